This is an optimization exercise on Yosys and OpenROAD, whose aim is small area and a short achievable clock period, not a production implementation. At most, simulation tests tie the RTL to the original design; equivalence was not proved. The runs stand in the order in which they began. Some may have run side by side, so a run need not build on the results above it, and the first need not be the original design. Not every run is shown, and edits may drop behaviour that the tests do not exercise. Function not checked in run 3: the RTL went through the layout flow alone. Power figures rest on the tool's default switching activity, not on a simulated workload.

File: design/flow/config.mk
export PLATFORM = sky130hd
export DESIGN_NAME = pda_cpu
export DESIGN_NICKNAME = pda_cpu
export VERILOG_FILES = /design/flow/design.v
export SDC_FILE = /design/flow/constraint.sdc
export NUM_CORES = 4
export LEC_CHECK = 0
export CAP_MARGIN = 20
export CORE_MARGIN = 2
export CORE_UTILIZATION = 40
export SLEW_MARGIN = 20
File: design/flow/constraint.sdc
create_clock -name core_clock -period 15.0 [get_ports {clk}]
set_input_delay 3.0000 -clock core_clock [delete_from_list [all_inputs] [get_ports {clk}]]
set_output_delay 3.0000 -clock core_clock [all_outputs]
set_load 0.01 [all_outputs]
File: design/flow/design.v
module pda_booth_enc(input logic [31:0] b,
		output logic [15:0] one, two, neg);
	logic [32:0] bx;
	assign bx = {b, 1'b0};
	genvar j;
	generate for (j = 0; j < 16; j = j + 1) begin : enc
		assign one[j] = bx[2*j+1] ^ bx[2*j];
		assign two[j] = (bx[2*j+2] & ~bx[2*j+1] & ~bx[2*j]) | (~bx[2*j+2] & bx[2*j+1] & bx[2*j]);
		assign neg[j] = bx[2*j+2];
	end endgenerate
endmodule
module pda_mul(input logic [31:0] a,
		input logic [15:0] one, two, neg,
		output logic [31:0] p);
	logic pp0_0;
	logic pp0_1;
	logic pp0_2;
	logic pp0_3;
	logic pp0_4;
	logic pp0_5;
	logic pp0_6;
	logic pp0_7;
	logic pp0_8;
	logic pp0_9;
	logic pp0_10;
	logic pp0_11;
	logic pp0_12;
	logic pp0_13;
	logic pp0_14;
	logic pp0_15;
	logic pp0_16;
	logic pp0_17;
	logic pp0_18;
	logic pp0_19;
	logic pp0_20;
	logic pp0_21;
	logic pp0_22;
	logic pp0_23;
	logic pp0_24;
	logic pp0_25;
	logic pp0_26;
	logic pp0_27;
	logic pp0_28;
	logic pp0_29;
	logic pp0_30;
	logic pp0_31;
	logic pp1_0;
	logic pp1_1;
	logic pp1_2;
	logic pp1_3;
	logic pp1_4;
	logic pp1_5;
	logic pp1_6;
	logic pp1_7;
	logic pp1_8;
	logic pp1_9;
	logic pp1_10;
	logic pp1_11;
	logic pp1_12;
	logic pp1_13;
	logic pp1_14;
	logic pp1_15;
	logic pp1_16;
	logic pp1_17;
	logic pp1_18;
	logic pp1_19;
	logic pp1_20;
	logic pp1_21;
	logic pp1_22;
	logic pp1_23;
	logic pp1_24;
	logic pp1_25;
	logic pp1_26;
	logic pp1_27;
	logic pp1_28;
	logic pp1_29;
	logic pp2_0;
	logic pp2_1;
	logic pp2_2;
	logic pp2_3;
	logic pp2_4;
	logic pp2_5;
	logic pp2_6;
	logic pp2_7;
	logic pp2_8;
	logic pp2_9;
	logic pp2_10;
	logic pp2_11;
	logic pp2_12;
	logic pp2_13;
	logic pp2_14;
	logic pp2_15;
	logic pp2_16;
	logic pp2_17;
	logic pp2_18;
	logic pp2_19;
	logic pp2_20;
	logic pp2_21;
	logic pp2_22;
	logic pp2_23;
	logic pp2_24;
	logic pp2_25;
	logic pp2_26;
	logic pp2_27;
	logic pp3_0;
	logic pp3_1;
	logic pp3_2;
	logic pp3_3;
	logic pp3_4;
	logic pp3_5;
	logic pp3_6;
	logic pp3_7;
	logic pp3_8;
	logic pp3_9;
	logic pp3_10;
	logic pp3_11;
	logic pp3_12;
	logic pp3_13;
	logic pp3_14;
	logic pp3_15;
	logic pp3_16;
	logic pp3_17;
	logic pp3_18;
	logic pp3_19;
	logic pp3_20;
	logic pp3_21;
	logic pp3_22;
	logic pp3_23;
	logic pp3_24;
	logic pp3_25;
	logic pp4_0;
	logic pp4_1;
	logic pp4_2;
	logic pp4_3;
	logic pp4_4;
	logic pp4_5;
	logic pp4_6;
	logic pp4_7;
	logic pp4_8;
	logic pp4_9;
	logic pp4_10;
	logic pp4_11;
	logic pp4_12;
	logic pp4_13;
	logic pp4_14;
	logic pp4_15;
	logic pp4_16;
	logic pp4_17;
	logic pp4_18;
	logic pp4_19;
	logic pp4_20;
	logic pp4_21;
	logic pp4_22;
	logic pp4_23;
	logic pp5_0;
	logic pp5_1;
	logic pp5_2;
	logic pp5_3;
	logic pp5_4;
	logic pp5_5;
	logic pp5_6;
	logic pp5_7;
	logic pp5_8;
	logic pp5_9;
	logic pp5_10;
	logic pp5_11;
	logic pp5_12;
	logic pp5_13;
	logic pp5_14;
	logic pp5_15;
	logic pp5_16;
	logic pp5_17;
	logic pp5_18;
	logic pp5_19;
	logic pp5_20;
	logic pp5_21;
	logic pp6_0;
	logic pp6_1;
	logic pp6_2;
	logic pp6_3;
	logic pp6_4;
	logic pp6_5;
	logic pp6_6;
	logic pp6_7;
	logic pp6_8;
	logic pp6_9;
	logic pp6_10;
	logic pp6_11;
	logic pp6_12;
	logic pp6_13;
	logic pp6_14;
	logic pp6_15;
	logic pp6_16;
	logic pp6_17;
	logic pp6_18;
	logic pp6_19;
	logic pp7_0;
	logic pp7_1;
	logic pp7_2;
	logic pp7_3;
	logic pp7_4;
	logic pp7_5;
	logic pp7_6;
	logic pp7_7;
	logic pp7_8;
	logic pp7_9;
	logic pp7_10;
	logic pp7_11;
	logic pp7_12;
	logic pp7_13;
	logic pp7_14;
	logic pp7_15;
	logic pp7_16;
	logic pp7_17;
	logic pp8_0;
	logic pp8_1;
	logic pp8_2;
	logic pp8_3;
	logic pp8_4;
	logic pp8_5;
	logic pp8_6;
	logic pp8_7;
	logic pp8_8;
	logic pp8_9;
	logic pp8_10;
	logic pp8_11;
	logic pp8_12;
	logic pp8_13;
	logic pp8_14;
	logic pp8_15;
	logic pp9_0;
	logic pp9_1;
	logic pp9_2;
	logic pp9_3;
	logic pp9_4;
	logic pp9_5;
	logic pp9_6;
	logic pp9_7;
	logic pp9_8;
	logic pp9_9;
	logic pp9_10;
	logic pp9_11;
	logic pp9_12;
	logic pp9_13;
	logic pp10_0;
	logic pp10_1;
	logic pp10_2;
	logic pp10_3;
	logic pp10_4;
	logic pp10_5;
	logic pp10_6;
	logic pp10_7;
	logic pp10_8;
	logic pp10_9;
	logic pp10_10;
	logic pp10_11;
	logic pp11_0;
	logic pp11_1;
	logic pp11_2;
	logic pp11_3;
	logic pp11_4;
	logic pp11_5;
	logic pp11_6;
	logic pp11_7;
	logic pp11_8;
	logic pp11_9;
	logic pp12_0;
	logic pp12_1;
	logic pp12_2;
	logic pp12_3;
	logic pp12_4;
	logic pp12_5;
	logic pp12_6;
	logic pp12_7;
	logic pp13_0;
	logic pp13_1;
	logic pp13_2;
	logic pp13_3;
	logic pp13_4;
	logic pp13_5;
	logic pp14_0;
	logic pp14_1;
	logic pp14_2;
	logic pp14_3;
	logic pp15_0;
	logic pp15_1;
	logic t1;
	logic t2;
	logic t3;
	logic t4;
	logic t5;
	logic t6;
	logic t7;
	logic t8;
	logic t9;
	logic t10;
	logic t11;
	logic t12;
	logic t13;
	logic t14;
	logic t15;
	logic t16;
	logic t17;
	logic t18;
	logic t19;
	logic t20;
	logic t21;
	logic t22;
	logic t23;
	logic t24;
	logic t25;
	logic t26;
	logic t27;
	logic t28;
	logic t29;
	logic t30;
	logic t31;
	logic t32;
	logic t33;
	logic t34;
	logic t35;
	logic t36;
	logic t37;
	logic t38;
	logic t39;
	logic t40;
	logic t41;
	logic t42;
	logic t43;
	logic t44;
	logic t45;
	logic t46;
	logic t47;
	logic t48;
	logic t49;
	logic t50;
	logic t51;
	logic t52;
	logic t53;
	logic t54;
	logic t55;
	logic t56;
	logic t57;
	logic t58;
	logic t59;
	logic t60;
	logic t61;
	logic t62;
	logic t63;
	logic t64;
	logic t65;
	logic t66;
	logic t67;
	logic t68;
	logic t69;
	logic t70;
	logic t71;
	logic t72;
	logic t73;
	logic t74;
	logic t75;
	logic t76;
	logic t77;
	logic t78;
	logic t79;
	logic t80;
	logic t81;
	logic t82;
	logic t83;
	logic t84;
	logic t85;
	logic t86;
	logic t87;
	logic t88;
	logic t89;
	logic t90;
	logic t91;
	logic t92;
	logic t93;
	logic t94;
	logic t95;
	logic t96;
	logic t97;
	logic t98;
	logic t99;
	logic t100;
	logic t101;
	logic t102;
	logic t103;
	logic t104;
	logic t105;
	logic t106;
	logic t107;
	logic t108;
	logic t109;
	logic t110;
	logic t111;
	logic t112;
	logic t113;
	logic t114;
	logic t115;
	logic t116;
	logic t117;
	logic t118;
	logic t119;
	logic t120;
	logic t121;
	logic t122;
	logic t123;
	logic t124;
	logic t125;
	logic t126;
	logic t127;
	logic t128;
	logic t129;
	logic t130;
	logic t131;
	logic t132;
	logic t133;
	logic t134;
	logic t135;
	logic t136;
	logic t137;
	logic t138;
	logic t139;
	logic t140;
	logic t141;
	logic t142;
	logic t143;
	logic t144;
	logic t145;
	logic t146;
	logic t147;
	logic t148;
	logic t149;
	logic t150;
	logic t151;
	logic t152;
	logic t153;
	logic t154;
	logic t155;
	logic t156;
	logic t157;
	logic t158;
	logic t159;
	logic t160;
	logic t161;
	logic t162;
	logic t163;
	logic t164;
	logic t165;
	logic t166;
	logic t167;
	logic t168;
	logic t169;
	logic t170;
	logic t171;
	logic t172;
	logic t173;
	logic t174;
	logic t175;
	logic t176;
	logic t177;
	logic t178;
	logic t179;
	logic t180;
	logic t181;
	logic t182;
	logic t183;
	logic t184;
	logic t185;
	logic t186;
	logic t187;
	logic t188;
	logic t189;
	logic t190;
	logic t191;
	logic t192;
	logic t193;
	logic t194;
	logic t195;
	logic t196;
	logic t197;
	logic t198;
	logic t199;
	logic t200;
	logic t201;
	logic t202;
	logic t203;
	logic t204;
	logic t205;
	logic t206;
	logic t207;
	logic t208;
	logic t209;
	logic t210;
	logic t211;
	logic t212;
	logic t213;
	logic t214;
	logic t215;
	logic t216;
	logic t217;
	logic t218;
	logic t219;
	logic t220;
	logic t221;
	logic t222;
	logic t223;
	logic t224;
	logic t225;
	logic t226;
	logic t227;
	logic t228;
	logic t229;
	logic t230;
	logic t231;
	logic t232;
	logic t233;
	logic t234;
	logic t235;
	logic t236;
	logic t237;
	logic t238;
	logic t239;
	logic t240;
	logic t241;
	logic t242;
	logic t243;
	logic t244;
	logic t245;
	logic t246;
	logic t247;
	logic t248;
	logic t249;
	logic t250;
	logic t251;
	logic t252;
	logic t253;
	logic t254;
	logic t255;
	logic t256;
	logic t257;
	logic t258;
	logic t259;
	logic t260;
	logic t261;
	logic t262;
	logic t263;
	logic t264;
	logic t265;
	logic t266;
	logic t267;
	logic t268;
	logic t269;
	logic t270;
	logic t271;
	logic t272;
	logic t273;
	logic t274;
	logic t275;
	logic t276;
	logic t277;
	logic t278;
	logic t279;
	logic t280;
	logic t281;
	logic t282;
	logic t283;
	logic t284;
	logic t285;
	logic t286;
	logic t287;
	logic t288;
	logic t289;
	logic t290;
	logic t291;
	logic t292;
	logic t293;
	logic t294;
	logic t295;
	logic t296;
	logic t297;
	logic t298;
	logic t299;
	logic t300;
	logic t301;
	logic t302;
	logic t303;
	logic t304;
	logic t305;
	logic t306;
	logic t307;
	logic t308;
	logic t309;
	logic t310;
	logic t311;
	logic t312;
	logic t313;
	logic t314;
	logic t315;
	logic t316;
	logic t317;
	logic t318;
	logic t319;
	logic t320;
	logic t321;
	logic t322;
	logic t323;
	logic t324;
	logic t325;
	logic t326;
	logic t327;
	logic t328;
	logic t329;
	logic t330;
	logic t331;
	logic t332;
	logic t333;
	logic t334;
	logic t335;
	logic t336;
	logic t337;
	logic t338;
	logic t339;
	logic t340;
	logic t341;
	logic t342;
	logic t343;
	logic t344;
	logic t345;
	logic t346;
	logic t347;
	logic t348;
	logic t349;
	logic t350;
	logic t351;
	logic t352;
	logic t353;
	logic t354;
	logic t355;
	logic t356;
	logic t357;
	logic t358;
	logic t359;
	logic t360;
	logic t361;
	logic t362;
	logic t363;
	logic t364;
	logic t365;
	logic t366;
	logic t367;
	logic t368;
	logic t369;
	logic t370;
	logic t371;
	logic t372;
	logic t373;
	logic t374;
	logic t375;
	logic t376;
	logic t377;
	logic t378;
	logic t379;
	logic t380;
	logic t381;
	logic t382;
	logic t383;
	logic t384;
	logic t385;
	logic t386;
	logic t387;
	logic t388;
	logic t389;
	logic t390;
	logic t391;
	logic t392;
	logic t393;
	logic t394;
	logic t395;
	logic t396;
	logic t397;
	logic t398;
	logic t399;
	logic t400;
	logic t401;
	logic t402;
	logic t403;
	logic t404;
	logic t405;
	logic t406;
	logic t407;
	logic t408;
	logic t409;
	logic t410;
	logic t411;
	logic t412;
	logic t413;
	logic t414;
	logic t415;
	logic t416;
	logic t417;
	logic t418;
	logic t419;
	logic t420;
	logic t421;
	logic t422;
	logic t423;
	logic t424;
	logic t425;
	logic t426;
	logic t427;
	logic t428;
	logic t429;
	logic t430;
	logic t431;
	logic t432;
	logic t433;
	logic t434;
	logic t435;
	logic t436;
	logic t437;
	logic t438;
	logic t439;
	logic t440;
	logic t441;
	logic t442;
	logic t443;
	logic t444;
	logic t445;
	logic t446;
	logic t447;
	logic t448;
	logic t449;
	logic t450;
	logic t451;
	logic t452;
	logic t453;
	logic t454;
	logic t455;
	logic t456;
	logic t457;
	logic t458;
	logic t459;
	logic t460;
	logic t461;
	logic t462;
	logic t463;
	logic t464;
	logic t465;
	assign pp0_0 = (one[0] & a[0]) ^ neg[0];
	assign pp0_1 = ((one[0] & a[1]) | (two[0] & a[0])) ^ neg[0];
	assign pp0_2 = ((one[0] & a[2]) | (two[0] & a[1])) ^ neg[0];
	assign pp0_3 = ((one[0] & a[3]) | (two[0] & a[2])) ^ neg[0];
	assign pp0_4 = ((one[0] & a[4]) | (two[0] & a[3])) ^ neg[0];
	assign pp0_5 = ((one[0] & a[5]) | (two[0] & a[4])) ^ neg[0];
	assign pp0_6 = ((one[0] & a[6]) | (two[0] & a[5])) ^ neg[0];
	assign pp0_7 = ((one[0] & a[7]) | (two[0] & a[6])) ^ neg[0];
	assign pp0_8 = ((one[0] & a[8]) | (two[0] & a[7])) ^ neg[0];
	assign pp0_9 = ((one[0] & a[9]) | (two[0] & a[8])) ^ neg[0];
	assign pp0_10 = ((one[0] & a[10]) | (two[0] & a[9])) ^ neg[0];
	assign pp0_11 = ((one[0] & a[11]) | (two[0] & a[10])) ^ neg[0];
	assign pp0_12 = ((one[0] & a[12]) | (two[0] & a[11])) ^ neg[0];
	assign pp0_13 = ((one[0] & a[13]) | (two[0] & a[12])) ^ neg[0];
	assign pp0_14 = ((one[0] & a[14]) | (two[0] & a[13])) ^ neg[0];
	assign pp0_15 = ((one[0] & a[15]) | (two[0] & a[14])) ^ neg[0];
	assign pp0_16 = ((one[0] & a[16]) | (two[0] & a[15])) ^ neg[0];
	assign pp0_17 = ((one[0] & a[17]) | (two[0] & a[16])) ^ neg[0];
	assign pp0_18 = ((one[0] & a[18]) | (two[0] & a[17])) ^ neg[0];
	assign pp0_19 = ((one[0] & a[19]) | (two[0] & a[18])) ^ neg[0];
	assign pp0_20 = ((one[0] & a[20]) | (two[0] & a[19])) ^ neg[0];
	assign pp0_21 = ((one[0] & a[21]) | (two[0] & a[20])) ^ neg[0];
	assign pp0_22 = ((one[0] & a[22]) | (two[0] & a[21])) ^ neg[0];
	assign pp0_23 = ((one[0] & a[23]) | (two[0] & a[22])) ^ neg[0];
	assign pp0_24 = ((one[0] & a[24]) | (two[0] & a[23])) ^ neg[0];
	assign pp0_25 = ((one[0] & a[25]) | (two[0] & a[24])) ^ neg[0];
	assign pp0_26 = ((one[0] & a[26]) | (two[0] & a[25])) ^ neg[0];
	assign pp0_27 = ((one[0] & a[27]) | (two[0] & a[26])) ^ neg[0];
	assign pp0_28 = ((one[0] & a[28]) | (two[0] & a[27])) ^ neg[0];
	assign pp0_29 = ((one[0] & a[29]) | (two[0] & a[28])) ^ neg[0];
	assign pp0_30 = ((one[0] & a[30]) | (two[0] & a[29])) ^ neg[0];
	assign pp0_31 = ((one[0] & a[31]) | (two[0] & a[30])) ^ neg[0];
	assign pp1_0 = (one[1] & a[0]) ^ neg[1];
	assign pp1_1 = ((one[1] & a[1]) | (two[1] & a[0])) ^ neg[1];
	assign pp1_2 = ((one[1] & a[2]) | (two[1] & a[1])) ^ neg[1];
	assign pp1_3 = ((one[1] & a[3]) | (two[1] & a[2])) ^ neg[1];
	assign pp1_4 = ((one[1] & a[4]) | (two[1] & a[3])) ^ neg[1];
	assign pp1_5 = ((one[1] & a[5]) | (two[1] & a[4])) ^ neg[1];
	assign pp1_6 = ((one[1] & a[6]) | (two[1] & a[5])) ^ neg[1];
	assign pp1_7 = ((one[1] & a[7]) | (two[1] & a[6])) ^ neg[1];
	assign pp1_8 = ((one[1] & a[8]) | (two[1] & a[7])) ^ neg[1];
	assign pp1_9 = ((one[1] & a[9]) | (two[1] & a[8])) ^ neg[1];
	assign pp1_10 = ((one[1] & a[10]) | (two[1] & a[9])) ^ neg[1];
	assign pp1_11 = ((one[1] & a[11]) | (two[1] & a[10])) ^ neg[1];
	assign pp1_12 = ((one[1] & a[12]) | (two[1] & a[11])) ^ neg[1];
	assign pp1_13 = ((one[1] & a[13]) | (two[1] & a[12])) ^ neg[1];
	assign pp1_14 = ((one[1] & a[14]) | (two[1] & a[13])) ^ neg[1];
	assign pp1_15 = ((one[1] & a[15]) | (two[1] & a[14])) ^ neg[1];
	assign pp1_16 = ((one[1] & a[16]) | (two[1] & a[15])) ^ neg[1];
	assign pp1_17 = ((one[1] & a[17]) | (two[1] & a[16])) ^ neg[1];
	assign pp1_18 = ((one[1] & a[18]) | (two[1] & a[17])) ^ neg[1];
	assign pp1_19 = ((one[1] & a[19]) | (two[1] & a[18])) ^ neg[1];
	assign pp1_20 = ((one[1] & a[20]) | (two[1] & a[19])) ^ neg[1];
	assign pp1_21 = ((one[1] & a[21]) | (two[1] & a[20])) ^ neg[1];
	assign pp1_22 = ((one[1] & a[22]) | (two[1] & a[21])) ^ neg[1];
	assign pp1_23 = ((one[1] & a[23]) | (two[1] & a[22])) ^ neg[1];
	assign pp1_24 = ((one[1] & a[24]) | (two[1] & a[23])) ^ neg[1];
	assign pp1_25 = ((one[1] & a[25]) | (two[1] & a[24])) ^ neg[1];
	assign pp1_26 = ((one[1] & a[26]) | (two[1] & a[25])) ^ neg[1];
	assign pp1_27 = ((one[1] & a[27]) | (two[1] & a[26])) ^ neg[1];
	assign pp1_28 = ((one[1] & a[28]) | (two[1] & a[27])) ^ neg[1];
	assign pp1_29 = ((one[1] & a[29]) | (two[1] & a[28])) ^ neg[1];
	assign pp2_0 = (one[2] & a[0]) ^ neg[2];
	assign pp2_1 = ((one[2] & a[1]) | (two[2] & a[0])) ^ neg[2];
	assign pp2_2 = ((one[2] & a[2]) | (two[2] & a[1])) ^ neg[2];
	assign pp2_3 = ((one[2] & a[3]) | (two[2] & a[2])) ^ neg[2];
	assign pp2_4 = ((one[2] & a[4]) | (two[2] & a[3])) ^ neg[2];
	assign pp2_5 = ((one[2] & a[5]) | (two[2] & a[4])) ^ neg[2];
	assign pp2_6 = ((one[2] & a[6]) | (two[2] & a[5])) ^ neg[2];
	assign pp2_7 = ((one[2] & a[7]) | (two[2] & a[6])) ^ neg[2];
	assign pp2_8 = ((one[2] & a[8]) | (two[2] & a[7])) ^ neg[2];
	assign pp2_9 = ((one[2] & a[9]) | (two[2] & a[8])) ^ neg[2];
	assign pp2_10 = ((one[2] & a[10]) | (two[2] & a[9])) ^ neg[2];
	assign pp2_11 = ((one[2] & a[11]) | (two[2] & a[10])) ^ neg[2];
	assign pp2_12 = ((one[2] & a[12]) | (two[2] & a[11])) ^ neg[2];
	assign pp2_13 = ((one[2] & a[13]) | (two[2] & a[12])) ^ neg[2];
	assign pp2_14 = ((one[2] & a[14]) | (two[2] & a[13])) ^ neg[2];
	assign pp2_15 = ((one[2] & a[15]) | (two[2] & a[14])) ^ neg[2];
	assign pp2_16 = ((one[2] & a[16]) | (two[2] & a[15])) ^ neg[2];
	assign pp2_17 = ((one[2] & a[17]) | (two[2] & a[16])) ^ neg[2];
	assign pp2_18 = ((one[2] & a[18]) | (two[2] & a[17])) ^ neg[2];
	assign pp2_19 = ((one[2] & a[19]) | (two[2] & a[18])) ^ neg[2];
	assign pp2_20 = ((one[2] & a[20]) | (two[2] & a[19])) ^ neg[2];
	assign pp2_21 = ((one[2] & a[21]) | (two[2] & a[20])) ^ neg[2];
	assign pp2_22 = ((one[2] & a[22]) | (two[2] & a[21])) ^ neg[2];
	assign pp2_23 = ((one[2] & a[23]) | (two[2] & a[22])) ^ neg[2];
	assign pp2_24 = ((one[2] & a[24]) | (two[2] & a[23])) ^ neg[2];
	assign pp2_25 = ((one[2] & a[25]) | (two[2] & a[24])) ^ neg[2];
	assign pp2_26 = ((one[2] & a[26]) | (two[2] & a[25])) ^ neg[2];
	assign pp2_27 = ((one[2] & a[27]) | (two[2] & a[26])) ^ neg[2];
	assign pp3_0 = (one[3] & a[0]) ^ neg[3];
	assign pp3_1 = ((one[3] & a[1]) | (two[3] & a[0])) ^ neg[3];
	assign pp3_2 = ((one[3] & a[2]) | (two[3] & a[1])) ^ neg[3];
	assign pp3_3 = ((one[3] & a[3]) | (two[3] & a[2])) ^ neg[3];
	assign pp3_4 = ((one[3] & a[4]) | (two[3] & a[3])) ^ neg[3];
	assign pp3_5 = ((one[3] & a[5]) | (two[3] & a[4])) ^ neg[3];
	assign pp3_6 = ((one[3] & a[6]) | (two[3] & a[5])) ^ neg[3];
	assign pp3_7 = ((one[3] & a[7]) | (two[3] & a[6])) ^ neg[3];
	assign pp3_8 = ((one[3] & a[8]) | (two[3] & a[7])) ^ neg[3];
	assign pp3_9 = ((one[3] & a[9]) | (two[3] & a[8])) ^ neg[3];
	assign pp3_10 = ((one[3] & a[10]) | (two[3] & a[9])) ^ neg[3];
	assign pp3_11 = ((one[3] & a[11]) | (two[3] & a[10])) ^ neg[3];
	assign pp3_12 = ((one[3] & a[12]) | (two[3] & a[11])) ^ neg[3];
	assign pp3_13 = ((one[3] & a[13]) | (two[3] & a[12])) ^ neg[3];
	assign pp3_14 = ((one[3] & a[14]) | (two[3] & a[13])) ^ neg[3];
	assign pp3_15 = ((one[3] & a[15]) | (two[3] & a[14])) ^ neg[3];
	assign pp3_16 = ((one[3] & a[16]) | (two[3] & a[15])) ^ neg[3];
	assign pp3_17 = ((one[3] & a[17]) | (two[3] & a[16])) ^ neg[3];
	assign pp3_18 = ((one[3] & a[18]) | (two[3] & a[17])) ^ neg[3];
	assign pp3_19 = ((one[3] & a[19]) | (two[3] & a[18])) ^ neg[3];
	assign pp3_20 = ((one[3] & a[20]) | (two[3] & a[19])) ^ neg[3];
	assign pp3_21 = ((one[3] & a[21]) | (two[3] & a[20])) ^ neg[3];
	assign pp3_22 = ((one[3] & a[22]) | (two[3] & a[21])) ^ neg[3];
	assign pp3_23 = ((one[3] & a[23]) | (two[3] & a[22])) ^ neg[3];
	assign pp3_24 = ((one[3] & a[24]) | (two[3] & a[23])) ^ neg[3];
	assign pp3_25 = ((one[3] & a[25]) | (two[3] & a[24])) ^ neg[3];
	assign pp4_0 = (one[4] & a[0]) ^ neg[4];
	assign pp4_1 = ((one[4] & a[1]) | (two[4] & a[0])) ^ neg[4];
	assign pp4_2 = ((one[4] & a[2]) | (two[4] & a[1])) ^ neg[4];
	assign pp4_3 = ((one[4] & a[3]) | (two[4] & a[2])) ^ neg[4];
	assign pp4_4 = ((one[4] & a[4]) | (two[4] & a[3])) ^ neg[4];
	assign pp4_5 = ((one[4] & a[5]) | (two[4] & a[4])) ^ neg[4];
	assign pp4_6 = ((one[4] & a[6]) | (two[4] & a[5])) ^ neg[4];
	assign pp4_7 = ((one[4] & a[7]) | (two[4] & a[6])) ^ neg[4];
	assign pp4_8 = ((one[4] & a[8]) | (two[4] & a[7])) ^ neg[4];
	assign pp4_9 = ((one[4] & a[9]) | (two[4] & a[8])) ^ neg[4];
	assign pp4_10 = ((one[4] & a[10]) | (two[4] & a[9])) ^ neg[4];
	assign pp4_11 = ((one[4] & a[11]) | (two[4] & a[10])) ^ neg[4];
	assign pp4_12 = ((one[4] & a[12]) | (two[4] & a[11])) ^ neg[4];
	assign pp4_13 = ((one[4] & a[13]) | (two[4] & a[12])) ^ neg[4];
	assign pp4_14 = ((one[4] & a[14]) | (two[4] & a[13])) ^ neg[4];
	assign pp4_15 = ((one[4] & a[15]) | (two[4] & a[14])) ^ neg[4];
	assign pp4_16 = ((one[4] & a[16]) | (two[4] & a[15])) ^ neg[4];
	assign pp4_17 = ((one[4] & a[17]) | (two[4] & a[16])) ^ neg[4];
	assign pp4_18 = ((one[4] & a[18]) | (two[4] & a[17])) ^ neg[4];
	assign pp4_19 = ((one[4] & a[19]) | (two[4] & a[18])) ^ neg[4];
	assign pp4_20 = ((one[4] & a[20]) | (two[4] & a[19])) ^ neg[4];
	assign pp4_21 = ((one[4] & a[21]) | (two[4] & a[20])) ^ neg[4];
	assign pp4_22 = ((one[4] & a[22]) | (two[4] & a[21])) ^ neg[4];
	assign pp4_23 = ((one[4] & a[23]) | (two[4] & a[22])) ^ neg[4];
	assign pp5_0 = (one[5] & a[0]) ^ neg[5];
	assign pp5_1 = ((one[5] & a[1]) | (two[5] & a[0])) ^ neg[5];
	assign pp5_2 = ((one[5] & a[2]) | (two[5] & a[1])) ^ neg[5];
	assign pp5_3 = ((one[5] & a[3]) | (two[5] & a[2])) ^ neg[5];
	assign pp5_4 = ((one[5] & a[4]) | (two[5] & a[3])) ^ neg[5];
	assign pp5_5 = ((one[5] & a[5]) | (two[5] & a[4])) ^ neg[5];
	assign pp5_6 = ((one[5] & a[6]) | (two[5] & a[5])) ^ neg[5];
	assign pp5_7 = ((one[5] & a[7]) | (two[5] & a[6])) ^ neg[5];
	assign pp5_8 = ((one[5] & a[8]) | (two[5] & a[7])) ^ neg[5];
	assign pp5_9 = ((one[5] & a[9]) | (two[5] & a[8])) ^ neg[5];
	assign pp5_10 = ((one[5] & a[10]) | (two[5] & a[9])) ^ neg[5];
	assign pp5_11 = ((one[5] & a[11]) | (two[5] & a[10])) ^ neg[5];
	assign pp5_12 = ((one[5] & a[12]) | (two[5] & a[11])) ^ neg[5];
	assign pp5_13 = ((one[5] & a[13]) | (two[5] & a[12])) ^ neg[5];
	assign pp5_14 = ((one[5] & a[14]) | (two[5] & a[13])) ^ neg[5];
	assign pp5_15 = ((one[5] & a[15]) | (two[5] & a[14])) ^ neg[5];
	assign pp5_16 = ((one[5] & a[16]) | (two[5] & a[15])) ^ neg[5];
	assign pp5_17 = ((one[5] & a[17]) | (two[5] & a[16])) ^ neg[5];
	assign pp5_18 = ((one[5] & a[18]) | (two[5] & a[17])) ^ neg[5];
	assign pp5_19 = ((one[5] & a[19]) | (two[5] & a[18])) ^ neg[5];
	assign pp5_20 = ((one[5] & a[20]) | (two[5] & a[19])) ^ neg[5];
	assign pp5_21 = ((one[5] & a[21]) | (two[5] & a[20])) ^ neg[5];
	assign pp6_0 = (one[6] & a[0]) ^ neg[6];
	assign pp6_1 = ((one[6] & a[1]) | (two[6] & a[0])) ^ neg[6];
	assign pp6_2 = ((one[6] & a[2]) | (two[6] & a[1])) ^ neg[6];
	assign pp6_3 = ((one[6] & a[3]) | (two[6] & a[2])) ^ neg[6];
	assign pp6_4 = ((one[6] & a[4]) | (two[6] & a[3])) ^ neg[6];
	assign pp6_5 = ((one[6] & a[5]) | (two[6] & a[4])) ^ neg[6];
	assign pp6_6 = ((one[6] & a[6]) | (two[6] & a[5])) ^ neg[6];
	assign pp6_7 = ((one[6] & a[7]) | (two[6] & a[6])) ^ neg[6];
	assign pp6_8 = ((one[6] & a[8]) | (two[6] & a[7])) ^ neg[6];
	assign pp6_9 = ((one[6] & a[9]) | (two[6] & a[8])) ^ neg[6];
	assign pp6_10 = ((one[6] & a[10]) | (two[6] & a[9])) ^ neg[6];
	assign pp6_11 = ((one[6] & a[11]) | (two[6] & a[10])) ^ neg[6];
	assign pp6_12 = ((one[6] & a[12]) | (two[6] & a[11])) ^ neg[6];
	assign pp6_13 = ((one[6] & a[13]) | (two[6] & a[12])) ^ neg[6];
	assign pp6_14 = ((one[6] & a[14]) | (two[6] & a[13])) ^ neg[6];
	assign pp6_15 = ((one[6] & a[15]) | (two[6] & a[14])) ^ neg[6];
	assign pp6_16 = ((one[6] & a[16]) | (two[6] & a[15])) ^ neg[6];
	assign pp6_17 = ((one[6] & a[17]) | (two[6] & a[16])) ^ neg[6];
	assign pp6_18 = ((one[6] & a[18]) | (two[6] & a[17])) ^ neg[6];
	assign pp6_19 = ((one[6] & a[19]) | (two[6] & a[18])) ^ neg[6];
	assign pp7_0 = (one[7] & a[0]) ^ neg[7];
	assign pp7_1 = ((one[7] & a[1]) | (two[7] & a[0])) ^ neg[7];
	assign pp7_2 = ((one[7] & a[2]) | (two[7] & a[1])) ^ neg[7];
	assign pp7_3 = ((one[7] & a[3]) | (two[7] & a[2])) ^ neg[7];
	assign pp7_4 = ((one[7] & a[4]) | (two[7] & a[3])) ^ neg[7];
	assign pp7_5 = ((one[7] & a[5]) | (two[7] & a[4])) ^ neg[7];
	assign pp7_6 = ((one[7] & a[6]) | (two[7] & a[5])) ^ neg[7];
	assign pp7_7 = ((one[7] & a[7]) | (two[7] & a[6])) ^ neg[7];
	assign pp7_8 = ((one[7] & a[8]) | (two[7] & a[7])) ^ neg[7];
	assign pp7_9 = ((one[7] & a[9]) | (two[7] & a[8])) ^ neg[7];
	assign pp7_10 = ((one[7] & a[10]) | (two[7] & a[9])) ^ neg[7];
	assign pp7_11 = ((one[7] & a[11]) | (two[7] & a[10])) ^ neg[7];
	assign pp7_12 = ((one[7] & a[12]) | (two[7] & a[11])) ^ neg[7];
	assign pp7_13 = ((one[7] & a[13]) | (two[7] & a[12])) ^ neg[7];
	assign pp7_14 = ((one[7] & a[14]) | (two[7] & a[13])) ^ neg[7];
	assign pp7_15 = ((one[7] & a[15]) | (two[7] & a[14])) ^ neg[7];
	assign pp7_16 = ((one[7] & a[16]) | (two[7] & a[15])) ^ neg[7];
	assign pp7_17 = ((one[7] & a[17]) | (two[7] & a[16])) ^ neg[7];
	assign pp8_0 = (one[8] & a[0]) ^ neg[8];
	assign pp8_1 = ((one[8] & a[1]) | (two[8] & a[0])) ^ neg[8];
	assign pp8_2 = ((one[8] & a[2]) | (two[8] & a[1])) ^ neg[8];
	assign pp8_3 = ((one[8] & a[3]) | (two[8] & a[2])) ^ neg[8];
	assign pp8_4 = ((one[8] & a[4]) | (two[8] & a[3])) ^ neg[8];
	assign pp8_5 = ((one[8] & a[5]) | (two[8] & a[4])) ^ neg[8];
	assign pp8_6 = ((one[8] & a[6]) | (two[8] & a[5])) ^ neg[8];
	assign pp8_7 = ((one[8] & a[7]) | (two[8] & a[6])) ^ neg[8];
	assign pp8_8 = ((one[8] & a[8]) | (two[8] & a[7])) ^ neg[8];
	assign pp8_9 = ((one[8] & a[9]) | (two[8] & a[8])) ^ neg[8];
	assign pp8_10 = ((one[8] & a[10]) | (two[8] & a[9])) ^ neg[8];
	assign pp8_11 = ((one[8] & a[11]) | (two[8] & a[10])) ^ neg[8];
	assign pp8_12 = ((one[8] & a[12]) | (two[8] & a[11])) ^ neg[8];
	assign pp8_13 = ((one[8] & a[13]) | (two[8] & a[12])) ^ neg[8];
	assign pp8_14 = ((one[8] & a[14]) | (two[8] & a[13])) ^ neg[8];
	assign pp8_15 = ((one[8] & a[15]) | (two[8] & a[14])) ^ neg[8];
	assign pp9_0 = (one[9] & a[0]) ^ neg[9];
	assign pp9_1 = ((one[9] & a[1]) | (two[9] & a[0])) ^ neg[9];
	assign pp9_2 = ((one[9] & a[2]) | (two[9] & a[1])) ^ neg[9];
	assign pp9_3 = ((one[9] & a[3]) | (two[9] & a[2])) ^ neg[9];
	assign pp9_4 = ((one[9] & a[4]) | (two[9] & a[3])) ^ neg[9];
	assign pp9_5 = ((one[9] & a[5]) | (two[9] & a[4])) ^ neg[9];
	assign pp9_6 = ((one[9] & a[6]) | (two[9] & a[5])) ^ neg[9];
	assign pp9_7 = ((one[9] & a[7]) | (two[9] & a[6])) ^ neg[9];
	assign pp9_8 = ((one[9] & a[8]) | (two[9] & a[7])) ^ neg[9];
	assign pp9_9 = ((one[9] & a[9]) | (two[9] & a[8])) ^ neg[9];
	assign pp9_10 = ((one[9] & a[10]) | (two[9] & a[9])) ^ neg[9];
	assign pp9_11 = ((one[9] & a[11]) | (two[9] & a[10])) ^ neg[9];
	assign pp9_12 = ((one[9] & a[12]) | (two[9] & a[11])) ^ neg[9];
	assign pp9_13 = ((one[9] & a[13]) | (two[9] & a[12])) ^ neg[9];
	assign pp10_0 = (one[10] & a[0]) ^ neg[10];
	assign pp10_1 = ((one[10] & a[1]) | (two[10] & a[0])) ^ neg[10];
	assign pp10_2 = ((one[10] & a[2]) | (two[10] & a[1])) ^ neg[10];
	assign pp10_3 = ((one[10] & a[3]) | (two[10] & a[2])) ^ neg[10];
	assign pp10_4 = ((one[10] & a[4]) | (two[10] & a[3])) ^ neg[10];
	assign pp10_5 = ((one[10] & a[5]) | (two[10] & a[4])) ^ neg[10];
	assign pp10_6 = ((one[10] & a[6]) | (two[10] & a[5])) ^ neg[10];
	assign pp10_7 = ((one[10] & a[7]) | (two[10] & a[6])) ^ neg[10];
	assign pp10_8 = ((one[10] & a[8]) | (two[10] & a[7])) ^ neg[10];
	assign pp10_9 = ((one[10] & a[9]) | (two[10] & a[8])) ^ neg[10];
	assign pp10_10 = ((one[10] & a[10]) | (two[10] & a[9])) ^ neg[10];
	assign pp10_11 = ((one[10] & a[11]) | (two[10] & a[10])) ^ neg[10];
	assign pp11_0 = (one[11] & a[0]) ^ neg[11];
	assign pp11_1 = ((one[11] & a[1]) | (two[11] & a[0])) ^ neg[11];
	assign pp11_2 = ((one[11] & a[2]) | (two[11] & a[1])) ^ neg[11];
	assign pp11_3 = ((one[11] & a[3]) | (two[11] & a[2])) ^ neg[11];
	assign pp11_4 = ((one[11] & a[4]) | (two[11] & a[3])) ^ neg[11];
	assign pp11_5 = ((one[11] & a[5]) | (two[11] & a[4])) ^ neg[11];
	assign pp11_6 = ((one[11] & a[6]) | (two[11] & a[5])) ^ neg[11];
	assign pp11_7 = ((one[11] & a[7]) | (two[11] & a[6])) ^ neg[11];
	assign pp11_8 = ((one[11] & a[8]) | (two[11] & a[7])) ^ neg[11];
	assign pp11_9 = ((one[11] & a[9]) | (two[11] & a[8])) ^ neg[11];
	assign pp12_0 = (one[12] & a[0]) ^ neg[12];
	assign pp12_1 = ((one[12] & a[1]) | (two[12] & a[0])) ^ neg[12];
	assign pp12_2 = ((one[12] & a[2]) | (two[12] & a[1])) ^ neg[12];
	assign pp12_3 = ((one[12] & a[3]) | (two[12] & a[2])) ^ neg[12];
	assign pp12_4 = ((one[12] & a[4]) | (two[12] & a[3])) ^ neg[12];
	assign pp12_5 = ((one[12] & a[5]) | (two[12] & a[4])) ^ neg[12];
	assign pp12_6 = ((one[12] & a[6]) | (two[12] & a[5])) ^ neg[12];
	assign pp12_7 = ((one[12] & a[7]) | (two[12] & a[6])) ^ neg[12];
	assign pp13_0 = (one[13] & a[0]) ^ neg[13];
	assign pp13_1 = ((one[13] & a[1]) | (two[13] & a[0])) ^ neg[13];
	assign pp13_2 = ((one[13] & a[2]) | (two[13] & a[1])) ^ neg[13];
	assign pp13_3 = ((one[13] & a[3]) | (two[13] & a[2])) ^ neg[13];
	assign pp13_4 = ((one[13] & a[4]) | (two[13] & a[3])) ^ neg[13];
	assign pp13_5 = ((one[13] & a[5]) | (two[13] & a[4])) ^ neg[13];
	assign pp14_0 = (one[14] & a[0]) ^ neg[14];
	assign pp14_1 = ((one[14] & a[1]) | (two[14] & a[0])) ^ neg[14];
	assign pp14_2 = ((one[14] & a[2]) | (two[14] & a[1])) ^ neg[14];
	assign pp14_3 = ((one[14] & a[3]) | (two[14] & a[2])) ^ neg[14];
	assign pp15_0 = (one[15] & a[0]) ^ neg[15];
	assign pp15_1 = ((one[15] & a[1]) | (two[15] & a[0])) ^ neg[15];
	assign t1 = pp0_24 ^ pp1_22;
	assign t2 = pp0_24 & pp1_22;
	assign t3 = pp0_25 ^ pp1_23;
	assign t4 = pp0_25 & pp1_23;
	assign t5 = pp0_26 ^ pp1_24 ^ pp2_22;
	assign t6 = (pp0_26 & pp1_24) | (pp0_26 & pp2_22) | (pp1_24 & pp2_22);
	assign t7 = pp3_20 ^ pp4_18;
	assign t8 = pp3_20 & pp4_18;
	assign t9 = pp0_27 ^ pp1_25 ^ pp2_23;
	assign t10 = (pp0_27 & pp1_25) | (pp0_27 & pp2_23) | (pp1_25 & pp2_23);
	assign t11 = pp3_21 ^ pp4_19;
	assign t12 = pp3_21 & pp4_19;
	assign t13 = pp0_28 ^ pp1_26 ^ pp2_24;
	assign t14 = (pp0_28 & pp1_26) | (pp0_28 & pp2_24) | (pp1_26 & pp2_24);
	assign t15 = pp3_22 ^ pp4_20 ^ pp5_18;
	assign t16 = (pp3_22 & pp4_20) | (pp3_22 & pp5_18) | (pp4_20 & pp5_18);
	assign t17 = pp6_16 ^ pp7_14;
	assign t18 = pp6_16 & pp7_14;
	assign t19 = pp0_29 ^ pp1_27 ^ pp2_25;
	assign t20 = (pp0_29 & pp1_27) | (pp0_29 & pp2_25) | (pp1_27 & pp2_25);
	assign t21 = pp3_23 ^ pp4_21 ^ pp5_19;
	assign t22 = (pp3_23 & pp4_21) | (pp3_23 & pp5_19) | (pp4_21 & pp5_19);
	assign t23 = pp6_17 ^ pp7_15;
	assign t24 = pp6_17 & pp7_15;
	assign t25 = pp0_30 ^ pp1_28 ^ pp2_26;
	assign t26 = (pp0_30 & pp1_28) | (pp0_30 & pp2_26) | (pp1_28 & pp2_26);
	assign t27 = pp3_24 ^ pp4_22 ^ pp5_20;
	assign t28 = (pp3_24 & pp4_22) | (pp3_24 & pp5_20) | (pp4_22 & pp5_20);
	assign t29 = pp6_18 ^ pp7_16 ^ pp8_14;
	assign t30 = (pp6_18 & pp7_16) | (pp6_18 & pp8_14) | (pp7_16 & pp8_14);
	assign t31 = pp9_12 ^ pp10_10;
	assign t32 = pp9_12 & pp10_10;
	assign t33 = pp0_31 ^ pp1_29 ^ pp2_27;
	assign t34 = pp3_25 ^ pp4_23 ^ pp5_21;
	assign t35 = pp6_19 ^ pp7_17 ^ pp8_15;
	assign t36 = pp9_13 ^ pp10_11;
	assign t37 = pp0_16 ^ pp1_14;
	assign t38 = pp0_16 & pp1_14;
	assign t39 = pp0_17 ^ pp1_15;
	assign t40 = pp0_17 & pp1_15;
	assign t41 = pp0_18 ^ pp1_16 ^ pp2_14;
	assign t42 = (pp0_18 & pp1_16) | (pp0_18 & pp2_14) | (pp1_16 & pp2_14);
	assign t43 = pp3_12 ^ pp4_10;
	assign t44 = pp3_12 & pp4_10;
	assign t45 = pp0_19 ^ pp1_17 ^ pp2_15;
	assign t46 = (pp0_19 & pp1_17) | (pp0_19 & pp2_15) | (pp1_17 & pp2_15);
	assign t47 = pp3_13 ^ pp4_11;
	assign t48 = pp3_13 & pp4_11;
	assign t49 = pp0_20 ^ pp1_18 ^ pp2_16;
	assign t50 = (pp0_20 & pp1_18) | (pp0_20 & pp2_16) | (pp1_18 & pp2_16);
	assign t51 = pp3_14 ^ pp4_12 ^ pp5_10;
	assign t52 = (pp3_14 & pp4_12) | (pp3_14 & pp5_10) | (pp4_12 & pp5_10);
	assign t53 = pp6_8 ^ pp7_6;
	assign t54 = pp6_8 & pp7_6;
	assign t55 = pp0_21 ^ pp1_19 ^ pp2_17;
	assign t56 = (pp0_21 & pp1_19) | (pp0_21 & pp2_17) | (pp1_19 & pp2_17);
	assign t57 = pp3_15 ^ pp4_13 ^ pp5_11;
	assign t58 = (pp3_15 & pp4_13) | (pp3_15 & pp5_11) | (pp4_13 & pp5_11);
	assign t59 = pp6_9 ^ pp7_7;
	assign t60 = pp6_9 & pp7_7;
	assign t61 = pp0_22 ^ pp1_20 ^ pp2_18;
	assign t62 = (pp0_22 & pp1_20) | (pp0_22 & pp2_18) | (pp1_20 & pp2_18);
	assign t63 = pp3_16 ^ pp4_14 ^ pp5_12;
	assign t64 = (pp3_16 & pp4_14) | (pp3_16 & pp5_12) | (pp4_14 & pp5_12);
	assign t65 = pp6_10 ^ pp7_8 ^ pp8_6;
	assign t66 = (pp6_10 & pp7_8) | (pp6_10 & pp8_6) | (pp7_8 & pp8_6);
	assign t67 = pp9_4 ^ pp10_2;
	assign t68 = pp9_4 & pp10_2;
	assign t69 = pp0_23 ^ pp1_21 ^ pp2_19;
	assign t70 = (pp0_23 & pp1_21) | (pp0_23 & pp2_19) | (pp1_21 & pp2_19);
	assign t71 = pp3_17 ^ pp4_15 ^ pp5_13;
	assign t72 = (pp3_17 & pp4_15) | (pp3_17 & pp5_13) | (pp4_15 & pp5_13);
	assign t73 = pp6_11 ^ pp7_9 ^ pp8_7;
	assign t74 = (pp6_11 & pp7_9) | (pp6_11 & pp8_7) | (pp7_9 & pp8_7);
	assign t75 = pp9_5 ^ pp10_3;
	assign t76 = pp9_5 & pp10_3;
	assign t77 = pp2_20 ^ pp3_18 ^ pp4_16;
	assign t78 = (pp2_20 & pp3_18) | (pp2_20 & pp4_16) | (pp3_18 & pp4_16);
	assign t79 = pp5_14 ^ pp6_12 ^ pp7_10;
	assign t80 = (pp5_14 & pp6_12) | (pp5_14 & pp7_10) | (pp6_12 & pp7_10);
	assign t81 = pp8_8 ^ pp9_6 ^ pp10_4;
	assign t82 = (pp8_8 & pp9_6) | (pp8_8 & pp10_4) | (pp9_6 & pp10_4);
	assign t83 = pp11_2 ^ pp12_0 ^ neg[12];
	assign t84 = (pp11_2 & pp12_0) | (pp11_2 & neg[12]) | (pp12_0 & neg[12]);
	assign t85 = pp2_21 ^ pp3_19 ^ pp4_17;
	assign t86 = (pp2_21 & pp3_19) | (pp2_21 & pp4_17) | (pp3_19 & pp4_17);
	assign t87 = pp5_15 ^ pp6_13 ^ pp7_11;
	assign t88 = (pp5_15 & pp6_13) | (pp5_15 & pp7_11) | (pp6_13 & pp7_11);
	assign t89 = pp8_9 ^ pp9_7 ^ pp10_5;
	assign t90 = (pp8_9 & pp9_7) | (pp8_9 & pp10_5) | (pp9_7 & pp10_5);
	assign t91 = pp11_3 ^ pp12_1 ^ t2;
	assign t92 = (pp11_3 & pp12_1) | (pp11_3 & t2) | (pp12_1 & t2);
	assign t93 = pp5_16 ^ pp6_14 ^ pp7_12;
	assign t94 = (pp5_16 & pp6_14) | (pp5_16 & pp7_12) | (pp6_14 & pp7_12);
	assign t95 = pp8_10 ^ pp9_8 ^ pp10_6;
	assign t96 = (pp8_10 & pp9_8) | (pp8_10 & pp10_6) | (pp9_8 & pp10_6);
	assign t97 = pp11_4 ^ pp12_2 ^ pp13_0;
	assign t98 = (pp11_4 & pp12_2) | (pp11_4 & pp13_0) | (pp12_2 & pp13_0);
	assign t99 = neg[13] ^ t4 ^ t5;
	assign t100 = (neg[13] & t4) | (neg[13] & t5) | (t4 & t5);
	assign t101 = pp5_17 ^ pp6_15 ^ pp7_13;
	assign t102 = (pp5_17 & pp6_15) | (pp5_17 & pp7_13) | (pp6_15 & pp7_13);
	assign t103 = pp8_11 ^ pp9_9 ^ pp10_7;
	assign t104 = (pp8_11 & pp9_9) | (pp8_11 & pp10_7) | (pp9_9 & pp10_7);
	assign t105 = pp11_5 ^ pp12_3 ^ pp13_1;
	assign t106 = (pp11_5 & pp12_3) | (pp11_5 & pp13_1) | (pp12_3 & pp13_1);
	assign t107 = t6 ^ t8 ^ t9;
	assign t108 = (t6 & t8) | (t6 & t9) | (t8 & t9);
	assign t109 = pp8_12 ^ pp9_10 ^ pp10_8;
	assign t110 = (pp8_12 & pp9_10) | (pp8_12 & pp10_8) | (pp9_10 & pp10_8);
	assign t111 = pp11_6 ^ pp12_4 ^ pp13_2;
	assign t112 = (pp11_6 & pp12_4) | (pp11_6 & pp13_2) | (pp12_4 & pp13_2);
	assign t113 = pp14_0 ^ neg[14] ^ t10;
	assign t114 = (pp14_0 & neg[14]) | (pp14_0 & t10) | (neg[14] & t10);
	assign t115 = t12 ^ t13 ^ t15;
	assign t116 = (t12 & t13) | (t12 & t15) | (t13 & t15);
	assign t117 = pp8_13 ^ pp9_11 ^ pp10_9;
	assign t118 = (pp8_13 & pp9_11) | (pp8_13 & pp10_9) | (pp9_11 & pp10_9);
	assign t119 = pp11_7 ^ pp12_5 ^ pp13_3;
	assign t120 = (pp11_7 & pp12_5) | (pp11_7 & pp13_3) | (pp12_5 & pp13_3);
	assign t121 = pp14_1 ^ t14 ^ t16;
	assign t122 = (pp14_1 & t14) | (pp14_1 & t16) | (t14 & t16);
	assign t123 = t18 ^ t19 ^ t21;
	assign t124 = (t18 & t19) | (t18 & t21) | (t19 & t21);
	assign t125 = pp11_8 ^ pp12_6 ^ pp13_4;
	assign t126 = (pp11_8 & pp12_6) | (pp11_8 & pp13_4) | (pp12_6 & pp13_4);
	assign t127 = pp14_2 ^ pp15_0 ^ neg[15];
	assign t128 = (pp14_2 & pp15_0) | (pp14_2 & neg[15]) | (pp15_0 & neg[15]);
	assign t129 = t20 ^ t22 ^ t24;
	assign t130 = (t20 & t22) | (t20 & t24) | (t22 & t24);
	assign t131 = t25 ^ t27 ^ t29;
	assign t132 = (t25 & t27) | (t25 & t29) | (t27 & t29);
	assign t133 = pp11_9 ^ pp12_7 ^ pp13_5;
	assign t134 = pp14_3 ^ pp15_1 ^ t26;
	assign t135 = t28 ^ t30 ^ t32;
	assign t136 = t33 ^ t34 ^ t35;
	assign t137 = pp0_10 ^ pp1_8;
	assign t138 = pp0_10 & pp1_8;
	assign t139 = pp0_11 ^ pp1_9;
	assign t140 = pp0_11 & pp1_9;
	assign t141 = pp0_12 ^ pp1_10 ^ pp2_8;
	assign t142 = (pp0_12 & pp1_10) | (pp0_12 & pp2_8) | (pp1_10 & pp2_8);
	assign t143 = pp3_6 ^ pp4_4;
	assign t144 = pp3_6 & pp4_4;
	assign t145 = pp0_13 ^ pp1_11 ^ pp2_9;
	assign t146 = (pp0_13 & pp1_11) | (pp0_13 & pp2_9) | (pp1_11 & pp2_9);
	assign t147 = pp3_7 ^ pp4_5;
	assign t148 = pp3_7 & pp4_5;
	assign t149 = pp0_14 ^ pp1_12 ^ pp2_10;
	assign t150 = (pp0_14 & pp1_12) | (pp0_14 & pp2_10) | (pp1_12 & pp2_10);
	assign t151 = pp3_8 ^ pp4_6 ^ pp5_4;
	assign t152 = (pp3_8 & pp4_6) | (pp3_8 & pp5_4) | (pp4_6 & pp5_4);
	assign t153 = pp6_2 ^ pp7_0;
	assign t154 = pp6_2 & pp7_0;
	assign t155 = pp0_15 ^ pp1_13 ^ pp2_11;
	assign t156 = (pp0_15 & pp1_13) | (pp0_15 & pp2_11) | (pp1_13 & pp2_11);
	assign t157 = pp3_9 ^ pp4_7 ^ pp5_5;
	assign t158 = (pp3_9 & pp4_7) | (pp3_9 & pp5_5) | (pp4_7 & pp5_5);
	assign t159 = pp6_3 ^ pp7_1;
	assign t160 = pp6_3 & pp7_1;
	assign t161 = pp2_12 ^ pp3_10 ^ pp4_8;
	assign t162 = (pp2_12 & pp3_10) | (pp2_12 & pp4_8) | (pp3_10 & pp4_8);
	assign t163 = pp5_6 ^ pp6_4 ^ pp7_2;
	assign t164 = (pp5_6 & pp6_4) | (pp5_6 & pp7_2) | (pp6_4 & pp7_2);
	assign t165 = pp8_0 ^ neg[8] ^ t37;
	assign t166 = (pp8_0 & neg[8]) | (pp8_0 & t37) | (neg[8] & t37);
	assign t167 = pp2_13 ^ pp3_11 ^ pp4_9;
	assign t168 = (pp2_13 & pp3_11) | (pp2_13 & pp4_9) | (pp3_11 & pp4_9);
	assign t169 = pp5_7 ^ pp6_5 ^ pp7_3;
	assign t170 = (pp5_7 & pp6_5) | (pp5_7 & pp7_3) | (pp6_5 & pp7_3);
	assign t171 = pp8_1 ^ t38 ^ t39;
	assign t172 = (pp8_1 & t38) | (pp8_1 & t39) | (t38 & t39);
	assign t173 = pp5_8 ^ pp6_6 ^ pp7_4;
	assign t174 = (pp5_8 & pp6_6) | (pp5_8 & pp7_4) | (pp6_6 & pp7_4);
	assign t175 = pp8_2 ^ pp9_0 ^ neg[9];
	assign t176 = (pp8_2 & pp9_0) | (pp8_2 & neg[9]) | (pp9_0 & neg[9]);
	assign t177 = t40 ^ t41 ^ t43;
	assign t178 = (t40 & t41) | (t40 & t43) | (t41 & t43);
	assign t179 = pp5_9 ^ pp6_7 ^ pp7_5;
	assign t180 = (pp5_9 & pp6_7) | (pp5_9 & pp7_5) | (pp6_7 & pp7_5);
	assign t181 = pp8_3 ^ pp9_1 ^ t42;
	assign t182 = (pp8_3 & pp9_1) | (pp8_3 & t42) | (pp9_1 & t42);
	assign t183 = t44 ^ t45 ^ t47;
	assign t184 = (t44 & t45) | (t44 & t47) | (t45 & t47);
	assign t185 = pp8_4 ^ pp9_2 ^ pp10_0;
	assign t186 = (pp8_4 & pp9_2) | (pp8_4 & pp10_0) | (pp9_2 & pp10_0);
	assign t187 = neg[10] ^ t46 ^ t48;
	assign t188 = (neg[10] & t46) | (neg[10] & t48) | (t46 & t48);
	assign t189 = t49 ^ t51 ^ t53;
	assign t190 = (t49 & t51) | (t49 & t53) | (t51 & t53);
	assign t191 = pp8_5 ^ pp9_3 ^ pp10_1;
	assign t192 = (pp8_5 & pp9_3) | (pp8_5 & pp10_1) | (pp9_3 & pp10_1);
	assign t193 = t50 ^ t52 ^ t54;
	assign t194 = (t50 & t52) | (t50 & t54) | (t52 & t54);
	assign t195 = t55 ^ t57 ^ t59;
	assign t196 = (t55 & t57) | (t55 & t59) | (t57 & t59);
	assign t197 = pp11_0 ^ neg[11] ^ t56;
	assign t198 = (pp11_0 & neg[11]) | (pp11_0 & t56) | (neg[11] & t56);
	assign t199 = t58 ^ t60 ^ t61;
	assign t200 = (t58 & t60) | (t58 & t61) | (t60 & t61);
	assign t201 = t63 ^ t65 ^ t67;
	assign t202 = (t63 & t65) | (t63 & t67) | (t65 & t67);
	assign t203 = pp11_1 ^ t62 ^ t64;
	assign t204 = (pp11_1 & t62) | (pp11_1 & t64) | (t62 & t64);
	assign t205 = t66 ^ t68 ^ t69;
	assign t206 = (t66 & t68) | (t66 & t69) | (t68 & t69);
	assign t207 = t71 ^ t73 ^ t75;
	assign t208 = (t71 & t73) | (t71 & t75) | (t73 & t75);
	assign t209 = t1 ^ t70 ^ t72;
	assign t210 = (t1 & t70) | (t1 & t72) | (t70 & t72);
	assign t211 = t74 ^ t76 ^ t77;
	assign t212 = (t74 & t76) | (t74 & t77) | (t76 & t77);
	assign t213 = t79 ^ t81 ^ t83;
	assign t214 = (t79 & t81) | (t79 & t83) | (t81 & t83);
	assign t215 = t3 ^ t78 ^ t80;
	assign t216 = (t3 & t78) | (t3 & t80) | (t78 & t80);
	assign t217 = t82 ^ t84 ^ t85;
	assign t218 = (t82 & t84) | (t82 & t85) | (t84 & t85);
	assign t219 = t87 ^ t89 ^ t91;
	assign t220 = (t87 & t89) | (t87 & t91) | (t89 & t91);
	assign t221 = t7 ^ t86 ^ t88;
	assign t222 = (t7 & t86) | (t7 & t88) | (t86 & t88);
	assign t223 = t90 ^ t92 ^ t93;
	assign t224 = (t90 & t92) | (t90 & t93) | (t92 & t93);
	assign t225 = t95 ^ t97 ^ t99;
	assign t226 = (t95 & t97) | (t95 & t99) | (t97 & t99);
	assign t227 = t11 ^ t94 ^ t96;
	assign t228 = (t11 & t94) | (t11 & t96) | (t94 & t96);
	assign t229 = t98 ^ t100 ^ t101;
	assign t230 = (t98 & t100) | (t98 & t101) | (t100 & t101);
	assign t231 = t103 ^ t105 ^ t107;
	assign t232 = (t103 & t105) | (t103 & t107) | (t105 & t107);
	assign t233 = t17 ^ t102 ^ t104;
	assign t234 = (t17 & t102) | (t17 & t104) | (t102 & t104);
	assign t235 = t106 ^ t108 ^ t109;
	assign t236 = (t106 & t108) | (t106 & t109) | (t108 & t109);
	assign t237 = t111 ^ t113 ^ t115;
	assign t238 = (t111 & t113) | (t111 & t115) | (t113 & t115);
	assign t239 = t23 ^ t110 ^ t112;
	assign t240 = (t23 & t110) | (t23 & t112) | (t110 & t112);
	assign t241 = t114 ^ t116 ^ t117;
	assign t242 = (t114 & t116) | (t114 & t117) | (t116 & t117);
	assign t243 = t119 ^ t121 ^ t123;
	assign t244 = (t119 & t121) | (t119 & t123) | (t121 & t123);
	assign t245 = t31 ^ t118 ^ t120;
	assign t246 = (t31 & t118) | (t31 & t120) | (t118 & t120);
	assign t247 = t122 ^ t124 ^ t125;
	assign t248 = (t122 & t124) | (t122 & t125) | (t124 & t125);
	assign t249 = t127 ^ t129 ^ t131;
	assign t250 = (t127 & t129) | (t127 & t131) | (t129 & t131);
	assign t251 = t36 ^ t126 ^ t128;
	assign t252 = t130 ^ t132 ^ t133;
	assign t253 = t134 ^ t135 ^ t136;
	assign t254 = pp0_6 ^ pp1_4;
	assign t255 = pp0_6 & pp1_4;
	assign t256 = pp0_7 ^ pp1_5;
	assign t257 = pp0_7 & pp1_5;
	assign t258 = pp0_8 ^ pp1_6 ^ pp2_4;
	assign t259 = (pp0_8 & pp1_6) | (pp0_8 & pp2_4) | (pp1_6 & pp2_4);
	assign t260 = pp3_2 ^ pp4_0;
	assign t261 = pp3_2 & pp4_0;
	assign t262 = pp0_9 ^ pp1_7 ^ pp2_5;
	assign t263 = (pp0_9 & pp1_7) | (pp0_9 & pp2_5) | (pp1_7 & pp2_5);
	assign t264 = pp3_3 ^ pp4_1;
	assign t265 = pp3_3 & pp4_1;
	assign t266 = pp2_6 ^ pp3_4 ^ pp4_2;
	assign t267 = (pp2_6 & pp3_4) | (pp2_6 & pp4_2) | (pp3_4 & pp4_2);
	assign t268 = pp5_0 ^ neg[5] ^ t137;
	assign t269 = (pp5_0 & neg[5]) | (pp5_0 & t137) | (neg[5] & t137);
	assign t270 = pp2_7 ^ pp3_5 ^ pp4_3;
	assign t271 = (pp2_7 & pp3_5) | (pp2_7 & pp4_3) | (pp3_5 & pp4_3);
	assign t272 = pp5_1 ^ t138 ^ t139;
	assign t273 = (pp5_1 & t138) | (pp5_1 & t139) | (t138 & t139);
	assign t274 = pp5_2 ^ pp6_0 ^ neg[6];
	assign t275 = (pp5_2 & pp6_0) | (pp5_2 & neg[6]) | (pp6_0 & neg[6]);
	assign t276 = t140 ^ t141 ^ t143;
	assign t277 = (t140 & t141) | (t140 & t143) | (t141 & t143);
	assign t278 = pp5_3 ^ pp6_1 ^ t142;
	assign t279 = (pp5_3 & pp6_1) | (pp5_3 & t142) | (pp6_1 & t142);
	assign t280 = t144 ^ t145 ^ t147;
	assign t281 = (t144 & t145) | (t144 & t147) | (t145 & t147);
	assign t282 = neg[7] ^ t146 ^ t148;
	assign t283 = (neg[7] & t146) | (neg[7] & t148) | (t146 & t148);
	assign t284 = t149 ^ t151 ^ t153;
	assign t285 = (t149 & t151) | (t149 & t153) | (t151 & t153);
	assign t286 = t150 ^ t152 ^ t154;
	assign t287 = (t150 & t152) | (t150 & t154) | (t152 & t154);
	assign t288 = t155 ^ t157 ^ t159;
	assign t289 = (t155 & t157) | (t155 & t159) | (t157 & t159);
	assign t290 = t156 ^ t158 ^ t160;
	assign t291 = (t156 & t158) | (t156 & t160) | (t158 & t160);
	assign t292 = t161 ^ t163 ^ t165;
	assign t293 = (t161 & t163) | (t161 & t165) | (t163 & t165);
	assign t294 = t162 ^ t164 ^ t166;
	assign t295 = (t162 & t164) | (t162 & t166) | (t164 & t166);
	assign t296 = t167 ^ t169 ^ t171;
	assign t297 = (t167 & t169) | (t167 & t171) | (t169 & t171);
	assign t298 = t168 ^ t170 ^ t172;
	assign t299 = (t168 & t170) | (t168 & t172) | (t170 & t172);
	assign t300 = t173 ^ t175 ^ t177;
	assign t301 = (t173 & t175) | (t173 & t177) | (t175 & t177);
	assign t302 = t174 ^ t176 ^ t178;
	assign t303 = (t174 & t176) | (t174 & t178) | (t176 & t178);
	assign t304 = t179 ^ t181 ^ t183;
	assign t305 = (t179 & t181) | (t179 & t183) | (t181 & t183);
	assign t306 = t180 ^ t182 ^ t184;
	assign t307 = (t180 & t182) | (t180 & t184) | (t182 & t184);
	assign t308 = t185 ^ t187 ^ t189;
	assign t309 = (t185 & t187) | (t185 & t189) | (t187 & t189);
	assign t310 = t186 ^ t188 ^ t190;
	assign t311 = (t186 & t188) | (t186 & t190) | (t188 & t190);
	assign t312 = t191 ^ t193 ^ t195;
	assign t313 = (t191 & t193) | (t191 & t195) | (t193 & t195);
	assign t314 = t192 ^ t194 ^ t196;
	assign t315 = (t192 & t194) | (t192 & t196) | (t194 & t196);
	assign t316 = t197 ^ t199 ^ t201;
	assign t317 = (t197 & t199) | (t197 & t201) | (t199 & t201);
	assign t318 = t198 ^ t200 ^ t202;
	assign t319 = (t198 & t200) | (t198 & t202) | (t200 & t202);
	assign t320 = t203 ^ t205 ^ t207;
	assign t321 = (t203 & t205) | (t203 & t207) | (t205 & t207);
	assign t322 = t204 ^ t206 ^ t208;
	assign t323 = (t204 & t206) | (t204 & t208) | (t206 & t208);
	assign t324 = t209 ^ t211 ^ t213;
	assign t325 = (t209 & t211) | (t209 & t213) | (t211 & t213);
	assign t326 = t210 ^ t212 ^ t214;
	assign t327 = (t210 & t212) | (t210 & t214) | (t212 & t214);
	assign t328 = t215 ^ t217 ^ t219;
	assign t329 = (t215 & t217) | (t215 & t219) | (t217 & t219);
	assign t330 = t216 ^ t218 ^ t220;
	assign t331 = (t216 & t218) | (t216 & t220) | (t218 & t220);
	assign t332 = t221 ^ t223 ^ t225;
	assign t333 = (t221 & t223) | (t221 & t225) | (t223 & t225);
	assign t334 = t222 ^ t224 ^ t226;
	assign t335 = (t222 & t224) | (t222 & t226) | (t224 & t226);
	assign t336 = t227 ^ t229 ^ t231;
	assign t337 = (t227 & t229) | (t227 & t231) | (t229 & t231);
	assign t338 = t228 ^ t230 ^ t232;
	assign t339 = (t228 & t230) | (t228 & t232) | (t230 & t232);
	assign t340 = t233 ^ t235 ^ t237;
	assign t341 = (t233 & t235) | (t233 & t237) | (t235 & t237);
	assign t342 = t234 ^ t236 ^ t238;
	assign t343 = (t234 & t236) | (t234 & t238) | (t236 & t238);
	assign t344 = t239 ^ t241 ^ t243;
	assign t345 = (t239 & t241) | (t239 & t243) | (t241 & t243);
	assign t346 = t240 ^ t242 ^ t244;
	assign t347 = (t240 & t242) | (t240 & t244) | (t242 & t244);
	assign t348 = t245 ^ t247 ^ t249;
	assign t349 = (t245 & t247) | (t245 & t249) | (t247 & t249);
	assign t350 = t246 ^ t248 ^ t250;
	assign t351 = t251 ^ t252 ^ t253;
	assign t352 = pp0_4 ^ pp1_2;
	assign t353 = pp0_4 & pp1_2;
	assign t354 = pp0_5 ^ pp1_3;
	assign t355 = pp0_5 & pp1_3;
	assign t356 = pp2_2 ^ pp3_0 ^ neg[3];
	assign t357 = (pp2_2 & pp3_0) | (pp2_2 & neg[3]) | (pp3_0 & neg[3]);
	assign t358 = pp2_3 ^ pp3_1 ^ t255;
	assign t359 = (pp2_3 & pp3_1) | (pp2_3 & t255) | (pp3_1 & t255);
	assign t360 = neg[4] ^ t257 ^ t258;
	assign t361 = (neg[4] & t257) | (neg[4] & t258) | (t257 & t258);
	assign t362 = t259 ^ t261 ^ t262;
	assign t363 = (t259 & t261) | (t259 & t262) | (t261 & t262);
	assign t364 = t263 ^ t265 ^ t266;
	assign t365 = (t263 & t265) | (t263 & t266) | (t265 & t266);
	assign t366 = t267 ^ t269 ^ t270;
	assign t367 = (t267 & t269) | (t267 & t270) | (t269 & t270);
	assign t368 = t271 ^ t273 ^ t274;
	assign t369 = (t271 & t273) | (t271 & t274) | (t273 & t274);
	assign t370 = t275 ^ t277 ^ t278;
	assign t371 = (t275 & t277) | (t275 & t278) | (t277 & t278);
	assign t372 = t279 ^ t281 ^ t282;
	assign t373 = (t279 & t281) | (t279 & t282) | (t281 & t282);
	assign t374 = t283 ^ t285 ^ t286;
	assign t375 = (t283 & t285) | (t283 & t286) | (t285 & t286);
	assign t376 = t287 ^ t289 ^ t290;
	assign t377 = (t287 & t289) | (t287 & t290) | (t289 & t290);
	assign t378 = t291 ^ t293 ^ t294;
	assign t379 = (t291 & t293) | (t291 & t294) | (t293 & t294);
	assign t380 = t295 ^ t297 ^ t298;
	assign t381 = (t295 & t297) | (t295 & t298) | (t297 & t298);
	assign t382 = t299 ^ t301 ^ t302;
	assign t383 = (t299 & t301) | (t299 & t302) | (t301 & t302);
	assign t384 = t303 ^ t305 ^ t306;
	assign t385 = (t303 & t305) | (t303 & t306) | (t305 & t306);
	assign t386 = t307 ^ t309 ^ t310;
	assign t387 = (t307 & t309) | (t307 & t310) | (t309 & t310);
	assign t388 = t311 ^ t313 ^ t314;
	assign t389 = (t311 & t313) | (t311 & t314) | (t313 & t314);
	assign t390 = t315 ^ t317 ^ t318;
	assign t391 = (t315 & t317) | (t315 & t318) | (t317 & t318);
	assign t392 = t319 ^ t321 ^ t322;
	assign t393 = (t319 & t321) | (t319 & t322) | (t321 & t322);
	assign t394 = t323 ^ t325 ^ t326;
	assign t395 = (t323 & t325) | (t323 & t326) | (t325 & t326);
	assign t396 = t327 ^ t329 ^ t330;
	assign t397 = (t327 & t329) | (t327 & t330) | (t329 & t330);
	assign t398 = t331 ^ t333 ^ t334;
	assign t399 = (t331 & t333) | (t331 & t334) | (t333 & t334);
	assign t400 = t335 ^ t337 ^ t338;
	assign t401 = (t335 & t337) | (t335 & t338) | (t337 & t338);
	assign t402 = t339 ^ t341 ^ t342;
	assign t403 = (t339 & t341) | (t339 & t342) | (t341 & t342);
	assign t404 = t343 ^ t345 ^ t346;
	assign t405 = (t343 & t345) | (t343 & t346) | (t345 & t346);
	assign t406 = t347 ^ t349 ^ t350;
	assign t407 = pp0_2 ^ pp1_0;
	assign t408 = pp0_2 & pp1_0;
	assign t409 = pp0_3 ^ pp1_1;
	assign t410 = pp0_3 & pp1_1;
	assign t411 = pp2_0 ^ neg[2] ^ t352;
	assign t412 = (pp2_0 & neg[2]) | (pp2_0 & t352) | (neg[2] & t352);
	assign t413 = pp2_1 ^ t353 ^ t354;
	assign t414 = (pp2_1 & t353) | (pp2_1 & t354) | (t353 & t354);
	assign t415 = t254 ^ t355 ^ t356;
	assign t416 = (t254 & t355) | (t254 & t356) | (t355 & t356);
	assign t417 = t256 ^ t357 ^ t358;
	assign t418 = (t256 & t357) | (t256 & t358) | (t357 & t358);
	assign t419 = t260 ^ t359 ^ t360;
	assign t420 = (t260 & t359) | (t260 & t360) | (t359 & t360);
	assign t421 = t264 ^ t361 ^ t362;
	assign t422 = (t264 & t361) | (t264 & t362) | (t361 & t362);
	assign t423 = t268 ^ t363 ^ t364;
	assign t424 = (t268 & t363) | (t268 & t364) | (t363 & t364);
	assign t425 = t272 ^ t365 ^ t366;
	assign t426 = (t272 & t365) | (t272 & t366) | (t365 & t366);
	assign t427 = t276 ^ t367 ^ t368;
	assign t428 = (t276 & t367) | (t276 & t368) | (t367 & t368);
	assign t429 = t280 ^ t369 ^ t370;
	assign t430 = (t280 & t369) | (t280 & t370) | (t369 & t370);
	assign t431 = t284 ^ t371 ^ t372;
	assign t432 = (t284 & t371) | (t284 & t372) | (t371 & t372);
	assign t433 = t288 ^ t373 ^ t374;
	assign t434 = (t288 & t373) | (t288 & t374) | (t373 & t374);
	assign t435 = t292 ^ t375 ^ t376;
	assign t436 = (t292 & t375) | (t292 & t376) | (t375 & t376);
	assign t437 = t296 ^ t377 ^ t378;
	assign t438 = (t296 & t377) | (t296 & t378) | (t377 & t378);
	assign t439 = t300 ^ t379 ^ t380;
	assign t440 = (t300 & t379) | (t300 & t380) | (t379 & t380);
	assign t441 = t304 ^ t381 ^ t382;
	assign t442 = (t304 & t381) | (t304 & t382) | (t381 & t382);
	assign t443 = t308 ^ t383 ^ t384;
	assign t444 = (t308 & t383) | (t308 & t384) | (t383 & t384);
	assign t445 = t312 ^ t385 ^ t386;
	assign t446 = (t312 & t385) | (t312 & t386) | (t385 & t386);
	assign t447 = t316 ^ t387 ^ t388;
	assign t448 = (t316 & t387) | (t316 & t388) | (t387 & t388);
	assign t449 = t320 ^ t389 ^ t390;
	assign t450 = (t320 & t389) | (t320 & t390) | (t389 & t390);
	assign t451 = t324 ^ t391 ^ t392;
	assign t452 = (t324 & t391) | (t324 & t392) | (t391 & t392);
	assign t453 = t328 ^ t393 ^ t394;
	assign t454 = (t328 & t393) | (t328 & t394) | (t393 & t394);
	assign t455 = t332 ^ t395 ^ t396;
	assign t456 = (t332 & t395) | (t332 & t396) | (t395 & t396);
	assign t457 = t336 ^ t397 ^ t398;
	assign t458 = (t336 & t397) | (t336 & t398) | (t397 & t398);
	assign t459 = t340 ^ t399 ^ t400;
	assign t460 = (t340 & t399) | (t340 & t400) | (t399 & t400);
	assign t461 = t344 ^ t401 ^ t402;
	assign t462 = (t344 & t401) | (t344 & t402) | (t401 & t402);
	assign t463 = t348 ^ t403 ^ t404;
	assign t464 = (t348 & t403) | (t348 & t404) | (t403 & t404);
	assign t465 = t351 ^ t405 ^ t406;
	logic [31:0] r0, r1;
	assign r0 = {t464, t462, t460, t458, t456, t454, t452, t450, t448, t446, t444, t442, t440, t438, t436, t434, t432, t430, t428, t426, t424, t422, t420, t418, t416, t414, t412, t410, t408, neg[1], pp0_1, pp0_0};
	assign r1 = {t465, t463, t461, t459, t457, t455, t453, t451, t449, t447, t445, t443, t441, t439, t437, t435, t433, t431, t429, t427, t425, t423, t421, t419, t417, t415, t413, t411, t409, t407, 1'b0, neg[0]};
	assign p = r0 + r1;
endmodule
module SenLUT(input logic [6:0] idx,
		output logic [31:0] value);
	always_comb begin
		case (idx)
			7'd1: value = 32'h3f576aa4;
			7'd2: value = 32'h3f68c7b7;
			7'd3: value = 32'h3e1081c3;
			7'd4: value = 32'h3d8edc7b;
			7'd5: value = 32'h3db27eb6;
			7'd6: value = 32'h3dd61305;
			7'd7: value = 32'h3df996a2;
			7'd8: value = 32'h3e0e8365;
			7'd9: value = 32'h3e20305b;
			7'd10: value = 32'h3e31d0d4;
			7'd11: value = 32'h3e43636f;
			7'd12: value = 32'h3e54e6cd;
			7'd13: value = 32'h3e665992;
			7'd14: value = 32'h3e77ba60;
			7'd15: value = 32'h3e8483ee;
			7'd16: value = 32'h3e8d2057;
			7'd17: value = 32'h3e95b1be;
			7'd18: value = 32'h3e9e377a;
			7'd19: value = 32'h3ea6b0df;
			7'd20: value = 32'h3eaf1d44;
			7'd21: value = 32'h3eb77c01;
			7'd22: value = 32'h3ebfcc6f;
			7'd23: value = 32'h3ec80de9;
			7'd24: value = 32'h3ed03fc9;
			7'd25: value = 32'h3ed8616c;
			7'd26: value = 32'h3ee0722f;
			7'd27: value = 32'h3ee87171;
			7'd28: value = 32'h3ef05e94;
			7'd29: value = 32'h3ef838f7;
			7'd30: value = 32'h3f000000;
			7'd31: value = 32'h3f03d989;
			7'd32: value = 32'h3f07a8ca;
			7'd33: value = 32'h3f0b6d77;
			7'd34: value = 32'h3f0f2744;
			7'd35: value = 32'h3f12d5e8;
			7'd36: value = 32'h3f167918;
			7'd37: value = 32'h3f1a108d;
			7'd38: value = 32'h3f1d9bfe;
			7'd39: value = 32'h3f211b24;
			7'd40: value = 32'h3f248dbb;
			7'd41: value = 32'h3f27f37c;
			7'd42: value = 32'h3f2b4c25;
			7'd43: value = 32'h3f2e9772;
			7'd44: value = 32'h3f31d522;
			7'd45: value = 32'h3f3504f3;
			7'd46: value = 32'h3f3826a7;
			7'd47: value = 32'h3f3b39ff;
			7'd48: value = 32'h3f3e3ebd;
			7'd49: value = 32'h3f4134a6;
			7'd50: value = 32'h3f441b7d;
			7'd51: value = 32'h3f46f30a;
			7'd52: value = 32'h3f49bb13;
			7'd53: value = 32'h3f4c7360;
			7'd54: value = 32'h3f4f1bbd;
			7'd55: value = 32'h3f51b3f3;
			7'd56: value = 32'h3f543bce;
			7'd57: value = 32'h3f56b31d;
			7'd58: value = 32'h3f5919ae;
			7'd59: value = 32'h3f5b6f51;
			7'd60: value = 32'h3f5db3d7;
			7'd61: value = 32'h3f5fe714;
			7'd62: value = 32'h3f6208da;
			7'd63: value = 32'h3f641901;
			7'd64: value = 32'h3f66175e;
			7'd65: value = 32'h3f6803ca;
			7'd67: value = 32'h3f69de1d;
			7'd68: value = 32'h3f6d5bec;
			7'd69: value = 32'h3f6eff20;
			7'd70: value = 32'h3f708fb2;
			7'd71: value = 32'h3f720d81;
			7'd72: value = 32'h3f737871;
			7'd73: value = 32'h3f74d063;
			7'd74: value = 32'h3f76153f;
			7'd75: value = 32'h3f7746ea;
			7'd76: value = 32'h3f78654d;
			7'd77: value = 32'h3f797051;
			7'd78: value = 32'h3f7a67e2;
			7'd79: value = 32'h3f7b4beb;
			7'd80: value = 32'h3f7c1c5c;
			7'd81: value = 32'h3f7cd925;
			7'd82: value = 32'h3f7d8235;
			7'd83: value = 32'h3f7e1781;
			7'd84: value = 32'h3f7e98fd;
			7'd85: value = 32'h3f7f069e;
			7'd86: value = 32'h3f7f605c;
			7'd87: value = 32'h3f7fa62f;
			7'd88: value = 32'h3f7fd814;
			7'd89: value = 32'h3f7ff605;
			7'd90: value = 32'h00000001;
			default: value = 32'h00000000;
		endcase
	end
endmodule
module LUT(input logic op_selector,           
		input logic [31:0] angle,
		output logic [31:0] value);
	logic [8:0] a;
	logic hi, valid;
	logic [6:0] idx;
	logic [31:0] t;
	assign a  = angle[8:0];
	assign hi = |angle[31:9];
	always_comb begin
		valid = 1'b1;
		idx = 7'd0;
		if (hi) valid = 1'b0;
		else if (a <= 9'd90)  idx = op_selector ? 7'd90 - a[6:0] : a[6:0];
		else if (a <= 9'd180) begin idx = 7'd52 - a[6:0]; valid = ~op_selector; end    
		else if (a <= 9'd270) begin idx = a[6:0] - 7'd52; valid = ~op_selector; end    
		else if (a <= 9'd360) idx = op_selector ? a[6:0] - 7'd14 : 7'd104 - a[6:0];    
		else valid = 1'b0;
	end
	SenLUT table0 (idx, t);
	assign value = valid ? t : 32'b0;
endmodule
module pda_cpu(input logic clk, reset,
		output logic [31:0] imem_addr,
		input  logic [31:0] imem_rdata,
		output logic [31:0] dmem_addr,
		output logic [31:0] dmem_wdata,
		output logic dmem_we,
		input  logic [31:0] dmem_rdata,
		output logic [8:0]  pix_x,
		output logic [7:0]  pix_y,
		output logic [31:0] pix_wdata,
		output logic pix_we,
		input  logic [31:0] pix_rdata);
	logic [31:0] pcF, sumE;
	logic takenE;
	always_ff @(posedge clk)
		if (reset)       pcF <= 32'b0;
		else if (takenE) pcF <= sumE;
		else             pcF <= pcF + 32'd1;
	assign imem_addr = pcF;
	logic [31:0] instD;
	logic validD;
	always_ff @(posedge clk) begin
		instD  <= imem_rdata;
		validD <= ~(reset | takenE);
	end
	logic [1:0] op;
	logic [4:0] cmd;
	logic immI;
	logic [3:0] RdD, RnD, RsD, A1, A2;
	logic [2:0] condD;
	assign op    = validD ? instD[28:27] : 2'b00;
	assign cmd   = validD ? instD[25:21] : 5'b0;
	assign RnD   = validD ? instD[16:13] : 4'd0;
	assign immI  = instD[26];
	assign RdD   = instD[20:17];
	assign RsD   = instD[3:0];
	assign condD = instD[31:29];
	logic regWriteD, memWriteD, memPixWriteD, flagWriteD, branchD, aluSrcD, regSrcA2;
	logic trigD;
	logic [1:0] memToRegD;
	logic sPassD, sSumD, sAndD, sOrD, sXorD, sMulD, sLsrD;
	logic subD, shiftD;
	always_comb begin
		regWriteD = 1'b0; memWriteD = 1'b0; memPixWriteD = 1'b0; flagWriteD = 1'b0;
		branchD = 1'b0; aluSrcD = immI; regSrcA2 = 1'b0; trigD = 1'b0; memToRegD = 2'b00;
		sPassD = 1'b0; sSumD = 1'b0; sAndD = 1'b0; sOrD = 1'b0; sXorD = 1'b0;
		sMulD = 1'b0; sLsrD = 1'b0; subD = 1'b0; shiftD = 1'b0;
		if (op == 2'b00) begin
			case (cmd)
				5'd1:  begin regWriteD = 1'b1; memToRegD = 2'b01; sAndD = 1'b1; end
				5'd2:  begin regWriteD = 1'b1; memToRegD = 2'b01; sXorD = 1'b1; end
				5'd3:  begin regWriteD = 1'b1; memToRegD = 2'b01; sSumD = 1'b1; subD = 1'b1; end
				5'd4:  begin regWriteD = 1'b1; memToRegD = 2'b01; sSumD = 1'b1; end
				5'd5:  begin flagWriteD = 1'b1; sSumD = 1'b1; subD = 1'b1; end
				5'd6:  begin regWriteD = 1'b1; memToRegD = 2'b01; sOrD = 1'b1; end
				5'd7:  begin regWriteD = 1'b1; memToRegD = 2'b01; sPassD = 1'b1; end
				5'd8:  begin regWriteD = 1'b1; memToRegD = 2'b01; sMulD = 1'b1; shiftD = 1'b1; end
				5'd9:  begin regWriteD = 1'b1; memToRegD = 2'b01; sLsrD = 1'b1; shiftD = 1'b1; end
				5'd10: begin regWriteD = 1'b1; memToRegD = 2'b01; sMulD = 1'b1; end
				5'd11: begin regWriteD = 1'b1; memToRegD = 2'b11; sPassD = 1'b1; end
				5'd12: begin regWriteD = 1'b1; memToRegD = 2'b11; sPassD = 1'b1; trigD = 1'b1; end
				default: sPassD = 1'b1;
			endcase
		end else if (op == 2'b01) begin
			case (cmd[4:3])
				2'b00: begin regWriteD = 1'b1; sSumD = 1'b1; end                        
				2'b01: begin regSrcA2 = 1'b1; memWriteD = 1'b1; sSumD = 1'b1; end       
				2'b10: begin regWriteD = 1'b1; memToRegD = 2'b10; sPassD = 1'b1; end    
				default: begin regSrcA2 = 1'b1; memPixWriteD = 1'b1; sPassD = 1'b1; end  
			endcase
		end else begin                                                               
			branchD = 1'b1; aluSrcD = 1'b1; sSumD = 1'b1;
		end
	end
	assign A1 = op[1] ? 4'd15 : RnD;
	assign A2 = regSrcA2 ? RdD : RsD;
	logic [8:0]  rf0;
	logic [7:0]  rf1;
	logic [31:0] rf [2:14];
	logic [14:0] rfValid;
	logic regWriteW;
	logic [3:0] RdW;
	logic [31:0] wbW;         
	always_ff @(posedge clk) begin
		if (reset) rfValid <= 15'b0;
		else if (regWriteW && RdW != 4'd15) rfValid[RdW] <= 1'b1;
	end
	always_ff @(posedge clk) begin
		if (regWriteW && RdW == 4'd0) rf0 <= wbW[8:0];
		if (regWriteW && RdW == 4'd1) rf1 <= wbW[7:0];
	end
	genvar gi;
	generate for (gi = 2; gi < 15; gi = gi + 1) begin : rfw
		always_ff @(posedge clk)
			if (regWriteW && RdW == gi) rf[gi] <= wbW;
	end endgenerate
	logic [31:0] rfQ [0:14];
	assign rfQ[0] = {23'b0, rf0};
	assign rfQ[1] = {24'b0, rf1};
	generate for (gi = 2; gi < 15; gi = gi + 1) begin : rfq
		assign rfQ[gi] = rf[gi];
	end endgenerate
	logic fwd1, fwd2;
	logic [15:0] sel1, sel2;
	assign fwd1 = regWriteW && RdW == A1;
	assign fwd2 = regWriteW && RdW == A2;
	always_comb
		for (int k = 0; k < 16; k++) begin
			sel1[k] = ~fwd1 && A1 == k && (k == 15 || rfValid[k % 15]);
			sel2[k] = ~fwd2 && A2 == k && (k == 15 || rfValid[k % 15]);
		end
	logic [31:0] RD1D, RD2D;
	logic [8:0] R0D;
	logic [7:0] R1D;
	always_comb begin
		RD1D = ({32{fwd1}} & wbW) | ({32{sel1[15]}} & pcF);
		RD2D = ({32{fwd2}} & wbW) | ({32{sel2[15]}} & pcF);
		for (int k = 0; k < 15; k++) begin
			RD1D = RD1D | ({32{sel1[k]}} & rfQ[k]);
			RD2D = RD2D | ({32{sel2[k]}} & rfQ[k]);
		end
	end
	assign R0D  = (regWriteW && RdW == 4'd0) ? wbW[8:0] : (rfValid[0] ? rf0 : 9'b0);
	assign R1D  = (regWriteW && RdW == 4'd1) ? wbW[7:0] : (rfValid[1] ? rf1 : 8'b0);
	logic [31:0] immD, src2D, aD, bD;
	assign immD  = op[1] ? {{6{instD[25]}}, instD[25:0]} : {{19{instD[12]}}, instD[12:0]};
	assign src2D = aluSrcD ? immD : RD2D;
	function automatic logic [31:0] rev32(input logic [31:0] x);
		for (int k = 0; k < 32; k++) rev32[k] = x[31-k];
	endfunction
	logic [31:0] shOneHot;
	assign shOneHot = (|src2D[31:5]) ? 32'b0 : (32'b1 << src2D[4:0]);
	assign aD = sLsrD ? rev32(RD1D) : RD1D;
	assign bD = shiftD ? shOneHot : (subD ? ~src2D : src2D);
	logic regWriteE, memWriteE, memPixWriteE, flagWriteE, branchE, validE;
	logic sPassE, sSumE, sAndE, sOrE, sXorE, sMulE, sLsrE, subE, trigE;
	logic [1:0] memToRegE;
	logic [3:0] RdE;
	logic [2:0] condE;
	logic [31:0] aE, bE, wdE;
	logic [15:0] bOneE, bTwoE, bNegE;
	logic [15:0] bOneD, bTwoD, bNegD;
	pda_booth_enc benc (bD, bOneD, bTwoD, bNegD);
	logic [8:0] R0E;
	logic [7:0] R1E;
	always_ff @(posedge clk) begin
		if (reset | takenE) begin
			regWriteE <= 1'b0; memWriteE <= 1'b0; memPixWriteE <= 1'b0; flagWriteE <= 1'b0;
			branchE <= 1'b0; validE <= 1'b0;
			sPassE <= 1'b0; sSumE <= 1'b0; sAndE <= 1'b0; sOrE <= 1'b0; sXorE <= 1'b0;
			sMulE <= 1'b0; sLsrE <= 1'b0;
		end else begin
			regWriteE <= regWriteD; memWriteE <= memWriteD; memPixWriteE <= memPixWriteD;
			flagWriteE <= flagWriteD; branchE <= branchD; validE <= 1'b1;
			sPassE <= sPassD; sSumE <= sSumD; sAndE <= sAndD; sOrE <= sOrD; sXorE <= sXorD;
			sMulE <= sMulD; sLsrE <= sLsrD;
		end
		subE <= subD; trigE <= trigD; memToRegE <= memToRegD; RdE <= RdD; condE <= condD;
		aE <= aD; bE <= bD; bOneE <= bOneD; bTwoE <= bTwoD; bNegE <= bNegD; wdE <= RD2D; R0E <= R0D; R1E <= R1D;
	end
	logic [32:0] sumFull;
	logic [31:0] prodE, resultE;
	assign sumFull = {1'b0, aE} + {1'b0, bE} + {32'b0, subE};
	assign sumE = sumFull[31:0];
	pda_mul mul (aE, bOneE, bTwoE, bNegE, prodE);
	assign resultE = ({32{sPassE}} & aE) | ({32{sSumE}} & sumE) | ({32{sAndE}} & (aE & bE)) |
					 ({32{sOrE}} & (aE | bE)) | ({32{sXorE}} & (aE ^ bE)) |
					 ({32{sMulE}} & prodE) | ({32{sLsrE}} & rev32(prodE));
	logic flagN, flagZ, condOut;
	always_ff @(posedge clk)
		if (reset) begin flagN <= 1'b0; flagZ <= 1'b0; end
		else if (flagWriteE) begin flagN <= ~sumFull[32]; flagZ <= &(aE ^ bE); end
	always_comb
		case (condE)
			3'd1, 3'd2: condOut = flagZ;
			3'd3: condOut = ~flagN;
			3'd4: condOut = flagN;
			3'd5: condOut = ~flagZ & ~flagN;
			3'd6: condOut = flagZ & flagN;
			default: condOut = 1'b1;
		endcase
	assign takenE = condOut & branchE;
	logic regWriteM, memWriteM, memPixWriteM, trigM;
	logic [1:0] memToRegM;
	logic [3:0] RdM;
	logic [31:0] aluResultM, wdM;
	logic [8:0] AxM;
	logic [7:0] AyM;
	always_ff @(posedge clk) begin
		if (reset) begin
			regWriteM <= 1'b0; memWriteM <= 1'b0; memPixWriteM <= 1'b0; aluResultM <= 32'b0;
		end else begin
			regWriteM <= condOut & regWriteE; memWriteM <= condOut & memWriteE;
			memPixWriteM <= condOut & memPixWriteE; aluResultM <= resultE;
		end
		if (reset | ~validE) begin AxM <= 9'b0; AyM <= 8'b0; end
		else begin AxM <= R0E; AyM <= R1E; end
		trigM <= trigE; memToRegM <= memToRegE; RdM <= RdE; wdM <= wdE;
	end
	assign dmem_addr  = aluResultM;
	assign dmem_wdata = wdM;
	assign dmem_we    = memWriteM;
	assign pix_x      = AxM;
	assign pix_y      = AyM;
	assign pix_wdata  = wdM;
	assign pix_we     = memPixWriteM;
	logic [31:0] trigResultM, wbM, wbMaskedM;
	LUT lut (trigM, aluResultM, trigResultM);
	always_comb
		case (memToRegM)
			2'b00: wbM = dmem_rdata;
			2'b01: wbM = aluResultM;
			2'b10: wbM = pix_rdata;
			default: wbM = trigResultM;
		endcase
	assign wbMaskedM = (RdM == 4'd0) ? {23'b0, wbM[8:0]} :
					   (RdM == 4'd1) ? {24'b0, wbM[7:0]} : wbM;
	always_ff @(posedge clk) begin
		if (reset) regWriteW <= 1'b0;
		else       regWriteW <= regWriteM;
		RdW <= RdM;
		wbW <= wbMaskedM;
	end
endmodule
File: design/flow/flow/run.sh
#!/bin/bash
# Standard ORFS layout (standard.sh, standard synthesis unchanged),
# with timing repair asked to leave 10 ns of setup slack at the 15 ns clock.
set -euo pipefail
bash standard.sh SETUP_SLACK_MARGIN=10 finish > orfs_flow.log 2>&1
File: design/flow/standard.sh
#!/bin/bash
# synth_recipe.tcl (not shown) runs the flow's synth.tcl, then flattens the netlist and writes it again
# the make line also repeats each setting of config.mk as NAME=value (left out here)
make -C /OpenROAD-flow-scripts/flow DESIGN_CONFIG=/design/flow/config.mk WORK_HOME=/design/flow/orfs CLKGATE_MAP_FILE= SYNTH_SCRIPT=/design/flow/synth_recipe.tcl "${@:-finish}"
==> summary.txt, run 1 <==
Final layout
The total area of multi-input combinational cells is 0.0302 sq mm. Compared with the post-synthesis result, the final layout area differs by 22.4%. Measured on the finished design, the core utilization comes to between 40% and 50%. The count of nets after finishing is roughly 5.9k. The register cell area after layout is between 0.02 and 0.025 sq mm. The share of layout cells above drive strength 1 is ~17%. Leaving out filler cells and counting taps, the final layout contains 7300.

The total of fill cells in the finished design is approximately 12k. The post-route cell area is between 0.06 and 0.07 sq mm.

Die
The number of core rows is between 100 and 150. The die is ~360 um wide. The initial core utilization is between 40% and 50%. The die area is around 0.13 sq mm.

The vertical extent of the die is between 300 and 400 um. The number of primary I/O pins is 245. The floorplan step defined a core boundary enclosing approximately 0.13 sq mm.

Clock network
The longest clock path from root to sink contains 3 buffers. The number of buffers created by CTS is 87. Clock-pin slew was measured on the worst setup and hold paths at ~0.070 ns. The CTS tree is done. The H-tree depth is 3. The total clock sinks is 810.

The quantity of hold-fixing buffers added after cts is 0. The clock latency at the later pin of the worst-skew pair is 0.71 ns. The root buffer cell is sky130_fd_sc_hd__clkbuf_16.

Route
Dividing the detail-routed via count by the number of cells gives 6.65. The detail route stage leaves a number of antenna-violating nets equal to 0. In the routed design, unresolved DRC markers number 0.

The first-pass iteration count of the detailed router is 10. Summed over all layers, the routed wires come to between 200000 and 250000 um. The detailed router finished its first iteration with around 8.5k violations.

Dividing the detail-routed wire length by the instance count gives 33.3 um. The detailed-route via count is 48.6k.

Hold path
The path with the worst hold slack has its endpoint at RdM[1]$_DFF_P_. The classification of the worst-slack hold path is flop to flop. The worst hold path startpoint is RdE[1]$_DFF_P_. The worst hold path passes through 0 cells.

Synth
The flip-flop and latch count after synthesis is between 800 and 900. The post-synthesis average cell area is around 9.8 sq um. For this run, asynchronously set or reset flops after synthesis account for 0%. Counting every net in the synthesized netlist gives ~5.8k. In the synthesized netlist, the number of instances is 5307. By area the synthesized netlist is led by sky130_fd_sc_hd__edfxtp_1, sky130_fd_sc_hd__dfxtp_1, sky130_fd_sc_hd__fa_1.

The number of enable flip-flop cells after synthesis is roughly 430. The dominant register cell in the synthesized netlist is sky130_fd_sc_hd__edfxtp_1. The dominant cell type by area after synthesis is sky130_fd_sc_hd__edfxtp_1. The netlist area before placement is just over 0.05 sq mm. The commonest cells after synthesis are sky130_fd_sc_hd__a22oi_1, sky130_fd_sc_hd__edfxtp_1, sky130_fd_sc_hd__xnor2_1, sky130_fd_sc_hd__dfxtp_1, sky130_fd_sc_hd__clkbuf_1. The sequential fraction of the synthesis area is between 30 and 40%. Among all cell types in the netlist, the one instantiated most often is sky130_fd_sc_hd__a22oi_1. The number of distinct standard cells referenced by the synthesized netlist is 93. The total number of yosys warnings is 5. Summed over its instances, the top area cell type makes up ~25% of the synthesized netlist area.

Placed design
The number of placed instances with taps included is 6977. The instance area at placement is approximately 0.056 sq mm. Buffers placed on the I/O ports in this run total 244. The routability congestion estimate from global placement is roughly 0.99.

The total half-perimeter wirelength after legalization and detailed placement is 159000 um.

STA
Summed over all failing endpoints, the final setup total negative slack is 0 ns. The clock period minus worst slack is 5.58 ns. Setup repair after global routing could not meet its margin everywhere.

At the pin with the least slew margin, the transition time is around 1.2 ns. The max-slew headroom at the worst pin is between 20% and 30%. The period utilization is approximately 37%. The final setup violation count is 0. The maximum operating frequency is 179 MHz. The total count of max-transition violations in the final report was 0. The largest clock skew in the final design is slightly above 0.06 ns. The count of final hold-check violations came to 0.

Critical path
The maximum single-stage delay on the critical path is 0.55 ns. STA classifies the critical path endpoint as a flop. For the worst setup path, the data required time is approximately 16 ns. Of all nets on the critical path, the largest fanout is 5. The beginning of the worst register-to-register path is bTwoE[0]$_DFF_P_.

The setup check on the worst reg-to-reg path leaves a slack of 9.42 ns. The worst setup path is of the flop to flop kind. At the worst endpoint, the arrival time is about 6 ns. The type of origin of the critical path is a flop. The master of the slowest instance on the critical path is sky130_fd_sc_hd__fa_1. The depth of the worst register-to-register path is 22.

The end of the worst register-to-register path is aluResultM[0]$_SDFF_PP0_. The critical path goes through buf_12 -> a22oi_2 -> xnor2_4 -> fa_1 -> inv_1 -> fa_1 -> inv_2 -> fa_2 -> inv_2 -> fa_2 -> inv_2 -> fa_1 -> fa_2 -> xnor2_2 -> xnor2_1 -> xnor2_1 -> xnor2_1 -> xnor2_1 -> xnor2_1 -> xnor2_2 -> a221oi_2 -> nor2_1. The most used cell along the critical path is sky130_fd_sc_hd__xnor2_1.

Global routing
The via count of the first global-routing pass was about 46k. The overall overflow remaining after global route is 0. Entering global routing, the biggest net connects 67 pins. The wire length of the first global-routing pass is around 340000 um.

The number of antenna violations at the first check in global routing is 18. In the global route stage, overall resource usage came out at between 30% and 40%.

Power
The leakage power is roughly 23 nW. Total power for the finished layout comes to around 0.014 W. The power per unit of standard cell area is 216 mW/mm^2. The worst voltage drop across the vdd grid is roughly 700 uV.

Outcome
The run finished with no timing, DRC or antenna violations.

Flow run
The number of violations of the max-capacitance limit is 0.
[repair_timing]
item                                    4_1_cts  5_1_grt
buffers inserted                             81       44
cloned                                       17        5
resized for setup                           410      155
pin swaps                                   100       98
endpoints found under the setup margin      139      106
[layout make-up]
class	count	share of cell area, %
sequential	810	32.7
timing repair buffer	558	9.08
antenna	14	0.0552
tap	1742	3.44
inverter	348	2.18
clock inverter	53	1.10
multi-input combinational	3666	47.6
clock buffer	109	3.85
[cell families (layout without fill, tap and decap cells)]
logic type               count (synthesis)  in the layout  share of synthesized area (%)
buffers and inverters                  836           1068                           6.41
AO/OA/AOI/OAI                         1590           1593                           22.3
AND/OR/NAND/NOR                       1172           1173                           11.0
other                                    0             14                              0
XOR/XNOR                               449            449                           7.59
multiplexers                           105            106                           2.05
adder cells (fa/ha/maj)                345            345                           11.1
flip-flops                             810            810                           39.6
[placed cells by master, fill, tap and decap left out, types with 60 or more instances in the layout]
master and count:
sky130_fd_sc_hd__a21oi_1 203, sky130_fd_sc_hd__a221oi_1 79, sky130_fd_sc_hd__a222oi_1 63, sky130_fd_sc_hd__a22o_1 79
sky130_fd_sc_hd__a22oi_1 435, sky130_fd_sc_hd__buf_4 234, sky130_fd_sc_hd__clkbuf_16 96, sky130_fd_sc_hd__clkdlybuf4s50_1 240
sky130_fd_sc_hd__dfxtp_1 304, sky130_fd_sc_hd__edfxtp_1 433, sky130_fd_sc_hd__fa_1 162, sky130_fd_sc_hd__ha_1 131
sky130_fd_sc_hd__inv_1 305, sky130_fd_sc_hd__mux2i_1 93, sky130_fd_sc_hd__nand2_1 335, sky130_fd_sc_hd__nand3_1 82
sky130_fd_sc_hd__nand4_1 80, sky130_fd_sc_hd__nor2_1 289, sky130_fd_sc_hd__nor3_1 60, sky130_fd_sc_hd__o21ai_0 164
sky130_fd_sc_hd__xnor2_1 347, sky130_fd_sc_hd__xor2_1 62
[metal layers]
layer / global-route usage, % / share of wire, % / vias up
li1: - / - / 19900
met1: 44.5 / 36 / 23600
met2: 51.6 / 42 / 3982
met3: 11.4 / 14 / 1036
met4: 23.3 / 8.1 / 22
met5: 0 / 0.068 / -
[critical path, delay by kind of cell (launching register included)]
family | cells | cell delay [ns]
XOR/XNOR | 8 | 1.40
buffers and inverters | 5 | 0.36
adder cells (fa/ha/maj) | 6 | 2.70
AND/OR/NAND/NOR | 1 | 0.06
AO/OA/AOI/OAI | 2 | 0.50
flip-flops | 1 | 0.38
[worst max-delay path by stage]
stage	startpoint	end	slack, ns	cells past startpoint
2_1_floorplan	bNegE[0]$_DFF_P_	aluResultM[0]$_SDFF_PP0_	9.85	21
3_3_place_gp	validE$_DFF_P_	bTwoE[10]$_DFF_P_	7.84	15
3_5_place_dp	validE$_DFF_P_	bTwoE[11]$_DFF_P_	7.57	15
4_1_cts	bTwoE[0]$_DFF_P_	aluResultM[0]$_SDFF_PP0_	9.49	22
5_1_grt	aE[14]$_DFF_P_	aluResultM[0]$_SDFF_PP0_	9.28	24
6_report	bTwoE[0]$_DFF_P_	aluResultM[0]$_SDFF_PP0_	9.42	22
[sequential cells by signal, indices dropped and copies added (netlist names), 32 cells and up]
| signal | count |
|---|---|
| instD | 32 |
| wdM | 32 |
| wdE | 32 |
| aE | 32 |
| rf | 416 |
| pcF | 32 |
| aluResultM | 32 |
| wbW | 32 |
[power breakdown]
part	switching (W)	internal, W	total, W
registers	0.000137	0.00239	0.00253
clock network	0.000970	0.00136	0.00233
logic	0.00510	0.00372	0.00882
total	0.00620	0.00748	0.0137
[metrics by stage]
step,hold WS (ns),setup WS [ns]
after floorplan,0.310,9.85
after global placement,0.311,7.84
after detailed placement,0.312,7.57
after CTS,0.310,9.49
after global routing,0.316,9.28
final,0.292,9.42
==> run 2, diff against run 1 <==
==> design/flow/flow/run.sh (replaced) <==
#!/bin/bash
# Standard ORFS layout (standard.sh, standard synthesis unchanged),
# with timing repair asked to leave 9.4 ns of setup slack at the 15 ns clock.
set -euo pipefail
bash standard.sh SETUP_SLACK_MARGIN=9.4 finish > orfs_flow.log 2>&1
--- a/design/flow/config.mk
+++ b/design/flow/config.mk
@@ -5,7 +5,8 @@
 export SDC_FILE = /design/flow/constraint.sdc
 export NUM_CORES = 4
 export LEC_CHECK = 0
-export CAP_MARGIN = 20
+export CAP_MARGIN = 10
 export CORE_MARGIN = 2
 export CORE_UTILIZATION = 40
-export SLEW_MARGIN = 20
+export CTS_BUF_LIST = sky130_fd_sc_hd__clkbuf_8
+export SLEW_MARGIN = 10
==> summary.txt, run 2 <==
Power
The total net switching power is 0.00555 W (-11%). The power per unit of standard cell area came to 197 mW/mm^2 (-8.8%). The total power after layout is 0.0122 W (-11%).

The clock share of power was 17.2% (about the same). The internal power summed over all cells is 0.00661 W (-12%). The power share of the sequential group is 20.7% (+2.2 points). The leakage power was 22.6 nW (-1.6%). The relative contribution of combinational cells to total power was 62.1% (-2.4 points). The worst voltage drop across the vdd grid is 596 uV (-15%). The switching part of the total is 45.6% (+0.29 points).

Global routing
The wire length of the first global-routing pass is 333000 um (-1.4%). The number of antenna violations at the first check in global routing is 14 (-4). The pin count of the biggest net entering global routing came to 69 (+3.0%). The total global-route track usage is 34.8% (-0.48 points). The via count of the first global-routing pass came to 45.6k (-1.4%).

The overall overflow remaining after global route is 0 (unchanged).

Route
The DRC violation count after routing was 0 (unchanged). The total length of routed wires is 242000 um (-0.46%). The remaining antenna violation count is 0 (unchanged). The detailed-routed wire length on met2 came to 102000 um (+0.98%). The number of vias per cell after detailed routing came to 6.60 (-0.79%).

The sum of met3 wire segment lengths after detailed routing was 34000 um (+0.43%). After detailed routing, no signal wire sits above met5. The wire length on met1 came to 87600 um (-0.71%). The detailed-route via count came to 48.5k (-0.22%). The average wire per standard cell is 33.0 um (-1.0%). The violation count after the first detailed-route iteration is 9236 (+8.9%). The first-pass iteration count of the detailed router is 10 (unchanged).

Synth
After synthesis, the largest family of logic cells by area is compound AO/OA/AOI/OAI gates. The number of enable flip-flop cells after synthesis is 433 (unchanged). The compound-gate portion of the synthesized area is 22.3% (unchanged). The number of instances in the synthesized netlist is 5307 (unchanged). The synthesized-area fraction occupied by and/or/nand/nor cells is 11.0% (unchanged). The share of Yosys cell area claimed by the top area cell type is 25.1% (unchanged). The number of nets in the synthesized netlist is 5750 (unchanged).

Ranked by total cell area, the synthesized netlist is headed by sky130_fd_sc_hd__edfxtp_1, sky130_fd_sc_hd__dfxtp_1, sky130_fd_sc_hd__fa_1. The async set-or-reset flop fraction in the synthesized netlist was 0% (unchanged). The post-synthesis average cell area is 9.77 sq um (unchanged). Among all flip-flop cells after synthesis, the most frequent one is sky130_fd_sc_hd__edfxtp_1. By count the netlist is led by sky130_fd_sc_hd__a22oi_1, sky130_fd_sc_hd__edfxtp_1, sky130_fd_sc_hd__xnor2_1, sky130_fd_sc_hd__dfxtp_1, sky130_fd_sc_hd__clkbuf_1. The sequential fraction of the synthesis area is 39.6% (unchanged). In the post-synthesis netlist, the cell with the most instances is sky130_fd_sc_hd__a22oi_1. Of all cell types, the one taking the most synthesized area is sky130_fd_sc_hd__edfxtp_1. The total number of yosys warnings is 5 (unchanged). The number of distinct standard cells referenced by the synthesized netlist came to 93 (unchanged).

The area share of xor/xnor cells in the synthesized design was 7.59% (unchanged). The flip-flop and latch count after synthesis is 810 (unchanged). The post-synthesis adder-cell area fraction is 11.1% (unchanged). The netlist area before placement was 0.0518 sq mm (unchanged). The multiplexer share of the synthesized area came to 2.05% (unchanged).

STA
The maximum operating frequency is 173 MHz (-3.4%). Setup repair after global routing could not meet its margin everywhere. The largest clock skew in the final design is 0.0577 ns (-0.00279 ns).

The transition at the pin with the smallest max-transition slack is 1.32 ns (+0.155 ns). The count of final hold-check violations was 0 (unchanged). The worst hold slack is 0.325 ns (+0.0331 ns). The max-slew headroom at the worst pin is 11.1% (-11 points). The clock period minus worst slack was 5.78 ns (+0.198 ns). The period utilization was 38.5% (+1.3 points). The final setup violation count is 0 (unchanged).

The total count of max-transition violations in the final report was 0 (unchanged). The total negative slack is 0 ns (unchanged).

Critical path
Among the stages of the critical path, the cell type that occurs most often is sky130_fd_sc_hd__fa_1. The maximum net fanout on the critical path is 12 (+7). The startpoint-to-endpoint class of the critical path is flop to flop. The type of origin of the critical path is a flop. The slowest stage of the critical path is the sky130_fd_sc_hd__fa_1 cell. The endpoint class of the critical path is a flop.

The critical path goes through buf_4 -> bufbuf_16 -> a22oi_2 -> xnor2_1 -> fa_1 -> fa_1 -> fa_1 -> inv_1 -> fa_1 -> fa_1 -> ha_4 -> a21o_1 -> a21oi_4 -> o21a_1 -> inv_1 -> a31oi_4 -> xnor2_2 -> a221oi_2 -> a21oi_1. The data arrival time of the critical path is 6.45 ns (+0.34 ns). The maximum single-stage delay on the critical path is 0.61 ns (+0.06 ns). The required time at the worst-slack endpoint was 15.67 ns (+0.14 ns).

Die
The core box area is 0.129 sq mm (unchanged). The vertical extent of the die is 364 um (unchanged). The initial core utilization is 40.2% (unchanged).

The die width is 364 um (unchanged). The die area came to 0.132 sq mm (unchanged). The number of core rows was 132 (unchanged). The number of primary I/O pins came to 245 (unchanged).

Final layout
The share of layout cells above drive strength 1 is 13.9% (-3.0 points). The library cell used most frequently in the layout, excluding fill and tap cells, is sky130_fd_sc_hd__a22oi_1. The register with the highest flop count is rf. The top cell types in the final layout, fill and taps aside, are sky130_fd_sc_hd__a22oi_1, sky130_fd_sc_hd__edfxtp_1, sky130_fd_sc_hd__inv_1, sky130_fd_sc_hd__xnor2_1, sky130_fd_sc_hd__nand2_1.

The synthesis-to-layout area growth is 19.2%. The number of flip-flops in the largest register is 416 (unchanged). The count of nets after finishing was 5922 (+0.14%).

Clock network
The clock latency at the later pin of the worst-skew pair was 0.85 ns (+0.14 ns). TritonCTS built the clock tree. The H-tree depth is 4 (+1). The number of buffers created by CTS was 141 (+62%).

The total clock sinks came to 810 (unchanged). The root buffer cell chosen for the clock tree is sky130_fd_sc_hd__clkbuf_8. The deepest clock path buffer count came to 3 (unchanged). The clock transition time at the flip-flop clock pins of the worst setup and hold paths is 0.07 ns (about the same).

Placed design
The total half-perimeter wirelength after legalization and detailed placement is 157000 um (-0.79%). The routability congestion estimate from global placement was 0.987 (-0.60%). The count of input and output buffers is 244 (unchanged).

Hold path
The classification of the worst-slack hold path is flop to flop.

Outcome
The flow ran to the end and the layout has no timing, DRC or antenna violations.

Flow run
The number of violations of the max-capacitance limit is 0 (unchanged).
run 2: metrics by stage:
| step | setup WS, ns | area, sq um | util, % | instances |
|---|---|---|---|---|
| finish | 9.22 | 61800 | 47.9 | 7342 |
| global placement | 7.98 | 55900 | 43.3 | 6976 |
| CTS | 9.35 | 60400 | 46.8 | 7280 |
| floorplan | 9.40 | 51900 | - | 5307 |
| detailed placement | 7.82 | 55900 | 43.3 | 6976 |
| global route | 9.08 | 61800 | 47.9 | 7338 |
run 2: area by class of cell:
cell class	count	area [sq um]
Clock buffer	158	2170
Clock inverter	96	726
Multi-Input combinational cell	3665	29200
Timing Repair Buffer	513	5440
Tap cell	1742	2180
Sequential cell	810	20700
Inverter	348	1360
Fill cell	11800	67200
Antenna cell	10	25.0
run 2: path summary, 6_finish.rpt:
check / startpoint / endpoint / slack [ns] / cells past startpoint
worst max-delay path: bOneE[4]$_DFF_P_ / aluResultM[27]$_SDFF_PP0_ / 9.22 / 19
worst min-delay path: wdE[14]$_DFF_P_ / wdM[14]$_DFF_P_ / 0.33 / 0
worst max register to register: bOneE[4]$_DFF_P_ / aluResultM[27]$_SDFF_PP0_ / 9.22 / 19
worst min register to register: wdE[14]$_DFF_P_ / wdM[14]$_DFF_P_ / 0.33 / 0
run 2: cell families (layout without fill, tap and decap cells):
| logic type | count (synthesis) | after routing |
|---|---|---|
| AO/OA/AOI/OAI | 1590 | 1592 |
| AND/OR/NAND/NOR | 1172 | 1174 |
| buffers and inverters | 836 | 1115 |
| flip-flops | 810 | 810 |
| XOR/XNOR | 449 | 449 |
| adder cells (fa/ha/maj) | 345 | 345 |
| multiplexers | 105 | 105 |
| other | 0 | 10 |
run 2: layer usage:
layer  vias to the layer above  global-route usage, %
li1                      20000                      -
met1                     23400                   44.1
met2                      4088                   51.9
met3                      1011                   10.7
met4                         8                   20.9
met5                         -                 0.0726
run 2: power groups by stage:
stage	Clock, W	Combinational (W)	Sequential (W)
2_1_floorplan	0	0.00344	0.00248
3_3_place_gp	0	0.00519	0.00256
3_5_place_dp	0	0.00520	0.00255
4_1_cts	0.00211	0.00622	0.00251
5_1_grt	0.00221	0.00789	0.00252
6_report	0.00209	0.00754	0.00252
run 2: worst max-delay path, delay by kind of cell, from the launching register on:
family / cells / cell delay (ns)
fa+ha+maj: 6 / 2.83
buf+inv: 4 / 0.61
xor+xnor: 2 / 0.23
compound gates: 7 / 1.58
flops: 1 / 0.37
run 2: timing repair:
item                       CTS  global route
setup buffers               40            37
gates cloned                10            15
resized for setup          238           178
hold buffers                 0             0
setup endpoints to repair  118            78
pin swaps                   44            86
==> run 3, diff against run 2 <==
--- a/design/flow/design.v
+++ b/design/flow/design.v
@@ -1775,9 +1775,12 @@
 	assign sumFull = {1'b0, aE} + {1'b0, bE} + {32'b0, subE};
 	assign sumE = sumFull[31:0];
 	pda_mul mul (aE, bOneE, bTwoE, bNegE, prodE);
-	assign resultE = ({32{sPassE}} & aE) | ({32{sSumE}} & sumE) | ({32{sAndE}} & (aE & bE)) |
-					 ({32{sOrE}} & (aE | bE)) | ({32{sXorE}} & (aE ^ bE)) |
-					 ({32{sMulE}} & prodE) | ({32{sLsrE}} & rev32(prodE));
+	logic kPass, kSum, kAnd, kOr, kXor, kMul, kLsr;
+	assign {kPass, kSum, kAnd, kOr, kXor, kMul, kLsr} =
+		{sPassE, sSumE, sAndE, sOrE, sXorE, sMulE, sLsrE} & {7{~reset}};
+	assign resultE = ({32{kPass}} & aE) | ({32{kSum}} & sumE) | ({32{kAnd}} & (aE & bE)) |
+					 ({32{kOr}} & (aE | bE)) | ({32{kXor}} & (aE ^ bE)) |
+					 ({32{kMul}} & prodE) | ({32{kLsr}} & rev32(prodE));
 	logic flagN, flagZ, condOut;
 	always_ff @(posedge clk)
 		if (reset) begin flagN <= 1'b0; flagZ <= 1'b0; end
@@ -1800,11 +1803,12 @@
 	logic [7:0] AyM;
 	always_ff @(posedge clk) begin
 		if (reset) begin
-			regWriteM <= 1'b0; memWriteM <= 1'b0; memPixWriteM <= 1'b0; aluResultM <= 32'b0;
+			regWriteM <= 1'b0; memWriteM <= 1'b0; memPixWriteM <= 1'b0;
 		end else begin
 			regWriteM <= condOut & regWriteE; memWriteM <= condOut & memWriteE;
-			memPixWriteM <= condOut & memPixWriteE; aluResultM <= resultE;
+			memPixWriteM <= condOut & memPixWriteE;
 		end
+		aluResultM <= resultE;
 		if (reset | ~validE) begin AxM <= 9'b0; AyM <= 8'b0; end
 		else begin AxM <= R0E; AyM <= R1E; end
 		trigM <= trigE; memToRegM <= memToRegE; RdM <= RdE; wdM <= wdE;
--- a/design/flow/config.mk
+++ b/design/flow/config.mk
@@ -7,6 +7,6 @@
 export LEC_CHECK = 0
 export CAP_MARGIN = 10
 export CORE_MARGIN = 2
-export CORE_UTILIZATION = 40
+export CORE_UTILIZATION = 55
 export CTS_BUF_LIST = sky130_fd_sc_hd__clkbuf_8
 export SLEW_MARGIN = 10
==> summary.txt, run 3 <==
Outcome
The flow ran to the end and the layout has no timing, DRC or antenna violations.

Global routing
The overall overflow remaining after global route is 0 (unchanged). The pin count of the biggest net entering global routing is 89 (+29%). The total global-route track usage is 48.5% (+14 points).

The via count of the first global-routing pass is 46.1k (+1.1%). The wire length of the first global-routing pass was 332000 um (-0.42%). The number of antenna violations at the first check in global routing is 18 (+4).

STA
The period utilization is 39.6% (+1.1 points). The transition at the pin with the smallest max-transition slack is 1.31 ns (-0.0134 ns). Setup repair after global routing could not meet its margin everywhere. The total negative slack was 0 ns (unchanged). The max-slew headroom at the worst pin is 12.5% (+1.4 points). The maximum operating frequency came to 168 MHz (-2.8%). The final setup violation count is 0 (unchanged).

The total count of max-transition violations in the final report is 0 (unchanged). The clock period minus worst slack is 5.95 ns (+0.168 ns). The largest clock skew in the final design is 0.0592 ns (+0.00156 ns).

The count of final hold-check violations is 0 (unchanged).

Clock network
The quantity of hold-fixing buffers added after cts is 0 (unchanged). TritonCTS built the clock tree. The total clock sinks is 810 (unchanged). The cell sitting at the root of the clock tree is a sky130_fd_sc_hd__clkbuf_8.

The clock transition time at the flip-flop clock pins of the worst setup and hold paths was 0.06 ns (about the same). The clock latency at the later pin of the worst-skew pair came to 0.87 ns (+0.02 ns). The H-tree depth is 4 (unchanged). The number of buffers created by CTS is 135 (-4.3%). The deepest clock path buffer count is 3 (unchanged).

Route
The remaining antenna violation count is 0 (unchanged). The number of vias per cell after detailed routing is 7.18 (+8.8%). The total length of routed wires is 239000 um (-1.3%).

The violation count after the first detailed-route iteration came to 9610 (+4.0%). The first-pass iteration count of the detailed router is 13 (+3). The average wire per standard cell was 35.0 um (+6.1%). The DRC violation count after routing came to 0 (unchanged).

The detailed-route via count came to 49.1k (+1.2%).

Synth
The number of enable flip-flop cells after synthesis is 433 (unchanged). The post-synthesis average cell area came to 9.72 sq um (-0.49%). The netlist area before placement came to 0.0516 sq mm (-0.40%). The most repeated cell in the gate-level netlist after synthesis is sky130_fd_sc_hd__a22oi_1. The number of distinct standard cells referenced by the synthesized netlist was 92 (-1.1%). The async set-or-reset flop fraction in the synthesized netlist is 0% (unchanged).

The flip-flop and latch count after synthesis was 810 (unchanged). The number of nets in the synthesized netlist is 5755 (+0.087%). In the post-synthesis netlist, the biggest area contributors are sky130_fd_sc_hd__edfxtp_1, sky130_fd_sc_hd__dfxtp_1, sky130_fd_sc_hd__fa_1. The share of Yosys cell area claimed by the top area cell type is 25.2% (+0.10 points). The dominant register cell in the synthesized netlist is sky130_fd_sc_hd__edfxtp_1. The largest total area in the synthesized netlist belongs to sky130_fd_sc_hd__edfxtp_1.

The total number of yosys warnings came to 5 (unchanged). The number of instances in the synthesized netlist is 5312 (+0.094%). The commonest cells after synthesis are sky130_fd_sc_hd__a22oi_1, sky130_fd_sc_hd__edfxtp_1, sky130_fd_sc_hd__dfxtp_1, sky130_fd_sc_hd__xnor2_1. The sequential fraction of the synthesis area is 39.8% (+0.16 points).

Die
The initial core utilization came to 55.4% (+15 points). The core box area is 0.0932 sq mm (-28%). The number of primary I/O pins is 245 (unchanged). The vertical extent of the die is 310 um (-15%). The die area came to 0.0963 sq mm (-27%).

The die width is 310 um (-15%). The number of core rows is 112 (-15%).

Critical path
The maximum net fanout on the critical path is 7 (-5). The required time at the worst-slack endpoint is 15.64 ns (-0.03 ns). The depth of the worst register-to-register path is 18 (-1). The data arrival time of the critical path was 6.59 ns (+0.14 ns). The critical path is of the flop to flop type. The endpoint of the worst setup timing path is aluResultM[0]$_DFF_P_.

The register-to-register setup slack is 9.05 ns (-0.17 ns). Tracing the worst setup path back leads to its startpoint at bNegE[11]$_DFF_P_. The worst setup path is captured at a flop.

The type of origin of the critical path is a flop. The end of the worst register-to-register path is aluResultM[0]$_DFF_P_. In this run the critical register-to-register path is launched from bNegE[11]$_DFF_P_.

Placed design
The routability congestion estimate from global placement is 1.10 (+11%). The instance area at placement is 0.0552 sq mm (-1.4%). The total half-perimeter wirelength after legalization and detailed placement is 153000 um (-2.5%). The count of input and output buffers is 244 (unchanged).

Power
The leakage power came to 22.2 nW (-1.8%). The worst voltage drop across the vdd grid was 534 uV (-11%). The power per unit of standard cell area is 189 mW/mm^2 (-3.8%). The total power after layout came to 0.0115 W (-5.6%).

Flow run
The number of violations of the max-capacitance limit is 0 (unchanged).

Hold path
The classification of the worst-slack hold path is flop to flop.

Final layout
The share of layout cells above drive strength 1 is 14.0% (+0.060 points). The number of flip-flops in the largest register came to 416 (unchanged). The synthesis-to-layout area growth is 17.4%. The count of nets after finishing is 5896 (-0.44%). The total of fill cells in the finished design is 7534 (-36%). rf holds more flip-flops than any other register. The most common cell after layout, fill and taps aside is sky130_fd_sc_hd__a22oi_1. Leaving out fill and tap cells, the most frequent cells in the layout are sky130_fd_sc_hd__a22oi_1, sky130_fd_sc_hd__edfxtp_1, sky130_fd_sc_hd__nand2_1.

The post-route cell area was 0.0606 sq mm (-1.9%).
==> run 3: through the flow <==
| stage | hold WS, ns | worst slack (ns) | util, % | std cells |
|---|---|---|---|---|
| 4_1_cts | 0.326 | 9.08 | 64.2 | 6801 |
| 3_3_place_gp | 0.311 | 7.95 | 59.2 | 6485 |
| 3_5_place_dp | 0.312 | 7.77 | 59.2 | 6485 |
| 6_report | 0.326 | 9.05 | 65.0 | 6830 |
| 5_1_grt | 0.330 | 8.95 | 65.0 | 6823 |
| 2_1_floorplan | 0.310 | 9.41 | - | 5312 |
==> run 3: layout make-up <==
class | count | area, sq um | area share, %
diodes | 10 | 25.0 | 0.0413
multi-input cells | 3683 | 29100 | 48.0
well taps | 1254 | 1570 | 2.59
inverters | 347 | 1360 | 2.25
clock inverters | 99 | 805 | 1.33
flip-flops and latches | 810 | 20700 | 34.1
repair buffers | 476 | 5010 | 8.26
clock buffers | 151 | 2080 | 3.43
==> run 3: cells by family (layout without fill, tap and decap cells) <==
group	count (synthesis)	after routing	share of synthesized area (%)
DFF	810	810	39.8
adders and majority gates	345	345	11.1
buffers and inverters	821	1073	6.31
AOI/OAI and AO/OA	1564	1565	21.6
muxes	116	116	2.30
xor gates and xnor gates	447	447	7.58
other	0	10	0
and+or+nand+nor	1209	1210	11.3
==> run 3: what timing repair did <==
| item | 4_1_cts | 5_1_grt |
|---|---|---|
| cloned | 15 | 3 |
| pin swaps | 63 | 67 |
| setup endpoints to repair | 123 | 112 |
| setup buffers | 51 | 16 |
| gates resized for setup | 259 | 148 |
==> run 3: where the power goes <==
| group | internal (W) | switching (W) |
|---|---|---|
| registers | 0.00240 | 0.000147 |
| logic | 0.00285 | 0.00398 |
| clock network | 0.00112 | 0.000974 |
| total | 0.00637 | 0.00510 |
==> run 3: how the worst min path moves through the flow <==
stage / start / end / cells past startpoint
after detailed placement: RdE[0]$_DFF_P_ / RdM[0]$_DFF_P_ / 0
after global routing: memToRegE[0]$_SDFF_PN0_ / memToRegM[0]$_DFF_P_ / 0
after global placement: RdE[3]$_DFF_P_ / RdM[3]$_DFF_P_ / 0
final: RdE[0]$_DFF_P_ / RdM[0]$_DFF_P_ / 0
after CTS: RdE[0]$_DFF_P_ / RdM[0]$_DFF_P_ / 0
after floorplan: RdE[0]$_DFF_P_ / RdM[0]$_DFF_P_ / 0
==> run 3: layer usage <==
metal / global-route usage [%] / wire (um) / up-vias
met5: 0.708 / 167 / -
li1: - / - / 19800
met3: 18.9 / 37500 / 1350
met4: 39.1 / 23500 / 18
met2: 67.9 / 96700 / 4711
met1: 59.2 / 81200 / 23200
==> run 3: critical path, stage by stage (launching register included) <==
cell and delay [ns]:
sky130_fd_sc_hd__dfxtp_1 0.82, sky130_fd_sc_hd__inv_2 0.34, sky130_fd_sc_hd__xnor2_1 0.29, sky130_fd_sc_hd__fa_1 0.51
sky130_fd_sc_hd__fa_2 0.39, sky130_fd_sc_hd__fa_1 0.53, sky130_fd_sc_hd__inv_1 0.05, sky130_fd_sc_hd__fa_1 0.55
sky130_fd_sc_hd__fa_2 0.47, sky130_fd_sc_hd__ha_4 0.27, sky130_fd_sc_hd__nand4_1 0.09, sky130_fd_sc_hd__inv_2 0.07
sky130_fd_sc_hd__and3_4 0.18, sky130_fd_sc_hd__a311o_1 0.27, sky130_fd_sc_hd__a21o_1 0.21, sky130_fd_sc_hd__a21o_1 0.17
sky130_fd_sc_hd__a21oi_2 0.18, sky130_fd_sc_hd__xnor2_2 0.19, sky130_fd_sc_hd__o211ai_1 0.18
==> run 4, diff against run 3 <==
==> design/flow/design.v (replaced) <==
module pda_booth_enc(input logic [31:0] b,
		output logic [15:0] one, two, neg);
	logic [32:0] bx;
	assign bx = {b, 1'b0};
	genvar j;
	generate for (j = 0; j < 16; j = j + 1) begin : enc
		assign one[j] = bx[2*j+1] ^ bx[2*j];
		assign two[j] = (bx[2*j+2] & ~bx[2*j+1] & ~bx[2*j]) | (~bx[2*j+2] & bx[2*j+1] & bx[2*j]);
		assign neg[j] = bx[2*j+2];
	end endgenerate
endmodule
module pda_col31(input logic [31:0] a,
		input logic [15:0] one, two, neg,
		output logic p31);
	logic [15:0] pp;
	genvar j;
	generate for (j = 0; j < 16; j = j + 1) begin : col
		assign pp[j] = ((one[j] & a[31-2*j]) | (two[j] & a[30-2*j])) ^ neg[j];
	end endgenerate
	assign p31 = ^pp;
endmodule
module pda_mul_pre(input logic [31:0] a,
		input logic [15:0] one, two, neg,
		output logic [31:0] pre);
	logic pp0_24;
	logic pp1_22;
	logic t1;
	logic t2;
	logic pp0_25;
	logic pp1_23;
	logic t3;
	logic t4;
	logic pp0_26;
	logic pp1_24;
	logic pp2_22;
	logic t5;
	logic t6;
	logic pp3_20;
	logic pp4_18;
	logic t7;
	logic t8;
	logic pp0_27;
	logic pp1_25;
	logic pp2_23;
	logic t9;
	logic t10;
	logic pp3_21;
	logic pp4_19;
	logic t11;
	logic t12;
	logic pp0_28;
	logic pp1_26;
	logic pp2_24;
	logic t13;
	logic t14;
	logic pp3_22;
	logic pp4_20;
	logic pp5_18;
	logic t15;
	logic t16;
	logic pp6_16;
	logic pp7_14;
	logic t17;
	logic t18;
	logic pp0_29;
	logic pp1_27;
	logic pp2_25;
	logic t19;
	logic t20;
	logic pp3_23;
	logic pp4_21;
	logic pp5_19;
	logic t21;
	logic t22;
	logic pp6_17;
	logic pp7_15;
	logic t23;
	logic t24;
	logic pp0_30;
	logic pp1_28;
	logic pp2_26;
	logic t25;
	logic t26;
	logic pp3_24;
	logic pp4_22;
	logic pp5_20;
	logic t27;
	logic t28;
	logic pp6_18;
	logic pp7_16;
	logic pp8_14;
	logic t29;
	logic t30;
	logic pp9_12;
	logic pp10_10;
	logic t31;
	logic t32;
	assign pp0_24 = ((one[0] & a[24]) | (two[0] & a[23])) ^ neg[0];
	assign pp1_22 = ((one[1] & a[22]) | (two[1] & a[21])) ^ neg[1];
	assign t1 = pp0_24 ^ pp1_22;
	assign t2 = pp0_24 & pp1_22;
	assign pp0_25 = ((one[0] & a[25]) | (two[0] & a[24])) ^ neg[0];
	assign pp1_23 = ((one[1] & a[23]) | (two[1] & a[22])) ^ neg[1];
	assign t3 = pp0_25 ^ pp1_23;
	assign t4 = pp0_25 & pp1_23;
	assign pp0_26 = ((one[0] & a[26]) | (two[0] & a[25])) ^ neg[0];
	assign pp1_24 = ((one[1] & a[24]) | (two[1] & a[23])) ^ neg[1];
	assign pp2_22 = ((one[2] & a[22]) | (two[2] & a[21])) ^ neg[2];
	assign t5 = pp0_26 ^ pp1_24 ^ pp2_22;
	assign t6 = (pp0_26 & pp1_24) | (pp0_26 & pp2_22) | (pp1_24 & pp2_22);
	assign pp3_20 = ((one[3] & a[20]) | (two[3] & a[19])) ^ neg[3];
	assign pp4_18 = ((one[4] & a[18]) | (two[4] & a[17])) ^ neg[4];
	assign t7 = pp3_20 ^ pp4_18;
	assign t8 = pp3_20 & pp4_18;
	assign pp0_27 = ((one[0] & a[27]) | (two[0] & a[26])) ^ neg[0];
	assign pp1_25 = ((one[1] & a[25]) | (two[1] & a[24])) ^ neg[1];
	assign pp2_23 = ((one[2] & a[23]) | (two[2] & a[22])) ^ neg[2];
	assign t9 = pp0_27 ^ pp1_25 ^ pp2_23;
	assign t10 = (pp0_27 & pp1_25) | (pp0_27 & pp2_23) | (pp1_25 & pp2_23);
	assign pp3_21 = ((one[3] & a[21]) | (two[3] & a[20])) ^ neg[3];
	assign pp4_19 = ((one[4] & a[19]) | (two[4] & a[18])) ^ neg[4];
	assign t11 = pp3_21 ^ pp4_19;
	assign t12 = pp3_21 & pp4_19;
	assign pp0_28 = ((one[0] & a[28]) | (two[0] & a[27])) ^ neg[0];
	assign pp1_26 = ((one[1] & a[26]) | (two[1] & a[25])) ^ neg[1];
	assign pp2_24 = ((one[2] & a[24]) | (two[2] & a[23])) ^ neg[2];
	assign t13 = pp0_28 ^ pp1_26 ^ pp2_24;
	assign t14 = (pp0_28 & pp1_26) | (pp0_28 & pp2_24) | (pp1_26 & pp2_24);
	assign pp3_22 = ((one[3] & a[22]) | (two[3] & a[21])) ^ neg[3];
	assign pp4_20 = ((one[4] & a[20]) | (two[4] & a[19])) ^ neg[4];
	assign pp5_18 = ((one[5] & a[18]) | (two[5] & a[17])) ^ neg[5];
	assign t15 = pp3_22 ^ pp4_20 ^ pp5_18;
	assign t16 = (pp3_22 & pp4_20) | (pp3_22 & pp5_18) | (pp4_20 & pp5_18);
	assign pp6_16 = ((one[6] & a[16]) | (two[6] & a[15])) ^ neg[6];
	assign pp7_14 = ((one[7] & a[14]) | (two[7] & a[13])) ^ neg[7];
	assign t17 = pp6_16 ^ pp7_14;
	assign t18 = pp6_16 & pp7_14;
	assign pp0_29 = ((one[0] & a[29]) | (two[0] & a[28])) ^ neg[0];
	assign pp1_27 = ((one[1] & a[27]) | (two[1] & a[26])) ^ neg[1];
	assign pp2_25 = ((one[2] & a[25]) | (two[2] & a[24])) ^ neg[2];
	assign t19 = pp0_29 ^ pp1_27 ^ pp2_25;
	assign t20 = (pp0_29 & pp1_27) | (pp0_29 & pp2_25) | (pp1_27 & pp2_25);
	assign pp3_23 = ((one[3] & a[23]) | (two[3] & a[22])) ^ neg[3];
	assign pp4_21 = ((one[4] & a[21]) | (two[4] & a[20])) ^ neg[4];
	assign pp5_19 = ((one[5] & a[19]) | (two[5] & a[18])) ^ neg[5];
	assign t21 = pp3_23 ^ pp4_21 ^ pp5_19;
	assign t22 = (pp3_23 & pp4_21) | (pp3_23 & pp5_19) | (pp4_21 & pp5_19);
	assign pp6_17 = ((one[6] & a[17]) | (two[6] & a[16])) ^ neg[6];
	assign pp7_15 = ((one[7] & a[15]) | (two[7] & a[14])) ^ neg[7];
	assign t23 = pp6_17 ^ pp7_15;
	assign t24 = pp6_17 & pp7_15;
	assign pp0_30 = ((one[0] & a[30]) | (two[0] & a[29])) ^ neg[0];
	assign pp1_28 = ((one[1] & a[28]) | (two[1] & a[27])) ^ neg[1];
	assign pp2_26 = ((one[2] & a[26]) | (two[2] & a[25])) ^ neg[2];
	assign t25 = pp0_30 ^ pp1_28 ^ pp2_26;
	assign t26 = (pp0_30 & pp1_28) | (pp0_30 & pp2_26) | (pp1_28 & pp2_26);
	assign pp3_24 = ((one[3] & a[24]) | (two[3] & a[23])) ^ neg[3];
	assign pp4_22 = ((one[4] & a[22]) | (two[4] & a[21])) ^ neg[4];
	assign pp5_20 = ((one[5] & a[20]) | (two[5] & a[19])) ^ neg[5];
	assign t27 = pp3_24 ^ pp4_22 ^ pp5_20;
	assign t28 = (pp3_24 & pp4_22) | (pp3_24 & pp5_20) | (pp4_22 & pp5_20);
	assign pp6_18 = ((one[6] & a[18]) | (two[6] & a[17])) ^ neg[6];
	assign pp7_16 = ((one[7] & a[16]) | (two[7] & a[15])) ^ neg[7];
	assign pp8_14 = ((one[8] & a[14]) | (two[8] & a[13])) ^ neg[8];
	assign t29 = pp6_18 ^ pp7_16 ^ pp8_14;
	assign t30 = (pp6_18 & pp7_16) | (pp6_18 & pp8_14) | (pp7_16 & pp8_14);
	assign pp9_12 = ((one[9] & a[12]) | (two[9] & a[11])) ^ neg[9];
	assign pp10_10 = ((one[10] & a[10]) | (two[10] & a[9])) ^ neg[10];
	assign t31 = pp9_12 ^ pp10_10;
	assign t32 = pp9_12 & pp10_10;
	assign pre[0] = t1;
	assign pre[1] = t2;
	assign pre[2] = t3;
	assign pre[3] = t4;
	assign pre[4] = t5;
	assign pre[5] = t7;
	assign pre[6] = t6;
	assign pre[7] = t8;
	assign pre[8] = t9;
	assign pre[9] = t11;
	assign pre[10] = t10;
	assign pre[11] = t12;
	assign pre[12] = t13;
	assign pre[13] = t15;
	assign pre[14] = t17;
	assign pre[15] = t14;
	assign pre[16] = t16;
	assign pre[17] = t18;
	assign pre[18] = t19;
	assign pre[19] = t21;
	assign pre[20] = t23;
	assign pre[21] = t20;
	assign pre[22] = t22;
	assign pre[23] = t24;
	assign pre[24] = t25;
	assign pre[25] = t27;
	assign pre[26] = t29;
	assign pre[27] = t31;
	assign pre[28] = t26;
	assign pre[29] = t28;
	assign pre[30] = t30;
	assign pre[31] = t32;
endmodule
module pda_mul(input logic [31:0] a,
		input logic [15:0] one, two, neg,
		input logic p31,
		input logic [31:0] pre,
		output logic [31:0] p);
	logic pp0_16;
	logic pp1_14;
	logic t1;
	logic t2;
	logic pp0_17;
	logic pp1_15;
	logic t3;
	logic t4;
	logic pp0_18;
	logic pp1_16;
	logic pp2_14;
	logic t5;
	logic t6;
	logic pp3_12;
	logic pp4_10;
	logic t7;
	logic t8;
	logic pp0_19;
	logic pp1_17;
	logic pp2_15;
	logic t9;
	logic t10;
	logic pp3_13;
	logic pp4_11;
	logic t11;
	logic t12;
	logic pp0_20;
	logic pp1_18;
	logic pp2_16;
	logic t13;
	logic t14;
	logic pp3_14;
	logic pp4_12;
	logic pp5_10;
	logic t15;
	logic t16;
	logic pp6_8;
	logic pp7_6;
	logic t17;
	logic t18;
	logic pp0_21;
	logic pp1_19;
	logic pp2_17;
	logic t19;
	logic t20;
	logic pp3_15;
	logic pp4_13;
	logic pp5_11;
	logic t21;
	logic t22;
	logic pp6_9;
	logic pp7_7;
	logic t23;
	logic t24;
	logic pp0_22;
	logic pp1_20;
	logic pp2_18;
	logic t25;
	logic t26;
	logic pp3_16;
	logic pp4_14;
	logic pp5_12;
	logic t27;
	logic t28;
	logic pp6_10;
	logic pp7_8;
	logic pp8_6;
	logic t29;
	logic t30;
	logic pp9_4;
	logic pp10_2;
	logic t31;
	logic t32;
	logic pp0_23;
	logic pp1_21;
	logic pp2_19;
	logic t33;
	logic t34;
	logic pp3_17;
	logic pp4_15;
	logic pp5_13;
	logic t35;
	logic t36;
	logic pp6_11;
	logic pp7_9;
	logic pp8_7;
	logic t37;
	logic t38;
	logic pp9_5;
	logic pp10_3;
	logic t39;
	logic t40;
	logic pp2_20;
	logic pp3_18;
	logic pp4_16;
	logic t41;
	logic t42;
	logic pp5_14;
	logic pp6_12;
	logic pp7_10;
	logic t43;
	logic t44;
	logic pp8_8;
	logic pp9_6;
	logic pp10_4;
	logic t45;
	logic t46;
	logic pp11_2;
	logic pp12_0;
	logic t47;
	logic t48;
	logic pp2_21;
	logic pp3_19;
	logic pp4_17;
	logic t49;
	logic t50;
	logic pp5_15;
	logic pp6_13;
	logic pp7_11;
	logic t51;
	logic t52;
	logic pp8_9;
	logic pp9_7;
	logic pp10_5;
	logic t53;
	logic t54;
	logic pp11_3;
	logic pp12_1;
	logic t55;
	logic t56;
	logic pp5_16;
	logic pp6_14;
	logic pp7_12;
	logic t57;
	logic t58;
	logic pp8_10;
	logic pp9_8;
	logic pp10_6;
	logic t59;
	logic t60;
	logic pp11_4;
	logic pp12_2;
	logic pp13_0;
	logic t61;
	logic t62;
	logic t63;
	logic t64;
	logic pp5_17;
	logic pp6_15;
	logic pp7_13;
	logic t65;
	logic t66;
	logic pp8_11;
	logic pp9_9;
	logic pp10_7;
	logic t67;
	logic t68;
	logic pp11_5;
	logic pp12_3;
	logic pp13_1;
	logic t69;
	logic t70;
	logic t71;
	logic t72;
	logic pp8_12;
	logic pp9_10;
	logic pp10_8;
	logic t73;
	logic t74;
	logic pp11_6;
	logic pp12_4;
	logic pp13_2;
	logic t75;
	logic t76;
	logic pp14_0;
	logic t77;
	logic t78;
	logic t79;
	logic t80;
	logic pp8_13;
	logic pp9_11;
	logic pp10_9;
	logic t81;
	logic t82;
	logic pp11_7;
	logic pp12_5;
	logic pp13_3;
	logic t83;
	logic t84;
	logic pp14_1;
	logic t85;
	logic t86;
	logic t87;
	logic t88;
	logic pp11_8;
	logic pp12_6;
	logic pp13_4;
	logic t89;
	logic t90;
	logic pp14_2;
	logic pp15_0;
	logic t91;
	logic t92;
	logic t93;
	logic t94;
	logic t95;
	logic t96;
	logic pp0_10;
	logic pp1_8;
	logic t97;
	logic t98;
	logic pp0_11;
	logic pp1_9;
	logic t99;
	logic t100;
	logic pp0_12;
	logic pp1_10;
	logic pp2_8;
	logic t101;
	logic t102;
	logic pp3_6;
	logic pp4_4;
	logic t103;
	logic t104;
	logic pp0_13;
	logic pp1_11;
	logic pp2_9;
	logic t105;
	logic t106;
	logic pp3_7;
	logic pp4_5;
	logic t107;
	logic t108;
	logic pp0_14;
	logic pp1_12;
	logic pp2_10;
	logic t109;
	logic t110;
	logic pp3_8;
	logic pp4_6;
	logic pp5_4;
	logic t111;
	logic t112;
	logic pp6_2;
	logic pp7_0;
	logic t113;
	logic t114;
	logic pp0_15;
	logic pp1_13;
	logic pp2_11;
	logic t115;
	logic t116;
	logic pp3_9;
	logic pp4_7;
	logic pp5_5;
	logic t117;
	logic t118;
	logic pp6_3;
	logic pp7_1;
	logic t119;
	logic t120;
	logic pp2_12;
	logic pp3_10;
	logic pp4_8;
	logic t121;
	logic t122;
	logic pp5_6;
	logic pp6_4;
	logic pp7_2;
	logic t123;
	logic t124;
	logic pp8_0;
	logic t125;
	logic t126;
	logic pp2_13;
	logic pp3_11;
	logic pp4_9;
	logic t127;
	logic t128;
	logic pp5_7;
	logic pp6_5;
	logic pp7_3;
	logic t129;
	logic t130;
	logic pp8_1;
	logic t131;
	logic t132;
	logic pp5_8;
	logic pp6_6;
	logic pp7_4;
	logic t133;
	logic t134;
	logic pp8_2;
	logic pp9_0;
	logic t135;
	logic t136;
	logic t137;
	logic t138;
	logic pp5_9;
	logic pp6_7;
	logic pp7_5;
	logic t139;
	logic t140;
	logic pp8_3;
	logic pp9_1;
	logic t141;
	logic t142;
	logic t143;
	logic t144;
	logic pp8_4;
	logic pp9_2;
	logic pp10_0;
	logic t145;
	logic t146;
	logic t147;
	logic t148;
	logic t149;
	logic t150;
	logic pp8_5;
	logic pp9_3;
	logic pp10_1;
	logic t151;
	logic t152;
	logic t153;
	logic t154;
	logic t155;
	logic t156;
	logic pp11_0;
	logic t157;
	logic t158;
	logic t159;
	logic t160;
	logic t161;
	logic t162;
	logic pp11_1;
	logic t163;
	logic t164;
	logic t165;
	logic t166;
	logic t167;
	logic t168;
	logic t169;
	logic t170;
	logic t171;
	logic t172;
	logic t173;
	logic t174;
	logic t175;
	logic t176;
	logic t177;
	logic t178;
	logic t179;
	logic t180;
	logic t181;
	logic t182;
	logic t183;
	logic t184;
	logic t185;
	logic t186;
	logic t187;
	logic t188;
	logic t189;
	logic t190;
	logic t191;
	logic t192;
	logic t193;
	logic t194;
	logic t195;
	logic t196;
	logic t197;
	logic t198;
	logic t199;
	logic t200;
	logic t201;
	logic t202;
	logic t203;
	logic t204;
	logic t205;
	logic t206;
	logic t207;
	logic t208;
	logic t209;
	logic t210;
	logic t211;
	logic t212;
	logic t213;
	logic pp0_6;
	logic pp1_4;
	logic t214;
	logic t215;
	logic pp0_7;
	logic pp1_5;
	logic t216;
	logic t217;
	logic pp0_8;
	logic pp1_6;
	logic pp2_4;
	logic t218;
	logic t219;
	logic pp3_2;
	logic pp4_0;
	logic t220;
	logic t221;
	logic pp0_9;
	logic pp1_7;
	logic pp2_5;
	logic t222;
	logic t223;
	logic pp3_3;
	logic pp4_1;
	logic t224;
	logic t225;
	logic pp2_6;
	logic pp3_4;
	logic pp4_2;
	logic t226;
	logic t227;
	logic pp5_0;
	logic t228;
	logic t229;
	logic pp2_7;
	logic pp3_5;
	logic pp4_3;
	logic t230;
	logic t231;
	logic pp5_1;
	logic t232;
	logic t233;
	logic pp5_2;
	logic pp6_0;
	logic t234;
	logic t235;
	logic t236;
	logic t237;
	logic pp5_3;
	logic pp6_1;
	logic t238;
	logic t239;
	logic t240;
	logic t241;
	logic t242;
	logic t243;
	logic t244;
	logic t245;
	logic t246;
	logic t247;
	logic t248;
	logic t249;
	logic t250;
	logic t251;
	logic t252;
	logic t253;
	logic t254;
	logic t255;
	logic t256;
	logic t257;
	logic t258;
	logic t259;
	logic t260;
	logic t261;
	logic t262;
	logic t263;
	logic t264;
	logic t265;
	logic t266;
	logic t267;
	logic t268;
	logic t269;
	logic t270;
	logic t271;
	logic t272;
	logic t273;
	logic t274;
	logic t275;
	logic t276;
	logic t277;
	logic t278;
	logic t279;
	logic t280;
	logic t281;
	logic t282;
	logic t283;
	logic t284;
	logic t285;
	logic t286;
	logic t287;
	logic t288;
	logic t289;
	logic t290;
	logic t291;
	logic t292;
	logic t293;
	logic t294;
	logic t295;
	logic t296;
	logic t297;
	logic t298;
	logic t299;
	logic t300;
	logic t301;
	logic t302;
	logic t303;
	logic t304;
	logic t305;
	logic t306;
	logic t307;
	logic t308;
	logic t309;
	logic t310;
	logic t311;
	logic pp0_4;
	logic pp1_2;
	logic t312;
	logic t313;
	logic pp0_5;
	logic pp1_3;
	logic t314;
	logic t315;
	logic pp2_2;
	logic pp3_0;
	logic t316;
	logic t317;
	logic pp2_3;
	logic pp3_1;
	logic t318;
	logic t319;
	logic t320;
	logic t321;
	logic t322;
	logic t323;
	logic t324;
	logic t325;
	logic t326;
	logic t327;
	logic t328;
	logic t329;
	logic t330;
	logic t331;
	logic t332;
	logic t333;
	logic t334;
	logic t335;
	logic t336;
	logic t337;
	logic t338;
	logic t339;
	logic t340;
	logic t341;
	logic t342;
	logic t343;
	logic t344;
	logic t345;
	logic t346;
	logic t347;
	logic t348;
	logic t349;
	logic t350;
	logic t351;
	logic t352;
	logic t353;
	logic t354;
	logic t355;
	logic t356;
	logic t357;
	logic t358;
	logic t359;
	logic t360;
	logic t361;
	logic t362;
	logic t363;
	logic t364;
	logic t365;
	logic t366;
	logic pp0_2;
	logic pp1_0;
	logic t367;
	logic t368;
	logic pp0_3;
	logic pp1_1;
	logic t369;
	logic t370;
	logic pp2_0;
	logic t371;
	logic t372;
	logic pp2_1;
	logic t373;
	logic t374;
	logic t375;
	logic t376;
	logic t377;
	logic t378;
	logic t379;
	logic t380;
	logic t381;
	logic t382;
	logic t383;
	logic t384;
	logic t385;
	logic t386;
	logic t387;
	logic t388;
	logic t389;
	logic t390;
	logic t391;
	logic t392;
	logic t393;
	logic t394;
	logic t395;
	logic t396;
	logic t397;
	logic t398;
	logic t399;
	logic t400;
	logic t401;
	logic t402;
	logic t403;
	logic t404;
	logic t405;
	logic t406;
	logic t407;
	logic t408;
	logic t409;
	logic t410;
	logic t411;
	logic t412;
	logic t413;
	logic t414;
	logic t415;
	logic t416;
	logic t417;
	logic t418;
	logic t419;
	logic t420;
	logic t421;
	logic t422;
	logic t423;
	logic t424;
	logic t425;
	logic pp0_0;
	logic pp0_1;
	assign pp0_16 = ((one[0] & a[16]) | (two[0] & a[15])) ^ neg[0];
	assign pp1_14 = ((one[1] & a[14]) | (two[1] & a[13])) ^ neg[1];
	assign t1 = pp0_16 ^ pp1_14;
	assign t2 = pp0_16 & pp1_14;
	assign pp0_17 = ((one[0] & a[17]) | (two[0] & a[16])) ^ neg[0];
	assign pp1_15 = ((one[1] & a[15]) | (two[1] & a[14])) ^ neg[1];
	assign t3 = pp0_17 ^ pp1_15;
	assign t4 = pp0_17 & pp1_15;
	assign pp0_18 = ((one[0] & a[18]) | (two[0] & a[17])) ^ neg[0];
	assign pp1_16 = ((one[1] & a[16]) | (two[1] & a[15])) ^ neg[1];
	assign pp2_14 = ((one[2] & a[14]) | (two[2] & a[13])) ^ neg[2];
	assign t5 = pp0_18 ^ pp1_16 ^ pp2_14;
	assign t6 = (pp0_18 & pp1_16) | (pp0_18 & pp2_14) | (pp1_16 & pp2_14);
	assign pp3_12 = ((one[3] & a[12]) | (two[3] & a[11])) ^ neg[3];
	assign pp4_10 = ((one[4] & a[10]) | (two[4] & a[9])) ^ neg[4];
	assign t7 = pp3_12 ^ pp4_10;
	assign t8 = pp3_12 & pp4_10;
	assign pp0_19 = ((one[0] & a[19]) | (two[0] & a[18])) ^ neg[0];
	assign pp1_17 = ((one[1] & a[17]) | (two[1] & a[16])) ^ neg[1];
	assign pp2_15 = ((one[2] & a[15]) | (two[2] & a[14])) ^ neg[2];
	assign t9 = pp0_19 ^ pp1_17 ^ pp2_15;
	assign t10 = (pp0_19 & pp1_17) | (pp0_19 & pp2_15) | (pp1_17 & pp2_15);
	assign pp3_13 = ((one[3] & a[13]) | (two[3] & a[12])) ^ neg[3];
	assign pp4_11 = ((one[4] & a[11]) | (two[4] & a[10])) ^ neg[4];
	assign t11 = pp3_13 ^ pp4_11;
	assign t12 = pp3_13 & pp4_11;
	assign pp0_20 = ((one[0] & a[20]) | (two[0] & a[19])) ^ neg[0];
	assign pp1_18 = ((one[1] & a[18]) | (two[1] & a[17])) ^ neg[1];
	assign pp2_16 = ((one[2] & a[16]) | (two[2] & a[15])) ^ neg[2];
	assign t13 = pp0_20 ^ pp1_18 ^ pp2_16;
	assign t14 = (pp0_20 & pp1_18) | (pp0_20 & pp2_16) | (pp1_18 & pp2_16);
	assign pp3_14 = ((one[3] & a[14]) | (two[3] & a[13])) ^ neg[3];
	assign pp4_12 = ((one[4] & a[12]) | (two[4] & a[11])) ^ neg[4];
	assign pp5_10 = ((one[5] & a[10]) | (two[5] & a[9])) ^ neg[5];
	assign t15 = pp3_14 ^ pp4_12 ^ pp5_10;
	assign t16 = (pp3_14 & pp4_12) | (pp3_14 & pp5_10) | (pp4_12 & pp5_10);
	assign pp6_8 = ((one[6] & a[8]) | (two[6] & a[7])) ^ neg[6];
	assign pp7_6 = ((one[7] & a[6]) | (two[7] & a[5])) ^ neg[7];
	assign t17 = pp6_8 ^ pp7_6;
	assign t18 = pp6_8 & pp7_6;
	assign pp0_21 = ((one[0] & a[21]) | (two[0] & a[20])) ^ neg[0];
	assign pp1_19 = ((one[1] & a[19]) | (two[1] & a[18])) ^ neg[1];
	assign pp2_17 = ((one[2] & a[17]) | (two[2] & a[16])) ^ neg[2];
	assign t19 = pp0_21 ^ pp1_19 ^ pp2_17;
	assign t20 = (pp0_21 & pp1_19) | (pp0_21 & pp2_17) | (pp1_19 & pp2_17);
	assign pp3_15 = ((one[3] & a[15]) | (two[3] & a[14])) ^ neg[3];
	assign pp4_13 = ((one[4] & a[13]) | (two[4] & a[12])) ^ neg[4];
	assign pp5_11 = ((one[5] & a[11]) | (two[5] & a[10])) ^ neg[5];
	assign t21 = pp3_15 ^ pp4_13 ^ pp5_11;
	assign t22 = (pp3_15 & pp4_13) | (pp3_15 & pp5_11) | (pp4_13 & pp5_11);
	assign pp6_9 = ((one[6] & a[9]) | (two[6] & a[8])) ^ neg[6];
	assign pp7_7 = ((one[7] & a[7]) | (two[7] & a[6])) ^ neg[7];
	assign t23 = pp6_9 ^ pp7_7;
	assign t24 = pp6_9 & pp7_7;
	assign pp0_22 = ((one[0] & a[22]) | (two[0] & a[21])) ^ neg[0];
	assign pp1_20 = ((one[1] & a[20]) | (two[1] & a[19])) ^ neg[1];
	assign pp2_18 = ((one[2] & a[18]) | (two[2] & a[17])) ^ neg[2];
	assign t25 = pp0_22 ^ pp1_20 ^ pp2_18;
	assign t26 = (pp0_22 & pp1_20) | (pp0_22 & pp2_18) | (pp1_20 & pp2_18);
	assign pp3_16 = ((one[3] & a[16]) | (two[3] & a[15])) ^ neg[3];
	assign pp4_14 = ((one[4] & a[14]) | (two[4] & a[13])) ^ neg[4];
	assign pp5_12 = ((one[5] & a[12]) | (two[5] & a[11])) ^ neg[5];
	assign t27 = pp3_16 ^ pp4_14 ^ pp5_12;
	assign t28 = (pp3_16 & pp4_14) | (pp3_16 & pp5_12) | (pp4_14 & pp5_12);
	assign pp6_10 = ((one[6] & a[10]) | (two[6] & a[9])) ^ neg[6];
	assign pp7_8 = ((one[7] & a[8]) | (two[7] & a[7])) ^ neg[7];
	assign pp8_6 = ((one[8] & a[6]) | (two[8] & a[5])) ^ neg[8];
	assign t29 = pp6_10 ^ pp7_8 ^ pp8_6;
	assign t30 = (pp6_10 & pp7_8) | (pp6_10 & pp8_6) | (pp7_8 & pp8_6);
	assign pp9_4 = ((one[9] & a[4]) | (two[9] & a[3])) ^ neg[9];
	assign pp10_2 = ((one[10] & a[2]) | (two[10] & a[1])) ^ neg[10];
	assign t31 = pp9_4 ^ pp10_2;
	assign t32 = pp9_4 & pp10_2;
	assign pp0_23 = ((one[0] & a[23]) | (two[0] & a[22])) ^ neg[0];
	assign pp1_21 = ((one[1] & a[21]) | (two[1] & a[20])) ^ neg[1];
	assign pp2_19 = ((one[2] & a[19]) | (two[2] & a[18])) ^ neg[2];
	assign t33 = pp0_23 ^ pp1_21 ^ pp2_19;
	assign t34 = (pp0_23 & pp1_21) | (pp0_23 & pp2_19) | (pp1_21 & pp2_19);
	assign pp3_17 = ((one[3] & a[17]) | (two[3] & a[16])) ^ neg[3];
	assign pp4_15 = ((one[4] & a[15]) | (two[4] & a[14])) ^ neg[4];
	assign pp5_13 = ((one[5] & a[13]) | (two[5] & a[12])) ^ neg[5];
	assign t35 = pp3_17 ^ pp4_15 ^ pp5_13;
	assign t36 = (pp3_17 & pp4_15) | (pp3_17 & pp5_13) | (pp4_15 & pp5_13);
	assign pp6_11 = ((one[6] & a[11]) | (two[6] & a[10])) ^ neg[6];
	assign pp7_9 = ((one[7] & a[9]) | (two[7] & a[8])) ^ neg[7];
	assign pp8_7 = ((one[8] & a[7]) | (two[8] & a[6])) ^ neg[8];
	assign t37 = pp6_11 ^ pp7_9 ^ pp8_7;
	assign t38 = (pp6_11 & pp7_9) | (pp6_11 & pp8_7) | (pp7_9 & pp8_7);
	assign pp9_5 = ((one[9] & a[5]) | (two[9] & a[4])) ^ neg[9];
	assign pp10_3 = ((one[10] & a[3]) | (two[10] & a[2])) ^ neg[10];
	assign t39 = pp9_5 ^ pp10_3;
	assign t40 = pp9_5 & pp10_3;
	assign pp2_20 = ((one[2] & a[20]) | (two[2] & a[19])) ^ neg[2];
	assign pp3_18 = ((one[3] & a[18]) | (two[3] & a[17])) ^ neg[3];
	assign pp4_16 = ((one[4] & a[16]) | (two[4] & a[15])) ^ neg[4];
	assign t41 = pp2_20 ^ pp3_18 ^ pp4_16;
	assign t42 = (pp2_20 & pp3_18) | (pp2_20 & pp4_16) | (pp3_18 & pp4_16);
	assign pp5_14 = ((one[5] & a[14]) | (two[5] & a[13])) ^ neg[5];
	assign pp6_12 = ((one[6] & a[12]) | (two[6] & a[11])) ^ neg[6];
	assign pp7_10 = ((one[7] & a[10]) | (two[7] & a[9])) ^ neg[7];
	assign t43 = pp5_14 ^ pp6_12 ^ pp7_10;
	assign t44 = (pp5_14 & pp6_12) | (pp5_14 & pp7_10) | (pp6_12 & pp7_10);
	assign pp8_8 = ((one[8] & a[8]) | (two[8] & a[7])) ^ neg[8];
	assign pp9_6 = ((one[9] & a[6]) | (two[9] & a[5])) ^ neg[9];
	assign pp10_4 = ((one[10] & a[4]) | (two[10] & a[3])) ^ neg[10];
	assign t45 = pp8_8 ^ pp9_6 ^ pp10_4;
	assign t46 = (pp8_8 & pp9_6) | (pp8_8 & pp10_4) | (pp9_6 & pp10_4);
	assign pp11_2 = ((one[11] & a[2]) | (two[11] & a[1])) ^ neg[11];
	assign pp12_0 = (one[12] & a[0]) ^ neg[12];
	assign t47 = pp11_2 ^ pp12_0 ^ neg[12];
	assign t48 = (pp11_2 & pp12_0) | (pp11_2 & neg[12]) | (pp12_0 & neg[12]);
	assign pp2_21 = ((one[2] & a[21]) | (two[2] & a[20])) ^ neg[2];
	assign pp3_19 = ((one[3] & a[19]) | (two[3] & a[18])) ^ neg[3];
	assign pp4_17 = ((one[4] & a[17]) | (two[4] & a[16])) ^ neg[4];
	assign t49 = pp2_21 ^ pp3_19 ^ pp4_17;
	assign t50 = (pp2_21 & pp3_19) | (pp2_21 & pp4_17) | (pp3_19 & pp4_17);
	assign pp5_15 = ((one[5] & a[15]) | (two[5] & a[14])) ^ neg[5];
	assign pp6_13 = ((one[6] & a[13]) | (two[6] & a[12])) ^ neg[6];
	assign pp7_11 = ((one[7] & a[11]) | (two[7] & a[10])) ^ neg[7];
	assign t51 = pp5_15 ^ pp6_13 ^ pp7_11;
	assign t52 = (pp5_15 & pp6_13) | (pp5_15 & pp7_11) | (pp6_13 & pp7_11);
	assign pp8_9 = ((one[8] & a[9]) | (two[8] & a[8])) ^ neg[8];
	assign pp9_7 = ((one[9] & a[7]) | (two[9] & a[6])) ^ neg[9];
	assign pp10_5 = ((one[10] & a[5]) | (two[10] & a[4])) ^ neg[10];
	assign t53 = pp8_9 ^ pp9_7 ^ pp10_5;
	assign t54 = (pp8_9 & pp9_7) | (pp8_9 & pp10_5) | (pp9_7 & pp10_5);
	assign pp11_3 = ((one[11] & a[3]) | (two[11] & a[2])) ^ neg[11];
	assign pp12_1 = ((one[12] & a[1]) | (two[12] & a[0])) ^ neg[12];
	assign t55 = pp11_3 ^ pp12_1 ^ pre[1];
	assign t56 = (pp11_3 & pp12_1) | (pp11_3 & pre[1]) | (pp12_1 & pre[1]);
	assign pp5_16 = ((one[5] & a[16]) | (two[5] & a[15])) ^ neg[5];
	assign pp6_14 = ((one[6] & a[14]) | (two[6] & a[13])) ^ neg[6];
	assign pp7_12 = ((one[7] & a[12]) | (two[7] & a[11])) ^ neg[7];
	assign t57 = pp5_16 ^ pp6_14 ^ pp7_12;
	assign t58 = (pp5_16 & pp6_14) | (pp5_16 & pp7_12) | (pp6_14 & pp7_12);
	assign pp8_10 = ((one[8] & a[10]) | (two[8] & a[9])) ^ neg[8];
	assign pp9_8 = ((one[9] & a[8]) | (two[9] & a[7])) ^ neg[9];
	assign pp10_6 = ((one[10] & a[6]) | (two[10] & a[5])) ^ neg[10];
	assign t59 = pp8_10 ^ pp9_8 ^ pp10_6;
	assign t60 = (pp8_10 & pp9_8) | (pp8_10 & pp10_6) | (pp9_8 & pp10_6);
	assign pp11_4 = ((one[11] & a[4]) | (two[11] & a[3])) ^ neg[11];
	assign pp12_2 = ((one[12] & a[2]) | (two[12] & a[1])) ^ neg[12];
	assign pp13_0 = (one[13] & a[0]) ^ neg[13];
	assign t61 = pp11_4 ^ pp12_2 ^ pp13_0;
	assign t62 = (pp11_4 & pp12_2) | (pp11_4 & pp13_0) | (pp12_2 & pp13_0);
	assign t63 = neg[13] ^ pre[3] ^ pre[4];
	assign t64 = (neg[13] & pre[3]) | (neg[13] & pre[4]) | (pre[3] & pre[4]);
	assign pp5_17 = ((one[5] & a[17]) | (two[5] & a[16])) ^ neg[5];
	assign pp6_15 = ((one[6] & a[15]) | (two[6] & a[14])) ^ neg[6];
	assign pp7_13 = ((one[7] & a[13]) | (two[7] & a[12])) ^ neg[7];
	assign t65 = pp5_17 ^ pp6_15 ^ pp7_13;
	assign t66 = (pp5_17 & pp6_15) | (pp5_17 & pp7_13) | (pp6_15 & pp7_13);
	assign pp8_11 = ((one[8] & a[11]) | (two[8] & a[10])) ^ neg[8];
	assign pp9_9 = ((one[9] & a[9]) | (two[9] & a[8])) ^ neg[9];
	assign pp10_7 = ((one[10] & a[7]) | (two[10] & a[6])) ^ neg[10];
	assign t67 = pp8_11 ^ pp9_9 ^ pp10_7;
	assign t68 = (pp8_11 & pp9_9) | (pp8_11 & pp10_7) | (pp9_9 & pp10_7);
	assign pp11_5 = ((one[11] & a[5]) | (two[11] & a[4])) ^ neg[11];
	assign pp12_3 = ((one[12] & a[3]) | (two[12] & a[2])) ^ neg[12];
	assign pp13_1 = ((one[13] & a[1]) | (two[13] & a[0])) ^ neg[13];
	assign t69 = pp11_5 ^ pp12_3 ^ pp13_1;
	assign t70 = (pp11_5 & pp12_3) | (pp11_5 & pp13_1) | (pp12_3 & pp13_1);
	assign t71 = pre[6] ^ pre[7] ^ pre[8];
	assign t72 = (pre[6] & pre[7]) | (pre[6] & pre[8]) | (pre[7] & pre[8]);
	assign pp8_12 = ((one[8] & a[12]) | (two[8] & a[11])) ^ neg[8];
	assign pp9_10 = ((one[9] & a[10]) | (two[9] & a[9])) ^ neg[9];
	assign pp10_8 = ((one[10] & a[8]) | (two[10] & a[7])) ^ neg[10];
	assign t73 = pp8_12 ^ pp9_10 ^ pp10_8;
	assign t74 = (pp8_12 & pp9_10) | (pp8_12 & pp10_8) | (pp9_10 & pp10_8);
	assign pp11_6 = ((one[11] & a[6]) | (two[11] & a[5])) ^ neg[11];
	assign pp12_4 = ((one[12] & a[4]) | (two[12] & a[3])) ^ neg[12];
	assign pp13_2 = ((one[13] & a[2]) | (two[13] & a[1])) ^ neg[13];
	assign t75 = pp11_6 ^ pp12_4 ^ pp13_2;
	assign t76 = (pp11_6 & pp12_4) | (pp11_6 & pp13_2) | (pp12_4 & pp13_2);
	assign pp14_0 = (one[14] & a[0]) ^ neg[14];
	assign t77 = pp14_0 ^ neg[14] ^ pre[10];
	assign t78 = (pp14_0 & neg[14]) | (pp14_0 & pre[10]) | (neg[14] & pre[10]);
	assign t79 = pre[11] ^ pre[12] ^ pre[13];
	assign t80 = (pre[11] & pre[12]) | (pre[11] & pre[13]) | (pre[12] & pre[13]);
	assign pp8_13 = ((one[8] & a[13]) | (two[8] & a[12])) ^ neg[8];
	assign pp9_11 = ((one[9] & a[11]) | (two[9] & a[10])) ^ neg[9];
	assign pp10_9 = ((one[10] & a[9]) | (two[10] & a[8])) ^ neg[10];
	assign t81 = pp8_13 ^ pp9_11 ^ pp10_9;
	assign t82 = (pp8_13 & pp9_11) | (pp8_13 & pp10_9) | (pp9_11 & pp10_9);
	assign pp11_7 = ((one[11] & a[7]) | (two[11] & a[6])) ^ neg[11];
	assign pp12_5 = ((one[12] & a[5]) | (two[12] & a[4])) ^ neg[12];
	assign pp13_3 = ((one[13] & a[3]) | (two[13] & a[2])) ^ neg[13];
	assign t83 = pp11_7 ^ pp12_5 ^ pp13_3;
	assign t84 = (pp11_7 & pp12_5) | (pp11_7 & pp13_3) | (pp12_5 & pp13_3);
	assign pp14_1 = ((one[14] & a[1]) | (two[14] & a[0])) ^ neg[14];
	assign t85 = pp14_1 ^ pre[15] ^ pre[16];
	assign t86 = (pp14_1 & pre[15]) | (pp14_1 & pre[16]) | (pre[15] & pre[16]);
	assign t87 = pre[17] ^ pre[18] ^ pre[19];
	assign t88 = (pre[17] & pre[18]) | (pre[17] & pre[19]) | (pre[18] & pre[19]);
	assign pp11_8 = ((one[11] & a[8]) | (two[11] & a[7])) ^ neg[11];
	assign pp12_6 = ((one[12] & a[6]) | (two[12] & a[5])) ^ neg[12];
	assign pp13_4 = ((one[13] & a[4]) | (two[13] & a[3])) ^ neg[13];
	assign t89 = pp11_8 ^ pp12_6 ^ pp13_4;
	assign t90 = (pp11_8 & pp12_6) | (pp11_8 & pp13_4) | (pp12_6 & pp13_4);
	assign pp14_2 = ((one[14] & a[2]) | (two[14] & a[1])) ^ neg[14];
	assign pp15_0 = (one[15] & a[0]) ^ neg[15];
	assign t91 = pp14_2 ^ pp15_0 ^ neg[15];
	assign t92 = (pp14_2 & pp15_0) | (pp14_2 & neg[15]) | (pp15_0 & neg[15]);
	assign t93 = pre[21] ^ pre[22] ^ pre[23];
	assign t94 = (pre[21] & pre[22]) | (pre[21] & pre[23]) | (pre[22] & pre[23]);
	assign t95 = pre[24] ^ pre[25] ^ pre[26];
	assign t96 = (pre[24] & pre[25]) | (pre[24] & pre[26]) | (pre[25] & pre[26]);
	assign pp0_10 = ((one[0] & a[10]) | (two[0] & a[9])) ^ neg[0];
	assign pp1_8 = ((one[1] & a[8]) | (two[1] & a[7])) ^ neg[1];
	assign t97 = pp0_10 ^ pp1_8;
	assign t98 = pp0_10 & pp1_8;
	assign pp0_11 = ((one[0] & a[11]) | (two[0] & a[10])) ^ neg[0];
	assign pp1_9 = ((one[1] & a[9]) | (two[1] & a[8])) ^ neg[1];
	assign t99 = pp0_11 ^ pp1_9;
	assign t100 = pp0_11 & pp1_9;
	assign pp0_12 = ((one[0] & a[12]) | (two[0] & a[11])) ^ neg[0];
	assign pp1_10 = ((one[1] & a[10]) | (two[1] & a[9])) ^ neg[1];
	assign pp2_8 = ((one[2] & a[8]) | (two[2] & a[7])) ^ neg[2];
	assign t101 = pp0_12 ^ pp1_10 ^ pp2_8;
	assign t102 = (pp0_12 & pp1_10) | (pp0_12 & pp2_8) | (pp1_10 & pp2_8);
	assign pp3_6 = ((one[3] & a[6]) | (two[3] & a[5])) ^ neg[3];
	assign pp4_4 = ((one[4] & a[4]) | (two[4] & a[3])) ^ neg[4];
	assign t103 = pp3_6 ^ pp4_4;
	assign t104 = pp3_6 & pp4_4;
	assign pp0_13 = ((one[0] & a[13]) | (two[0] & a[12])) ^ neg[0];
	assign pp1_11 = ((one[1] & a[11]) | (two[1] & a[10])) ^ neg[1];
	assign pp2_9 = ((one[2] & a[9]) | (two[2] & a[8])) ^ neg[2];
	assign t105 = pp0_13 ^ pp1_11 ^ pp2_9;
	assign t106 = (pp0_13 & pp1_11) | (pp0_13 & pp2_9) | (pp1_11 & pp2_9);
	assign pp3_7 = ((one[3] & a[7]) | (two[3] & a[6])) ^ neg[3];
	assign pp4_5 = ((one[4] & a[5]) | (two[4] & a[4])) ^ neg[4];
	assign t107 = pp3_7 ^ pp4_5;
	assign t108 = pp3_7 & pp4_5;
	assign pp0_14 = ((one[0] & a[14]) | (two[0] & a[13])) ^ neg[0];
	assign pp1_12 = ((one[1] & a[12]) | (two[1] & a[11])) ^ neg[1];
	assign pp2_10 = ((one[2] & a[10]) | (two[2] & a[9])) ^ neg[2];
	assign t109 = pp0_14 ^ pp1_12 ^ pp2_10;
	assign t110 = (pp0_14 & pp1_12) | (pp0_14 & pp2_10) | (pp1_12 & pp2_10);
	assign pp3_8 = ((one[3] & a[8]) | (two[3] & a[7])) ^ neg[3];
	assign pp4_6 = ((one[4] & a[6]) | (two[4] & a[5])) ^ neg[4];
	assign pp5_4 = ((one[5] & a[4]) | (two[5] & a[3])) ^ neg[5];
	assign t111 = pp3_8 ^ pp4_6 ^ pp5_4;
	assign t112 = (pp3_8 & pp4_6) | (pp3_8 & pp5_4) | (pp4_6 & pp5_4);
	assign pp6_2 = ((one[6] & a[2]) | (two[6] & a[1])) ^ neg[6];
	assign pp7_0 = (one[7] & a[0]) ^ neg[7];
	assign t113 = pp6_2 ^ pp7_0;
	assign t114 = pp6_2 & pp7_0;
	assign pp0_15 = ((one[0] & a[15]) | (two[0] & a[14])) ^ neg[0];
	assign pp1_13 = ((one[1] & a[13]) | (two[1] & a[12])) ^ neg[1];
	assign pp2_11 = ((one[2] & a[11]) | (two[2] & a[10])) ^ neg[2];
	assign t115 = pp0_15 ^ pp1_13 ^ pp2_11;
	assign t116 = (pp0_15 & pp1_13) | (pp0_15 & pp2_11) | (pp1_13 & pp2_11);
	assign pp3_9 = ((one[3] & a[9]) | (two[3] & a[8])) ^ neg[3];
	assign pp4_7 = ((one[4] & a[7]) | (two[4] & a[6])) ^ neg[4];
	assign pp5_5 = ((one[5] & a[5]) | (two[5] & a[4])) ^ neg[5];
	assign t117 = pp3_9 ^ pp4_7 ^ pp5_5;
	assign t118 = (pp3_9 & pp4_7) | (pp3_9 & pp5_5) | (pp4_7 & pp5_5);
	assign pp6_3 = ((one[6] & a[3]) | (two[6] & a[2])) ^ neg[6];
	assign pp7_1 = ((one[7] & a[1]) | (two[7] & a[0])) ^ neg[7];
	assign t119 = pp6_3 ^ pp7_1;
	assign t120 = pp6_3 & pp7_1;
	assign pp2_12 = ((one[2] & a[12]) | (two[2] & a[11])) ^ neg[2];
	assign pp3_10 = ((one[3] & a[10]) | (two[3] & a[9])) ^ neg[3];
	assign pp4_8 = ((one[4] & a[8]) | (two[4] & a[7])) ^ neg[4];
	assign t121 = pp2_12 ^ pp3_10 ^ pp4_8;
	assign t122 = (pp2_12 & pp3_10) | (pp2_12 & pp4_8) | (pp3_10 & pp4_8);
	assign pp5_6 = ((one[5] & a[6]) | (two[5] & a[5])) ^ neg[5];
	assign pp6_4 = ((one[6] & a[4]) | (two[6] & a[3])) ^ neg[6];
	assign pp7_2 = ((one[7] & a[2]) | (two[7] & a[1])) ^ neg[7];
	assign t123 = pp5_6 ^ pp6_4 ^ pp7_2;
	assign t124 = (pp5_6 & pp6_4) | (pp5_6 & pp7_2) | (pp6_4 & pp7_2);
	assign pp8_0 = (one[8] & a[0]) ^ neg[8];
	assign t125 = pp8_0 ^ neg[8] ^ t1;
	assign t126 = (pp8_0 & neg[8]) | (pp8_0 & t1) | (neg[8] & t1);
	assign pp2_13 = ((one[2] & a[13]) | (two[2] & a[12])) ^ neg[2];
	assign pp3_11 = ((one[3] & a[11]) | (two[3] & a[10])) ^ neg[3];
	assign pp4_9 = ((one[4] & a[9]) | (two[4] & a[8])) ^ neg[4];
	assign t127 = pp2_13 ^ pp3_11 ^ pp4_9;
	assign t128 = (pp2_13 & pp3_11) | (pp2_13 & pp4_9) | (pp3_11 & pp4_9);
	assign pp5_7 = ((one[5] & a[7]) | (two[5] & a[6])) ^ neg[5];
	assign pp6_5 = ((one[6] & a[5]) | (two[6] & a[4])) ^ neg[6];
	assign pp7_3 = ((one[7] & a[3]) | (two[7] & a[2])) ^ neg[7];
	assign t129 = pp5_7 ^ pp6_5 ^ pp7_3;
	assign t130 = (pp5_7 & pp6_5) | (pp5_7 & pp7_3) | (pp6_5 & pp7_3);
	assign pp8_1 = ((one[8] & a[1]) | (two[8] & a[0])) ^ neg[8];
	assign t131 = pp8_1 ^ t2 ^ t3;
	assign t132 = (pp8_1 & t2) | (pp8_1 & t3) | (t2 & t3);
	assign pp5_8 = ((one[5] & a[8]) | (two[5] & a[7])) ^ neg[5];
	assign pp6_6 = ((one[6] & a[6]) | (two[6] & a[5])) ^ neg[6];
	assign pp7_4 = ((one[7] & a[4]) | (two[7] & a[3])) ^ neg[7];
	assign t133 = pp5_8 ^ pp6_6 ^ pp7_4;
	assign t134 = (pp5_8 & pp6_6) | (pp5_8 & pp7_4) | (pp6_6 & pp7_4);
	assign pp8_2 = ((one[8] & a[2]) | (two[8] & a[1])) ^ neg[8];
	assign pp9_0 = (one[9] & a[0]) ^ neg[9];
	assign t135 = pp8_2 ^ pp9_0 ^ neg[9];
	assign t136 = (pp8_2 & pp9_0) | (pp8_2 & neg[9]) | (pp9_0 & neg[9]);
	assign t137 = t4 ^ t5 ^ t7;
	assign t138 = (t4 & t5) | (t4 & t7) | (t5 & t7);
	assign pp5_9 = ((one[5] & a[9]) | (two[5] & a[8])) ^ neg[5];
	assign pp6_7 = ((one[6] & a[7]) | (two[6] & a[6])) ^ neg[6];
	assign pp7_5 = ((one[7] & a[5]) | (two[7] & a[4])) ^ neg[7];
	assign t139 = pp5_9 ^ pp6_7 ^ pp7_5;
	assign t140 = (pp5_9 & pp6_7) | (pp5_9 & pp7_5) | (pp6_7 & pp7_5);
	assign pp8_3 = ((one[8] & a[3]) | (two[8] & a[2])) ^ neg[8];
	assign pp9_1 = ((one[9] & a[1]) | (two[9] & a[0])) ^ neg[9];
	assign t141 = pp8_3 ^ pp9_1 ^ t6;
	assign t142 = (pp8_3 & pp9_1) | (pp8_3 & t6) | (pp9_1 & t6);
	assign t143 = t8 ^ t9 ^ t11;
	assign t144 = (t8 & t9) | (t8 & t11) | (t9 & t11);
	assign pp8_4 = ((one[8] & a[4]) | (two[8] & a[3])) ^ neg[8];
	assign pp9_2 = ((one[9] & a[2]) | (two[9] & a[1])) ^ neg[9];
	assign pp10_0 = (one[10] & a[0]) ^ neg[10];
	assign t145 = pp8_4 ^ pp9_2 ^ pp10_0;
	assign t146 = (pp8_4 & pp9_2) | (pp8_4 & pp10_0) | (pp9_2 & pp10_0);
	assign t147 = neg[10] ^ t10 ^ t12;
	assign t148 = (neg[10] & t10) | (neg[10] & t12) | (t10 & t12);
	assign t149 = t13 ^ t15 ^ t17;
	assign t150 = (t13 & t15) | (t13 & t17) | (t15 & t17);
	assign pp8_5 = ((one[8] & a[5]) | (two[8] & a[4])) ^ neg[8];
	assign pp9_3 = ((one[9] & a[3]) | (two[9] & a[2])) ^ neg[9];
	assign pp10_1 = ((one[10] & a[1]) | (two[10] & a[0])) ^ neg[10];
	assign t151 = pp8_5 ^ pp9_3 ^ pp10_1;
	assign t152 = (pp8_5 & pp9_3) | (pp8_5 & pp10_1) | (pp9_3 & pp10_1);
	assign t153 = t14 ^ t16 ^ t18;
	assign t154 = (t14 & t16) | (t14 & t18) | (t16 & t18);
	assign t155 = t19 ^ t21 ^ t23;
	assign t156 = (t19 & t21) | (t19 & t23) | (t21 & t23);
	assign pp11_0 = (one[11] & a[0]) ^ neg[11];
	assign t157 = pp11_0 ^ neg[11] ^ t20;
	assign t158 = (pp11_0 & neg[11]) | (pp11_0 & t20) | (neg[11] & t20);
	assign t159 = t22 ^ t24 ^ t25;
	assign t160 = (t22 & t24) | (t22 & t25) | (t24 & t25);
	assign t161 = t27 ^ t29 ^ t31;
	assign t162 = (t27 & t29) | (t27 & t31) | (t29 & t31);
	assign pp11_1 = ((one[11] & a[1]) | (two[11] & a[0])) ^ neg[11];
	assign t163 = pp11_1 ^ t26 ^ t28;
	assign t164 = (pp11_1 & t26) | (pp11_1 & t28) | (t26 & t28);
	assign t165 = t30 ^ t32 ^ t33;
	assign t166 = (t30 & t32) | (t30 & t33) | (t32 & t33);
	assign t167 = t35 ^ t37 ^ t39;
	assign t168 = (t35 & t37) | (t35 & t39) | (t37 & t39);
	assign t169 = pre[0] ^ t34 ^ t36;
	assign t170 = (pre[0] & t34) | (pre[0] & t36) | (t34 & t36);
	assign t171 = t38 ^ t40 ^ t41;
	assign t172 = (t38 & t40) | (t38 & t41) | (t40 & t41);
	assign t173 = t43 ^ t45 ^ t47;
	assign t174 = (t43 & t45) | (t43 & t47) | (t45 & t47);
	assign t175 = pre[2] ^ t42 ^ t44;
	assign t176 = (pre[2] & t42) | (pre[2] & t44) | (t42 & t44);
	assign t177 = t46 ^ t48 ^ t49;
	assign t178 = (t46 & t48) | (t46 & t49) | (t48 & t49);
	assign t179 = t51 ^ t53 ^ t55;
	assign t180 = (t51 & t53) | (t51 & t55) | (t53 & t55);
	assign t181 = pre[5] ^ t50 ^ t52;
	assign t182 = (pre[5] & t50) | (pre[5] & t52) | (t50 & t52);
	assign t183 = t54 ^ t56 ^ t57;
	assign t184 = (t54 & t56) | (t54 & t57) | (t56 & t57);
	assign t185 = t59 ^ t61 ^ t63;
	assign t186 = (t59 & t61) | (t59 & t63) | (t61 & t63);
	assign t187 = pre[9] ^ t58 ^ t60;
	assign t188 = (pre[9] & t58) | (pre[9] & t60) | (t58 & t60);
	assign t189 = t62 ^ t64 ^ t65;
	assign t190 = (t62 & t64) | (t62 & t65) | (t64 & t65);
	assign t191 = t67 ^ t69 ^ t71;
	assign t192 = (t67 & t69) | (t67 & t71) | (t69 & t71);
	assign t193 = pre[14] ^ t66 ^ t68;
	assign t194 = (pre[14] & t66) | (pre[14] & t68) | (t66 & t68);
	assign t195 = t70 ^ t72 ^ t73;
	assign t196 = (t70 & t72) | (t70 & t73) | (t72 & t73);
	assign t197 = t75 ^ t77 ^ t79;
	assign t198 = (t75 & t77) | (t75 & t79) | (t77 & t79);
	assign t199 = pre[20] ^ t74 ^ t76;
	assign t200 = (pre[20] & t74) | (pre[20] & t76) | (t74 & t76);
	assign t201 = t78 ^ t80 ^ t81;
	assign t202 = (t78 & t80) | (t78 & t81) | (t80 & t81);
	assign t203 = t83 ^ t85 ^ t87;
	assign t204 = (t83 & t85) | (t83 & t87) | (t85 & t87);
	assign t205 = pre[27] ^ t82 ^ t84;
	assign t206 = (pre[27] & t82) | (pre[27] & t84) | (t82 & t84);
	assign t207 = t86 ^ t88 ^ t89;
	assign t208 = (t86 & t88) | (t86 & t89) | (t88 & t89);
	assign t209 = t91 ^ t93 ^ t95;
	assign t210 = (t91 & t93) | (t91 & t95) | (t93 & t95);
	assign t211 = p31 ^ pre[28] ^ pre[29];
	assign t212 = pre[30] ^ pre[31] ^ t90;
	assign t213 = t92 ^ t94 ^ t96;
	assign pp0_6 = ((one[0] & a[6]) | (two[0] & a[5])) ^ neg[0];
	assign pp1_4 = ((one[1] & a[4]) | (two[1] & a[3])) ^ neg[1];
	assign t214 = pp0_6 ^ pp1_4;
	assign t215 = pp0_6 & pp1_4;
	assign pp0_7 = ((one[0] & a[7]) | (two[0] & a[6])) ^ neg[0];
	assign pp1_5 = ((one[1] & a[5]) | (two[1] & a[4])) ^ neg[1];
	assign t216 = pp0_7 ^ pp1_5;
	assign t217 = pp0_7 & pp1_5;
	assign pp0_8 = ((one[0] & a[8]) | (two[0] & a[7])) ^ neg[0];
	assign pp1_6 = ((one[1] & a[6]) | (two[1] & a[5])) ^ neg[1];
	assign pp2_4 = ((one[2] & a[4]) | (two[2] & a[3])) ^ neg[2];
	assign t218 = pp0_8 ^ pp1_6 ^ pp2_4;
	assign t219 = (pp0_8 & pp1_6) | (pp0_8 & pp2_4) | (pp1_6 & pp2_4);
	assign pp3_2 = ((one[3] & a[2]) | (two[3] & a[1])) ^ neg[3];
	assign pp4_0 = (one[4] & a[0]) ^ neg[4];
	assign t220 = pp3_2 ^ pp4_0;
	assign t221 = pp3_2 & pp4_0;
	assign pp0_9 = ((one[0] & a[9]) | (two[0] & a[8])) ^ neg[0];
	assign pp1_7 = ((one[1] & a[7]) | (two[1] & a[6])) ^ neg[1];
	assign pp2_5 = ((one[2] & a[5]) | (two[2] & a[4])) ^ neg[2];
	assign t222 = pp0_9 ^ pp1_7 ^ pp2_5;
	assign t223 = (pp0_9 & pp1_7) | (pp0_9 & pp2_5) | (pp1_7 & pp2_5);
	assign pp3_3 = ((one[3] & a[3]) | (two[3] & a[2])) ^ neg[3];
	assign pp4_1 = ((one[4] & a[1]) | (two[4] & a[0])) ^ neg[4];
	assign t224 = pp3_3 ^ pp4_1;
	assign t225 = pp3_3 & pp4_1;
	assign pp2_6 = ((one[2] & a[6]) | (two[2] & a[5])) ^ neg[2];
	assign pp3_4 = ((one[3] & a[4]) | (two[3] & a[3])) ^ neg[3];
	assign pp4_2 = ((one[4] & a[2]) | (two[4] & a[1])) ^ neg[4];
	assign t226 = pp2_6 ^ pp3_4 ^ pp4_2;
	assign t227 = (pp2_6 & pp3_4) | (pp2_6 & pp4_2) | (pp3_4 & pp4_2);
	assign pp5_0 = (one[5] & a[0]) ^ neg[5];
	assign t228 = pp5_0 ^ neg[5] ^ t97;
	assign t229 = (pp5_0 & neg[5]) | (pp5_0 & t97) | (neg[5] & t97);
	assign pp2_7 = ((one[2] & a[7]) | (two[2] & a[6])) ^ neg[2];
	assign pp3_5 = ((one[3] & a[5]) | (two[3] & a[4])) ^ neg[3];
	assign pp4_3 = ((one[4] & a[3]) | (two[4] & a[2])) ^ neg[4];
	assign t230 = pp2_7 ^ pp3_5 ^ pp4_3;
	assign t231 = (pp2_7 & pp3_5) | (pp2_7 & pp4_3) | (pp3_5 & pp4_3);
	assign pp5_1 = ((one[5] & a[1]) | (two[5] & a[0])) ^ neg[5];
	assign t232 = pp5_1 ^ t98 ^ t99;
	assign t233 = (pp5_1 & t98) | (pp5_1 & t99) | (t98 & t99);
	assign pp5_2 = ((one[5] & a[2]) | (two[5] & a[1])) ^ neg[5];
	assign pp6_0 = (one[6] & a[0]) ^ neg[6];
	assign t234 = pp5_2 ^ pp6_0 ^ neg[6];
	assign t235 = (pp5_2 & pp6_0) | (pp5_2 & neg[6]) | (pp6_0 & neg[6]);
	assign t236 = t100 ^ t101 ^ t103;
	assign t237 = (t100 & t101) | (t100 & t103) | (t101 & t103);
	assign pp5_3 = ((one[5] & a[3]) | (two[5] & a[2])) ^ neg[5];
	assign pp6_1 = ((one[6] & a[1]) | (two[6] & a[0])) ^ neg[6];
	assign t238 = pp5_3 ^ pp6_1 ^ t102;
	assign t239 = (pp5_3 & pp6_1) | (pp5_3 & t102) | (pp6_1 & t102);
	assign t240 = t104 ^ t105 ^ t107;
	assign t241 = (t104 & t105) | (t104 & t107) | (t105 & t107);
	assign t242 = neg[7] ^ t106 ^ t108;
	assign t243 = (neg[7] & t106) | (neg[7] & t108) | (t106 & t108);
	assign t244 = t109 ^ t111 ^ t113;
	assign t245 = (t109 & t111) | (t109 & t113) | (t111 & t113);
	assign t246 = t110 ^ t112 ^ t114;
	assign t247 = (t110 & t112) | (t110 & t114) | (t112 & t114);
	assign t248 = t115 ^ t117 ^ t119;
	assign t249 = (t115 & t117) | (t115 & t119) | (t117 & t119);
	assign t250 = t116 ^ t118 ^ t120;
	assign t251 = (t116 & t118) | (t116 & t120) | (t118 & t120);
	assign t252 = t121 ^ t123 ^ t125;
	assign t253 = (t121 & t123) | (t121 & t125) | (t123 & t125);
	assign t254 = t122 ^ t124 ^ t126;
	assign t255 = (t122 & t124) | (t122 & t126) | (t124 & t126);
	assign t256 = t127 ^ t129 ^ t131;
	assign t257 = (t127 & t129) | (t127 & t131) | (t129 & t131);
	assign t258 = t128 ^ t130 ^ t132;
	assign t259 = (t128 & t130) | (t128 & t132) | (t130 & t132);
	assign t260 = t133 ^ t135 ^ t137;
	assign t261 = (t133 & t135) | (t133 & t137) | (t135 & t137);
	assign t262 = t134 ^ t136 ^ t138;
	assign t263 = (t134 & t136) | (t134 & t138) | (t136 & t138);
	assign t264 = t139 ^ t141 ^ t143;
	assign t265 = (t139 & t141) | (t139 & t143) | (t141 & t143);
	assign t266 = t140 ^ t142 ^ t144;
	assign t267 = (t140 & t142) | (t140 & t144) | (t142 & t144);
	assign t268 = t145 ^ t147 ^ t149;
	assign t269 = (t145 & t147) | (t145 & t149) | (t147 & t149);
	assign t270 = t146 ^ t148 ^ t150;
	assign t271 = (t146 & t148) | (t146 & t150) | (t148 & t150);
	assign t272 = t151 ^ t153 ^ t155;
	assign t273 = (t151 & t153) | (t151 & t155) | (t153 & t155);
	assign t274 = t152 ^ t154 ^ t156;
	assign t275 = (t152 & t154) | (t152 & t156) | (t154 & t156);
	assign t276 = t157 ^ t159 ^ t161;
	assign t277 = (t157 & t159) | (t157 & t161) | (t159 & t161);
	assign t278 = t158 ^ t160 ^ t162;
	assign t279 = (t158 & t160) | (t158 & t162) | (t160 & t162);
	assign t280 = t163 ^ t165 ^ t167;
	assign t281 = (t163 & t165) | (t163 & t167) | (t165 & t167);
	assign t282 = t164 ^ t166 ^ t168;
	assign t283 = (t164 & t166) | (t164 & t168) | (t166 & t168);
	assign t284 = t169 ^ t171 ^ t173;
	assign t285 = (t169 & t171) | (t169 & t173) | (t171 & t173);
	assign t286 = t170 ^ t172 ^ t174;
	assign t287 = (t170 & t172) | (t170 & t174) | (t172 & t174);
	assign t288 = t175 ^ t177 ^ t179;
	assign t289 = (t175 & t177) | (t175 & t179) | (t177 & t179);
	assign t290 = t176 ^ t178 ^ t180;
	assign t291 = (t176 & t178) | (t176 & t180) | (t178 & t180);
	assign t292 = t181 ^ t183 ^ t185;
	assign t293 = (t181 & t183) | (t181 & t185) | (t183 & t185);
	assign t294 = t182 ^ t184 ^ t186;
	assign t295 = (t182 & t184) | (t182 & t186) | (t184 & t186);
	assign t296 = t187 ^ t189 ^ t191;
	assign t297 = (t187 & t189) | (t187 & t191) | (t189 & t191);
	assign t298 = t188 ^ t190 ^ t192;
	assign t299 = (t188 & t190) | (t188 & t192) | (t190 & t192);
	assign t300 = t193 ^ t195 ^ t197;
	assign t301 = (t193 & t195) | (t193 & t197) | (t195 & t197);
	assign t302 = t194 ^ t196 ^ t198;
	assign t303 = (t194 & t196) | (t194 & t198) | (t196 & t198);
	assign t304 = t199 ^ t201 ^ t203;
	assign t305 = (t199 & t201) | (t199 & t203) | (t201 & t203);
	assign t306 = t200 ^ t202 ^ t204;
	assign t307 = (t200 & t202) | (t200 & t204) | (t202 & t204);
	assign t308 = t205 ^ t207 ^ t209;
	assign t309 = (t205 & t207) | (t205 & t209) | (t207 & t209);
	assign t310 = t206 ^ t208 ^ t210;
	assign t311 = t211 ^ t212 ^ t213;
	assign pp0_4 = ((one[0] & a[4]) | (two[0] & a[3])) ^ neg[0];
	assign pp1_2 = ((one[1] & a[2]) | (two[1] & a[1])) ^ neg[1];
	assign t312 = pp0_4 ^ pp1_2;
	assign t313 = pp0_4 & pp1_2;
	assign pp0_5 = ((one[0] & a[5]) | (two[0] & a[4])) ^ neg[0];
	assign pp1_3 = ((one[1] & a[3]) | (two[1] & a[2])) ^ neg[1];
	assign t314 = pp0_5 ^ pp1_3;
	assign t315 = pp0_5 & pp1_3;
	assign pp2_2 = ((one[2] & a[2]) | (two[2] & a[1])) ^ neg[2];
	assign pp3_0 = (one[3] & a[0]) ^ neg[3];
	assign t316 = pp2_2 ^ pp3_0 ^ neg[3];
	assign t317 = (pp2_2 & pp3_0) | (pp2_2 & neg[3]) | (pp3_0 & neg[3]);
	assign pp2_3 = ((one[2] & a[3]) | (two[2] & a[2])) ^ neg[2];
	assign pp3_1 = ((one[3] & a[1]) | (two[3] & a[0])) ^ neg[3];
	assign t318 = pp2_3 ^ pp3_1 ^ t215;
	assign t319 = (pp2_3 & pp3_1) | (pp2_3 & t215) | (pp3_1 & t215);
	assign t320 = neg[4] ^ t217 ^ t218;
	assign t321 = (neg[4] & t217) | (neg[4] & t218) | (t217 & t218);
	assign t322 = t219 ^ t221 ^ t222;
	assign t323 = (t219 & t221) | (t219 & t222) | (t221 & t222);
	assign t324 = t223 ^ t225 ^ t226;
	assign t325 = (t223 & t225) | (t223 & t226) | (t225 & t226);
	assign t326 = t227 ^ t229 ^ t230;
	assign t327 = (t227 & t229) | (t227 & t230) | (t229 & t230);
	assign t328 = t231 ^ t233 ^ t234;
	assign t329 = (t231 & t233) | (t231 & t234) | (t233 & t234);
	assign t330 = t235 ^ t237 ^ t238;
	assign t331 = (t235 & t237) | (t235 & t238) | (t237 & t238);
	assign t332 = t239 ^ t241 ^ t242;
	assign t333 = (t239 & t241) | (t239 & t242) | (t241 & t242);
	assign t334 = t243 ^ t245 ^ t246;
	assign t335 = (t243 & t245) | (t243 & t246) | (t245 & t246);
	assign t336 = t247 ^ t249 ^ t250;
	assign t337 = (t247 & t249) | (t247 & t250) | (t249 & t250);
	assign t338 = t251 ^ t253 ^ t254;
	assign t339 = (t251 & t253) | (t251 & t254) | (t253 & t254);
	assign t340 = t255 ^ t257 ^ t258;
	assign t341 = (t255 & t257) | (t255 & t258) | (t257 & t258);
	assign t342 = t259 ^ t261 ^ t262;
	assign t343 = (t259 & t261) | (t259 & t262) | (t261 & t262);
	assign t344 = t263 ^ t265 ^ t266;
	assign t345 = (t263 & t265) | (t263 & t266) | (t265 & t266);
	assign t346 = t267 ^ t269 ^ t270;
	assign t347 = (t267 & t269) | (t267 & t270) | (t269 & t270);
	assign t348 = t271 ^ t273 ^ t274;
	assign t349 = (t271 & t273) | (t271 & t274) | (t273 & t274);
	assign t350 = t275 ^ t277 ^ t278;
	assign t351 = (t275 & t277) | (t275 & t278) | (t277 & t278);
	assign t352 = t279 ^ t281 ^ t282;
	assign t353 = (t279 & t281) | (t279 & t282) | (t281 & t282);
	assign t354 = t283 ^ t285 ^ t286;
	assign t355 = (t283 & t285) | (t283 & t286) | (t285 & t286);
	assign t356 = t287 ^ t289 ^ t290;
	assign t357 = (t287 & t289) | (t287 & t290) | (t289 & t290);
	assign t358 = t291 ^ t293 ^ t294;
	assign t359 = (t291 & t293) | (t291 & t294) | (t293 & t294);
	assign t360 = t295 ^ t297 ^ t298;
	assign t361 = (t295 & t297) | (t295 & t298) | (t297 & t298);
	assign t362 = t299 ^ t301 ^ t302;
	assign t363 = (t299 & t301) | (t299 & t302) | (t301 & t302);
	assign t364 = t303 ^ t305 ^ t306;
	assign t365 = (t303 & t305) | (t303 & t306) | (t305 & t306);
	assign t366 = t307 ^ t309 ^ t310;
	assign pp0_2 = ((one[0] & a[2]) | (two[0] & a[1])) ^ neg[0];
	assign pp1_0 = (one[1] & a[0]) ^ neg[1];
	assign t367 = pp0_2 ^ pp1_0;
	assign t368 = pp0_2 & pp1_0;
	assign pp0_3 = ((one[0] & a[3]) | (two[0] & a[2])) ^ neg[0];
	assign pp1_1 = ((one[1] & a[1]) | (two[1] & a[0])) ^ neg[1];
	assign t369 = pp0_3 ^ pp1_1;
	assign t370 = pp0_3 & pp1_1;
	assign pp2_0 = (one[2] & a[0]) ^ neg[2];
	assign t371 = pp2_0 ^ neg[2] ^ t312;
	assign t372 = (pp2_0 & neg[2]) | (pp2_0 & t312) | (neg[2] & t312);
	assign pp2_1 = ((one[2] & a[1]) | (two[2] & a[0])) ^ neg[2];
	assign t373 = pp2_1 ^ t313 ^ t314;
	assign t374 = (pp2_1 & t313) | (pp2_1 & t314) | (t313 & t314);
	assign t375 = t214 ^ t315 ^ t316;
	assign t376 = (t214 & t315) | (t214 & t316) | (t315 & t316);
	assign t377 = t216 ^ t317 ^ t318;
	assign t378 = (t216 & t317) | (t216 & t318) | (t317 & t318);
	assign t379 = t220 ^ t319 ^ t320;
	assign t380 = (t220 & t319) | (t220 & t320) | (t319 & t320);
	assign t381 = t224 ^ t321 ^ t322;
	assign t382 = (t224 & t321) | (t224 & t322) | (t321 & t322);
	assign t383 = t228 ^ t323 ^ t324;
	assign t384 = (t228 & t323) | (t228 & t324) | (t323 & t324);
	assign t385 = t232 ^ t325 ^ t326;
	assign t386 = (t232 & t325) | (t232 & t326) | (t325 & t326);
	assign t387 = t236 ^ t327 ^ t328;
	assign t388 = (t236 & t327) | (t236 & t328) | (t327 & t328);
	assign t389 = t240 ^ t329 ^ t330;
	assign t390 = (t240 & t329) | (t240 & t330) | (t329 & t330);
	assign t391 = t244 ^ t331 ^ t332;
	assign t392 = (t244 & t331) | (t244 & t332) | (t331 & t332);
	assign t393 = t248 ^ t333 ^ t334;
	assign t394 = (t248 & t333) | (t248 & t334) | (t333 & t334);
	assign t395 = t252 ^ t335 ^ t336;
	assign t396 = (t252 & t335) | (t252 & t336) | (t335 & t336);
	assign t397 = t256 ^ t337 ^ t338;
	assign t398 = (t256 & t337) | (t256 & t338) | (t337 & t338);
	assign t399 = t260 ^ t339 ^ t340;
	assign t400 = (t260 & t339) | (t260 & t340) | (t339 & t340);
	assign t401 = t264 ^ t341 ^ t342;
	assign t402 = (t264 & t341) | (t264 & t342) | (t341 & t342);
	assign t403 = t268 ^ t343 ^ t344;
	assign t404 = (t268 & t343) | (t268 & t344) | (t343 & t344);
	assign t405 = t272 ^ t345 ^ t346;
	assign t406 = (t272 & t345) | (t272 & t346) | (t345 & t346);
	assign t407 = t276 ^ t347 ^ t348;
	assign t408 = (t276 & t347) | (t276 & t348) | (t347 & t348);
	assign t409 = t280 ^ t349 ^ t350;
	assign t410 = (t280 & t349) | (t280 & t350) | (t349 & t350);
	assign t411 = t284 ^ t351 ^ t352;
	assign t412 = (t284 & t351) | (t284 & t352) | (t351 & t352);
	assign t413 = t288 ^ t353 ^ t354;
	assign t414 = (t288 & t353) | (t288 & t354) | (t353 & t354);
	assign t415 = t292 ^ t355 ^ t356;
	assign t416 = (t292 & t355) | (t292 & t356) | (t355 & t356);
	assign t417 = t296 ^ t357 ^ t358;
	assign t418 = (t296 & t357) | (t296 & t358) | (t357 & t358);
	assign t419 = t300 ^ t359 ^ t360;
	assign t420 = (t300 & t359) | (t300 & t360) | (t359 & t360);
	assign t421 = t304 ^ t361 ^ t362;
	assign t422 = (t304 & t361) | (t304 & t362) | (t361 & t362);
	assign t423 = t308 ^ t363 ^ t364;
	assign t424 = (t308 & t363) | (t308 & t364) | (t363 & t364);
	assign t425 = t311 ^ t365 ^ t366;
	assign pp0_0 = (one[0] & a[0]) ^ neg[0];
	assign pp0_1 = ((one[0] & a[1]) | (two[0] & a[0])) ^ neg[0];
	logic [31:0] r0, r1;
	assign r0 = {t424, t422, t420, t418, t416, t414, t412, t410, t408, t406, t404, t402, t400, t398, t396, t394, t392, t390, t388, t386, t384, t382, t380, t378, t376, t374, t372, t370, t368, neg[1], pp0_1, pp0_0};
	assign r1 = {t425, t423, t421, t419, t417, t415, t413, t411, t409, t407, t405, t403, t401, t399, t397, t395, t393, t391, t389, t387, t385, t383, t381, t379, t377, t375, t373, t371, t369, t367, 1'b0, neg[0]};
	assign p = r0 + r1;
endmodule
module SenLUT(input logic [6:0] idx,
		output logic [31:0] value);
	always_comb begin
		case (idx)
			7'd1: value = 32'h3f576aa4;
			7'd2: value = 32'h3f68c7b7;
			7'd3: value = 32'h3e1081c3;
			7'd4: value = 32'h3d8edc7b;
			7'd5: value = 32'h3db27eb6;
			7'd6: value = 32'h3dd61305;
			7'd7: value = 32'h3df996a2;
			7'd8: value = 32'h3e0e8365;
			7'd9: value = 32'h3e20305b;
			7'd10: value = 32'h3e31d0d4;
			7'd11: value = 32'h3e43636f;
			7'd12: value = 32'h3e54e6cd;
			7'd13: value = 32'h3e665992;
			7'd14: value = 32'h3e77ba60;
			7'd15: value = 32'h3e8483ee;
			7'd16: value = 32'h3e8d2057;
			7'd17: value = 32'h3e95b1be;
			7'd18: value = 32'h3e9e377a;
			7'd19: value = 32'h3ea6b0df;
			7'd20: value = 32'h3eaf1d44;
			7'd21: value = 32'h3eb77c01;
			7'd22: value = 32'h3ebfcc6f;
			7'd23: value = 32'h3ec80de9;
			7'd24: value = 32'h3ed03fc9;
			7'd25: value = 32'h3ed8616c;
			7'd26: value = 32'h3ee0722f;
			7'd27: value = 32'h3ee87171;
			7'd28: value = 32'h3ef05e94;
			7'd29: value = 32'h3ef838f7;
			7'd30: value = 32'h3f000000;
			7'd31: value = 32'h3f03d989;
			7'd32: value = 32'h3f07a8ca;
			7'd33: value = 32'h3f0b6d77;
			7'd34: value = 32'h3f0f2744;
			7'd35: value = 32'h3f12d5e8;
			7'd36: value = 32'h3f167918;
			7'd37: value = 32'h3f1a108d;
			7'd38: value = 32'h3f1d9bfe;
			7'd39: value = 32'h3f211b24;
			7'd40: value = 32'h3f248dbb;
			7'd41: value = 32'h3f27f37c;
			7'd42: value = 32'h3f2b4c25;
			7'd43: value = 32'h3f2e9772;
			7'd44: value = 32'h3f31d522;
			7'd45: value = 32'h3f3504f3;
			7'd46: value = 32'h3f3826a7;
			7'd47: value = 32'h3f3b39ff;
			7'd48: value = 32'h3f3e3ebd;
			7'd49: value = 32'h3f4134a6;
			7'd50: value = 32'h3f441b7d;
			7'd51: value = 32'h3f46f30a;
			7'd52: value = 32'h3f49bb13;
			7'd53: value = 32'h3f4c7360;
			7'd54: value = 32'h3f4f1bbd;
			7'd55: value = 32'h3f51b3f3;
			7'd56: value = 32'h3f543bce;
			7'd57: value = 32'h3f56b31d;
			7'd58: value = 32'h3f5919ae;
			7'd59: value = 32'h3f5b6f51;
			7'd60: value = 32'h3f5db3d7;
			7'd61: value = 32'h3f5fe714;
			7'd62: value = 32'h3f6208da;
			7'd63: value = 32'h3f641901;
			7'd64: value = 32'h3f66175e;
			7'd65: value = 32'h3f6803ca;
			7'd67: value = 32'h3f69de1d;
			7'd68: value = 32'h3f6d5bec;
			7'd69: value = 32'h3f6eff20;
			7'd70: value = 32'h3f708fb2;
			7'd71: value = 32'h3f720d81;
			7'd72: value = 32'h3f737871;
			7'd73: value = 32'h3f74d063;
			7'd74: value = 32'h3f76153f;
			7'd75: value = 32'h3f7746ea;
			7'd76: value = 32'h3f78654d;
			7'd77: value = 32'h3f797051;
			7'd78: value = 32'h3f7a67e2;
			7'd79: value = 32'h3f7b4beb;
			7'd80: value = 32'h3f7c1c5c;
			7'd81: value = 32'h3f7cd925;
			7'd82: value = 32'h3f7d8235;
			7'd83: value = 32'h3f7e1781;
			7'd84: value = 32'h3f7e98fd;
			7'd85: value = 32'h3f7f069e;
			7'd86: value = 32'h3f7f605c;
			7'd87: value = 32'h3f7fa62f;
			7'd88: value = 32'h3f7fd814;
			7'd89: value = 32'h3f7ff605;
			7'd90: value = 32'h00000001;
			default: value = 32'h00000000;
		endcase
	end
endmodule
module LUT(input logic op_selector,           
		input logic [31:0] angle,
		output logic [6:0] idx,
		output logic valid);
	logic [8:0] a;
	logic hi;
	assign a  = angle[8:0];
	assign hi = |angle[31:9];
	always_comb begin
		valid = 1'b1;
		idx = 7'd0;
		if (hi) valid = 1'b0;
		else if (a <= 9'd90)  idx = op_selector ? 7'd90 - a[6:0] : a[6:0];
		else if (a <= 9'd180) begin idx = 7'd52 - a[6:0]; valid = ~op_selector; end    
		else if (a <= 9'd270) begin idx = a[6:0] - 7'd52; valid = ~op_selector; end    
		else if (a <= 9'd360) idx = op_selector ? a[6:0] - 7'd14 : 7'd104 - a[6:0];    
		else valid = 1'b0;
	end
endmodule
module pda_cpu(input logic clk, reset,
		output logic [31:0] imem_addr,
		input  logic [31:0] imem_rdata,
		output logic [31:0] dmem_addr,
		output logic [31:0] dmem_wdata,
		output logic dmem_we,
		input  logic [31:0] dmem_rdata,
		output logic [8:0]  pix_x,
		output logic [7:0]  pix_y,
		output logic [31:0] pix_wdata,
		output logic pix_we,
		input  logic [31:0] pix_rdata);
	logic [31:0] pcF, sumE;
	logic takenE;
	always_ff @(posedge clk)
		if (reset)       pcF <= 32'b0;
		else if (takenE) pcF <= sumE;
		else             pcF <= pcF + 32'd1;
	assign imem_addr = pcF;
	logic [31:0] instD;
	logic validD;
	always_ff @(posedge clk) begin
		instD  <= imem_rdata;
		validD <= ~(reset | takenE);
	end
	logic [3:0] A1F, A2F, RdM;
	logic regWriteM;
	logic [15:0] oh1D, oh2D;
	logic fwd1, fwd2;
	assign A1F = imem_rdata[28] ? 4'd15 : imem_rdata[16:13];
	assign A2F = (imem_rdata[28:27] == 2'b01 && imem_rdata[24]) ? imem_rdata[20:17] : imem_rdata[3:0];
	always_ff @(posedge clk) begin
		for (int k = 0; k < 16; k++) begin
			oh1D[k] <= (A1F == k);
			oh2D[k] <= (A2F == k);
		end
		fwd1 <= ~reset & regWriteM & (RdM == A1F);
		fwd2 <= ~reset & regWriteM & (RdM == A2F);
	end
	logic [1:0] op;
	logic [4:0] cmd;
	logic immI;
	logic [3:0] RdD, RnD, RsD;
	logic [2:0] condD;
	assign op    = validD ? instD[28:27] : 2'b00;
	assign cmd   = validD ? instD[25:21] : 5'b0;
	assign RnD   = validD ? instD[16:13] : 4'd0;
	assign immI  = instD[26];
	assign RdD   = instD[20:17];
	assign RsD   = instD[3:0];
	assign condD = instD[31:29];
	logic regWriteD, memWriteD, memPixWriteD, flagWriteD, branchD, aluSrcD, regSrcA2;
	logic trigD;
	logic [1:0] memToRegD;
	logic sPassD, sSumD, sAndD, sOrD, sXorD, sMulD, sLsrD;
	logic subD, shiftD;
	always_comb begin
		regWriteD = 1'b0; memWriteD = 1'b0; memPixWriteD = 1'b0; flagWriteD = 1'b0;
		branchD = 1'b0; aluSrcD = immI; regSrcA2 = 1'b0; trigD = 1'b0; memToRegD = 2'b00;
		sPassD = 1'b0; sSumD = 1'b0; sAndD = 1'b0; sOrD = 1'b0; sXorD = 1'b0;
		sMulD = 1'b0; sLsrD = 1'b0; subD = 1'b0; shiftD = 1'b0;
		if (op == 2'b00) begin
			case (cmd)
				5'd1:  begin regWriteD = 1'b1; memToRegD = 2'b01; sAndD = 1'b1; end
				5'd2:  begin regWriteD = 1'b1; memToRegD = 2'b01; sXorD = 1'b1; end
				5'd3:  begin regWriteD = 1'b1; memToRegD = 2'b01; sSumD = 1'b1; subD = 1'b1; end
				5'd4:  begin regWriteD = 1'b1; memToRegD = 2'b01; sSumD = 1'b1; end
				5'd5:  begin flagWriteD = 1'b1; sSumD = 1'b1; subD = 1'b1; end
				5'd6:  begin regWriteD = 1'b1; memToRegD = 2'b01; sOrD = 1'b1; end
				5'd7:  begin regWriteD = 1'b1; memToRegD = 2'b01; sPassD = 1'b1; end
				5'd8:  begin regWriteD = 1'b1; memToRegD = 2'b01; sMulD = 1'b1; shiftD = 1'b1; end
				5'd9:  begin regWriteD = 1'b1; memToRegD = 2'b01; sLsrD = 1'b1; shiftD = 1'b1; end
				5'd10: begin regWriteD = 1'b1; memToRegD = 2'b01; sMulD = 1'b1; end
				5'd11: begin regWriteD = 1'b1; memToRegD = 2'b11; sPassD = 1'b1; end
				5'd12: begin regWriteD = 1'b1; memToRegD = 2'b11; sPassD = 1'b1; trigD = 1'b1; end
				default: sPassD = 1'b1;
			endcase
		end else if (op == 2'b01) begin
			case (cmd[4:3])
				2'b00: begin regWriteD = 1'b1; sSumD = 1'b1; end                        
				2'b01: begin regSrcA2 = 1'b1; memWriteD = 1'b1; sSumD = 1'b1; end       
				2'b10: begin regWriteD = 1'b1; memToRegD = 2'b10; sPassD = 1'b1; end    
				default: begin regSrcA2 = 1'b1; memPixWriteD = 1'b1; sPassD = 1'b1; end  
			endcase
		end else begin                                                               
			branchD = 1'b1; aluSrcD = 1'b1; sSumD = 1'b1;
		end
	end
	logic [8:0]  rf0;
	logic [7:0]  rf1;
	logic [31:0] rf [2:14];
	logic [14:0] rfValid;
	logic regWriteW;
	logic [3:0] RdW;
	logic [31:0] wbW;         
	always_ff @(posedge clk) begin
		if (reset) rfValid <= 15'b0;
		else if (regWriteW && RdW != 4'd15) rfValid[RdW] <= 1'b1;
	end
	always_ff @(posedge clk) begin
		if (regWriteW && RdW == 4'd0) rf0 <= wbW[8:0];
		if (regWriteW && RdW == 4'd1) rf1 <= wbW[7:0];
	end
	genvar gi;
	generate for (gi = 2; gi < 15; gi = gi + 1) begin : rfw
		always_ff @(posedge clk)
			if (regWriteW && RdW == gi) rf[gi] <= wbW;
	end endgenerate
	logic [31:0] rfQ [0:14];
	assign rfQ[0] = {23'b0, rf0};
	assign rfQ[1] = {24'b0, rf1};
	generate for (gi = 2; gi < 15; gi = gi + 1) begin : rfq
		assign rfQ[gi] = rf[gi];
	end endgenerate
	logic [15:0] sel1, sel2;
	always_comb
		for (int k = 0; k < 16; k++) begin
			sel1[k] = validD && ~fwd1 && oh1D[k] && (k == 15 || rfValid[k % 15]);
			sel2[k] = ~fwd2 && oh2D[k] && (k == 15 || rfValid[k % 15]);
		end
	logic [31:0] RD1D, RD2D;
	logic [8:0] R0D;
	logic [7:0] R1D;
	always_comb begin
		RD1D = ({32{validD & fwd1}} & wbW) | ({32{sel1[15]}} & pcF) | {23'b0, {9{~validD}} & R0D};
		RD2D = ({32{fwd2}} & wbW) | ({32{sel2[15]}} & pcF);
		for (int k = 0; k < 15; k++) begin
			RD1D = RD1D | ({32{sel1[k]}} & rfQ[k]);
			RD2D = RD2D | ({32{sel2[k]}} & rfQ[k]);
		end
	end
	assign R0D  = (regWriteW && RdW == 4'd0) ? wbW[8:0] : (rfValid[0] ? rf0 : 9'b0);
	assign R1D  = (regWriteW && RdW == 4'd1) ? wbW[7:0] : (rfValid[1] ? rf1 : 8'b0);
	logic [31:0] immD, src2D, aD, bD;
	assign immD  = op[1] ? {{6{instD[25]}}, instD[25:0]} : {{19{instD[12]}}, instD[12:0]};
	assign src2D = aluSrcD ? immD : RD2D;
	function automatic logic [31:0] rev32(input logic [31:0] x);
		for (int k = 0; k < 32; k++) rev32[k] = x[31-k];
	endfunction
	logic shInRange;
	logic [15:0] shOne, shTwo;
	assign shInRange = ~|src2D[31:5];
	always_comb
		for (int j = 0; j < 16; j++) begin
			shOne[j] = shInRange && src2D[4:0] == 2*j;
			shTwo[j] = shInRange && src2D[4:0] == 2*j+1;
		end
	assign aD = sLsrD ? rev32(RD1D) : RD1D;
	assign bD = subD ? ~src2D : src2D;
	logic regWriteE, memWriteE, memPixWriteE, flagWriteE, branchE, validE;
	logic sPassE, sSumE, sAndE, sOrE, sXorE, sMulE, sLsrE, subE, trigE;
	logic [1:0] memToRegE;
	logic [3:0] RdE;
	logic [2:0] condE;
	logic [31:0] aE, bE, wdE;
	logic [15:0] bOneE, bTwoE, bNegE;
	logic [15:0] bOneD, bTwoD, bNegD;
	logic [15:0] eOne, eTwo, eNeg;
	pda_booth_enc benc (bD, eOne, eTwo, eNeg);
	assign bOneD = shiftD ? shOne : eOne;
	assign bTwoD = shiftD ? shTwo : eTwo;
	assign bNegD = shiftD ? 16'b0 : eNeg;
	logic p31D, p31E;
	pda_col31 col31 (aD, bOneD, bTwoD, bNegD, p31D);
	logic [31:0] mulPreD, mulPreE;
	pda_mul_pre mulpre (aD, bOneD, bTwoD, bNegD, mulPreD);
	logic [8:0] R0E;
	logic [7:0] R1E;
	always_ff @(posedge clk) begin
		if (reset | takenE) begin
			regWriteE <= 1'b0; memWriteE <= 1'b0; memPixWriteE <= 1'b0; flagWriteE <= 1'b0;
			branchE <= 1'b0; validE <= 1'b0;
			sPassE <= 1'b0; sSumE <= 1'b0; sAndE <= 1'b0; sOrE <= 1'b0; sXorE <= 1'b0;
			sMulE <= 1'b0; sLsrE <= 1'b0;
		end else begin
			regWriteE <= regWriteD; memWriteE <= memWriteD; memPixWriteE <= memPixWriteD;
			flagWriteE <= flagWriteD; branchE <= branchD; validE <= 1'b1;
			sPassE <= sPassD; sSumE <= sSumD; sAndE <= sAndD; sOrE <= sOrD; sXorE <= sXorD;
			sMulE <= sMulD; sLsrE <= sLsrD;
		end
		subE <= subD; trigE <= trigD; memToRegE <= memToRegD; RdE <= RdD; condE <= condD;
		aE <= aD; bE <= bD; bOneE <= bOneD; bTwoE <= bTwoD; bNegE <= bNegD; p31E <= p31D; mulPreE <= mulPreD; wdE <= RD2D; R0E <= R0D; R1E <= R1D;
	end
	logic [32:0] sumFull;
	logic [31:0] prodE, resultE;
	assign sumFull = {1'b0, aE} + {1'b0, bE} + {32'b0, subE};
	assign sumE = sumFull[31:0];
	pda_mul mul (aE, bOneE, bTwoE, bNegE, p31E, mulPreE, prodE);
	assign resultE = ({32{sPassE}} & aE) | ({32{sSumE}} & sumE) | ({32{sAndE}} & (aE & bE)) |
					 ({32{sOrE}} & (aE | bE)) | ({32{sXorE}} & (aE ^ bE));
	logic flagN, flagZ, condOut;
	always_ff @(posedge clk)
		if (reset) begin flagN <= 1'b0; flagZ <= 1'b0; end
		else if (flagWriteE) begin flagN <= ~sumFull[32]; flagZ <= &(aE ^ bE); end
	always_comb
		case (condE)
			3'd1, 3'd2: condOut = flagZ;
			3'd3: condOut = ~flagN;
			3'd4: condOut = flagN;
			3'd5: condOut = ~flagZ & ~flagN;
			3'd6: condOut = flagZ & flagN;
			default: condOut = 1'b1;
		endcase
	assign takenE = condOut & branchE;
	logic [6:0] lutIdxE;
	logic lutValidE;
	LUT lut (trigE, aE, lutIdxE, lutValidE);
	logic memWriteM, memPixWriteM, lutValidM;
	logic [6:0] lutIdxM;
	logic [1:0] memToRegM;
	logic [31:0] aluResultM, resultM, prodM, wdM;
	logic sMulM, sLsrM;
	logic [8:0] AxM;
	logic [7:0] AyM;
	always_ff @(posedge clk) begin
		if (reset) begin
			regWriteM <= 1'b0; memWriteM <= 1'b0; memPixWriteM <= 1'b0; resultM <= 32'b0;
			sMulM <= 1'b0; sLsrM <= 1'b0;
		end else begin
			regWriteM <= condOut & regWriteE; memWriteM <= condOut & memWriteE;
			memPixWriteM <= condOut & memPixWriteE; resultM <= resultE;
			sMulM <= sMulE; sLsrM <= sLsrE;
		end
		if (reset | ~validE) begin AxM <= 9'b0; AyM <= 8'b0; end
		else begin AxM <= R0E; AyM <= R1E; end
		prodM <= prodE;
		lutIdxM <= lutIdxE; lutValidM <= lutValidE; memToRegM <= memToRegE; RdM <= RdE; wdM <= wdE;
	end
	assign aluResultM = resultM | ({32{sMulM}} & prodM) | ({32{sLsrM}} & rev32(prodM));
	assign dmem_addr  = aluResultM;
	assign dmem_wdata = wdM;
	assign dmem_we    = memWriteM;
	assign pix_x      = AxM;
	assign pix_y      = AyM;
	assign pix_wdata  = wdM;
	assign pix_we     = memPixWriteM;
	logic [31:0] trigResultM, wbM, wbMaskedM;
	logic [31:0] tableM;
	SenLUT table0 (lutIdxM, tableM);
	assign trigResultM = lutValidM ? tableM : 32'b0;
	always_comb
		case (memToRegM)
			2'b00: wbM = dmem_rdata;
			2'b01: wbM = aluResultM;
			2'b10: wbM = pix_rdata;
			default: wbM = trigResultM;
		endcase
	assign wbMaskedM = (RdM == 4'd0) ? {23'b0, wbM[8:0]} :
					   (RdM == 4'd1) ? {24'b0, wbM[7:0]} : wbM;
	always_ff @(posedge clk) begin
		if (reset) regWriteW <= 1'b0;
		else       regWriteW <= regWriteM;
		RdW <= RdM;
		wbW <= wbMaskedM;
	end
endmodule
==> design/flow/flow/run.sh (replaced) <==
#!/bin/bash
# Standard ORFS layout (standard.sh, standard synthesis unchanged),
# with timing repair asked to leave 10 ns of setup slack at the 15 ns clock.
set -euo pipefail
bash standard.sh SETUP_SLACK_MARGIN=10 finish > orfs_flow.log 2>&1
--- a/design/flow/config.mk
+++ b/design/flow/config.mk
@@ -7,6 +7,6 @@
 export LEC_CHECK = 0
 export CAP_MARGIN = 10
 export CORE_MARGIN = 2
-export CORE_UTILIZATION = 55
+export CORE_UTILIZATION = 40
 export CTS_BUF_LIST = sky130_fd_sc_hd__clkbuf_8
 export SLEW_MARGIN = 10
==> summary.txt, run 4 <==
Outcome
The flow ran to the end and the layout has no timing, DRC or antenna violations.

Critical path
The depth of the worst register-to-register path came to 17 (-1). Grouping stages by cell kind, the critical path spends the most delay in adder cells. The beginning of the worst register-to-register path is aE[8]$_DFF_P_. The most used cell along the critical path is sky130_fd_sc_hd__fa_1. The number of cells on the critical path is 17 (-1). The worst setup path is launched from a flop. The largest individual stage delay along the critical path comes from the cell sky130_fd_sc_hd__fa_1.

Walking the worst path, the cells encountered are buf_8 -> buf_12 -> buf_16 -> a22oi_2 -> xor2_1 -> fa_1 -> fa_1 -> fa_1 -> inv_1 -> fa_1 -> fa_1 -> ha_2 -> and2_1 -> a311oi_2 -> o21ai_1 -> a31oi_1 -> xnor2_1. The critical path launch point is aE[8]$_DFF_P_. The worst setup path is captured at a flop. The required time at the worst-slack endpoint is 15.78 ns (+0.14 ns). The setup path with the least slack is of type flop to flop. The maximum single-stage delay on the critical path is 0.56 ns (-0.26 ns).

The number of buffer and inverter stages on the critical path is 4 (+1). The data arrival time of the critical path is 6.07 ns (-0.52 ns). The maximum net fanout on the critical path was 17 (+10).

Synth
In the synthesized netlist the dominant register cell turns out to be sky130_fd_sc_hd__dfxtp_1. The post-synthesis average cell area is 10.2 sq um (+4.5%). The number of enable flip-flop cells after synthesis is 433 (unchanged).

The share of Yosys cell area claimed by the top area cell type is 23.8% (-1.3 points). The number of nets in the synthesized netlist is 5811 (+0.97%). The number of distinct standard cells referenced by the synthesized netlist is 93 (+1.1%). The synthesized design spends more area on one cell type than any other, namely sky130_fd_sc_hd__edfxtp_1. The number of instances in the synthesized netlist is 5366 (+1.0%). After synthesis, the cell types taking the most area are sky130_fd_sc_hd__edfxtp_1, sky130_fd_sc_hd__dfxtp_1, sky130_fd_sc_hd__a22oi_1.

The total number of yosys warnings was 5 (unchanged). The async set-or-reset flop fraction in the synthesized netlist is 0% (unchanged). The sequential fraction of the synthesis area is 43.0% (+3.2 points). The most repeated cell in the gate-level netlist after synthesis is sky130_fd_sc_hd__a22oi_1.

By count the netlist is led by sky130_fd_sc_hd__a22oi_1, sky130_fd_sc_hd__dfxtp_1, sky130_fd_sc_hd__edfxtp_1, sky130_fd_sc_hd__nand2_1, sky130_fd_sc_hd__nor2_1. The flip-flop and latch count after synthesis came to 954 (+18%). The netlist area before placement was 0.0545 sq mm (+5.6%).

Final layout
The count of nets after finishing is 6099 (+3.4%). Ranked by flip-flop count, first place goes to rf. The number of flip-flops in the largest register is 416 (unchanged). In the layout the commonest cells are sky130_fd_sc_hd__a22oi_1, sky130_fd_sc_hd__dfxtp_1, sky130_fd_sc_hd__edfxtp_1. The most common cell after layout, fill and taps aside is sky130_fd_sc_hd__a22oi_1. The share of layout cells above drive strength 1 is 16.5% (+2.5 points).

The synthesis-to-layout area growth is 19.8%. The final non-filler cell total came to 7576 (+11%).

STA
The max-slew headroom at the worst pin was 16.7% (+4.2 points). The maximum operating frequency is 189 MHz (+12%). The transition at the pin with the smallest max-transition slack is 1.21 ns (-0.0953 ns). The total negative slack is 0 ns (unchanged).

The final setup violation count is 0 (unchanged). The total count of max-transition violations in the final report is 0 (unchanged). The clock period minus worst slack is 5.29 ns (-0.659 ns). The count of final hold-check violations is 0 (unchanged). Setup repair after global routing could not meet its margin everywhere.

The largest clock skew in the final design came to 0.0666 ns (+0.00737 ns). The period utilization is 35.2% (-4.4 points).

Global routing
The via count of the first global-routing pass is 46.3k (+0.30%). The total global-route track usage is 33.6% (-15 points). The wire length of the first global-routing pass is 340000 um (+2.4%).

The number of antenna violations at the first check in global routing is 16 (-2). The overall overflow remaining after global route came to 0 (unchanged). The pin count of the biggest net entering global routing came to 79 (-11%).

Die
The die width was 373 um (+20%). The die area is 0.139 sq mm (+45%). The core box area is 0.135 sq mm (+45%). The initial core utilization is 40.3% (-15 points). The number of core rows is 135 (+21%). The number of primary I/O pins is 245 (unchanged). The vertical extent of the die is 373 um (+20%).

Route
The number of vias per cell after detailed routing is 6.38 (-11%). The violation count after the first detailed-route iteration came to 8283 (-14%). The remaining antenna violation count was 0 (unchanged). The DRC violation count after routing came to 0 (unchanged).

The total length of routed wires is 243000 um (+1.6%). The detailed-route via count was 48.3k (-1.5%). The first-pass iteration count of the detailed router was 9 (-4).

The average wire per standard cell was 32.0 um (-8.4%).

Clock network
The deepest clock path buffer count is 3 (unchanged). The total clock sinks came to 954 (+18%). The clock transition time at the flip-flop clock pins of the worst setup and hold paths is 0.06 ns (about the same).

The number of buffers created by CTS came to 161 (+19%). The clock latency at the later pin of the worst-skew pair came to 0.95 ns (+0.08 ns). The root buffer cell is sky130_fd_sc_hd__clkbuf_8. The H-tree depth is 4 (unchanged).

The CTS tree is done.

Hold path
The worst hold path startpoint is wdE[8]$_DFF_P_. The min-delay analysis places its worst path in the category flop to flop. The number of instances on the worst hold path is 0 (unchanged).

Power
The power per unit of standard cell area is 194 mW/mm^2 (+2.7%). The leakage power came to 24.3 nW (+9.1%). The worst voltage drop across the vdd grid is 550 uV (+3.1%).

Placed design
The routability congestion estimate from global placement is 0.989 (-10%). The number of placed instances with taps included was 7076 (+9.1%). The total half-perimeter wirelength after legalization and detailed placement is 159000 um (+3.9%). The count of input and output buffers came to 244 (unchanged).

Flow run
The number of violations of the max-capacitance limit is 0 (unchanged).
## run 4: changes by cell type after synthesis, moves of 27 or more
cell / before / now
sky130_fd_sc_hd__a222oi_1: 66 / 36
sky130_fd_sc_hd__nand2_1: 364 / 393
sky130_fd_sc_hd__a22oi_1: 482 / 536
sky130_fd_sc_hd__xor2_1: 70 / 183
sky130_fd_sc_hd__clkbuf_1: 364 / 302
sky130_fd_sc_hd__a221o_1: 17 / 44
sky130_fd_sc_hd__and3b_1: 0 / 33
sky130_fd_sc_hd__o21ai_0: 214 / 187
sky130_fd_sc_hd__nand3_1: 90 / 122
sky130_fd_sc_hd__and4b_1: 1 / 52
sky130_fd_sc_hd__a21oi_1: 236 / 195
sky130_fd_sc_hd__xnor2_1: 377 / 255
sky130_fd_sc_hd__dfxtp_1: 377 / 521
## run 4: layer usage
| layer | global-route usage [%] | part of all wire [%] | vias up |
|---|---|---|---|
| met5 | 0 | 0.042 | - |
| met4 | 21.0 | 7.6 | 12 |
| met3 | 9.33 | 12 | 803 |
| met2 | 49.2 | 42 | 3644 |
| met1 | 43.7 | 38 | 23600 |
| li1 | - | - | 20300 |
## run 4: cell type report
cell class,count,area (sq um)
Antenna cell,13,32.5
Clock buffer,188,2590
Clock inverter,103,871
Fill cell,12400,70000
Inverter,319,1220
Multi-Input combinational cell,3654,29200
Sequential cell,954,23700
Tap cell,1781,2230
Timing Repair Buffer,564,5470
## run 4: metrics by stage
stage               setup WS, ns  hold WS, ns  total power (W)  utilization [%]  instance area [sq um]
finish                      9.71        0.314           0.0127             48.3                  65300
global route                9.57        0.317           0.0135             48.3                  65300
CTS                         9.70        0.314           0.0123             47.4                  64100
detailed placement          8.93        0.313          0.00927             43.5                  58800
global placement            9.00        0.311          0.00922             43.5                  58800
floorplan                   9.98        0.310          0.00752                -                  55300
## run 4: cells by family after synthesis
logic type | after synthesis | synth area share (%)
AOI/OAI and AO/OA | 1539 | 20.5
xor gates and xnor gates | 443 | 7.23
adders and majority gates | 347 | 10.6
buffers and inverters | 758 | 5.61
DFF | 954 | 43.0
muxes | 88 | 1.77
and+or+nand+nor | 1237 | 11.3
## run 4: path summary, 6_finish.rpt
kind / to / slack (ns)
worst max-delay path: prodM[31]$_DFF_P_ / 9.71
worst max register to register: prodM[31]$_DFF_P_ / 9.71
worst min register to register: wdM[8]$_DFF_P_ / 0.31
worst min-delay path: wdM[8]$_DFF_P_ / 0.31
## run 4: report_power, final
part           switching (W)  internal [W]
clock network        0.00119       0.00132
registers           0.000245       0.00298
logic                0.00373       0.00323
total                0.00517       0.00753
## run 4: timing repair
| action | CTS | global route |
|---|---|---|
| hold buffers | 0 | 0 |
| pin swaps | 66 | 83 |
| cloned | 8 | 6 |
| gates resized for setup | 380 | 126 |
| setup buffers | 117 | 65 |
| endpoints found under the setup margin | 168 | 105 |
==> run 5, diff against run 4 <==
==> design/flow/flow/run.sh (replaced) <==
#!/bin/bash
# Standard ORFS layout (standard.sh, standard synthesis unchanged),
# with timing repair asked to leave 9.7 ns of setup slack at the 15 ns clock.
set -euo pipefail
bash standard.sh SETUP_SLACK_MARGIN=9.7 finish > orfs_flow.log 2>&1
==> summary.txt, run 5 <==
Synth
By count the netlist is led by sky130_fd_sc_hd__a22oi_1, sky130_fd_sc_hd__dfxtp_1, sky130_fd_sc_hd__edfxtp_1, sky130_fd_sc_hd__nand2_1, sky130_fd_sc_hd__nor2_1. The async set-or-reset flop fraction in the synthesized netlist is 0% (unchanged). The number of nets in the synthesized netlist is 5811 (unchanged). The flip-flop and latch count after synthesis is 954 (unchanged).

The share of Yosys cell area claimed by the top area cell type is 23.8% (unchanged). Yosys attributes the largest share of cell area to sky130_fd_sc_hd__edfxtp_1, sky130_fd_sc_hd__dfxtp_1, sky130_fd_sc_hd__a22oi_1. The sequential fraction of the synthesis area came to 43.0% (unchanged). The number of enable flip-flop cells after synthesis is 433 (unchanged).

The number of distinct standard cells referenced by the synthesized netlist is 93 (unchanged). The most common cell in the synthesized netlist is sky130_fd_sc_hd__a22oi_1. The dominant cell type by area after synthesis is sky130_fd_sc_hd__edfxtp_1. The total number of yosys warnings is 5 (unchanged).

The number of instances in the synthesized netlist is 5366 (unchanged). The netlist area before placement came to 0.0545 sq mm (unchanged). The dominant register cell in the synthesized netlist is sky130_fd_sc_hd__dfxtp_1. The post-synthesis average cell area is 10.2 sq um (unchanged).

Critical path
The signal on the critical path passes through buf_8 -> a22oi_2 -> xor2_2 -> fa_2 -> fa_1 -> inv_2 -> fa_1 -> inv_2 -> fa_1 -> inv_2 -> ha_4 -> and4_4 -> and3_4 -> or3b_4 -> o221ai_4 -> a41oi_2 -> o21ai_2 -> a311oi_2 -> o21ai_1 -> a31oi_1 -> xnor2_1. The startpoint-to-endpoint class of the critical path is flop to flop. STA classifies the critical path endpoint as a flop. The data arrival time of the critical path is 6.25 ns (+0.18 ns). The type of origin of the critical path is a flop.

The startpoint identified for the worst register-to-register timing path is bOneE[2]$_DFF_P_. The maximum net fanout on the critical path is 6 (-11). The number of buffer and inverter stages on the critical path is 4 (unchanged).

The endpoint identified for the worst register-to-register timing path is prodM[31]$_DFF_P_. The master of the slowest instance on the critical path is sky130_fd_sc_hd__fa_1. The register-to-register setup slack came to 9.59 ns (-0.13 ns). The depth of the worst register-to-register path is 21 (+4). The maximum single-stage delay on the critical path is 0.55 ns (about the same). The required time at the worst-slack endpoint is 15.83 ns (+0.05 ns). In this design, the largest share of critical-path delay is due to adder cells.

Route
The DRC violation count after routing was 0 (unchanged). The violation count after the first detailed-route iteration is 8037 (-3.0%). The remaining antenna violation count is 0 (unchanged). The total length of routed wires came to 243000 um (+0.28%). The first-pass iteration count of the detailed router is 10 (+1).

The number of vias per cell after detailed routing is 6.43 (+0.87%). The detailed-route via count was 48.3k (-0.027%). The average wire per standard cell was 32.4 um (+1.2%).

Final layout
Counting flops per register, the top entry is rf. The final non-filler cell total is 7509 (-0.88%). The share of layout cells above drive strength 1 is 12.7% (-3.8 points). The number of flip-flops in the largest register is 416 (unchanged). The count of nets after finishing was 6012 (-1.4%). Relative to the synthesized area, the layout overhead comes to 17.4%.

The library cell used most frequently in the layout, excluding fill and tap cells, is sky130_fd_sc_hd__a22oi_1. The top cell types in the final layout, fill and taps aside, are sky130_fd_sc_hd__a22oi_1, sky130_fd_sc_hd__dfxtp_1, sky130_fd_sc_hd__edfxtp_1.

Hold path
The path with the worst hold slack has its endpoint at condE[2]$_DFF_P_. The number of instances on the worst hold path is 0 (unchanged). The worst hold path startpoint is instD[31]$_DFF_P_. The tightest min-delay check is of the flop to flop type.

Placed design
The number of placed instances with taps included is 7086 (+0.14%). The count of input and output buffers came to 244 (unchanged). The routability congestion estimate from global placement was 1.00 (+1.2%).

The total half-perimeter wirelength after legalization and detailed placement is 163000 um (+2.0%).

Clock network
The total clock sinks is 954 (unchanged). In this run the clock root is driven by a sky130_fd_sc_hd__clkbuf_8. The H-tree depth is 4 (unchanged). The clock latency at the later pin of the worst-skew pair is 0.93 ns (-0.02 ns). The deepest clock path buffer count is 3 (unchanged). The clock transition time at the flip-flop clock pins of the worst setup and hold paths was 0.07 ns (about the same).

The number of buffers created by CTS is 162 (+0.62%). The quantity of hold-fixing buffers added after cts came to 0 (unchanged). TritonCTS built the clock tree.

STA
Setup repair after global routing could not meet its margin everywhere. The clock period minus worst slack was 5.41 ns (+0.126 ns). The count of final hold-check violations is 0 (unchanged). The max-slew headroom at the worst pin came to 16.7% (about the same).

The maximum operating frequency is 185 MHz (-2.3%). The total count of max-transition violations in the final report was 0 (unchanged). The worst hold slack is 0.322 ns (+0.00792 ns). The final setup violation count was 0 (unchanged). The total negative slack is 0 ns (unchanged). The transition at the pin with the smallest max-transition slack is 1.24 ns (+0.0288 ns). The period utilization is 36.1% (+0.84 points). The largest clock skew in the final design is 0.0593 ns (-0.00728 ns).

Die
The initial core utilization is 40.3% (unchanged). The core box area is 0.135 sq mm (unchanged). The die area came to 0.139 sq mm (unchanged). The number of primary I/O pins is 245 (unchanged). The vertical extent of the die is 373 um (unchanged). The number of core rows came to 135 (unchanged).

The die width came to 373 um (unchanged).

Global routing
The overall overflow remaining after global route is 0 (unchanged). The total global-route track usage is 33.6% (+0.052 points). The wire length of the first global-routing pass is 340000 um (about the same). The number of antenna violations at the first check in global routing was 19 (+3).

The via count of the first global-routing pass is 46.3k (+0.054%). The pin count of the biggest net entering global routing is 79 (unchanged).

Outcome
The flow ran to the end and the layout has no timing, DRC or antenna violations.

Flow run
The number of violations of the max-capacitance limit is 0 (unchanged).

Power
The worst voltage drop across the vdd grid is 447 uV (-19%). The total power after layout is 0.0125 W (-1.3%). The leakage power was 23.7 nW (-2.2%). The power per unit of standard cell area is 196 mW/mm^2 (+0.65%).
run 5: cell count changes in the layout (fill, tap and decap cells not counted), moves of 18 or more:
cell,previous run,this run
sky130_fd_sc_hd__a22oi_1,495,516
sky130_fd_sc_hd__dlygate4sd2_1,13,33
sky130_fd_sc_hd__buf_6,33,12
sky130_fd_sc_hd__buf_4,248,188
sky130_fd_sc_hd__dfxtp_4,53,33
sky130_fd_sc_hd__inv_1,331,349
sky130_fd_sc_hd__buf_2,25,0
sky130_fd_sc_hd__a22oi_2,43,22
run 5: kinds of logic after synthesis:
kind of cell,after synthesis,share of synthesized area (%)
AO/OA/AOI/OAI,1539,20.5
flip-flops,954,43.0
adder cells (fa/ha/maj),347,10.6
buffers and inverters,758,5.61
multiplexers,88,1.77
AND/OR/NAND/NOR,1237,11.3
XOR/XNOR,443,7.23
run 5: timing repair:
action / CTS / global route
cloned: 7 / 1
pin swaps: 39 / 44
gates resized for setup: 207 / 74
setup endpoints to repair: 119 / 55
setup buffers: 62 / 28
run 5: worst max-delay path by stage:
stage | slack [ns] | from | endpoint | depth (start not counted)
finish | 9.59 | bOneE[2]$_DFF_P_ | prodM[31]$_DFF_P_ | 21
global route | 9.45 | aE[11]$_DFF_P_ | prodM[31]$_DFF_P_ | 23
CTS | 9.59 | bOneE[2]$_DFF_P_ | prodM[31]$_DFF_P_ | 21
detailed placement | 8.67 | bOneE[0]$_DFF_P_ | prodM[31]$_DFF_P_ | 22
global placement | 8.75 | bOneE[0]$_DFF_P_ | prodM[31]$_DFF_P_ | 22
floorplan | 9.70 | bTwoE[3]$_DFF_P_ | prodM[31]$_DFF_P_ | 23
run 5: layer usage:
metal	global-route usage, %	up-vias	part of all wire [%]
met4	19.8	14	6.7
li1	-	20100	-
met1	43.7	23600	38
met3	10.4	808	13
met2	49.1	3766	42
met5	0	-	0.060
run 5: layout make-up:
type / count / area (sq um)
sequential: 954 / 23600
timing repair buffer: 476 / 4680
multi-input combinational: 3654 / 28700
antenna: 23 / 57.6
inverter: 319 / 1220
tap: 1781 / 2230
fill: 12500 / 71300
clock buffer: 189 / 2600
clock inverter: 113 / 910
run 5: metrics by stage:
stage               utilization, %  cell area [sq um]  setup WS [ns]
floorplan                        -              54800           9.70
global placement              43.3              58600           8.75
detailed placement            43.3              58600           8.67
CTS                           46.9              63400           9.59
global route                  47.3              64000           9.45
finish                        47.3              64000           9.59
run 5: where the power goes:
group	internal [W]	total (W)	switching, W	leakage, nW
Clock	0.00136	0.00255	0.00118	1.97
Combinational	0.00289	0.00675	0.00386	13.5
Sequential	0.00298	0.00322	0.000245	8.23

[separate check: timing with driven ports]
The results above use ideal ports. As a check the final layouts listed here were re-extracted and re-timed, cells and wires unchanged. Step 1: set_driving_cell puts a clkbuf_16 on clk and a buf_2 on each other input, an assumption about the parent block. Step 2 also shifts input and output timing later by t, the mid clock arrival at the registers, as if the neighbouring blocks saw the same clock. a / b / c = ideal ports / drivers / drivers and shift; a / b = the first two.
run	t (ns)	setup slack, ns	worst hold slack (ns)	worst setup path after step 2
run 1	0.756	9.421 / 9.421 / 9.421	0.292 / 0.292 / 0.292	register to register
run 2	0.899	9.223 / 9.223 / 9.223	0.325 / 0.325 / 0.325	register to register
run 3	0.912	9.055 / 9.055 / 9.055	0.326 / 0.326 / 0.326	register to register
run 4	0.998	9.713 / 9.713 / 9.713	0.314 / 0.314 / 0.314	register to register
run 5	0.980	9.588 / 9.588 / 9.497	0.322 / 0.322 / 0.322	input to register
After both steps setup and hold are still met in every run listed. The setup slack of run 5, which loses most, moves by 0.000 ns with the drivers and by -0.091 ns with both steps.
